This design comes from an exercise in tuning for small area, a short achievable clock period and few clock cycles on the open sky130 flow, not from production work. Where RTL was checked, it was by simulation tests only, not by an equivalence proof against the original. Runs are listed by start time; runs that overlapped did not see each other's results, and the first one shown may already differ from the original design. Some runs may be left out. An edit can pass the tests and still lose a function that they never use. The RTL of runs 3, 4, 9, 10 and 12 was laid out without a check of its function. The flow treats the clock pin as an ideal source, which a real chip does not have.

**config.mk**
```make
export PLATFORM = sky130hd
export DESIGN_NAME = Freq_Counter
export DESIGN_NICKNAME = Freq_Counter
export VERILOG_FILES = /design/flow/design.v
export SDC_FILE = /design/flow/constraint.sdc
export NUM_CORES = 8
export LEC_CHECK = 0
export CAP_MARGIN = 20
export CORE_MARGIN = 2
export CORE_UTILIZATION = 40
export SLEW_MARGIN = 20
```
**constraint.sdc**
```tcl
create_clock -name core_clock -period 11.0 [get_ports {clock}]
set_input_delay 2.2000 -clock core_clock [delete_from_list [all_inputs] [get_ports {clock}]]
set_output_delay 2.2000 -clock core_clock [all_outputs]
set_load 0.01 [all_outputs]
```
**design.v**
```verilog
module Freq_Counter (clock, iReset_N, SW1, iValid, iPixel, oReady, oValid, iPixel_new);
input	clock, iReset_N;		 
input	SW1;					 
input	iValid;
input	[7:0] iPixel;
output	oReady;
output reg oValid;
output reg [7:0] iPixel_new;
parameter AREA = 16384;
localparam [13:0] LAST_PIXEL = AREA - 1;
localparam S_CLEAR = 3'd0;		 
localparam S_COUNT = 3'd1;		 
localparam S_DRAIN = 3'd2;		 
localparam S_CDF   = 3'd3;		 
localparam S_CALC  = 3'd4;		 
reg [14:0] count [0:255];
reg [14:0] CDF [0:255];
(* fsm_encoding = "none" *)
reg [2:0]  state;
reg [13:0] pixel_count;
reg [7:0]  idx;
reg        lut_valid;			 
reg        p_valid;
reg        p_sw;
reg [7:0]  p_pixel;
reg [14:0] CDF_temp;
reg [14:0] CDF_min;
reg        min_found;
reg        div_busy;
reg [3:0]  div_step;
reg [21:0] div_rem;
reg [21:0] div_den;
reg [7:0]  div_quo;
reg        div_zero;
wire [14:0] cdf_sum = CDF_temp + count[idx];
wire [14:0] cdf_sub = CDF[idx] - CDF_min;
wire [21:0] div_num = {7'd0, cdf_sub} * 22'd255;
wire [14:0] area_sub = AREA - CDF_min;
wire        div_ge = (div_rem >= div_den);
assign oReady = (state == S_COUNT);
always @(posedge clock)
begin
	if (!iReset_N)
		p_valid <= 1'b0;
	else
		p_valid <= iValid & oReady;
	p_sw    <= SW1;
	p_pixel <= iPixel;
end
always @(posedge clock)
begin
	if (!iReset_N)
		oValid <= 1'b0;
	else
		oValid <= p_valid;
	if (p_sw && lut_valid)
		iPixel_new <= CDF[p_pixel][7:0];
	else
		iPixel_new <= p_pixel;
end
always @(posedge clock)
begin
	if (!iReset_N)
	begin
		state       <= S_CLEAR;
		idx         <= 8'd0;
		pixel_count <= 14'd0;
		lut_valid   <= 1'b0;
		div_busy    <= 1'b0;
	end
	else
	begin
		case (state)
		S_CLEAR:
		begin
			idx <= idx + 8'd1;
			if (idx == 8'd255)
			begin
				state       <= S_COUNT;
				pixel_count <= 14'd0;
			end
		end
		S_COUNT:
		begin
			if (iValid)
			begin
				pixel_count <= pixel_count + 14'd1;
				if (pixel_count == LAST_PIXEL)
					state <= S_DRAIN;
			end
		end
		S_DRAIN:
		begin
			state     <= S_CDF;
			idx       <= 8'd0;
			CDF_temp  <= 15'd0;
			min_found <= 1'b0;
		end
		S_CDF:
		begin
			CDF_temp <= cdf_sum;
			if (!min_found && count[idx] != 15'd0)
			begin
				CDF_min   <= count[idx];
				min_found <= 1'b1;
			end
			idx <= idx + 8'd1;
			if (idx == 8'd255)
			begin
				state    <= S_CALC;
				div_busy <= 1'b0;
			end
		end
		S_CALC:
		begin
			if (!div_busy)
			begin
				div_busy <= 1'b1;
				div_step <= 4'd0;
				div_rem  <= div_num;
				div_den  <= {area_sub, 7'd0};
				div_quo  <= 8'd0;
				div_zero <= (CDF[idx] <= CDF_min);
			end
			else
			begin
				if (div_ge)
					div_rem <= div_rem - div_den;
				div_quo  <= {div_quo[6:0], div_ge};
				div_den  <= div_den >> 1;
				div_step <= div_step + 4'd1;
				if (div_step == 4'd7)
				begin
					div_busy <= 1'b0;
					idx      <= idx + 8'd1;
					if (idx == 8'd255)
					begin
						state       <= S_COUNT;
						pixel_count <= 14'd0;
						lut_valid   <= 1'b1;
					end
				end
			end
		end
		default:
			state <= S_CLEAR;
		endcase
	end
end
always @(posedge clock)
begin
	if (iReset_N && (state == S_CLEAR || state == S_CDF))
		count[idx] <= 15'd0;
	else if (iReset_N && p_valid)
		count[p_pixel] <= count[p_pixel] + 15'd1;
end
always @(posedge clock)
begin
	if (iReset_N && state == S_CDF)
		CDF[idx] <= cdf_sum;
	else if (iReset_N && state == S_CALC && div_busy && div_step == 4'd7)
		CDF[idx] <= div_zero ? 15'd0 : {7'd0, div_quo[6:0], div_ge};
end
endmodule
```
**run.sh**
```bash
#!/bin/bash
# synth_recipe.tcl (not shown) runs the flow's synth.tcl, then flattens the netlist and writes it again
# the make line also repeats each setting of config.mk as NAME=value (left out here)
make -C /OpenROAD-flow-scripts/flow DESIGN_CONFIG=/design/flow/config.mk WORK_HOME=/design/flow/orfs CLKGATE_MAP_FILE= SYNTH_SCRIPT=/design/flow/synth_recipe.tcl finish
```
==> results of run 1 <==
## registers in the layout (all words and copies together), names as in the netlist, 8 cells and up, named ones only
| name | flops |
|---|---|
| CDF | 3840 |
| CDF_min | 15 |
| CDF_temp | 15 |
| count | 3840 |
| div_den | 22 |
| div_rem | 22 |
| iPixel_new | 8 |
| idx | 8 |
| p_pixel | 8 |
| pixel_count | 14 |
## final timing paths
kind / startpoint / to / slack [ns] / depth (start not counted)
max: flop / div_rem[21]$_DFFE_PP_ / 0.63 / 29
min: pixel_count[13]$_SDFFE_PN0P_ / pixel_count[13]$_SDFFE_PN0P_ / 0.49 / 2
max reg2reg: flop / div_rem[21]$_DFFE_PP_ / 0.63 / 29
min reg2reg: pixel_count[13]$_SDFFE_PN0P_ / pixel_count[13]$_SDFFE_PN0P_ / 0.49 / 2
## final cells by class
class / instances / area share
tap: 11800 / 0.0368
clock inverter: 517 / 0.0139
antenna: 69 / 0.000431
inverter: 156 / 0.00155
multi-input combinational: 7221 / 0.284
timing repair buffer: 1135 / 0.0258
clock buffer: 973 / 0.0522
sequential: 7821 / 0.585
## per-stage QoR
stage / instance area (um^2) / utilization / hold WS [ns] / std cells / setup TNS (ns)
3_5_place_dp: 374000 / 0.424 / 0.474 / 28100 / 0
3_3_place_gp: 374000 / 0.424 / 0.462 / 28100 / 0
2_1_floorplan: 353000 / - / 0.449 / 16400 / -4364.79
6_report: 401000 / 0.455 / 0.485 / 29700 / 0
4_1_cts: 400000 / 0.454 / 0.491 / 29600 / 0
5_1_grt: 401000 / 0.454 / 0.517 / 29600 / 0
## Yosys cell counts (33+ instances only)
master,count
inv_1,150
mux4_1,83
edfxtp_1,7767
mux2i_1,338
o21ai_0,157
xnor2_1,72
a211oi_1,55
a221oi_1,46
nand2b_1,33
dfxtp_1,54
nor2_1,725
mux4_2,3938
nand4_1,42
mux2_2,82
nor2b_1,69
a22oi_1,102
ha_1,122
clkbuf_1,513
o22ai_1,109
fa_1,38
buf_4,87
o211ai_1,33
nor3_1,72
nand3_1,72
a21oi_1,149
xor2_1,63
buf_6,70
buf_2,256
nand2_1,395
buf_1,194
## worst register-to-register path: cells and delay by family (launching register included)
family                   cells  cell delay [ns]
XOR/XNOR                     2             0.69
adder cells (fa/ha/maj)      5             2.32
flip-flops                   1             0.69
AND/OR/NAND/NOR              6             0.82
multiplexers                 5             2.50
buffers and inverters        5             1.50
AO/OA/AOI/OAI                6             1.57
## metal layers
metal,track usage,vias to the layer above,part of all wire,wire [um]
met5,0,-,0.00052,606
met4,0.0905,74,0.042,48500
met3,0.0818,2192,0.13,150000
met2,0.382,12700,0.45,521000
met1,0.357,106000,0.38,446000
li1,-,73200,-,-
## kinds of logic (layout without fill, tap and decap cells)
kind of cell,count (synthesis),count (layout),synth area share
other,0,69,0
buffers and inverters,1337,2781,0.0196
xor gates and xnor gates,136,136,0.00341
muxes,4443,4443,0.270
adders and majority gates,162,162,0.00653
DFF,7821,7821,0.663
AOI/OAI and AO/OA,907,907,0.0175
and+or+nand+nor,1573,1573,0.0198
==> key figures, run 1 <==
Outcome
  • Outcome: finished clean

Logic synthesis
  • Post-synthesis cell type with the largest combined area: edfxtp_1
  • Mean post-synth cell area: 21.6 um^2
  • Synth warn: 1
  • Share of synthesized registers carrying an async set or reset: 0
  • Largest cells by area after synthesis: edfxtp_1 (66%), mux4_2 (25%), mux2i_1 (0.96%)
  • Seq/Total Area, Yosys: 0.663
  • Main flop type after synthesis: edfxtp_1
  • Synthesized cell area: 353000 um^2
  • Number of flops mapped to enable cells by yosys: 7767
  • Top cell type's share of synthesized area: 0.660
  • Flops & latches, synth: 7821
  • Post-Synthesis Cells: 16400
  • Net Count, Synth: 16600
  • Unique masters post-synth: 104

Clock tree
  • Post-CTS Setup Inserts: 0
  • Clock transition time at the flip-flop clock pins of the worst setup and hold paths: 0.06 ns
  • Clock sink count: 7821
  • Max Root-Sink Buffers: 4
  • Worst-Skew Late Latency: 1.25 ns
  • CTS tree: yes
  • H-tree levels: 6
  • Root Driver: clkbuf_16
  • CTS resizes: 0
  • Post-CTS Hold Buffers: 0
  • CTS Buf Count: 805

Placed design
  • Pre-CTS setup slack: 0.813 ns
  • RD Place Congestion: 0.929
  • IO Port Bufs: 21
  • Post-DP HPWL: 741000 um

Critical path
  • CP Buf/Inv Count: 5
  • Slowest stage cell, crit path: mux4_2
  • Crit path largest cell delay: 0.70 ns
  • Startpoint Class: flop
  • CP Data Arrival Time: 11.26 ns
  • Worst-path fanout max: 32
  • CP required: 11.90 ns
  • Critical path class: flop to flop
  • CP delay by family, top: multiplexers
  • Worst Setup End Kind: flop
  • Most used cell along the critical path: mux4_2

Floorplan
  • Die area: 890000 um^2
  • Chip width: 944 um
  • Die Height: 944 um
  • Num rows: 345
  • Core footprint: 881000 um^2
  • Ports: 22
  • Initial core utilization: 0.401

Cells and area
  • Area growth, synth to finish: 13.5%
  • NumNets Final: 17300
  • Most frequent cells in the layout: edfxtp_1 (7767), mux4_2 (3938), buf_4 (972)
  • Most common cell after layout, fill and taps aside: edfxtp_1
  • Fillers: 73300
  • Register area: 234000 um^2
  • Multi-input gate area: 114000 um^2
  • Share of layout cells above drive strength 1: 0.388

STA
  • Max-slew violation count: 0
  • Max-slew headroom: 0.102
  • Clock Skews: 0.118 ns
  • Period utilisation layout: 0.942
  • Max Fclk: 96.5 MHz
  • RSZ-0062 raised after global routing: no
  • Final setup vio count: 0
  • Final hold viol count: 0
  • Fin crit period: 10.37 ns
  • Worst Tran Pin Value: 1.31 ns
  • Setup ws final: 0.634 ns

Route
  • Routed Antenna Nets: 0
  • Drt drc: 0
  • DRT iter0 DRCs: 29600
  • Via count: 195000
  • First-pass detailed-route iteration total: 8
  • Vias per inst: 6.55
  • Routed len/inst: 39.3 um
  • Total Wirelength: 1170000 um

Global route
  • Vias in the first global route: 189000
  • GRT overflow: 0
  • Initial antenna violation count: 128
  • GRT Total Usage: 0.256
  • Largest net degree at the start of global routing: 209
  • First-pass GRT wire length: 1590000 um

Min path
  • Min-Delay Path Class: flop to flop

Run
  • Max-Cap Viols: 0
Testbench counts, summed over its fixed seeds: cycles 739,376.
Power of run 1 is not shown: the default activity estimate is doubtful for this run.
==> run 2, diff against run 1 <==
==> design.v (replaced) <==
module Freq_Counter (clock, iReset_N, SW1, iValid, iPixel, oReady, oValid, iPixel_new);
input	clock, iReset_N;
input	SW1;
input	iValid;
input	[7:0] iPixel;
output	oReady;
output reg oValid;
output reg [7:0] iPixel_new;
localparam S_CLEAR = 3'd0;		 
localparam S_COUNT = 3'd1;		 
localparam S_DRAIN = 3'd2;		 
localparam S_PASS  = 3'd3;		 
localparam S_WAIT  = 3'd4;		 
(* fsm_encoding = "none" *)
reg [2:0]  state;
reg        rdy;
reg [3:0]  ph;					 
reg [3:0]  tr;					 
reg [13:0] pixel_count;
reg        drain_first;
reg        lut_valid;
assign oReady = rdy;
reg        v1, s1;
reg [7:0]  p1;
reg        v2, s2;
reg [7:0]  p2;
reg [7:0]  a2;
reg [7:0]  tbase;				 
reg [15:0] rs;					 
reg [15:0] ps;					 
wire [3:0] pos_n = p1[3:0] - ph - 4'd1;
reg [2047:0] tq;				 
wire [7:0]  tq_rd = tq[{a2, 3'b000} +: 8];
always @(posedge clock)
begin
	v1 <= iReset_N & iValid & rdy;
	s1 <= SW1;
	p1 <= iPixel;
	v2 <= iReset_N & v1;
	s2 <= s1 & lut_valid;
	p2 <= p1;
	a2 <= p1 + tbase - 8'd1;
	oValid <= iReset_N & v2;
	iPixel_new <= s2 ? tq_rd : p2;
	rs <= (iReset_N & v1) ? (16'd1 << p1[7:4]) : 16'd0;
	ps <= 16'd1 << pos_n;
end
always @(posedge clock)
begin
	if (!iReset_N)
	begin
		state       <= S_CLEAR;
		rdy         <= 1'b0;
		ph          <= 4'd14;
		pixel_count <= 14'd0;
		lut_valid   <= 1'b0;
	end
	else
	begin
		ph <= ph + 4'd1;
		case (state)
		S_CLEAR:
			if (ph == 4'd13)
			begin
				state <= S_COUNT;
				rdy   <= 1'b1;
			end
		S_COUNT:
			if (iValid)
			begin
				pixel_count <= pixel_count + 14'd1;
				if (pixel_count == 14'd16383)
				begin
					state       <= S_DRAIN;
					rdy         <= 1'b0;
					drain_first <= 1'b1;
				end
			end
		S_DRAIN:
		begin
			drain_first <= 1'b0;
			tr <= 4'd0;
			if (ph == 4'd15 && !drain_first)
				state <= S_PASS;
		end
		S_PASS:
			if (ph == 4'd15)
			begin
				tr <= tr + 4'd1;
				if (tr == 4'd15)
					state <= S_WAIT;
			end
		S_WAIT:
			if (ph == 4'd13)
			begin
				state     <= S_COUNT;
				rdy       <= 1'b1;
				lut_valid <= 1'b1;
			end
		default:
			state <= S_CLEAR;
		endcase
	end
end
wire [16*14-1:0] head_cnt;
genvar r, j;
generate
for (r = 0; r < 16; r = r + 1)
begin : ring
	reg  [15*16-1:0] q;
	wire [15*16-1:0] d;
	wire clr = (state == S_CLEAR) || (state == S_PASS && tr == r);
	for (j = 0; j < 16; j = j + 1)
	begin : pos
		wire       c  = q[15*j + 14];
		wire [9:0] hi = q[15*j + 4 +: 10];
		wire [3:0] lo = q[15*j +: 4];
		wire       e  = rs[r] & ps[j];
		wire [4:0] lo_n = {1'b0, lo} + {4'd0, e};
		if (j == 0)
		begin : head
			wire [9:0] hi_n = hi + {9'd0, c};
			assign d[15*15 +: 15] = clr ? 15'd0 : {lo_n[4], hi_n, lo_n[3:0]};
			assign head_cnt[14*r +: 14] = {hi_n, lo};
		end
		else
		begin : body
			assign d[15*(j-1) +: 15] = {c | lo_n[4], hi, lo_n[3:0]};
		end
	end
	always @(posedge clock)
		q <= d;
end
endgenerate
reg        hval, hfirst;
reg [13:0] hcnt;
reg        found;
reg [13:0] D;
reg [21:0] X;
reg        xval, xfirst;
always @(posedge clock)
begin
	hval   <= iReset_N && state == S_PASS;
	hfirst <= (tr == 4'd0) && (ph == 4'd0);
	hcnt   <= head_cnt[14*tr +: 14];
	xval   <= iReset_N & hval;
	xfirst <= hfirst;
	if (hval)
	begin
		if (hfirst || !found)
		begin
			found <= (hcnt != 14'd0);
			D     <= (hcnt == 14'd0) ? 14'h3fff : 14'd0 - hcnt;
			X     <= 22'd0;
		end
		else
			X <= X + {hcnt, 8'd0} - {8'd0, hcnt};
	end
end
wire [14:0] D15 = {1'b0, D};
wire [14:0] t7  = X[21:7];
wire        g7  = t7 >= D15;
wire [20:0] x7  = {g7 ? t7[13:0] - D : t7[13:0], X[6:0]};
wire [14:0] t6  = x7[20:6];
wire        g6  = t6 >= D15;
wire [19:0] x6  = {g6 ? t6[13:0] - D : t6[13:0], x7[5:0]};
reg  [19:0] X1;
reg  [1:0]  q1;
reg         v1d, f1d;
always @(posedge clock)
begin
	X1 <= x6; q1 <= {g7, g6}; v1d <= iReset_N & xval; f1d <= xfirst;
end
wire [14:0] t5  = X1[19:5];
wire        g5  = t5 >= D15;
wire [18:0] x5  = {g5 ? t5[13:0] - D : t5[13:0], X1[4:0]};
wire [14:0] t4  = x5[18:4];
wire        g4  = t4 >= D15;
wire [17:0] x4  = {g4 ? t4[13:0] - D : t4[13:0], x5[3:0]};
reg  [17:0] X2;
reg  [3:0]  q2;
reg         v2d, f2d;
always @(posedge clock)
begin
	X2 <= x4; q2 <= {q1, g5, g4}; v2d <= iReset_N & v1d; f2d <= f1d;
end
wire [14:0] t3  = X2[17:3];
wire        g3  = t3 >= D15;
wire [16:0] x3  = {g3 ? t3[13:0] - D : t3[13:0], X2[2:0]};
wire [14:0] t2  = x3[16:2];
wire        g2  = t2 >= D15;
wire [15:0] x2  = {g2 ? t2[13:0] - D : t2[13:0], x3[1:0]};
reg  [15:0] X3;
reg  [5:0]  q3;
reg         v3d, f3d;
always @(posedge clock)
begin
	X3 <= x2; q3 <= {q2, g3, g2}; v3d <= iReset_N & v2d; f3d <= f2d;
end
wire [14:0] t1  = X3[15:1];
wire        g1  = t1 >= D15;
wire [14:0] x1  = {g1 ? t1[13:0] - D : t1[13:0], X3[0]};
wire        g0  = x1 >= D15;
wire [7:0]  t_new = {q3, g1, g0};
always @(posedge clock)
begin
	tq    <= {v3d ? t_new : tq[7:0], tq[2047:8]};
	tbase <= (v3d && f3d) ? 8'd255 : tbase - 8'd1;
end
endmodule
==> key figures, run 2 <==
Outcome
  • Outcome: finished clean

Critical path
  • CP Buf/Inv Count: 3 (-2)
  • Worst Setup End Kind: flop
  • Crit path largest cell delay: 0.54 ns (-0.16 ns)
  • Slowest stage cell, crit path: inv_1
  • CP required: 11.89 ns (about the same)
  • Critical path class: flop to flop
  • CP delay by family, top: compound AO/OA/AOI/OAI gates
  • Startpoint Class: flop
  • Worst-path fanout max: 22 (-31%)
  • Cells along the critical path: inv_1 > ha_1 > nor2b_1 > o2111ai_1 > a211oi_1 > nor3_1 > o31ai_4 > buf_4 > o21ai_0 > inv_1 > ha_1 > nor2b_4 > o31ai_2 > nand3_1 > a221o_1 > or4_4 > a31oi_2 > o221ai_4 > mux2_4
  • CP Data Arrival Time: 7.04 ns (-4.22 ns)

Logic synthesis
  • Flops & latches, synth: 6120 (-22%)
  • Mean post-synth cell area: 15.1 um^2 (-30%)
  • Main flop type after synthesis: dfxtp_1
  • Synthesized cell area: 170000 um^2 (-52%)
  • Post-synthesis cell type with the largest combined area: dfxtp_1
  • Synth warn: 1 (unchanged)
  • Seq/Total Area, Yosys: 0.724 (+0.0606)
  • Largest cells by area after synthesis: dfxtp_1 (72%), mux4_2 (7.4%), ha_1 (5.3%)
  • Post-Synthesis Cells: 11200 (-31%)
  • Post-synth top cells: dfxtp_1 (6078), ha_1 (717), mux4_2 (557), nand3_1 (393), xor2_1 (393)
  • Unique masters post-synth: 83 (-20%)
  • Number of flops mapped to enable cells by yosys: 42 (-99%)
  • Net Count, Synth: 12000 (-28%)
  • Share of synthesized registers carrying an async set or reset: 0 (unchanged)
  • Top cell type's share of synthesized area: 0.717 (+0.0562)
  • Most common cell in the netlist: dfxtp_1

Cells and area
  • Share of layout cells above drive strength 1: 0.162 (-0.226)
  • Max FFs per register: 3840
  • Fillers: 36200 (-51%)
  • Most common cell after layout, fill and taps aside: dfxtp_1
  • Area growth, synth to finish: 16.0%
  • Final instance area: 197000 um^2 (-51%)
  • Fin cells: 17800 (-40%)
  • Most frequent cells in the layout: dfxtp_1 (6059), ha_1 (717), clkbuf_16 (600)
  • NumNets Final: 12400 (-29%)
  • Biggest register: ring.q
  • Largest registers: ring.q: 3840 flops, tq: 2048 flops, X: 22 flops

Placed design
  • DP Area: 177000 um^2 (-53%)
  • IO Port Bufs: 21 (unchanged)
  • RD Place Congestion: 0.802 (-14%)
  • Placed Cells: 16700 (-41%)
  • Post-DP HPWL: 206000 um (-72%)

Floorplan
  • Ports: 22 (unchanged)
  • Chip width: 656 um (-31%)
  • Core footprint: 423000 um^2 (-52%)
  • Initial core utilization: 0.401 (+0.000605)
  • Num rows: 239 (-31%)
  • Die area: 430000 um^2 (-52%)
  • Die Height: 656 um (-31%)

Clock tree
  • Post-CTS Setup Inserts: 0 (unchanged)
  • Post-CTS Hold Buffers: 0 (unchanged)
  • H-tree levels: 6 (unchanged)
  • CTS tree: yes
  • CTS resizes: 0 (unchanged)
  • Worst-Skew Late Latency: 1.04 ns (-0.21 ns)
  • Max Root-Sink Buffers: 4 (unchanged)
  • Clock transition time at the flip-flop clock pins of the worst setup and hold paths: 0.06 ns (about the same)
  • CTS Buf Count: 588 (-27%)
  • Root Driver: clkbuf_16
  • Clock sink count: 6120 (-22%)

Route
  • Routed len/inst: 18.6 um (-53%)
  • Uppermost layer routed: met4
  • Total Wirelength: 330000 um (-72%)
  • Drt drc: 0 (unchanged)
  • Met1 Wirelength: 149000 um (-66%)
  • Vias per inst: 4.67 (-29%)
  • First-pass detailed-route iteration total: 8 (unchanged)
  • Routed Antenna Nets: 0 (unchanged)
  • Wire length on met3: 12800 um (-91%)
  • DRT iter0 DRCs: 4173 (-86%)
  • Met2 wire len: 157000 um (-70%)
  • Via count: 83000 (-57%)

STA
  • Clock Skews: 0.0532 ns (-0.0650 ns)
  • Final hold viol count: 0 (unchanged)
  • Setup_tns: 0 ns (unchanged)
  • Max-slew violation count: 0 (unchanged)
  • Worst Tran Pin Value: 1.14 ns (-0.166 ns)
  • Max Fclk: 163 MHz (+69%)
  • Max-slew headroom: 0.234 (+0.133)
  • RSZ-0062 raised after global routing: no
  • Period utilisation layout: 0.559 (-0.383)
  • Fin crit period: 6.15 ns (-4.22 ns)
  • Final setup vio count: 0 (unchanged)

Global route
  • Largest net degree at the start of global routing: 148 (-29%)
  • GRT overflow: 0 (unchanged)
  • GRT Total Usage: 0.151 (-0.105)
  • Initial antenna violation count: 23 (-82%)
  • Vias in the first global route: 88100 (-53%)
  • First-pass GRT wire length: 511000 um (-68%)

Run
  • Max-Cap Viols: 0 (unchanged)

Min path
  • Min-Delay Path Class: flop to flop
[run 2: cell count changes after synthesis, sizes merged, moves of 294 or more]
cell    change
buf       -537
clkbuf    -361
dfxtp    +6024
edfxtp   -7725
ha        +595
mux4     -3466
nand3     +322
nor2      -393
xnor2     +294
xor2      +330
[run 2: worst paths after layout]
kind	from	endpoint	slack (ns)	cells after the start
min	ring[0].q[233]$_SDFF_PP0_	ring[0].q[218]$_DFF_P_	0.28	0
min reg2reg	ring[0].q[233]$_SDFF_PP0_	ring[0].q[218]$_DFF_P_	0.28	0
max reg2reg	D[1]$_SDFFCE_PN1P_	X2[10]$_DFF_P_	4.85	19
max	D[1]$_SDFFCE_PN1P_	X2[10]$_DFF_P_	4.85	19
[run 2: worst register-to-register path: cells and delay by family (launching register included)]
| family | cells | cell delay, ns |
|---|---|---|
| buffers and inverters | 3 | 0.88 |
| adders and majority gates | 2 | 0.68 |
| AOI/OAI and AO/OA | 8 | 2.29 |
| muxes | 1 | 0.41 |
| DFF | 1 | 0.52 |
| and+or+nand+nor | 5 | 1.26 |
[run 2: logic make-up after synthesis]
kind of cell,count (synthesis),share of synthesized area
muxes,771,0.0873
adders and majority gates,733,0.0547
AOI/OAI and AO/OA,891,0.0383
and+or+nand+nor,1518,0.0458
DFF,6120,0.724
buffers and inverters,438,0.0107
xor gates and xnor gates,759,0.0392
[run 2: through the flow]
stage	setup slack (ns)	utilization	hold WS [ns]
6_report	4.85	0.466	0.284
5_1_grt	4.33	0.466	0.290
4_1_cts	4.62	0.466	0.287
3_5_place_dp	4.66	0.417	0.312
3_3_place_gp	4.49	0.417	0.310
2_1_floorplan	5.88	-	0.310
[run 2: final cells by class]
class / instances / area, um^2 / area share
flip-flops and latches: 6120 / 123000 / 0.624
clock buffers: 840 / 17300 / 0.0877
multi-input cells: 4672 / 45100 / 0.229
diodes: 7 / 17.5 / 0.0000889
repair buffers: 93 / 842 / 0.00427
clock inverters: 219 / 3100 / 0.0158
inverters: 155 / 582 / 0.00295
well taps: 5663 / 7090 / 0.0360
[run 2: layer usage]
| metal | vias up | GRT usage |
|---|---|---|
| met5 | - | 0 |
| met4 | 0 | 0.0534 |
| met3 | 634 | 0.0219 |
| met2 | 1475 | 0.254 |
| met1 | 41100 | 0.198 |
| li1 | 39800 | - |
Testbench counts for the RTL of run 2, summed over its fixed seeds: cycles 664,216.
Power of run 2 is not shown: the default activity estimate is doubtful for this run.
==> run 3, diff against run 2 <==
--- a/design.v
+++ b/design.v
@@ -25,7 +25,7 @@
 reg        v2, s2;
 reg [7:0]  p2;
 reg [7:0]  a2;
-reg [7:0]  tbase;				 
+reg [7:0]  tb1;				 
 reg [15:0] rs;					 
 reg [15:0] ps;					 
 wire [3:0] pos_n = p1[3:0] - ph - 4'd1;
@@ -39,7 +39,7 @@
 	v2 <= iReset_N & v1;
 	s2 <= s1 & lut_valid;
 	p2 <= p1;
-	a2 <= p1 + tbase - 8'd1;
+	a2 <= p1 + tb1;
 	oValid <= iReset_N & v2;
 	iPixel_new <= s2 ? tq_rd : p2;
 	rs <= (iReset_N & v1) ? (16'd1 << p1[7:4]) : 16'd0;
@@ -58,6 +58,8 @@
 	else
 	begin
 		ph <= ph + 4'd1;
+		if (ph == 4'd15)
+			tr <= tr + 4'd1;
 		case (state)
 		S_CLEAR:
 			if (ph == 4'd13)
@@ -84,12 +86,8 @@
 				state <= S_PASS;
 		end
 		S_PASS:
-			if (ph == 4'd15)
-			begin
-				tr <= tr + 4'd1;
-				if (tr == 4'd15)
-					state <= S_WAIT;
-			end
+			if (ph == 4'd15 && tr == 4'd15)
+				state <= S_WAIT;
 		S_WAIT:
 			if (ph == 4'd13)
 			begin
@@ -102,60 +100,113 @@
 		endcase
 	end
 end
-wire [16*14-1:0] head_cnt;
+wire [16*10-1:0] head_cnt;		 
+wire [15:0]      head_ovf;		 
+wire             sweep_en = (state == S_COUNT) || (state == S_DRAIN) || (state == S_WAIT);
 genvar r, j;
 generate
 for (r = 0; r < 16; r = r + 1)
 begin : ring
-	reg  [15*16-1:0] q;
-	wire [15*16-1:0] d;
+	reg  [12*16-1:0] q;
+	wire [12*16-1:0] d;
 	wire clr = (state == S_CLEAR) || (state == S_PASS && tr == r);
+	wire swp = sweep_en && (tr == r);
 	for (j = 0; j < 16; j = j + 1)
 	begin : pos
-		wire       c  = q[15*j + 14];
-		wire [9:0] hi = q[15*j + 4 +: 10];
-		wire [3:0] lo = q[15*j +: 4];
+		wire       o  = q[12*j + 11];
+		wire       c  = q[12*j + 10];
+		wire [5:0] hi = q[12*j + 4 +: 6];
+		wire [3:0] lo = q[12*j +: 4];
 		wire       e  = rs[r] & ps[j];
 		wire [4:0] lo_n = {1'b0, lo} + {4'd0, e};
 		if (j == 0)
 		begin : head
-			wire [9:0] hi_n = hi + {9'd0, c};
-			assign d[15*15 +: 15] = clr ? 15'd0 : {lo_n[4], hi_n, lo_n[3:0]};
-			assign head_cnt[14*r +: 14] = {hi_n, lo};
+			wire [6:0] hi_n = {1'b0, hi} + {6'd0, c};
+			wire       o_n  = o | hi_n[6];
+			assign d[12*15 +: 12] = clr ? 12'd0 : {o_n & ~swp, lo_n[4], hi_n[5:0], lo_n[3:0]};
+			assign head_cnt[10*r +: 10] = {hi_n[5:0], lo};
+			assign head_ovf[r] = o_n;
 		end
 		else
 		begin : body
-			assign d[15*(j-1) +: 15] = {c | lo_n[4], hi, lo_n[3:0]};
+			assign d[12*(j-1) +: 12] = {o, c | lo_n[4], hi, lo_n[3:0]};
 		end
 	end
 	always @(posedge clock)
 		q <= d;
 end
 endgenerate
+reg  [15:0] xv;					 
+reg  [7:0]  xtag [0:15];
+reg  [3:0]  xext [0:15];
+wire [7:0]  xkey = {tr, ph};		 
+wire [15:0] xhit;
+wire [15:0] xfree_lo;			 
+reg  [3:0]  xrd;
+integer k;
+generate
+for (r = 0; r < 16; r = r + 1)
+begin : xs
+	assign xhit[r] = xv[r] && (xtag[r] == xkey);
+	if (r == 0)
+		assign xfree_lo[r] = !xv[r];
+	else
+		assign xfree_lo[r] = !xv[r] && (&xv[r-1:0]);
+end
+endgenerate
+always @(*)
+begin
+	xrd = 4'd0;
+	for (k = 0; k < 16; k = k + 1)
+		xrd = xrd | (xhit[k] ? xext[k] : 4'd0);
+end
+wire x_inc = sweep_en && head_ovf[tr];
+always @(posedge clock)
+begin
+	for (k = 0; k < 16; k = k + 1)
+	begin
+		if (state == S_CLEAR || (state == S_PASS && tr == 4'd15 && ph == 4'd15))
+			xv[k] <= 1'b0;
+		else if (x_inc && xhit[k])
+			xext[k] <= xext[k] + 4'd1;
+		else if (x_inc && !(|xhit) && xfree_lo[k])
+		begin
+			xv[k]   <= 1'b1;
+			xtag[k] <= xkey;
+			xext[k] <= 4'd1;
+		end
+	end
+end
 reg        hval, hfirst;
 reg [13:0] hcnt;
 reg        found;
 reg [13:0] D;
+reg [13:0] N;
+reg        nval, nfirst;
 reg [21:0] X;
 reg        xval, xfirst;
+wire [9:0] hsel = head_cnt[10*tr +: 10];
 always @(posedge clock)
 begin
 	hval   <= iReset_N && state == S_PASS;
 	hfirst <= (tr == 4'd0) && (ph == 4'd0);
-	hcnt   <= head_cnt[14*tr +: 14];
-	xval   <= iReset_N & hval;
-	xfirst <= hfirst;
+	hcnt   <= {xrd + {3'd0, head_ovf[tr]}, hsel};
+	nval   <= iReset_N & hval;
+	nfirst <= hfirst;
 	if (hval)
 	begin
 		if (hfirst || !found)
 		begin
 			found <= (hcnt != 14'd0);
 			D     <= (hcnt == 14'd0) ? 14'h3fff : 14'd0 - hcnt;
-			X     <= 22'd0;
+			N     <= 14'd0;
 		end
 		else
-			X <= X + {hcnt, 8'd0} - {8'd0, hcnt};
-	end
+			N <= N + hcnt;
+	end
+	xval   <= iReset_N & nval;
+	xfirst <= nfirst;
+	X      <= {N, 8'd0} - {8'd0, N};
 end
 wire [14:0] D15 = {1'b0, D};
 wire [14:0] t7  = X[21:7];
@@ -205,6 +256,6 @@
 always @(posedge clock)
 begin
 	tq    <= {v3d ? t_new : tq[7:0], tq[2047:8]};
-	tbase <= (v3d && f3d) ? 8'd255 : tbase - 8'd1;
+	tb1 <= (v3d && f3d) ? 8'd254 : tb1 - 8'd1;
 end
 endmodule
--- a/config.mk
+++ b/config.mk
@@ -5,6 +5,7 @@
 export SDC_FILE = /design/flow/constraint.sdc
 export NUM_CORES = 8
 export LEC_CHECK = 0
+export ABC_CLOCK_PERIOD_IN_PS = 3500
 export CAP_MARGIN = 20
 export CORE_MARGIN = 2
 export CORE_UTILIZATION = 40
==> key figures, run 3 <==
Clock tree
  • Post-CTS Hold Buffers: 0 (unchanged)
  • Root Driver: clkbuf_16
  • CTS tree: yes
  • Max Root-Sink Buffers: 4 (unchanged)
  • Worst-Skew Late Latency: 1.01 ns (-0.03 ns)
  • Post-CTS Setup Inserts: 0 (unchanged)
  • CTS resizes: 0 (unchanged)
  • Clock transition time at the flip-flop clock pins of the worst setup and hold paths: 0.06 ns (about the same)
  • H-tree levels: 6 (unchanged)
  • CTS Buf Count: 544 (-7.5%)
  • Clock sink count: 5576 (-8.9%)

Min path
  • Min-Delay Path Class: flop to flop

Logic synthesis
  • Most common cell in the netlist: dfxtp_1
  • Seq/Total Area, Yosys: 0.703 (-0.0213)
  • Net Count, Synth: 11300 (-5.6%)
  • Mean post-synth cell area: 15.3 um^2 (+1.5%)
  • Main flop type after synthesis: dfxtp_1
  • Number of flops mapped to enable cells by yosys: 226 (+440%)
  • Post-synth top cells: dfxtp_1 (5350), ha_1 (714), mux4_2 (706), xnor2_1 (506), nand3_1 (393)
  • Synthesized cell area: 162000 um^2 (-4.5%)
  • Flops & latches, synth: 5576 (-8.9%)
  • Largest cells by area after synthesis: dfxtp_1 (66%), mux4_2 (9.8%), ha_1 (5.5%)
  • Post-Synthesis Cells: 10600 (-5.9%)
  • Synth warn: 3 (+2)
  • Share of synthesized registers carrying an async set or reset: 0 (unchanged)
  • Top cell type's share of synthesized area: 0.661 (-0.0558)
  • Post-synthesis cell type with the largest combined area: dfxtp_1
  • Unique masters post-synth: 71 (-14%)

STA
  • Setup ws final: 4.44 ns (-0.409 ns)
  • Max Fclk: 152 MHz (-6.2%)
  • Final hold viol count: 0 (unchanged)
  • Setup_tns: 0 ns (unchanged)
  • Clock Skews: 0.0642 ns (+0.0110 ns)
  • Max-slew headroom: 0.262 (+0.0278)
  • Fin crit period: 6.56 ns (+0.409 ns)
  • Final hold slack: 0.293 ns (+0.00985 ns)
  • Max-slew violation count: 0 (unchanged)
  • Period utilisation layout: 0.596 (+0.0372)
  • Worst Tran Pin Value: 1.10 ns (-0.0406 ns)
  • RSZ-0062 raised after global routing: no
  • Final setup vio count: 0 (unchanged)

Critical path
  • CP Data Arrival Time: 7.39 ns (+0.35 ns)
  • Worst Setup End Kind: flop
  • Worst-path fanout max: 22 (unchanged)
  • CP delay by family, top: compound AO/OA/AOI/OAI gates
  • Critical path class: flop to flop
  • CP required: 11.84 ns (-0.05 ns)
  • R2R Setup Slk: 4.44 ns (-0.41 ns)
  • Crit path largest cell delay: 0.51 ns (-0.03 ns)
  • Startpoint Class: flop
  • Cells along the critical path: inv_1 > buf_4 > ha_1 > nor2b_1 > o31a_1 > o41ai_1 > o41ai_1 > a31oi_1 > o21ai_2 > buf_4 > a21oi_1 > ha_1 > nor2b_1 > o31a_1 > o31a_1 > o21ai_0 > o21ai_0 > nor4_1 > nor2_1 > a2111oi_4 > buf_4 > mux2_2
  • Slowest stage cell, crit path: a2111oi_4
  • CP Buf/Inv Count: 4 (+1)

Cells and area
  • Max FFs per register: 3072 (-20%)
  • NumNets Final: 11700 (-5.7%)
  • Most frequent cells in the layout: dfxtp_1 (5325), ha_1 (714), mux4_2 (706)
  • Most common cell after layout, fill and taps aside: dfxtp_1
  • Area growth, synth to finish: 15.6%
  • Biggest register: ring.q
  • Final instance area: 187000 um^2 (-4.9%)
  • Largest registers: ring.q: 3072 flops, tq: 2048 flops, xtag: 128 flops
  • Share of layout cells above drive strength 1: 0.180 (+0.0183)

Global route
  • M2 GR Usage: 0.244 (-0.00915)
  • Met1 track demand over resource: 0.187 (-0.0117)
  • Vias in the first global route: 84300 (-4.3%)
  • First-pass GRT wire length: 468000 um (-8.3%)
  • Largest net degree at the start of global routing: 137 (-7.4%)
  • GRT overflow: 0 (unchanged)
  • Met3 Use GR: 0.0229 (+0.00101)
  • GRT Total Usage: 0.143 (-0.00778)
  • Initial antenna violation count: 25 (+8.7%)
  • Busiest grt layer: met2

Floorplan
  • Die Height: 641 um (-2.3%)
  • Ports: 22 (unchanged)
  • Chip width: 641 um (-2.3%)
  • Num rows: 233 (-2.5%)
  • Die area: 410000 um^2 (-4.5%)
  • Initial core utilization: 0.402 (+0.000697)
  • Core footprint: 403000 um^2 (-4.7%)

Placed design
  • IO Port Bufs: 21 (unchanged)
  • RD Place Congestion: 0.797 (-0.62%)
  • DP Area: 169000 um^2 (-4.5%)
  • Post-DP HPWL: 185000 um (-10%)
  • Pre-CTS setup slack: 4.29 ns (-0.364 ns)

Route
  • Vias per inst: 4.68 (+0.12%)
  • Routed Antenna Nets: 0 (unchanged)
  • First-pass detailed-route iteration total: 5 (-3)
  • DRT iter0 DRCs: 3987 (-4.5%)
  • Routed len/inst: 17.6 um (-5.3%)
  • Drt drc: 0 (unchanged)
  • Via count: 78500 (-5.4%)
  • Total Wirelength: 295000 um (-11%)

Run
  • Max-Cap Viols: 0 (unchanged)

Outcome
  • Outcome: finished clean
run 3: changes by cell type in the layout (fill, tap and decap cells not counted), sizes merged, moves of 49 or more:
cell / delta
inv: -55
a22oi: -91
xnor2: +140
mux4: +149
o21ai: -67
edfxtp: +184
a221oi: -49
dfxtp: -728
clkbuf: -52
mux2i: -126
run 3: worst paths after layout:
path                              start                     to  cells after the start
hold / removal    ring[5].q[92]$_DFF_P_  ring[5].q[80]$_DFF_P_                      0
setup / recovery     D[1]$_SDFFCE_PN1P_          X2[9]$_DFF_P_                     22
hold reg to reg   ring[5].q[92]$_DFF_P_  ring[5].q[80]$_DFF_P_                      0
setup reg to reg     D[1]$_SDFFCE_PN1P_          X2[9]$_DFF_P_                     22
run 3: cells by family after synthesis:
kind of cell | synth area share
AO/OA/AOI/OAI | 0.0310
XOR/XNOR | 0.0474
adder cells (fa/ha/maj) | 0.0564
buffers and inverters | 0.00924
flip-flops | 0.703
multiplexers | 0.106
AND/OR/NAND/NOR | 0.0476
run 3: area by class of cell:
class / instances / area (um^2)
fill: 34600 / 216000
antenna: 5 / 12.5
tap: 5405 / 6760
sequential: 5576 / 114000
timing repair buffer: 103 / 888
inverter: 103 / 387
multi-input combinational: 4610 / 46700
clock inverter: 195 / 2710
clock buffer: 788 / 15900
run 3: through the flow:
step | utilization | std cells
2_1_floorplan | - | 10600
3_3_place_gp | 0.418 | 15800
3_5_place_dp | 0.418 | 15800
4_1_cts | 0.464 | 16800
5_1_grt | 0.465 | 16800
6_report | 0.465 | 16800
run 3: metal layers:
metal / vias up / part of all wire
met5: - / 0.000024
met2: 1227 / 0.48
met4: 2 / 0.026
met1: 38900 / 0.45
met3: 530 / 0.037
li1: 37800 / -
Power of run 3 is not shown: the default activity estimate is doubtful for this run.
==> run 4, diff against run 3 <==
--- a/config.mk
+++ b/config.mk
@@ -9,4 +9,7 @@
 export CAP_MARGIN = 20
 export CORE_MARGIN = 2
 export CORE_UTILIZATION = 40
+export CTS_CLUSTER_DIAMETER = 60
+export CTS_CLUSTER_SIZE = 30
+export SETUP_SLACK_MARGIN = 5
 export SLEW_MARGIN = 20
==> key figures, run 4 <==
Outcome
  • Outcome: finished clean

Cells and area
  • Area growth, synth to finish: 12.5%
  • NumNets Final: 11500 (-1.6%)
  • Share of layout cells above drive strength 1: 0.168 (-0.0123)
  • Max FFs per register: 3072 (unchanged)
  • Biggest register: ring.q
  • Register area: 114000 um^2 (unchanged)
  • Fillers: 34900 (+0.80%)
  • Most common cell after layout, fill and taps aside: dfxtp_1
  • Largest registers: ring.q: 3072 flops, tq: 2048 flops, xtag: 128 flops
  • Multi-input gate area: 46800 um^2 (+0.14%)
  • Most frequent cells in the layout: dfxtp_1 (5325), ha_1 (713), mux4_2 (706)

Placed design
  • IO Port Bufs: 21 (unchanged)
  • Post-DP HPWL: 185000 um (+0.35%)
  • RD Place Congestion: 0.804 (+0.94%)

Route
  • Routed len/inst: 17.5 um (-0.37%)
  • Drt drc: 0 (unchanged)
  • Via count: 77100 (-1.8%)
  • Total Wirelength: 289000 um (-2.2%)
  • Routed Antenna Nets: 0 (unchanged)
  • Vias per inst: 4.68 (about the same)
  • DRT iter0 DRCs: 3696 (-7.3%)
  • First-pass detailed-route iteration total: 5 (unchanged)

STA
  • Fin crit period: 5.73 ns (-0.828 ns)
  • Setup_tns: 0 ns (unchanged)
  • Final hold viol count: 0 (unchanged)
  • Max-slew violation count: 0 (unchanged)
  • Max Fclk: 175 MHz (+14%)
  • Period utilisation layout: 0.521 (-0.0753)
  • Max-slew headroom: 0.271 (+0.00865)
  • Worst Tran Pin Value: 1.07 ns (-0.0374 ns)
  • RSZ-0062 raised after global routing: no
  • Final setup vio count: 0 (unchanged)
  • Clock Skews: 0.0919 ns (+0.0277 ns)

Critical path
  • Critical path class: flop to flop
  • Worst Setup End Kind: flop
  • CP required: 11.76 ns (-0.08 ns)
  • Startpoint Class: flop
  • R2R cell count: 22 (unchanged)
  • CP Data Arrival Time: 6.49 ns (-0.90 ns)
  • Worst-path fanout max: 22 (unchanged)

Clock tree
  • CTS tree: yes
  • Post-CTS Hold Buffers: 0 (unchanged)
  • Root Driver: clkbuf_16
  • Worst-Skew Late Latency: 0.98 ns (-0.03 ns)
  • Clock sink count: 5576 (unchanged)
  • Max Root-Sink Buffers: 4 (unchanged)
  • Clock transition time at the flip-flop clock pins of the worst setup and hold paths: 0.10 ns (+0.04 ns)
  • H-tree levels: 5 (-1)
  • CTS Buf Count: 353 (-35%)

Min path
  • Worst Hold Depth: 0 (unchanged)
  • Min-Delay Path Class: flop to flop

Logic synthesis
  • Post-Synth Simple-Gate Area: 0.0476 (unchanged)
  • Top cell type's share of synthesized area: 0.661 (unchanged)
  • Synthesized cell area: 162000 um^2 (unchanged)
  • Post-Synthesis Cells: 10600 (unchanged)
  • Net Count, Synth: 11300 (unchanged)
  • Synth Area in XOR/XNOR: 0.0474 (unchanged)
  • Area fraction in compound gates after synthesis: 0.0310 (unchanged)
  • Seq/Total Area, Yosys: 0.703 (unchanged)
  • Flops & latches, synth: 5576 (unchanged)
  • Synth warn: 3 (unchanged)
  • Largest cells by area after synthesis: dfxtp_1 (66%), mux4_2 (9.8%), ha_1 (5.5%)
  • Post-Synth Adder-Cell Area: 0.0564 (unchanged)
  • Mean post-synth cell area: 15.3 um^2 (unchanged)
  • Post-synth top cells: dfxtp_1 (5350), ha_1 (714), mux4_2 (706), xnor2_1 (506), nand3_1 (393)
  • Share of synthesized registers carrying an async set or reset: 0 (unchanged)
  • Largest family of logic cells by synthesized area: multiplexers
  • Most common cell in the netlist: dfxtp_1
  • Post-synthesis mux area share: 0.106 (unchanged)
  • Main flop type after synthesis: dfxtp_1
  • Number of flops mapped to enable cells by yosys: 226 (unchanged)
  • Unique masters post-synth: 71 (unchanged)
  • Post-synthesis cell type with the largest combined area: dfxtp_1

Run
  • Max-Cap Viols: 0 (unchanged)

Floorplan
  • Num rows: 233 (unchanged)
  • Initial core utilization: 0.402 (unchanged)
  • Core footprint: 403000 um^2 (unchanged)
  • Chip width: 641 um (unchanged)
  • Die Height: 641 um (unchanged)
  • Ports: 22 (unchanged)
  • Die area: 410000 um^2 (unchanged)

Global route
  • Initial antenna violation count: 21 (-16%)
  • Largest net degree at the start of global routing: 133 (-2.9%)
  • First-pass GRT wire length: 459000 um (-1.9%)
  • GRT overflow: 0 (unchanged)
  • Vias in the first global route: 81900 (-2.9%)
  • GRT Total Usage: 0.140 (-0.00271)
run 4: worst paths after layout:
path	startpoint	end	slack [ns]
setup reg to reg	D[1]$_SDFFCE_PN1P_	X2[6]$_DFF_P_	5.27
hold reg to reg	ring[10].q[52]$_DFF_P_	ring[10].q[40]$_DFF_P_	0.29
setup / recovery	D[1]$_SDFFCE_PN1P_	X2[6]$_DFF_P_	5.27
hold / removal	ring[10].q[52]$_DFF_P_	ring[10].q[40]$_DFF_P_	0.29
run 4: layout make-up:
cell class | count | share of cell area
flip-flops and latches | 5576 | 0.625
multi-input cells | 4611 | 0.257
clock buffers | 376 | 0.0501
well taps | 5405 | 0.0371
clock inverters | 281 | 0.0231
repair buffers | 110 | 0.00530
inverters | 103 | 0.00218
diodes | 19 | 0.000261
run 4: logic make-up (layout without fill, tap and decap cells):
kind of cell	count (synthesis)	after routing
mux	817	817
compound gates	692	692
fa+ha+maj	724	724
simple gates	1499	1500
flops	5576	5576
buf+inv	378	870
other cells	0	19
xor+xnor	878	878
run 4: worst max-delay path: stages (launching register included):
cell and delay [ns]:
edfxtp_1 0.38, clkinvlp_4 0.14, buf_4 0.18, ha_1 0.28, nor2b_1 0.16, o31a_1 0.20, o41ai_2 0.10, o41ai_2 0.48
a31oi_1 0.20, o21ai_2 0.14, buf_4 0.27, mux2_2 0.39, ha_1 0.35, o21a_1 0.20, o31a_1 0.12, o31a_1 0.30
o21ai_2 0.24, o21ai_0 0.19, nor4_1 0.30, nor2_1 0.13, a2111oi_4 0.25, buf_12 0.19, mux2_2 0.35
run 4: metal layers:
layer  track usage  vias up  routed length, um
li1              -    37400                  -
met1         0.185    38200             133000
met2         0.241      955             139000
met3        0.0198      431               9720
met4        0.0381        0               7370
met5             0        -                  0
run 4: per-stage QoR:
stage | util | setup WS, ns | std cells | hold slack, ns | instance area, um^2
floorplan | - | 5.03 | 10600 | 0.310 | 162000
global placement | 0.418 | 3.87 | 15800 | 0.310 | 169000
detailed placement | 0.418 | 4.06 | 15800 | 0.312 | 169000
CTS | 0.452 | 5.01 | 16500 | 0.283 | 182000
global route | 0.452 | 5.02 | 16500 | 0.287 | 182000
finish | 0.452 | 5.27 | 16500 | 0.287 | 182000
run 4: timing repair:
item / in CTS / in global routing
resized for setup: 10 / 10
buffers inserted: 3 / 9
pin swaps: 1 / 1
cloned: 1 / 0
setup endpoints to repair: 42 / 44
Power of run 4 is not shown: the default activity estimate is doubtful for this run.
==> run 5, diff against run 4 <==
--- a/design.v
+++ b/design.v
@@ -25,7 +25,7 @@
 reg        v2, s2;
 reg [7:0]  p2;
 reg [7:0]  a2;
-reg [7:0]  tb1;				 
+reg [7:0]  tb1;					 
 reg [15:0] rs;					 
 reg [15:0] ps;					 
 wire [3:0] pos_n = p1[3:0] - ph - 4'd1;
@@ -100,7 +100,7 @@
 		endcase
 	end
 end
-wire [16*10-1:0] head_cnt;		 
+wire [16*12-1:0] head_q;		 
 wire [15:0]      head_ovf;		 
 wire             sweep_en = (state == S_COUNT) || (state == S_DRAIN) || (state == S_WAIT);
 genvar r, j;
@@ -124,7 +124,7 @@
 			wire [6:0] hi_n = {1'b0, hi} + {6'd0, c};
 			wire       o_n  = o | hi_n[6];
 			assign d[12*15 +: 12] = clr ? 12'd0 : {o_n & ~swp, lo_n[4], hi_n[5:0], lo_n[3:0]};
-			assign head_cnt[10*r +: 10] = {hi_n[5:0], lo};
+			assign head_q[12*r +: 12] = q[11:0];
 			assign head_ovf[r] = o_n;
 		end
 		else
@@ -139,10 +139,13 @@
 reg  [15:0] xv;					 
 reg  [7:0]  xtag [0:15];
 reg  [3:0]  xext [0:15];
-wire [7:0]  xkey = {tr, ph};		 
+wire [7:0]  xkey = {tr, ph};	 
 wire [15:0] xhit;
 wire [15:0] xfree_lo;			 
 reg  [3:0]  xrd;
+reg         sw_inc;				 
+reg  [15:0] sw_hit;
+reg  [7:0]  sw_key;
 integer k;
 generate
 for (r = 0; r < 16; r = r + 1)
@@ -160,24 +163,29 @@
 	for (k = 0; k < 16; k = k + 1)
 		xrd = xrd | (xhit[k] ? xext[k] : 4'd0);
 end
-wire x_inc = sweep_en && head_ovf[tr];
-always @(posedge clock)
-begin
+always @(posedge clock)
+begin
+	sw_inc <= iReset_N && sweep_en && head_ovf[tr];
+	sw_hit <= xhit;
+	sw_key <= xkey;
 	for (k = 0; k < 16; k = k + 1)
 	begin
 		if (state == S_CLEAR || (state == S_PASS && tr == 4'd15 && ph == 4'd15))
 			xv[k] <= 1'b0;
-		else if (x_inc && xhit[k])
+		else if (sw_inc && sw_hit[k])
 			xext[k] <= xext[k] + 4'd1;
-		else if (x_inc && !(|xhit) && xfree_lo[k])
+		else if (sw_inc && !(|sw_hit) && xfree_lo[k])
 		begin
 			xv[k]   <= 1'b1;
-			xtag[k] <= xkey;
+			xtag[k] <= sw_key;
 			xext[k] <= 4'd1;
 		end
 	end
 end
-reg        hval, hfirst;
+reg        rval, rfirst;			 
+reg [11:0] hraw;
+reg [3:0]  hext;
+reg        hval, hfirst;			 
 reg [13:0] hcnt;
 reg        found;
 reg [13:0] D;
@@ -185,12 +193,16 @@
 reg        nval, nfirst;
 reg [21:0] X;
 reg        xval, xfirst;
-wire [9:0] hsel = head_cnt[10*tr +: 10];
-always @(posedge clock)
-begin
-	hval   <= iReset_N && state == S_PASS;
-	hfirst <= (tr == 4'd0) && (ph == 4'd0);
-	hcnt   <= {xrd + {3'd0, head_ovf[tr]}, hsel};
+wire [6:0] hraw_hi = {1'b0, hraw[9:4]} + {6'd0, hraw[10]};
+always @(posedge clock)
+begin
+	rval   <= iReset_N && state == S_PASS;
+	rfirst <= (tr == 4'd0) && (ph == 4'd0);
+	hraw   <= head_q[12*tr +: 12];
+	hext   <= xrd;
+	hval   <= iReset_N & rval;
+	hfirst <= rfirst;
+	hcnt   <= {hext + {3'd0, hraw[11]} + {3'd0, hraw_hi[6]}, hraw_hi[5:0], hraw[3:0]};
 	nval   <= iReset_N & hval;
 	nfirst <= hfirst;
 	if (hval)
@@ -208,54 +220,67 @@
 	xfirst <= nfirst;
 	X      <= {N, 8'd0} - {8'd0, N};
 end
+localparam [7:0] REG = 8'b1111_1110;
 wire [14:0] D15 = {1'b0, D};
-wire [14:0] t7  = X[21:7];
-wire        g7  = t7 >= D15;
-wire [20:0] x7  = {g7 ? t7[13:0] - D : t7[13:0], X[6:0]};
-wire [14:0] t6  = x7[20:6];
-wire        g6  = t6 >= D15;
-wire [19:0] x6  = {g6 ? t6[13:0] - D : t6[13:0], x7[5:0]};
-reg  [19:0] X1;
-reg  [1:0]  q1;
-reg         v1d, f1d;
-always @(posedge clock)
-begin
-	X1 <= x6; q1 <= {g7, g6}; v1d <= iReset_N & xval; f1d <= xfirst;
-end
-wire [14:0] t5  = X1[19:5];
-wire        g5  = t5 >= D15;
-wire [18:0] x5  = {g5 ? t5[13:0] - D : t5[13:0], X1[4:0]};
-wire [14:0] t4  = x5[18:4];
-wire        g4  = t4 >= D15;
-wire [17:0] x4  = {g4 ? t4[13:0] - D : t4[13:0], x5[3:0]};
-reg  [17:0] X2;
-reg  [3:0]  q2;
-reg         v2d, f2d;
-always @(posedge clock)
-begin
-	X2 <= x4; q2 <= {q1, g5, g4}; v2d <= iReset_N & v1d; f2d <= f1d;
-end
-wire [14:0] t3  = X2[17:3];
-wire        g3  = t3 >= D15;
-wire [16:0] x3  = {g3 ? t3[13:0] - D : t3[13:0], X2[2:0]};
-wire [14:0] t2  = x3[16:2];
-wire        g2  = t2 >= D15;
-wire [15:0] x2  = {g2 ? t2[13:0] - D : t2[13:0], x3[1:0]};
-reg  [15:0] X3;
-reg  [5:0]  q3;
-reg         v3d, f3d;
-always @(posedge clock)
-begin
-	X3 <= x2; q3 <= {q2, g3, g2}; v3d <= iReset_N & v2d; f3d <= f2d;
-end
-wire [14:0] t1  = X3[15:1];
-wire        g1  = t1 >= D15;
-wire [14:0] x1  = {g1 ? t1[13:0] - D : t1[13:0], X3[0]};
-wire        g0  = x1 >= D15;
-wire [7:0]  t_new = {q3, g1, g0};
-always @(posedge clock)
-begin
-	tq    <= {v3d ? t_new : tq[7:0], tq[2047:8]};
-	tb1 <= (v3d && f3d) ? 8'd254 : tb1 - 8'd1;
+generate
+for (j = 7; j >= 0; j = j - 1)
+begin : dv
+	wire [j+14:0] xin;			 
+	wire [7-j:0]  qin;			 
+	wire          vin, fin;
+	wire [14:0]   top = xin[j+14:j];
+	wire          ge  = top >= D15;
+	wire [13:0]   sub = top[13:0] - D;
+	wire [j+13:0] xout;			 
+	wire [8-j:0]  qout = {qin, ge};
+	if (j > 0)
+	begin : lowbits
+		assign xout = {ge ? sub : top[13:0], xin[j-1:0]};
+	end
+	else
+	begin : nolow
+		assign xout = ge ? sub : top[13:0];
+	end
+	if (j == 7)
+	begin : first
+		assign xin = X;
+		assign qin = 1'b0;
+		assign vin = xval;
+		assign fin = xfirst;
+	end
+	else
+	begin : next
+		assign xin = dv[j+1].xo;
+		assign qin = dv[j+1].qo;
+		assign vin = dv[j+1].vo;
+		assign fin = dv[j+1].fo;
+	end
+	wire [j+13:0] xo;
+	wire [8-j:0]  qo;
+	wire          vo, fo;
+	if (REG[j])
+	begin : r
+		reg [j+13:0] xr;
+		reg [8-j:0]  qr;
+		reg          vr, fr;
+		always @(posedge clock)
+		begin
+			xr <= xout; qr <= qout; vr <= iReset_N & vin; fr <= fin;
+		end
+		assign xo = xr; assign qo = qr; assign vo = vr; assign fo = fr;
+	end
+	else
+	begin : w
+		assign xo = xout; assign qo = qout; assign vo = vin; assign fo = fin;
+	end
+end
+endgenerate
+wire [7:0] t_new = dv[0].qo[7:0];
+wire       t_we  = dv[0].vo;
+wire       t_first = dv[0].fo;
+always @(posedge clock)
+begin
+	tq  <= {t_we ? t_new : tq[7:0], tq[2047:8]};
+	tb1 <= (t_we && t_first) ? 8'd254 : tb1 - 8'd1;
 end
 endmodule
==> key figures, run 5 <==
Logic synthesis
  • Share of synthesized registers carrying an async set or reset: 0 (unchanged)
  • Synth warn: 3 (unchanged)
  • Flops & latches, synth: 5715 (+2.5%)
  • Main flop type after synthesis: dfxtp_1
  • Post-Synthesis Cells: 11100 (+5.2%)
  • Post-synth top cells: dfxtp_1 (5489), ha_1 (715), mux4_2 (560), xnor2_1 (459), xor2_1 (413)
  • Synthesized cell area: 165000 um^2 (+2.1%)
  • Mean post-synth cell area: 14.9 um^2 (-2.9%)
  • Unique masters post-synth: 74 (+4.2%)
  • Number of flops mapped to enable cells by yosys: 226 (unchanged)
  • Seq/Total Area, Yosys: 0.705 (+0.00239)
  • Top cell type's share of synthesized area: 0.664 (+0.00325)
  • Net Count, Synth: 11900 (+4.9%)
  • Post-synthesis cell type with the largest combined area: dfxtp_1
  • Most common cell in the netlist: dfxtp_1
  • Largest cells by area after synthesis: dfxtp_1 (66%), mux4_2 (7.6%), ha_1 (5.4%)

Route
  • Routed Antenna Nets: 0 (unchanged)
  • Drt drc: 0 (unchanged)
  • Total Wirelength: 321000 um (+11%)
  • Routed len/inst: 18.8 um (+7.1%)
  • First-pass detailed-route iteration total: 6 (+1)
  • DRT iter0 DRCs: 4504 (+22%)
  • Via count: 81700 (+6.0%)
  • Vias per inst: 4.79 (+2.4%)

STA
  • Final hold slack: 0.303 ns (+0.0159 ns)
  • Fin crit period: 4.66 ns (-1.07 ns)
  • Clock Skews: 0.0672 ns (-0.0247 ns)
  • Worst Tran Pin Value: 1.09 ns (+0.0204 ns)
  • Final hold viol count: 0 (unchanged)
  • Setup ws final: 6.34 ns (+1.07 ns)
  • Max Fclk: 215 MHz (+23%)
  • Setup_tns: 0 ns (unchanged)
  • Final setup vio count: 0 (unchanged)
  • Period utilisation layout: 0.423 (-0.0975)
  • RSZ-0062 raised after global routing: no
  • Max-slew violation count: 0 (unchanged)
  • Max-slew headroom: 0.276 (+0.00479)

Critical path
  • CP Launch Point: a2[1]$_DFF_P_
  • CP Data Arrival Time: 5.46 ns (-1.03 ns)
  • Worst-path fanout max: 135 (+510%)
  • Crit path largest cell delay: 1.05 ns (+0.57 ns)
  • CP required: 11.80 ns (+0.04 ns)
  • Worst Setup End Kind: flop
  • FF-to-FF Start: a2[1]$_DFF_P_
  • CP delay by family, top: buffers and inverters
  • Reg2reg end: iPixel_new[0]$_DFF_P_
  • Cells along the critical path: buf_12 > buf_4 > mux4_2 > a22o_1 > a221oi_1 > o22ai_1 > o21ai_0 > nand4_1
  • Startpoint Class: flop
  • R2R Setup Slk: 6.34 ns (+1.07 ns)
  • Critical path class: flop to flop
  • R2R cell count: 8 (-64%)
  • Worst setup endpoint: iPixel_new[0]$_DFF_P_
  • CP Buf/Inv Count: 2 (-2)
  • Number of cells on the critical path: 8 (-64%)
  • Slowest stage cell, crit path: dfxtp_4

Global route
  • Met1 track demand over resource: 0.200 (+0.0154)
  • Busiest grt layer: met2
  • GRT Total Usage: 0.151 (+0.0110)
  • GRT overflow: 0 (unchanged)
  • Vias in the first global route: 85200 (+4.0%)
  • Initial antenna violation count: 30 (+43%)
  • First-pass GRT wire length: 497000 um (+8.1%)
  • Met3 Use GR: 0.0183 (-0.00148)
  • Largest net degree at the start of global routing: 136 (+2.3%)
  • M2 GR Usage: 0.258 (+0.0172)

Run
  • Max-Cap Viols: 0 (unchanged)

Cells and area
  • Area growth, synth to finish: 12.0%
  • Most common cell after layout, fill and taps aside: dfxtp_1
  • Most frequent cells in the layout: dfxtp_1 (5470), ha_1 (715), mux4_2 (560)
  • Largest registers: ring.q: 3072 flops, tq: 2048 flops, xtag: 128 flops
  • Biggest register: ring.q
  • NumNets Final: 12000 (+4.4%)
  • Multi-input gate area: 47300 um^2 (+0.99%)
  • Max FFs per register: 3072 (unchanged)
  • Register area: 117000 um^2 (+2.4%)
  • Share of layout cells above drive strength 1: 0.145 (-0.0225)
  • Fillers: 36000 (+3.1%)

Placed design
  • RD Place Congestion: 0.815 (+1.4%)
  • Post-DP HPWL: 208000 um (+12%)
  • Pre-CTS setup slack: 6.23 ns (+2.17 ns)
  • IO Port Bufs: 21 (unchanged)

Floorplan
  • Die area: 419000 um^2 (+2.1%)
  • Num rows: 236 (+1.3%)
  • Chip width: 647 um (+1.0%)
  • Core footprint: 413000 um^2 (+2.3%)
  • Ports: 22 (unchanged)
  • Initial core utilization: 0.401 (-0.000852)
  • Die Height: 647 um (+1.0%)

Clock tree
  • Post-CTS Setup Inserts: 0 (-3)
  • Root Driver: clkbuf_16
  • CTS Buf Count: 361 (+2.3%)
  • CTS tree: yes
  • CTS resizes: 0 (-10)
  • Max Root-Sink Buffers: 4 (unchanged)
  • Clock transition time at the flip-flop clock pins of the worst setup and hold paths: 0.10 ns (about the same)
  • H-tree levels: 5 (unchanged)
  • Worst-Skew Late Latency: 0.98 ns (about the same)
  • Post-CTS Hold Buffers: 0 (unchanged)
  • Clock sink count: 5715 (+2.5%)

Min path
  • Min-Delay Path Class: flop to flop
  • Worst Hold Depth: 0 (unchanged)

Outcome
  • Outcome: finished clean
run 5: routing by layer:
layer | vias up | wire, um
met1 | 40700 | 147000
met3 | 473 | 10200
li1 | 39300 | -
met4 | 4 | 8800
met5 | - | 23
met2 | 1203 | 154000
run 5: worst min path at each step:
| stage | from | endpoint | slack, ns |
|---|---|---|---|
| floorplan | dv[1].qin[0]$_DFF_P_ | dv[0].qin[1]$_DFF_P_ | 0.31 |
| global placement | ring[15].q[113]$_DFF_P_ | ring[15].q[101]$_DFF_P_ | 0.31 |
| detailed placement | ring[10].q[164]$_DFF_P_ | ring[10].q[152]$_DFF_P_ | 0.31 |
| CTS | ring[1].q[117]$_DFF_P_ | ring[1].q[105]$_DFF_P_ | 0.31 |
| global route | ring[0].q[68]$_DFF_P_ | ring[0].q[56]$_DFF_P_ | 0.31 |
| finish | ring[0].q[68]$_DFF_P_ | ring[0].q[56]$_DFF_P_ | 0.30 |
run 5: kinds of logic (layout without fill, tap and decap cells):
logic type               after synthesis  after routing  synth area share
AND/OR/NAND/NOR                     1664           1664            0.0519
other                                  0             28                 0
XOR/XNOR                             872            872            0.0462
adder cells (fa/ha/maj)              727            727            0.0555
multiplexers                         760            760            0.0890
AO/OA/AOI/OAI                        968            968            0.0423
buffers and inverters                406            856            0.0101
flip-flops                          5715           5715             0.705
run 5: area by class of cell:
cell class / instances / share of cell area
diodes: 28 / 0.000378
multi-input cells: 4991 / 0.255
repair buffers: 93 / 0.00418
clock inverters: 281 / 0.0217
well taps: 5474 / 0.0369
flip-flops and latches: 5715 / 0.630
clock buffers: 388 / 0.0504
inverters: 94 / 0.00190
run 5: metrics by stage:
| stage | instance area, um^2 | util | instances |
|---|---|---|---|
| 2_1_floorplan | 165000 | - | 11100 |
| 3_3_place_gp | 172000 | 0.417 | 16400 |
| 3_5_place_dp | 172000 | 0.417 | 16400 |
| 4_1_cts | 185000 | 0.449 | 17000 |
| 5_1_grt | 185000 | 0.449 | 17100 |
| 6_report | 185000 | 0.449 | 17100 |
Testbench counts for the RTL of run 5, summed over its fixed seeds: cycles 664,216.
Power of run 5 is not shown: the default activity estimate is doubtful for this run.
==> run 6, diff against run 5 <==
==> flow/run.sh (new file) <==
#!/bin/bash
set -euo pipefail
bash standard.sh SETUP_SLACK_MARGIN=7 finish > standard_flow.log 2>&1
==> standard.sh (new file) <==
#!/bin/bash
# synth_recipe.tcl (not shown) runs the flow's synth.tcl, then flattens the netlist and writes it again
# the make line also repeats each setting of config.mk as NAME=value (left out here)
make -C /OpenROAD-flow-scripts/flow DESIGN_CONFIG=/design/flow/config.mk WORK_HOME=/design/flow/orfs CLKGATE_MAP_FILE= SYNTH_SCRIPT=/design/flow/synth_recipe.tcl "${@:-finish}"
--- a/config.mk
+++ b/config.mk
@@ -11,5 +11,4 @@
 export CORE_UTILIZATION = 40
 export CTS_CLUSTER_DIAMETER = 60
 export CTS_CLUSTER_SIZE = 30
-export SETUP_SLACK_MARGIN = 5
 export SLEW_MARGIN = 20
removed: run.sh
==> key figures, run 6 <==
Outcome
  • Outcome: finished clean

Clock tree
  • Clock transition time at the flip-flop clock pins of the worst setup and hold paths: 0.10 ns (about the same)
  • Root Driver: clkbuf_16
  • CTS Buf Count: 361 (unchanged)
  • H-tree levels: 5 (unchanged)
  • Clock sink count: 5715 (unchanged)
  • Max Root-Sink Buffers: 4 (unchanged)
  • Worst-Skew Late Latency: 0.98 ns (about the same)
  • CTS tree: yes

Critical path
  • Worst Setup End Kind: output port
  • FF-to-FF Start: a2[1]$_DFF_P_
  • Slowest stage cell, crit path: dfxtp_2
  • CP required: 8.80 ns (-3.00 ns)
  • CP delay by family, top: flip-flops
  • CP Launch Point: iPixel_new[1]$_DFF_P_
  • Startpoint Class: flop
  • Critical path class: flop to output port
  • Crit path largest cell delay: 0.45 ns (-0.60 ns)
  • Worst-path fanout max: 1 (-99%)
  • CP Data Arrival Time: 1.70 ns (-3.76 ns)
  • R2R Setup Slk: 7.11 ns (+0.77 ns)
  • CP Buf/Inv Count: 1 (-1)
  • Cells along the critical path: clkdlybuf4s15_2

Cells and area
  • Most frequent cells in the layout: dfxtp_1 (5466), ha_1 (715), mux4_2 (560)
  • Area growth, synth to finish: 12.2%
  • NumNets Final: 12000 (+0.050%)
  • Most common cell after layout, fill and taps aside: dfxtp_1
  • Fillers: 36000 (-0.031%)
  • Max FFs per register: 3072 (unchanged)
  • Multi-input gate area: 47300 um^2 (+0.12%)
  • Register area: 117000 um^2 (about the same)
  • Biggest register: ring.q
  • Share of layout cells above drive strength 1: 0.147 (+0.00139)
  • Largest registers: ring.q: 3072 flops, tq: 2048 flops, xtag: 128 flops

Floorplan
  • Core footprint: 413000 um^2 (unchanged)
  • Die area: 419000 um^2 (unchanged)
  • Die Height: 647 um (unchanged)
  • Ports: 22 (unchanged)
  • Initial core utilization: 0.401 (unchanged)
  • Num rows: 236 (unchanged)
  • Chip width: 647 um (unchanged)

Logic synthesis
  • Synthesized cell area: 165000 um^2 (unchanged)
  • Seq/Total Area, Yosys: 0.705 (unchanged)
  • Number of flops mapped to enable cells by yosys: 226 (unchanged)
  • Share of synthesized registers carrying an async set or reset: 0 (unchanged)
  • Mean post-synth cell area: 14.9 um^2 (unchanged)
  • Most common cell in the netlist: dfxtp_1
  • Post-Synthesis Cells: 11100 (unchanged)
  • Main flop type after synthesis: dfxtp_1
  • Net Count, Synth: 11900 (unchanged)
  • Post-synth top cells: dfxtp_1 (5489), ha_1 (715), mux4_2 (560), xnor2_1 (459), xor2_1 (413)
  • Flops & latches, synth: 5715 (unchanged)
  • Post-synthesis cell type with the largest combined area: dfxtp_1
  • Largest cells by area after synthesis: dfxtp_1 (66%), mux4_2 (7.6%), ha_1 (5.4%)
  • Top cell type's share of synthesized area: 0.664 (unchanged)
  • Unique masters post-synth: 74 (unchanged)
  • Synth warn: 3 (unchanged)

STA
  • Clock Skews: 0.0711 ns (+0.00392 ns)
  • Final hold viol count: 0 (unchanged)
  • Max Fclk: 256 MHz (+19%)
  • Period utilisation layout: 0.355 (-0.0688)
  • Final setup vio count: 0 (unchanged)
  • Setup_tns: 0 ns (unchanged)
  • Max-slew headroom: 0.274 (-0.00157)
  • Worst Tran Pin Value: 1.09 ns (+0.00235 ns)
  • Fin crit period: 3.90 ns (-0.756 ns)
  • RSZ-0062 raised after global routing: yes
  • Max-slew violation count: 0 (unchanged)

Route
  • First-pass detailed-route iteration total: 5 (-1)
  • Total Wirelength: 322000 um (+0.41%)
  • Drt drc: 0 (unchanged)
  • Routed Antenna Nets: 0 (unchanged)
  • Routed len/inst: 18.9 um (+0.38%)
  • Vias per inst: 4.78 (-0.11%)
  • Via count: 81600 (-0.082%)
  • DRT iter0 DRCs: 4350 (-3.4%)

Placed design
  • RD Place Congestion: 0.815 (unchanged)
  • Post-DP HPWL: 208000 um (unchanged)
  • IO Port Bufs: 21 (unchanged)

Global route
  • GRT Total Usage: 0.152 (+0.000468)
  • GRT overflow: 0 (unchanged)
  • Vias in the first global route: 85300 (+0.16%)
  • First-pass GRT wire length: 498000 um (+0.25%)
  • Initial antenna violation count: 29 (-3.3%)
  • Largest net degree at the start of global routing: 108 (-21%)

Run
  • Max-Cap Viols: 0 (unchanged)

Min path
  • Min-Delay Path Class: flop to flop
  • Hold Crit Start: ring[0].q[68]$_DFF_P_
-- run 6: changes by cell type in the layout (fill, tap and decap cells not counted), sizes merged --
cell           before  now
buf                73   77
bufbuf              0    1
clkbuf            388  389
clkdlybuf4s15       0    2
clkdlybuf4s50      20   10
diode              28   27
dlygate4sd2         0    7
nor2b             103  104
-- run 6: metal layers --
layer  global-route usage  routed length, um  vias to the layer above
met5                    0                 23                        -
met4               0.0469               8880                        4
met3               0.0185              10900                      478
met2                0.259             155000                     1200
met1                0.201             147000                    40700
li1                     -                  -                    39300
-- run 6: kinds of logic (layout without fill, tap and decap cells) --
logic type / after synthesis / count (layout) / share of synthesized area
buf+inv: 406 / 861 / 0.0101
compound gates: 968 / 968 / 0.0423
xor+xnor: 872 / 872 / 0.0462
fa+ha+maj: 727 / 727 / 0.0555
other cells: 0 / 27 / 0
simple gates: 1664 / 1665 / 0.0519
mux: 760 / 760 / 0.0890
flops: 5715 / 5715 / 0.705
-- run 6: worst paths after layout --
path,depth (start not counted),to
max,1,iPixel_new[1]
min,0,ring[0].q[56]$_DFF_P_
max reg2reg,8,iPixel_new[0]$_DFF_P_
min reg2reg,0,ring[0].q[56]$_DFF_P_
-- run 6: cell type report --
cell class,count,share of cell area
Clock buffer,388,0.0504
Tap cell,5474,0.0369
Timing Repair Buffer,98,0.00505
Sequential cell,5715,0.629
Clock inverter,281,0.0217
Multi-Input combinational cell,4992,0.255
Inverter,94,0.00190
Antenna cell,27,0.000364
-- run 6: stage by stage --
stage               hold WS (ns)  utilization  instances  worst slack (ns)  instance area [um^2]
finish                     0.303        0.450      17100              7.10                186000
global route               0.309        0.450      17100              6.97                186000
CTS                        0.305        0.450      17000              6.87                185000
global placement           0.310        0.417      16400              6.29                172000
floorplan                  0.310            -      11100              7.55                165000
detailed placement         0.312        0.417      16400              6.23                172000
-- run 6: what timing repair did --
| item | in CTS | in global routing |
|---|---|---|
| buffers inserted | 2 | 2 |
| endpoints found under the setup margin | 34 | 71 |
| hold buffers | 0 | 0 |
| gates cloned | 1 | 1 |
| resized for setup | 39 | 18 |
| pin swaps | 0 | 0 |
Power of run 6 is not shown: the default activity estimate is doubtful for this run.
==> run 7, diff against run 6 <==
--- a/design.v
+++ b/design.v
@@ -16,11 +16,12 @@
 reg        rdy;
 reg [3:0]  ph;					 
 reg [3:0]  tr;					 
-reg [13:0] pixel_count;
+reg [13:0] pixel_count;			 
 reg        drain_first;
 reg        lut_valid;
+reg        v1, s1;
 assign oReady = rdy;
-reg        v1, s1;
+wire last_left = v1 ? (pixel_count == 14'd16382) : (pixel_count == 14'd16383);
 reg [7:0]  p1;
 reg        v2, s2;
 reg [7:0]  p2;
@@ -58,6 +59,8 @@
 	else
 	begin
 		ph <= ph + 4'd1;
+		if (v1)
+			pixel_count <= pixel_count + 14'd1;
 		if (ph == 4'd15)
 			tr <= tr + 4'd1;
 		case (state)
@@ -68,10 +71,8 @@
 				rdy   <= 1'b1;
 			end
 		S_COUNT:
-			if (iValid)
+			if (iValid && last_left)
 			begin
-				pixel_count <= pixel_count + 14'd1;
-				if (pixel_count == 14'd16383)
 				begin
 					state       <= S_DRAIN;
 					rdy         <= 1'b0;
@@ -145,16 +146,18 @@
 reg  [3:0]  xrd;
 reg         sw_inc;				 
 reg  [15:0] sw_hit;
+reg  [15:0] sw_alloc;
 reg  [7:0]  sw_key;
+wire [15:0] xfree = ~xv & ~(sw_alloc & {16{sw_inc}});
 integer k;
 generate
 for (r = 0; r < 16; r = r + 1)
 begin : xs
 	assign xhit[r] = xv[r] && (xtag[r] == xkey);
 	if (r == 0)
-		assign xfree_lo[r] = !xv[r];
-	else
-		assign xfree_lo[r] = !xv[r] && (&xv[r-1:0]);
+		assign xfree_lo[r] = xfree[r];
+	else
+		assign xfree_lo[r] = xfree[r] && !(|xfree[r-1:0]);
 end
 endgenerate
 always @(*)
@@ -167,6 +170,7 @@
 begin
 	sw_inc <= iReset_N && sweep_en && head_ovf[tr];
 	sw_hit <= xhit;
+	sw_alloc <= (|xhit) ? 16'd0 : xfree_lo;
 	sw_key <= xkey;
 	for (k = 0; k < 16; k = k + 1)
 	begin
@@ -174,7 +178,7 @@
 			xv[k] <= 1'b0;
 		else if (sw_inc && sw_hit[k])
 			xext[k] <= xext[k] + 4'd1;
-		else if (sw_inc && !(|sw_hit) && xfree_lo[k])
+		else if (sw_inc && sw_alloc[k])
 		begin
 			xv[k]   <= 1'b1;
 			xtag[k] <= sw_key;
==> flow/run.sh (replaced) <==
#!/bin/bash
set -euo pipefail
bash standard.sh SETUP_SLACK_MARGIN=8 "BUFFER_PORTS_ARGS=-buffer_cell sky130_fd_sc_hd__buf_4" finish > standard_flow.log 2>&1
==> key figures, run 7 <==
Critical path
  • CP Buf/Inv Count: 1 (unchanged)
  • Crit path largest cell delay: 0.41 ns (-0.04 ns)
  • CP delay by family, top: flip-flops
  • CP required: 8.80 ns (about the same)
  • CP Launch Point: iPixel_new[0]$_DFF_P_
  • FF-to-FF Start: D[2]$_SDFFCE_PN1P_
  • Critical path class: flop to output port
  • Reg2reg end: dv[1].r.xr[5]$_DFF_P_
  • R2R cell count: 16 (+8)
  • Worst Setup End Kind: output port
  • CP Data Arrival Time: 1.51 ns (-0.19 ns)
  • R2R Setup Slk: 7.74 ns (+0.63 ns)
  • Worst-path fanout max: 1 (unchanged)
  • Startpoint Class: flop
  • Slowest stage cell, crit path: dfxtp_4
  • Number of cells on the critical path: 1 (unchanged)
  • Worst setup endpoint: iPixel_new[0]
  • Cells along the critical path: buf_6

Logic synthesis
  • Post-synthesis mux area share: 0.101 (+0.0120)
  • Unique masters post-synth: 71 (-4.1%)
  • Synth warn: 3 (unchanged)
  • Post-Synthesis Cells: 10900 (-1.7%)
  • Share of synthesized registers carrying an async set or reset: 0 (unchanged)
  • Top cell type's share of synthesized area: 0.663 (-0.00151)
  • Synthesized cell area: 166000 um^2 (+0.52%)
  • Most common cell in the netlist: dfxtp_1
  • Number of flops mapped to enable cells by yosys: 226 (unchanged)
  • Seq/Total Area, Yosys: 0.703 (-0.00172)
  • Post-Synth Simple-Gate Area: 0.0497 (-0.00226)
  • Area fraction in compound gates after synthesis: 0.0333 (-0.00904)
  • Flops & latches, synth: 5731 (+0.28%)
  • Post-synth top cells: dfxtp_1 (5505), ha_1 (715), mux4_2 (669), xnor2_1 (532), nand3_1 (387)
  • Largest family of logic cells by synthesized area: multiplexers
  • Net Count, Synth: 11700 (-1.6%)
  • Main flop type after synthesis: dfxtp_1
  • Mean post-synth cell area: 15.2 um^2 (+2.3%)
  • Post-synthesis cell type with the largest combined area: dfxtp_1
  • Synth Area in XOR/XNOR: 0.0462 (+0.0000771)
  • Largest cells by area after synthesis: dfxtp_1 (66%), mux4_2 (9.1%), ha_1 (5.4%)
  • Post-Synth Adder-Cell Area: 0.0552 (-0.000287)

STA
  • Setup_tns: 0 ns (unchanged)
  • RSZ-0062 raised after global routing: yes
  • Clock Skews: 0.0823 ns (+0.0112 ns)
  • Fin crit period: 3.71 ns (-0.187 ns)
  • Max Fclk: 269 MHz (+5.0%)
  • Final setup vio count: 0 (unchanged)
  • Max-slew headroom: 0.239 (-0.0348)
  • Max-slew violation count: 0 (unchanged)
  • Worst Tran Pin Value: 1.14 ns (+0.0522 ns)
  • Period utilisation layout: 0.338 (-0.0170)
  • Final hold viol count: 0 (unchanged)

Global route
  • Vias in the first global route: 84900 (-0.46%)
  • Initial antenna violation count: 26 (-10%)
  • GRT Total Usage: 0.144 (-0.00781)
  • GRT overflow: 0 (unchanged)
  • Largest net degree at the start of global routing: 149 (+38%)
  • First-pass GRT wire length: 483000 um (-3.0%)

Outcome
  • Outcome: finished clean

Clock tree
  • CTS Buf Count: 370 (+2.5%)
  • Clock transition time at the flip-flop clock pins of the worst setup and hold paths: 0.10 ns (about the same)
  • Clock sink count: 5731 (+0.28%)
  • Root Driver: clkbuf_16
  • Post-CTS Hold Buffers: 0 (unchanged)
  • H-tree levels: 5 (unchanged)
  • Worst-Skew Late Latency: 0.99 ns (about the same)
  • Max Root-Sink Buffers: 4 (unchanged)
  • CTS tree: yes

Run
  • Max-Cap Viols: 0 (unchanged)

Route
  • Drt drc: 0 (unchanged)
  • Wire length on met3: 11100 um (+2.1%)
  • Routed Antenna Nets: 0 (unchanged)
  • Total Wirelength: 313000 um (-2.9%)
  • DRT iter0 DRCs: 4102 (-5.7%)
  • First-pass detailed-route iteration total: 5 (unchanged)
  • Met1 Wirelength: 143000 um (-2.8%)
  • Vias per inst: 4.74 (-0.79%)
  • Via count: 81100 (-0.69%)
  • Routed len/inst: 18.3 um (-3.0%)
  • Uppermost layer routed: met4
  • Met2 wire len: 149000 um (-3.5%)

Min path
  • Min-Delay Path Class: flop to flop

Floorplan
  • Initial core utilization: 0.402 (+0.000936)
  • Die Height: 649 um (+0.26%)
  • Chip width: 649 um (+0.26%)
  • Core footprint: 414000 um^2 (+0.29%)
  • Num rows: 236 (unchanged)
  • Die area: 421000 um^2 (+0.52%)
  • Ports: 22 (unchanged)

Cells and area
  • Area growth, synth to finish: 14.6%
  • Most frequent cells in the layout: dfxtp_1 (5476), ha_1 (702), mux4_2 (669)
  • Max FFs per register: 3072 (unchanged)
  • Largest registers: ring.q: 3072 flops, tq: 2048 flops, xtag: 128 flops
  • Most common cell after layout, fill and taps aside: dfxtp_1
  • NumNets Final: 12000 (+0.18%)
  • Biggest register: ring.q
  • Share of layout cells above drive strength 1: 0.184 (+0.0375)

Placed design
  • IO Port Bufs: 21 (unchanged)
  • RD Place Congestion: 0.788 (-3.3%)
  • Post-DP HPWL: 191000 um (-8.3%)
==> run 7: changes by cell type after synthesis, moves of 41 or more <==
cell	previous run	this run
a21oi_1	179	138
a22o_1	60	8
a22oi_1	140	52
clkbuf_1	190	148
mux2_2	57	111
mux2i_1	116	48
mux4_2	560	669
nand2_1	199	155
xnor2_1	459	532
xor2_1	413	346
==> run 7: metrics by stage <==
| step | hold WS, ns | setup slack, ns | instances | utilization | cell area (um^2) |
|---|---|---|---|---|---|
| after detailed placement | 0.312 | 6.19 | 16200 | 0.417 | 173000 |
| after floorplan | 0.310 | 7.74 | 10900 | - | 166000 |
| final | 0.297 | 7.29 | 17100 | 0.461 | 191000 |
| after CTS | 0.292 | 7.20 | 17000 | 0.456 | 189000 |
| after global placement | 0.310 | 6.27 | 16200 | 0.417 | 173000 |
| after global routing | 0.298 | 7.21 | 17100 | 0.461 | 191000 |
==> run 7: area by class of cell <==
| class | instances | area (um^2) |
|---|---|---|
| Inverter | 113 | 454 |
| Clock buffer | 395 | 9590 |
| Multi-Input combinational cell | 4792 | 48400 |
| Fill cell | 35500 | 223000 |
| Clock inverter | 292 | 4240 |
| Timing Repair Buffer | 276 | 4070 |
| Sequential cell | 5731 | 117000 |
| Tap cell | 5474 | 6850 |
| Antenna cell | 14 | 35.0 |
==> run 7: kinds of logic after synthesis <==
kind of cell,count (synthesis)
buffers and inverters,400
multiplexers,828
flip-flops,5731
AND/OR/NAND/NOR,1597
AO/OA/AOI/OAI,762
adder cells (fa/ha/maj),727
XOR/XNOR,878
==> run 7: routing by layer <==
metal	vias to the layer above	track usage
met1	40400	0.192
met4	0	0.0425
met3	512	0.0180
met2	1173	0.245
li1	39000	-
met5	-	0
==> run 7: worst min path at each step <==
stage	slack [ns]	to	depth (start not counted)	startpoint
after floorplan	0.31	dv[0].qin[1]$_DFF_P_	0	dv[1].qin[0]$_DFF_P_
after global placement	0.31	ring[7].q[55]$_DFF_P_	0	ring[7].q[67]$_DFF_P_
after detailed placement	0.31	ring[13].q[174]$_DFF_P_	0	ring[13].q[186]$_SDFF_PP0_
after CTS	0.29	tq[576]$_DFF_P_	0	tq[584]$_DFF_P_
after global routing	0.30	tq[576]$_DFF_P_	0	tq[584]$_DFF_P_
final	0.30	ring[15].q[131]$_DFF_P_	0	ring[15].q[143]$_DFF_P_
==> run 7: timing repair <==
item | 4_1_cts | 5_1_grt
gates resized for setup | 182 | 150
endpoints found under the setup margin | 448 | 153
pin swaps | 34 | 66
buffers inserted | 75 | 63
gates cloned | 27 | 22
Testbench counts for the RTL of run 7, summed over its fixed seeds: cycles 664,216.
Power of run 7 is not shown: the default activity estimate is doubtful for this run.
==> run 8, diff against run 7 <==
==> flow/run.sh (replaced) <==
#!/bin/bash
set -euo pipefail
bash standard.sh SETUP_SLACK_MARGIN=7.4 \
  "BUFFER_PORTS_ARGS=-buffer_cell sky130_fd_sc_hd__buf_4" \
  "CTS_ARGS=-sink_clustering_enable -repair_clock_nets -sink_clustering_size 30 -sink_clustering_max_diameter 60 -dont_use_dummy_load" \
  finish > standard_flow.log 2>&1
--- a/config.mk
+++ b/config.mk
@@ -8,7 +8,5 @@
 export ABC_CLOCK_PERIOD_IN_PS = 3500
 export CAP_MARGIN = 20
 export CORE_MARGIN = 2
-export CORE_UTILIZATION = 40
-export CTS_CLUSTER_DIAMETER = 60
-export CTS_CLUSTER_SIZE = 30
+export CORE_UTILIZATION = 60
 export SLEW_MARGIN = 20
==> key figures, run 8 <==
Route
  • Routed Antenna Nets: 0 (unchanged)
  • First-pass detailed-route iteration total: 5 (unchanged)
  • DRT iter0 DRCs: 3841 (-6.4%)
  • Via count: 78600 (-3.1%)
  • Vias per inst: 5.33 (+12%)
  • Total Wirelength: 293000 um (-6.1%)
  • Routed len/inst: 19.9 um (+8.7%)
  • Drt drc: 0 (unchanged)

Logic synthesis
  • Net Count, Synth: 11700 (unchanged)
  • Most common cell in the netlist: dfxtp_1
  • Mean post-synth cell area: 15.2 um^2 (unchanged)
  • Seq/Total Area, Yosys: 0.703 (unchanged)
  • Post-synthesis cell type with the largest combined area: dfxtp_1
  • Post-synth top cells: dfxtp_1 (5505), ha_1 (715), mux4_2 (669), xnor2_1 (532), nand3_1 (387)
  • Number of flops mapped to enable cells by yosys: 226 (unchanged)
  • Synth warn: 3 (unchanged)
  • Top cell type's share of synthesized area: 0.663 (unchanged)
  • Main flop type after synthesis: dfxtp_1
  • Largest cells by area after synthesis: dfxtp_1 (66%), mux4_2 (9.1%), ha_1 (5.4%)
  • Unique masters post-synth: 71 (unchanged)
  • Share of synthesized registers carrying an async set or reset: 0 (unchanged)
  • Synthesized cell area: 166000 um^2 (unchanged)
  • Flops & latches, synth: 5731 (unchanged)
  • Post-Synthesis Cells: 10900 (unchanged)

STA
  • Fin crit period: 3.62 ns (-0.0898 ns)
  • Worst Tran Pin Value: 1.13 ns (-0.0156 ns)
  • RSZ-0062 raised after global routing: yes
  • Setup_tns: 0 ns (unchanged)
  • Max Fclk: 276 MHz (+2.5%)
  • Period utilisation layout: 0.329 (-0.00817)
  • Max-slew headroom: 0.250 (+0.0104)
  • Max-slew violation count: 0 (unchanged)
  • Final setup vio count: 0 (unchanged)
  • Final hold viol count: 0 (unchanged)
  • Clock Skews: 0.0720 ns (-0.0103 ns)

Clock tree
  • Worst-Skew Late Latency: 0.92 ns (-0.07 ns)
  • Clock transition time at the flip-flop clock pins of the worst setup and hold paths: 0.10 ns (about the same)
  • Root Driver: clkbuf_16
  • CTS Buf Count: 293 (-21%)
  • Max Root-Sink Buffers: 4 (unchanged)
  • Post-CTS Hold Buffers: 0 (unchanged)
  • Clock sink count: 5731 (unchanged)
  • H-tree levels: 5 (unchanged)
  • CTS tree: yes

Placed design
  • Placed Cells: 14400 (-11%)
  • RD Place Congestion: 0.819 (+3.9%)
  • IO Port Bufs: 21 (unchanged)
  • Post-DP HPWL: 187000 um (-1.7%)

Run
  • Max-Cap Viols: 0 (unchanged)

Global route
  • Initial antenna violation count: 32 (+23%)
  • Vias in the first global route: 81100 (-4.5%)
  • GRT Total Usage: 0.209 (+0.0649)
  • Largest net degree at the start of global routing: 101 (-32%)
  • First-pass GRT wire length: 459000 um (-5.0%)
  • GRT overflow: 0 (unchanged)

Critical path
  • Slowest stage cell, crit path: dfxtp_4
  • Worst-path fanout max: 1 (unchanged)
  • Crit path largest cell delay: 0.43 ns (+0.02 ns)
  • Startpoint Class: flop
  • CP required: 8.80 ns (about the same)
  • Critical path class: flop to output port
  • Worst Setup End Kind: output port
  • Cells along the critical path: buf_6
  • CP delay by family, top: flip-flops
  • CP Buf/Inv Count: 1 (unchanged)
  • CP Data Arrival Time: 1.42 ns (-0.09 ns)

Floorplan
  • Die Height: 531 um (-18%)
  • Num rows: 193 (-18%)
  • Initial core utilization: 0.603 (+0.201)
  • Die area: 281000 um^2 (-33%)
  • Chip width: 531 um (-18%)
  • Core footprint: 276000 um^2 (-33%)
  • Ports: 22 (unchanged)

Outcome
  • Outcome: finished clean

Cells and area
  • Most frequent cells in the layout: dfxtp_1 (5474), ha_1 (715), mux4_2 (669)
  • Biggest register: ring.q
  • Largest registers: ring.q: 3072 flops, tq: 2048 flops, xtag: 128 flops
  • Area growth, synth to finish: 7.20%
  • Most common cell after layout, fill and taps aside: dfxtp_1
  • Max FFs per register: 3072 (unchanged)
  • Fin cells: 14800 (-14%)
  • NumNets Final: 11800 (-2.1%)
  • Share of layout cells above drive strength 1: 0.137 (-0.0470)

Min path
  • Min-Delay Path Class: flop to flop
==> run 8: changes by cell type in the layout (fill, tap and decap cells not counted), moves of 39 or more <==
cell	delta
buf_4	-55
clkbuf_16	-103
clkinv_8	-65
inv_6	-42
inv_8	-39
mux2_2	+68
mux2_4	-68
==> run 8: layout make-up <==
type	instances	area, um^2
diodes	25	62.6
well taps	3705	4640
flip-flops and latches	5731	117000
clock buffers	293	7330
multi-input cells	4792	47600
fillers	20100	97700
repair buffers	98	1150
inverters	113	424
==> run 8: final timing paths <==
check	start	end	slack (ns)	cells past startpoint
worst max-delay path	iPixel_new[0]$_DFF_P_	iPixel_new[0]	7.38	1
worst min-delay path	ring[12].q[148]$_DFF_P_	ring[12].q[136]$_DFF_P_	0.26	0
worst min register to register	ring[12].q[148]$_DFF_P_	ring[12].q[136]$_DFF_P_	0.26	0
worst max register to register	a2[1]$_DFF_P_	iPixel_new[4]$_DFF_P_	7.52	7
==> run 8: repair_timing <==
action | 4_1_cts | 5_1_grt
gates resized for setup | 66 | 11
buffers inserted | 5 | 0
setup endpoints to repair | 217 | 39
cloned | 6 | 1
==> run 8: logic make-up after synthesis <==
logic type	share of synthesized area
and+or+nand+nor	0.0497
adders and majority gates	0.0552
buffers and inverters	0.0113
muxes	0.101
xor gates and xnor gates	0.0462
AOI/OAI and AO/OA	0.0333
DFF	0.703
==> run 8: metal layers <==
metal,vias up,share of wire,track usage
met2,1132,0.47,0.349
met5,-,0,0
met4,0,0.022,0.0485
met1,39000,0.47,0.292
li1,38100,-,-
met3,397,0.037,0.0255
==> run 8: per-stage QoR <==
| stage | hold slack [ns] | setup slack (ns) | utilization | area, um^2 |
|---|---|---|---|---|
| finish | 0.264 | 7.38 | 0.646 | 178000 |
| global route | 0.272 | 7.30 | 0.646 | 178000 |
| CTS | 0.249 | 7.20 | 0.646 | 178000 |
| detailed placement | 0.312 | 6.28 | 0.617 | 170000 |
| global placement | 0.310 | 6.18 | 0.617 | 170000 |
| floorplan | 0.310 | 7.59 | - | 166000 |
Power of run 8 is not shown: the default activity estimate is doubtful for this run.
==> run 9, diff against run 8 <==
--- a/design.v
+++ b/design.v
@@ -26,12 +26,25 @@
 reg        v2, s2;
 reg [7:0]  p2;
 reg [7:0]  a2;
+reg        v3, s3;
+reg [7:0]  p3;
+reg [1:0]  a3;
+reg [31:0] t3;					 
 reg [7:0]  tb1;					 
 reg [15:0] rs;					 
 reg [15:0] ps;					 
 wire [3:0] pos_n = p1[3:0] - ph - 4'd1;
 reg [2047:0] tq;				 
-wire [7:0]  tq_rd = tq[{a2, 3'b000} +: 8];
+wire [31:0] tq_q;
+generate
+genvar g;
+for (g = 0; g < 4; g = g + 1)
+begin : tqr
+	wire [511:0] part = tq[512*g +: 512];
+	assign tq_q[8*g +: 8] = part[{a2[5:0], 3'b000} +: 8];
+end
+endgenerate
+wire [7:0]  tq_rd = t3[{a3, 3'b000} +: 8];
 always @(posedge clock)
 begin
 	v1 <= iReset_N & iValid & rdy;
@@ -41,8 +54,13 @@
 	s2 <= s1 & lut_valid;
 	p2 <= p1;
 	a2 <= p1 + tb1;
-	oValid <= iReset_N & v2;
-	iPixel_new <= s2 ? tq_rd : p2;
+	v3 <= iReset_N & v2;
+	s3 <= s2;
+	p3 <= p2;
+	a3 <= a2[7:6];
+	t3 <= tq_q;
+	oValid <= iReset_N & v3;
+	iPixel_new <= s3 ? tq_rd : p3;
 	rs <= (iReset_N & v1) ? (16'd1 << p1[7:4]) : 16'd0;
 	ps <= 16'd1 << pos_n;
 end
==> key figures, run 9 <==
Critical path
  • Startpoint Class: flop
  • CP Buf/Inv Count: 1 (unchanged)
  • Cells along the critical path: buf_6
  • CP delay by family, top: flip-flops
  • R2R cell count: 5 (-2)
  • CP required: 8.80 ns (about the same)
  • CP Data Arrival Time: 1.43 ns (about the same)
  • FF-to-FF Start: a2[1]$_DFF_P_
  • Slowest stage cell, crit path: dfxtp_4
  • Crit path largest cell delay: 0.42 ns (about the same)
  • Reg2reg end: t3[12]$_DFF_P_
  • Critical path class: flop to output port
  • R2R Setup Slk: 7.54 ns (+0.02 ns)
  • Worst Setup End Kind: output port
  • Worst-path fanout max: 2 (+1)

Floorplan
  • Initial core utilization: 0.603 (+0.000762)
  • Chip width: 531 um (+0.15%)
  • Core footprint: 276000 um^2 (+0.17%)
  • Num rows: 193 (unchanged)
  • Ports: 22 (unchanged)
  • Die area: 282000 um^2 (+0.30%)
  • Die Height: 531 um (+0.15%)

Route
  • First-pass detailed-route iteration total: 6 (+1)
  • Routed Antenna Nets: 0 (unchanged)
  • Total Wirelength: 288000 um (-1.8%)
  • Vias per inst: 5.30 (-0.56%)
  • Routed len/inst: 19.8 um (-0.68%)
  • Drt drc: 0 (unchanged)
  • DRT iter0 DRCs: 3909 (+1.8%)
  • Via count: 77200 (-1.7%)

Placed design
  • IO Port Bufs: 21 (unchanged)
  • Post-DP HPWL: 186000 um (-0.82%)
  • DP Area: 171000 um^2 (+0.33%)
  • RD Place Congestion: 0.810 (-1.1%)

Cells and area
  • Final core occ: 0.647 (+0.000885)
  • Share of layout cells above drive strength 1: 0.142 (+0.00507)
  • Final instance area: 179000 um^2 (+0.31%)
  • NumNets Final: 11600 (-1.4%)
  • Most frequent cells in the layout: dfxtp_1 (5520), mux4_2 (745), ha_1 (715)
  • Max FFs per register: 3072 (unchanged)
  • Area growth, synth to finish: 7.21% (about the same)
  • Largest registers: ring.q: 3072 flops, tq: 2048 flops, xtag: 128 flops
  • Most common cell after layout, fill and taps aside: dfxtp_1
  • Biggest register: ring.q

Logic synthesis
  • Post-synthesis cell type with the largest combined area: dfxtp_1
  • Seq/Total Area, Yosys: 0.707 (+0.00316)
  • Most common cell in the netlist: dfxtp_1
  • Mean post-synth cell area: 15.5 um^2 (+1.8%)
  • Number of flops mapped to enable cells by yosys: 226 (unchanged)
  • Net Count, Synth: 11500 (-1.4%)
  • Largest cells by area after synthesis: dfxtp_1 (67%), mux4_2 (10%), ha_1 (5.4%)
  • Post-Synthesis Cells: 10800 (-1.5%)
  • Unique masters post-synth: 66 (-7.0%)
  • Share of synthesized registers carrying an async set or reset: 0 (unchanged)
  • Post-synth top cells: dfxtp_1 (5549), mux4_2 (745), ha_1 (715), xnor2_1 (529), nand3_1 (409)
  • Main flop type after synthesis: dfxtp_1
  • Flops & latches, synth: 5775 (+0.77%)
  • Synthesized cell area: 167000 um^2 (+0.30%)
  • Top cell type's share of synthesized area: 0.666 (+0.00329)
  • Synth warn: 3 (unchanged)

Min path
  • Hold Crit Start: ring[13].q[16]$_DFF_P_
  • Min-Delay Path Class: flop to flop
  • Hold endpoint: ring[13].q[4]$_DFF_P_
  • Worst Hold Depth: 0 (unchanged)

STA
  • Max Fclk: 275 MHz (-0.21%)
  • Max-slew headroom: 0.244 (-0.00532)
  • Final setup vio count: 0 (unchanged)
  • Max-slew violation count: 0 (unchanged)
  • Worst Tran Pin Value: 1.13 ns (+0.00798 ns)
  • Fin crit period: 3.63 ns (+0.00781 ns)
  • Period utilisation layout: 0.330 (+0.000710)
  • RSZ-0062 raised after global routing: yes
  • Clock Skews: 0.0871 ns (+0.0151 ns)
  • Final hold viol count: 0 (unchanged)
  • Setup_tns: 0 ns (unchanged)

Clock tree
  • Max Root-Sink Buffers: 4 (unchanged)
  • Worst-Skew Late Latency: 0.92 ns (about the same)
  • Clock transition time at the flip-flop clock pins of the worst setup and hold paths: 0.11 ns (about the same)
  • Root Driver: clkbuf_16
  • Post-CTS Hold Buffers: 0 (unchanged)
  • CTS Buf Count: 301 (+2.7%)
  • H-tree levels: 5 (unchanged)
  • CTS tree: yes
  • Clock sink count: 5775 (+0.77%)

Global route
  • Largest net degree at the start of global routing: 164 (+62%)
  • GRT Total Usage: 0.205 (-0.00413)
  • First-pass GRT wire length: 451000 um (-1.8%)
  • Vias in the first global route: 80200 (-1.1%)
  • GRT overflow: 0 (unchanged)
  • Initial antenna violation count: 20 (-38%)

Run
  • Max-Cap Viols: 0 (unchanged)

Outcome
  • Outcome: finished clean
## run 9: through the flow
stage	std cells	setup slack (ns)	hold slack [ns]
2_1_floorplan	10800	7.56	0.310
3_3_place_gp	14300	6.45	0.310
3_5_place_dp	14300	6.39	0.312
4_1_cts	14600	7.28	0.275
5_1_grt	14600	7.30	0.275
6_report	14600	7.37	0.271
## run 9: worst max-delay path by stage
| stage | from | end | slack (ns) | depth (start not counted) |
|---|---|---|---|---|
| after detailed placement | a2[0]$_DFF_P_ | t3[29]$_DFF_P_ | 6.39 | 5 |
| after floorplan | iValid | drain_first$_DFFE_PP_ | 7.56 | 6 |
| final | rdy$_SDFFE_PN0P_ | oReady | 7.37 | 1 |
| after global placement | a2[0]$_DFF_P_ | t3[29]$_DFF_P_ | 6.45 | 5 |
| after global routing | rdy$_SDFFE_PN0P_ | oReady | 7.30 | 1 |
| after CTS | rdy$_SDFFE_PN0P_ | oReady | 7.28 | 1 |
## run 9: layout make-up
type	count	area (um^2)
Sequential cell	5775	118000
Fill cell	20000	97600
Multi-Input combinational cell	4610	47400
Clock buffer	301	7530
Tap cell	3705	4640
Timing Repair Buffer	86	923
Inverter	94	353
Antenna cell	14	35.0
## run 9: cells by family after synthesis
family                   share of synthesized area
XOR/XNOR                                    0.0461
AO/OA/AOI/OAI                               0.0276
buffers and inverters                      0.00991
adder cells (fa/ha/maj)                     0.0549
flip-flops                                   0.707
multiplexers                                 0.108
AND/OR/NAND/NOR                             0.0470
## run 9: layer usage
layer  track usage  wire [um]
met3        0.0219       9000
met5             0          8
met2         0.343     137000
met1         0.282     134000
met4        0.0613       8300
## run 9: timing repair
| item | in CTS | in global routing |
|---|---|---|
| buffers inserted | 3 | 0 |
| resized for setup | 44 | 17 |
| endpoints found under the setup margin | 180 | 149 |
| cloned | 2 | 2 |
Power of run 9 is not shown: the default activity estimate is doubtful for this run.
==> run 10, diff against run 9 <==
--- a/design.v
+++ b/design.v
@@ -25,26 +25,22 @@
 reg [7:0]  p1;
 reg        v2, s2;
 reg [7:0]  p2;
-reg [7:0]  a2;
-reg        v3, s3;
-reg [7:0]  p3;
-reg [1:0]  a3;
-reg [31:0] t3;					 
+reg [15:0] a2_lo;				 
+reg [15:0] a2_hi;
 reg [7:0]  tb1;					 
 reg [15:0] rs;					 
 reg [15:0] ps;					 
 wire [3:0] pos_n = p1[3:0] - ph - 4'd1;
 reg [2047:0] tq;				 
-wire [31:0] tq_q;
-generate
-genvar g;
-for (g = 0; g < 4; g = g + 1)
-begin : tqr
-	wire [511:0] part = tq[512*g +: 512];
-	assign tq_q[8*g +: 8] = part[{a2[5:0], 3'b000} +: 8];
+reg  [7:0]  tq_rd;
+integer m;
+always @(*)
+begin
+	tq_rd = 8'd0;
+	for (m = 0; m < 256; m = m + 1)
+		tq_rd = tq_rd | (tq[8*m +: 8] & {8{a2_hi[m >> 4] & a2_lo[m & 15]}});
 end
-endgenerate
-wire [7:0]  tq_rd = t3[{a3, 3'b000} +: 8];
+wire [7:0] a1 = p1 + tb1;
 always @(posedge clock)
 begin
 	v1 <= iReset_N & iValid & rdy;
@@ -53,14 +49,10 @@
 	v2 <= iReset_N & v1;
 	s2 <= s1 & lut_valid;
 	p2 <= p1;
-	a2 <= p1 + tb1;
-	v3 <= iReset_N & v2;
-	s3 <= s2;
-	p3 <= p2;
-	a3 <= a2[7:6];
-	t3 <= tq_q;
-	oValid <= iReset_N & v3;
-	iPixel_new <= s3 ? tq_rd : p3;
+	a2_lo <= 16'd1 << a1[3:0];
+	a2_hi <= 16'd1 << a1[7:4];
+	oValid <= iReset_N & v2;
+	iPixel_new <= s2 ? tq_rd : p2;
 	rs <= (iReset_N & v1) ? (16'd1 << p1[7:4]) : 16'd0;
 	ps <= 16'd1 << pos_n;
 end
==> key figures, run 10 <==
Cells and area
  • Biggest register: ring.q
  • Final instance area: 177000 um^2 (-1.3%)
  • Max FFs per register: 3072 (unchanged)
  • Fillers: 20000 (+0.010%)
  • Most common cell after layout, fill and taps aside: dfxtp_1
  • NumNets Final: 12900 (+11%)
  • Largest registers: ring.q: 3072 flops, tq: 2048 flops, xtag: 128 flops
  • Share of layout cells above drive strength 1: 0.0781 (-0.0640)
  • Most frequent cells in the layout: dfxtp_1 (5471), ha_1 (715), nand3_1 (631)
  • Area growth, synth to finish: 7.26% (about the same)
  • Fin cells: 15800 (+8.5%)

STA
  • Clock Skews: 0.0837 ns (-0.00344 ns)
  • Final setup vio count: 0 (unchanged)
  • Final hold viol count: 0 (unchanged)
  • RSZ-0062 raised after global routing: yes
  • Setup_tns: 0 ns (unchanged)
  • Max Fclk: 262 MHz (-4.8%)
  • Max-slew violation count: 0 (unchanged)
  • Final hold slack: 0.286 ns (+0.0152 ns)
  • Worst Tran Pin Value: 1.42 ns (+0.287 ns)
  • Fin crit period: 3.82 ns (+0.184 ns)
  • Period utilisation layout: 0.347 (+0.0168)
  • Max-slew headroom: 0.0533 (-0.191)

Route
  • First-pass detailed-route iteration total: 10 (+4)
  • Routed Antenna Nets: 0 (unchanged)
  • Routed len/inst: 31.2 um (+58%)
  • Via count: 97900 (+27%)
  • Vias per inst: 6.19 (+17%)
  • Total Wirelength: 494000 um (+71%)
  • Drt drc: 0 (unchanged)
  • DRT iter0 DRCs: 12000 (+210%)

Logic synthesis
  • Most common cell in the netlist: dfxtp_1
  • Post-synth top cells: dfxtp_1 (5529), ha_1 (715), nand3_1 (631), xnor2_1 (532), nor2_1 (398)
  • Unique masters post-synth: 77 (+17%)
  • Post-Synthesis Cells: 12200 (+13%)
  • Number of flops mapped to enable cells by yosys: 226 (unchanged)
  • Mean post-synth cell area: 13.5 um^2 (-13%)
  • Synth warn: 3 (unchanged)
  • Net Count, Synth: 12900 (+12%)
  • Main flop type after synthesis: dfxtp_1
  • Largest cells by area after synthesis: dfxtp_1 (67%), ha_1 (5.4%), edfxtp_1 (4.1%)
  • Top cell type's share of synthesized area: 0.673 (+0.00670)
  • Share of synthesized registers carrying an async set or reset: 0 (unchanged)
  • Synthesized cell area: 165000 um^2 (-1.4%)
  • Flops & latches, synth: 5755 (-0.35%)
  • Post-synthesis cell type with the largest combined area: dfxtp_1
  • Seq/Total Area, Yosys: 0.714 (+0.00726)

Placed design
  • Post-DP HPWL: 330000 um (+78%)
  • RD Place Congestion: 1.04 (+29%)
  • Placed Cells: 15500 (+8.5%)
  • IO Port Bufs: 21 (unchanged)
  • DP Area: 169000 um^2 (-1.2%)

Critical path
  • Startpoint Class: flop
  • Worst Setup End Kind: flop
  • Critical path class: flop to flop
  • CP Buf/Inv Count: 1 (unchanged)
  • CP required: 11.84 ns (+3.04 ns)
  • Crit path largest cell delay: 1.17 ns (+0.75 ns)
  • Cells along the critical path: buf_4 > and2_1 > a221oi_1 > nand4_1 > nor3_1 > o2111ai_1 > nor4_1 > nor2_1
  • CP Data Arrival Time: 4.66 ns (+3.23 ns)
  • CP delay by family, top: simple AND/OR/NAND/NOR gates
  • Worst-path fanout max: 31 (+29)
  • Slowest stage cell, crit path: and2_1

Clock tree
  • Post-CTS Hold Buffers: 0 (unchanged)
  • Max Root-Sink Buffers: 4 (unchanged)
  • Clock sink count: 5755 (-0.35%)
  • CTS tree: yes
  • Clock transition time at the flip-flop clock pins of the worst setup and hold paths: 0.10 ns (about the same)
  • Root Driver: clkbuf_16
  • CTS Buf Count: 287 (-4.7%)
  • H-tree levels: 5 (unchanged)
  • Worst-Skew Late Latency: 0.94 ns (+0.02 ns)

Floorplan
  • Die Height: 528 um (-0.67%)
  • Chip width: 528 um (-0.67%)
  • Initial core utilization: 0.602 (-0.000854)
  • Ports: 22 (unchanged)
  • Die area: 278000 um^2 (-1.3%)
  • Num rows: 192 (-0.52%)
  • Core footprint: 273000 um^2 (-1.2%)

Global route
  • Met1 track demand over resource: 0.438 (+0.155)
  • Initial antenna violation count: 48 (+140%)
  • First-pass GRT wire length: 690000 um (+53%)
  • Met3 Use GR: 0.0915 (+0.0696)
  • Busiest grt layer: met2
  • M2 GR Usage: 0.529 (+0.186)
  • Vias in the first global route: 96400 (+20%)
  • Largest net degree at the start of global routing: 84 (-49%)
  • GRT Total Usage: 0.347 (+0.143)
  • GRT overflow: 0 (unchanged)

Min path
  • Min-Delay Path Class: flop to flop

Run
  • Max-Cap Viols: 0 (unchanged)

Outcome
  • Outcome: finished clean
-- run 10: kinds of logic after synthesis --
| group | share of synthesized area |
|---|---|
| DFF | 0.714 |
| muxes | 0.0109 |
| and+or+nand+nor | 0.0743 |
| AOI/OAI and AO/OA | 0.0833 |
| xor gates and xnor gates | 0.0474 |
| adders and majority gates | 0.0557 |
| buffers and inverters | 0.0146 |
-- run 10: cell type report --
| type | count | area (um^2) | area share |
|---|---|---|---|
| multi-input cells | 5812 | 44900 | 0.255 |
| diodes | 59 | 148 | 0.000836 |
| flip-flops and latches | 5755 | 118000 | 0.666 |
| well taps | 3589 | 4490 | 0.0254 |
| clock buffers | 287 | 7180 | 0.0407 |
| repair buffers | 204 | 1730 | 0.00982 |
| inverters | 115 | 435 | 0.00247 |
-- run 10: worst register-to-register path, cell delays in order (launching register included) --
cell and delay [ns]:
dfxtp_4 0.79, buf_4 0.66, and2_1 1.24, a221oi_1 0.43
nand4_1 0.23, nor3_1 0.09, o2111ai_1 0.09, nor4_1 0.08
nor2_1 0.09
-- run 10: layer usage --
metal,vias to the layer above,wire (um)
li1,42700,-
met1,48000,192000
met2,5488,215000
met3,1682,48600
met4,22,37900
met5,-,181
-- run 10: metrics by stage --
step,utilization,setup WS (ns)
floorplan,-,7.41
global placement,0.618,6.78
detailed placement,0.618,6.75
CTS,0.645,7.28
global route,0.646,7.28
finish,0.646,7.18
-- run 10: timing repair --
action,CTS,global route
pin swaps,0,0
setup endpoints to repair,219,45
buffers inserted,2,0
cloned,1,0
resized for setup,45,11
-- run 10: worst paths after layout --
check                           cells after the start                     from  slack, ns                 endpoint
worst max register to register                      8      a2_lo[5]$_SDFF_PP0_       7.18    iPixel_new[5]$_DFF_P_
worst min register to register                      0  ring[15].q[137]$_DFF_P_       0.29  ring[15].q[125]$_DFF_P_
worst max-delay path                                8      a2_lo[5]$_SDFF_PP0_       7.18    iPixel_new[5]$_DFF_P_
worst min-delay path                                0  ring[15].q[137]$_DFF_P_       0.29  ring[15].q[125]$_DFF_P_
Power of run 10 is not shown: the default activity estimate is doubtful for this run.
==> run 11, diff against run 10 <==
--- a/design.v
+++ b/design.v
@@ -25,22 +25,13 @@
 reg [7:0]  p1;
 reg        v2, s2;
 reg [7:0]  p2;
-reg [15:0] a2_lo;				 
-reg [15:0] a2_hi;
+reg [7:0]  a2;
 reg [7:0]  tb1;					 
 reg [15:0] rs;					 
 reg [15:0] ps;					 
 wire [3:0] pos_n = p1[3:0] - ph - 4'd1;
 reg [2047:0] tq;				 
-reg  [7:0]  tq_rd;
-integer m;
-always @(*)
-begin
-	tq_rd = 8'd0;
-	for (m = 0; m < 256; m = m + 1)
-		tq_rd = tq_rd | (tq[8*m +: 8] & {8{a2_hi[m >> 4] & a2_lo[m & 15]}});
-end
-wire [7:0] a1 = p1 + tb1;
+wire [7:0]  tq_rd = tq[{a2, 3'b000} +: 8];
 always @(posedge clock)
 begin
 	v1 <= iReset_N & iValid & rdy;
@@ -49,8 +40,7 @@
 	v2 <= iReset_N & v1;
 	s2 <= s1 & lut_valid;
 	p2 <= p1;
-	a2_lo <= 16'd1 << a1[3:0];
-	a2_hi <= 16'd1 << a1[7:4];
+	a2 <= p1 + tb1;
 	oValid <= iReset_N & v2;
 	iPixel_new <= s2 ? tq_rd : p2;
 	rs <= (iReset_N & v1) ? (16'd1 << p1[7:4]) : 16'd0;
--- a/config.mk
+++ b/config.mk
@@ -8,5 +8,5 @@
 export ABC_CLOCK_PERIOD_IN_PS = 3500
 export CAP_MARGIN = 20
 export CORE_MARGIN = 2
-export CORE_UTILIZATION = 60
+export CORE_UTILIZATION = 70
 export SLEW_MARGIN = 20
==> key figures, run 11 <==
Cells and area
  • Largest registers: ring.q: 3072 flops, tq: 2048 flops, xtag: 128 flops
  • Max FFs per register: 3072 (unchanged)
  • Multi-input gate area: 47600 um^2 (+5.9%)
  • Most frequent cells in the layout: dfxtp_1 (5478), ha_1 (715), mux4_2 (669)
  • Area growth, synth to finish: 5.84%
  • Biggest register: ring.q
  • NumNets Final: 11700 (-9.3%)
  • Fillers: 14400 (-28%)
  • Most common cell after layout, fill and taps aside: dfxtp_1
  • Share of layout cells above drive strength 1: 0.132 (+0.0539)
  • Register area: 117000 um^2 (-0.46%)

Critical path
  • CP Data Arrival Time: 1.43 ns (-3.23 ns)
  • Crit path largest cell delay: 0.42 ns (-0.75 ns)
  • CP required: 8.80 ns (-3.04 ns)
  • CP Buf/Inv Count: 1 (unchanged)
  • CP delay by family, top: flip-flops
  • R2R Setup Slk: 7.47 ns (+0.29 ns)
  • Worst Setup End Kind: output port
  • Worst-path fanout max: 2 (-94%)
  • Critical path class: flop to output port
  • Startpoint Class: flop
  • Cells along the critical path: buf_6
  • Slowest stage cell, crit path: dfxtp_4

STA
  • Clock Skews: 0.0647 ns (-0.0190 ns)
  • Worst Tran Pin Value: 1.13 ns (-0.292 ns)
  • Max-slew violation count: 0 (unchanged)
  • Max Fclk: 276 MHz (+5.2%)
  • Fin crit period: 3.63 ns (-0.187 ns)
  • RSZ-0062 raised after global routing: yes
  • Period utilisation layout: 0.330 (-0.0170)
  • Max-slew headroom: 0.248 (+0.194)
  • Setup_tns: 0 ns (unchanged)
  • Final hold viol count: 0 (unchanged)
  • Final setup vio count: 0 (unchanged)

Logic synthesis
  • Top cell type's share of synthesized area: 0.663 (-0.00999)
  • Mean post-synth cell area: 15.2 um^2 (+12%)
  • Synthesized cell area: 166000 um^2 (+1.1%)
  • Share of synthesized registers carrying an async set or reset: 0 (unchanged)
  • Flops & latches, synth: 5731 (-0.42%)
  • Main flop type after synthesis: dfxtp_1
  • Post-Synthesis Cells: 10900 (-10%)
  • Synth warn: 3 (unchanged)
  • Post-synthesis cell type with the largest combined area: dfxtp_1
  • Seq/Total Area, Yosys: 0.703 (-0.0104)
  • Most common cell in the netlist: dfxtp_1
  • Unique masters post-synth: 71 (-7.8%)
  • Post-synth top cells: dfxtp_1 (5505), ha_1 (715), mux4_2 (669), xnor2_1 (532), nand3_1 (387)
  • Number of flops mapped to enable cells by yosys: 226 (unchanged)
  • Net Count, Synth: 11700 (-9.5%)
  • Largest cells by area after synthesis: dfxtp_1 (66%), mux4_2 (9.1%), ha_1 (5.4%)

Floorplan
  • Num rows: 178 (-7.3%)
  • Die Height: 491 um (-6.9%)
  • Chip width: 491 um (-6.9%)
  • Ports: 22 (unchanged)
  • Core footprint: 236000 um^2 (-14%)
  • Die area: 242000 um^2 (-13%)
  • Initial core utilization: 0.705 (+0.103)

Route
  • DRT iter0 DRCs: 4782 (-60%)
  • First-pass detailed-route iteration total: 6 (-4)
  • Total Wirelength: 288000 um (-42%)
  • Drt drc: 0 (unchanged)
  • Routed len/inst: 20.4 um (-35%)
  • Via count: 79000 (-19%)
  • Routed Antenna Nets: 0 (unchanged)
  • Vias per inst: 5.58 (-9.9%)

Clock tree
  • CTS Buf Count: 235 (-18%)
  • Clock sink count: 5731 (-0.42%)
  • Root Driver: clkbuf_16
  • Post-CTS Hold Buffers: 0 (unchanged)
  • H-tree levels: 4 (-1)
  • Clock transition time at the flip-flop clock pins of the worst setup and hold paths: 0.11 ns (about the same)
  • Max Root-Sink Buffers: 3 (-1)
  • Worst-Skew Late Latency: 0.91 ns (-0.03 ns)
  • CTS tree: yes

Run
  • Max-Cap Viols: 0 (unchanged)

Placed design
  • IO Port Bufs: 21 (unchanged)
  • Post-DP HPWL: 186000 um (-44%)
  • RD Place Congestion: 0.851 (-18%)

Outcome
  • Outcome: finished clean

Global route
  • Vias in the first global route: 80800 (-16%)
  • GRT Total Usage: 0.237 (-0.110)
  • Initial antenna violation count: 19 (-60%)
  • GRT overflow: 0 (unchanged)
  • First-pass GRT wire length: 449000 um (-35%)
  • Largest net degree at the start of global routing: 160 (+90%)

Min path
  • Min-Delay Path Class: flop to flop
## run 11: cell types whose count changed after synthesis, moves of 69 or more
cell	before	now
buf_1	104	29
mux4_2	65	669
a22oi_1	259	52
clkbuf_1	343	148
nand4_1	171	44
a32o_1	70	0
nand2_1	297	155
nand3_1	631	387
mux2_2	18	111
a22o_1	201	8
a221oi_1	100	23
o21ai_0	153	84
a32oi_1	264	0
and2_1	362	291
## run 11: kinds of logic (layout without fill, tap and decap cells)
kind of cell,count (synthesis),after routing,synth area share
multiplexers,828,828,0.101
adder cells (fa/ha/maj),727,727,0.0552
AND/OR/NAND/NOR,1597,1597,0.0497
other,0,25,0
XOR/XNOR,878,878,0.0462
flip-flops,5731,5731,0.703
buffers and inverters,400,454,0.0113
AO/OA/AOI/OAI,762,762,0.0333
## run 11: per-stage QoR
| stage | util | hold slack [ns] | area, um^2 | instances | setup WS, ns |
|---|---|---|---|---|---|
| final | 0.746 | 0.289 | 176000 | 14200 | 7.37 |
| after global routing | 0.746 | 0.299 | 176000 | 14100 | 7.31 |
| after CTS | 0.746 | 0.289 | 176000 | 14100 | 7.27 |
| after detailed placement | 0.719 | 0.312 | 170000 | 13900 | 5.94 |
| after global placement | 0.719 | 0.310 | 170000 | 13900 | 6.05 |
| after floorplan | - | 0.310 | 166000 | 10900 | 7.59 |
## run 11: worst paths after layout
kind                         startpoint  cells past startpoint                    end
hold / removal    dv[4].r.xr[2]$_DFF_P_                      0  dv[3].r.xr[2]$_DFF_P_
setup reg to reg          a2[1]$_DFF_P_                      9  iPixel_new[4]$_DFF_P_
setup / recovery       rdy$_SDFFE_PN0P_                      1                 oReady
hold reg to reg   dv[4].r.xr[2]$_DFF_P_                      0  dv[3].r.xr[2]$_DFF_P_
## run 11: layer usage
metal | part of all wire | routed length, um | GRT usage | up-vias
li1 | - | - | - | 38000
met5 | 0 | 0 | 0 | -
met1 | 0.45 | 130000 | 0.327 | 39300
met2 | 0.49 | 141000 | 0.404 | 1268
met3 | 0.038 | 10800 | 0.0272 | 386
met4 | 0.023 | 6560 | 0.0588 | 0
## run 11: cell type report
cell class                      count  area share
Sequential cell                  5731       0.665
Multi-Input combinational cell   4792       0.270
Clock buffer                      235      0.0334
Tap cell                         3150      0.0224
Timing Repair Buffer              106     0.00608
Inverter                          113     0.00241
Antenna cell                       25    0.000355
## run 11: timing repair
action	4_1_cts	5_1_grt
hold endpoints to repair	0	0
setup endpoints to repair	201	20
setup buffers	9	1
cloned	2	0
gates resized for setup	63	5
pin swaps	1	0
Testbench counts for the RTL of run 11, summed over its fixed seeds: cycles 664,216.
Power of run 11 is not shown: the default activity estimate is doubtful for this run.
==> run 12, diff against run 11 <==
--- a/design.v
+++ b/design.v
@@ -17,7 +17,7 @@
 reg [3:0]  ph;					 
 reg [3:0]  tr;					 
 reg [13:0] pixel_count;			 
-reg        drain_first;
+reg [1:0]  drain_wait;
 reg        lut_valid;
 reg        v1, s1;
 assign oReady = rdy;
@@ -27,9 +27,15 @@
 reg [7:0]  p2;
 reg [7:0]  a2;
 reg [7:0]  tb1;					 
-reg [15:0] rs;					 
-reg [15:0] ps;					 
-wire [3:0] pos_n = p1[3:0] - ph - 4'd1;
+reg [15:0] xr, yr;				 
+reg [7:0]  xq, yq;				 
+reg        x2;					 
+reg        pd_v;				 
+reg [7:0]  pd_p;
+reg [2:0]  pd_q;
+wire [3:0] pos_n = p1[3:0] - ph - 4'd1;	 
+wire       y_go  = v1 & ~pos_n[0];
+wire       merge = pd_v & v1 & (pd_p == p1);
 reg [2047:0] tq;				 
 wire [7:0]  tq_rd = tq[{a2, 3'b000} +: 8];
 always @(posedge clock)
@@ -43,8 +49,14 @@
 	a2 <= p1 + tb1;
 	oValid <= iReset_N & v2;
 	iPixel_new <= s2 ? tq_rd : p2;
-	rs <= (iReset_N & v1) ? (16'd1 << p1[7:4]) : 16'd0;
-	ps <= 16'd1 << pos_n;
+	pd_v <= iReset_N & v1 & pos_n[0];
+	pd_p <= p1;
+	pd_q <= pos_n[3:1];
+	xr   <= (iReset_N & pd_v) ? (16'd1 << pd_p[7:4]) : 16'd0;
+	xq   <= 8'd1 << pd_q;
+	x2   <= merge;
+	yr   <= (iReset_N & y_go & ~merge) ? (16'd1 << p1[7:4]) : 16'd0;
+	yq   <= 8'd1 << pos_n[3:1];
 end
 always @(posedge clock)
 begin
@@ -52,7 +64,7 @@
 	begin
 		state       <= S_CLEAR;
 		rdy         <= 1'b0;
-		ph          <= 4'd14;
+		ph          <= 4'd13;
 		pixel_count <= 14'd0;
 		lut_valid   <= 1'b0;
 	end
@@ -65,7 +77,7 @@
 			tr <= tr + 4'd1;
 		case (state)
 		S_CLEAR:
-			if (ph == 4'd13)
+			if (ph == 4'd12)
 			begin
 				state <= S_COUNT;
 				rdy   <= 1'b1;
@@ -76,21 +88,21 @@
 				begin
 					state       <= S_DRAIN;
 					rdy         <= 1'b0;
-					drain_first <= 1'b1;
+					drain_wait  <= 2'b11;
 				end
 			end
 		S_DRAIN:
 		begin
-			drain_first <= 1'b0;
+			drain_wait <= {drain_wait[0], 1'b0};
 			tr <= 4'd0;
-			if (ph == 4'd15 && !drain_first)
+			if (ph == 4'd15 && drain_wait == 2'b00)
 				state <= S_PASS;
 		end
 		S_PASS:
 			if (ph == 4'd15 && tr == 4'd15)
 				state <= S_WAIT;
 		S_WAIT:
-			if (ph == 4'd13)
+			if (ph == 4'd12)
 			begin
 				state     <= S_COUNT;
 				rdy       <= 1'b1;
@@ -118,8 +130,22 @@
 		wire       c  = q[12*j + 10];
 		wire [5:0] hi = q[12*j + 4 +: 6];
 		wire [3:0] lo = q[12*j +: 4];
-		wire       e  = rs[r] & ps[j];
-		wire [4:0] lo_n = {1'b0, lo} + {4'd0, e};
+		wire [4:0] lo_n;
+		if (j % 2 == 0)
+		begin : inc
+			wire ex = xr[r] & xq[j/2];
+			wire ey = yr[r] & yq[j/2];
+			wire e1 = (ex & ~x2) | ey;
+			wire e2 = ex & x2;
+			wire k1 = (lo[0] & e1) | e2;
+			wire k2 = lo[1] & k1;
+			wire k3 = lo[2] & k2;
+			assign lo_n = {lo[3] & k3, lo[3] ^ k3, lo[2] ^ k2, lo[1] ^ k1, lo[0] ^ e1};
+		end
+		else
+		begin : noinc
+			assign lo_n = {1'b0, lo};
+		end
 		if (j == 0)
 		begin : head
 			wire [6:0] hi_n = {1'b0, hi} + {6'd0, c};
==> key figures, run 12 <==
Outcome
  • Outcome: finished clean

Critical path
  • Startpoint Class: flop
  • Slowest stage cell, crit path: dfxtp_4
  • Number of cells on the critical path: 1 (unchanged)
  • FF-to-FF Start: a2[1]$_DFF_P_
  • CP Data Arrival Time: 1.41 ns (-0.02 ns)
  • Cells along the critical path: buf_6
  • R2R cell count: 9 (unchanged)
  • CP Launch Point: rdy$_SDFFE_PN0P_
  • CP required: 8.80 ns (about the same)
  • CP Buf/Inv Count: 1 (unchanged)
  • Worst Setup End Kind: output port
  • Critical path class: flop to output port
  • Crit path largest cell delay: 0.42 ns (about the same)
  • CP delay by family, top: flip-flops
  • Worst-path fanout max: 2 (unchanged)

Cells and area
  • NumNets Final: 11100 (-5.4%)
  • Area growth, synth to finish: 5.88% (about the same)
  • Biggest register: ring.q
  • Most common cell after layout, fill and taps aside: dfxtp_1
  • Share of layout cells above drive strength 1: 0.120 (-0.0119)
  • Largest registers: ring.q: 3072 flops, tq: 2048 flops, xtag: 128 flops
  • Max FFs per register: 3072 (unchanged)
  • Most frequent cells in the layout: dfxtp_1 (5510), ha_1 (714), mux4_2 (579)

Clock tree
  • Post-CTS Hold Buffers: 0 (unchanged)
  • Root Driver: clkbuf_16
  • CTS Buf Count: 232 (-1.3%)
  • Clock transition time at the flip-flop clock pins of the worst setup and hold paths: 0.11 ns (about the same)
  • H-tree levels: 4 (unchanged)
  • Clock sink count: 5753 (+0.38%)
  • Worst-Skew Late Latency: 0.92 ns (about the same)
  • CTS tree: yes
  • Max Root-Sink Buffers: 3 (unchanged)

Logic synthesis
  • Number of flops mapped to enable cells by yosys: 227 (+0.44%)
  • Seq/Total Area, Yosys: 0.730 (+0.0266)
  • Synthesized cell area: 161000 um^2 (-3.3%)
  • Synth warn: 3 (unchanged)
  • Post-synthesis cell type with the largest combined area: dfxtp_1
  • Share of synthesized registers carrying an async set or reset: 0 (unchanged)
  • Most common cell in the netlist: dfxtp_1
  • Post-synth top cells: dfxtp_1 (5526), ha_1 (714), mux4_2 (579), nor2_1 (300), xnor2_1 (297)
  • Flops & latches, synth: 5753 (+0.38%)
  • Net Count, Synth: 11100 (-4.8%)
  • Largest cells by area after synthesis: dfxtp_1 (69%), mux4_2 (8.1%), ha_1 (5.6%)
  • Top cell type's share of synthesized area: 0.688 (+0.0250)
  • Post-Synthesis Cells: 10400 (-5.1%)
  • Unique masters post-synth: 75 (+5.6%)
  • Mean post-synth cell area: 15.5 um^2 (+1.9%)
  • Main flop type after synthesis: dfxtp_1

Global route
  • Vias in the first global route: 77800 (-3.8%)
  • Initial antenna violation count: 8 (-11)
  • GRT Total Usage: 0.251 (+0.0141)
  • First-pass GRT wire length: 452000 um (+0.63%)
  • GRT overflow: 0 (unchanged)
  • Largest net degree at the start of global routing: 128 (-20%)

Route
  • Vias per inst: 5.63 (+0.93%)
  • Via count: 75200 (-4.8%)
  • Drt drc: 0 (unchanged)
  • Routed len/inst: 22.1 um (+8.3%)
  • First-pass detailed-route iteration total: 6 (unchanged)
  • DRT iter0 DRCs: 4957 (+3.7%)
  • Total Wirelength: 294000 um (+2.2%)
  • Routed Antenna Nets: 0 (unchanged)

Floorplan
  • Core footprint: 228000 um^2 (-3.4%)
  • Num rows: 175 (-1.7%)
  • Chip width: 483 um (-1.6%)
  • Die area: 234000 um^2 (-3.2%)
  • Initial core utilization: 0.706 (about the same)
  • Ports: 22 (unchanged)
  • Die Height: 483 um (-1.6%)

STA
  • Setup_tns: 0 ns (unchanged)
  • RSZ-0062 raised after global routing: yes
  • Worst Tran Pin Value: 1.28 ns (+0.150 ns)
  • Final hold viol count: 0 (unchanged)
  • Period utilisation layout: 0.328 (-0.00148)
  • Clock Skews: 0.105 ns (+0.0402 ns)
  • Max-slew headroom: 0.147 (-0.101)
  • Max Fclk: 277 MHz (+0.45%)
  • Final setup vio count: 0 (unchanged)
  • Fin crit period: 3.61 ns (-0.0163 ns)
  • Max-slew violation count: 0 (unchanged)

Placed design
  • IO Port Bufs: 21 (unchanged)
  • RD Place Congestion: 0.857 (+0.66%)
  • Post-DP HPWL: 189000 um (+1.7%)

Min path
  • Hold Crit Start: ring[4].q[102]$_DFF_P_
  • Min-Delay Path Class: flop to flop
  • Worst Hold Depth: 0 (unchanged)

Run
  • Max-Cap Viols: 0 (unchanged)
==> run 12: metrics by stage <==
step	hold WS [ns]	util	instances	cell area, um^2	worst slack [ns]
2_1_floorplan	0.310	-	10400	161000	7.62
3_3_place_gp	0.310	0.718	13100	164000	6.65
3_5_place_dp	0.312	0.718	13100	164000	6.66
4_1_cts	0.272	0.746	13300	170000	7.31
5_1_grt	0.283	0.747	13400	170000	7.24
6_report	0.277	0.747	13400	170000	7.39
==> run 12: cell type report <==
type	count	area (um^2)
antenna	2	5.00
clock buffer	232	5810
fill	13800	57600
inverter	111	420
multi-input combinational	4118	41400
sequential	5753	117000
tap	3009	3760
timing repair buffer	128	1430
==> run 12: what timing repair did <==
action	4_1_cts	5_1_grt
pin swaps	4	3
gates cloned	4	0
setup endpoints to repair	324	199
setup buffers	13	13
gates resized for setup	62	26
==> run 12: cells by family after synthesis <==
family,count (synthesis),share of synthesized area
fa+ha+maj,725,0.0569
compound gates,925,0.0406
simple gates,1264,0.0408
mux,830,0.0975
flops,5753,0.730
xor+xnor,373,0.0203
buf+inv,494,0.0138
==> run 12: worst paths after layout <==
kind                      endpoint  slack (ns)
max                         oReady        7.39
min          ring[4].q[90]$_DFF_P_        0.28
max reg2reg  iPixel_new[2]$_DFF_P_        7.52
min reg2reg  ring[4].q[90]$_DFF_P_        0.28
==> run 12: metal layers <==
metal | GRT usage | vias to the layer above | share of wire
met5 | 0 | - | 0.000078
li1 | - | 35700 | -
met3 | 0.0340 | 476 | 0.043
met2 | 0.417 | 1505 | 0.48
met4 | 0.0749 | 4 | 0.031
met1 | 0.348 | 37500 | 0.45
Power of run 12 is not shown: the default activity estimate is doubtful for this run.
==> run 13, diff against run 12 <==
--- a/design.v
+++ b/design.v
@@ -20,10 +20,12 @@
 reg [1:0]  drain_wait;
 reg        lut_valid;
 reg        v1, s1;
-assign oReady = rdy;
+assign oReady = rdy;			 
 wire last_left = v1 ? (pixel_count == 14'd16382) : (pixel_count == 14'd16383);
 reg [7:0]  p1;
 reg        v2, s2;
+reg        v3;					 
+reg [7:0]  q3;
 reg [7:0]  p2;
 reg [7:0]  a2;
 reg [7:0]  tb1;					 
@@ -40,15 +42,17 @@
 wire [7:0]  tq_rd = tq[{a2, 3'b000} +: 8];
 always @(posedge clock)
 begin
-	v1 <= iReset_N & iValid & rdy;
+	v1 <= iReset_N & iValid & (state == S_COUNT);
 	s1 <= SW1;
 	p1 <= iPixel;
 	v2 <= iReset_N & v1;
 	s2 <= s1 & lut_valid;
 	p2 <= p1;
 	a2 <= p1 + tb1;
-	oValid <= iReset_N & v2;
-	iPixel_new <= s2 ? tq_rd : p2;
+	v3 <= iReset_N & v2;
+	q3 <= s2 ? tq_rd : p2;
+	oValid <= iReset_N & v3;
+	iPixel_new <= q3;
 	pd_v <= iReset_N & v1 & pos_n[0];
 	pd_p <= p1;
 	pd_q <= pos_n[3:1];
==> key figures, run 13 <==
Floorplan
  • Initial core utilization: 0.702 (-0.00364)
  • Die area: 234000 um^2 (about the same)
  • Chip width: 484 um (about the same)
  • Ports: 22 (unchanged)
  • Die Height: 484 um (about the same)
  • Core footprint: 229000 um^2 (+0.57%)
  • Num rows: 176 (+0.57%)

Route
  • Vias per inst: 5.59 (-0.83%)
  • Via count: 73800 (-1.9%)
  • First-pass detailed-route iteration total: 5 (-1)
  • Routed Antenna Nets: 0 (unchanged)
  • Routed len/inst: 21.8 um (-1.1%)
  • Drt drc: 0 (unchanged)
  • DRT iter0 DRCs: 4426 (-11%)
  • Total Wirelength: 288000 um (-2.2%)

STA
  • Final setup vio count: 0 (unchanged)
  • Final hold viol count: 0 (unchanged)
  • Max Fclk: 280 MHz (+1.2%)
  • Fin crit period: 3.57 ns (-0.0441 ns)
  • Max-slew violation count: 0 (unchanged)
  • Setup_tns: 0 ns (unchanged)
  • Max-slew headroom: 0.111 (-0.0353)
  • Clock Skews: 0.0929 ns (-0.0121 ns)
  • Worst Tran Pin Value: 1.32 ns (+0.0445 ns)
  • Period utilisation layout: 0.324 (-0.00401)
  • RSZ-0062 raised after global routing: yes

Outcome
  • Outcome: finished clean

Logic synthesis
  • Net Count, Synth: 10900 (-1.6%)
  • Main flop type after synthesis: dfxtp_1
  • Unique masters post-synth: 78 (+4.0%)
  • Synthesized cell area: 161000 um^2 (about the same)
  • Most common cell in the netlist: dfxtp_1
  • Seq/Total Area, Yosys: 0.731 (+0.000733)
  • Mean post-synth cell area: 15.8 um^2 (+1.8%)
  • Post-Synthesis Cells: 10200 (-1.8%)
  • Post-synthesis cell type with the largest combined area: dfxtp_1
  • Synth warn: 3 (unchanged)
  • Post-synth top cells: dfxtp_1 (5535), ha_1 (714), mux4_2 (669), nor2_1 (343), xnor2_1 (291)
  • Largest cells by area after synthesis: dfxtp_1 (69%), mux4_2 (9.4%), ha_1 (5.5%)
  • Share of synthesized registers carrying an async set or reset: 0 (unchanged)
  • Number of flops mapped to enable cells by yosys: 227 (unchanged)
  • Top cell type's share of synthesized area: 0.688 (+0.000756)
  • Flops & latches, synth: 5762 (+0.16%)

Cells and area
  • Biggest register: ring.q
  • Largest registers: ring.q: 3072 flops, tq: 2048 flops, xtag: 128 flops
  • Max FFs per register: 3072 (unchanged)
  • Register area: 118000 um^2 (+0.14%)
  • NumNets Final: 10900 (-1.5%)
  • Most common cell after layout, fill and taps aside: dfxtp_1
  • Most frequent cells in the layout: dfxtp_1 (5526), ha_1 (714), mux4_2 (669)
  • Area growth, synth to finish: 5.84% (about the same)
  • Fillers: 14000 (+0.95%)
  • Multi-input gate area: 41500 um^2 (about the same)
  • Share of layout cells above drive strength 1: 0.129 (+0.00861)

Critical path
  • CP Data Arrival Time: 1.37 ns (-0.04 ns)
  • CP Buf/Inv Count: 1 (unchanged)
  • Slowest stage cell, crit path: dfxtp_4
  • FF-to-FF Start: a2[0]$_DFF_P_
  • Startpoint Class: flop
  • CP delay by family, top: flip-flops
  • Critical path class: flop to output port
  • CP Launch Point: rdy$_SDFFE_PN0P_
  • Crit path largest cell delay: 0.40 ns (-0.02 ns)
  • Worst-path fanout max: 2 (unchanged)
  • Worst Setup End Kind: output port
  • CP required: 8.80 ns (about the same)
  • Cells along the critical path: buf_6

Global route
  • Met1 track demand over resource: 0.341 (-0.00633)
  • First-pass GRT wire length: 445000 um (-1.5%)
  • Initial antenna violation count: 14 (+6)
  • Largest net degree at the start of global routing: 130 (+1.6%)
  • GRT overflow: 0 (unchanged)
  • M2 GR Usage: 0.412 (-0.00499)
  • GRT Total Usage: 0.247 (-0.00441)
  • Busiest grt layer: met2
  • Vias in the first global route: 76600 (-1.5%)
  • Met3 Use GR: 0.0335 (-0.000437)

Clock tree
  • Clock transition time at the flip-flop clock pins of the worst setup and hold paths: 0.11 ns (about the same)
  • Worst-Skew Late Latency: 0.92 ns (about the same)
  • H-tree levels: 4 (unchanged)
  • Root Driver: clkbuf_16
  • Post-CTS Hold Buffers: 0 (unchanged)
  • CTS Buf Count: 231 (-0.43%)
  • Max Root-Sink Buffers: 3 (unchanged)
  • CTS tree: yes
  • Clock sink count: 5762 (+0.16%)

Min path
  • Hold Crit Start: ring[7].q[180]$_SDFF_PP0_
  • Min-Delay Path Class: flop to flop

Placed design
  • Post-DP HPWL: 188000 um (-0.76%)
  • RD Place Congestion: 0.878 (+2.4%)
  • IO Port Bufs: 21 (unchanged)

Run
  • Max-Cap Viols: 0 (unchanged)
## run 13: cell types whose count changed after synthesis, sizes merged, moves of 22 or more
cell,change
a22oi,+24
and3,-22
o211ai,-22
nand3,+24
mux4,+90
a211oi,-27
o21ai,-61
nand2,-36
mux2i,-92
nor2,+43
## run 13: final cells by class
type | instances | area share
repair buffers | 118 | 0.00731
clock buffers | 231 | 0.0339
well taps | 3026 | 0.0222
multi-input cells | 3950 | 0.243
flip-flops and latches | 5762 | 0.691
diodes | 9 | 0.000132
inverters | 110 | 0.00245
## run 13: cell families after synthesis
family	synth area share
buf+inv	0.0133
simple gates	0.0397
xor+xnor	0.0202
flops	0.731
fa+ha+maj	0.0569
compound gates	0.0347
mux	0.104
## run 13: path summary, 6_finish.rpt
| check | cells after the start | end | slack, ns |
|---|---|---|---|
| setup / recovery | 1 | oReady | 7.43 |
| hold reg to reg | 0 | ring[7].q[168]$_DFF_P_ | 0.26 |
| hold / removal | 0 | ring[7].q[168]$_DFF_P_ | 0.26 |
| setup reg to reg | 7 | q3[4]$_DFF_P_ | 7.54 |
## run 13: through the flow
step                 util  hold WS [ns]  worst slack [ns]  std cells  area (um^2)
global route        0.743         0.268              7.22      13200       170000
global placement    0.715         0.310              6.50      12900       164000
floorplan               -         0.310              7.57      10200       161000
detailed placement  0.715         0.312              6.33      12900       164000
finish              0.743         0.264              7.43      13200       170000
CTS                 0.742         0.251              7.01      13200       170000
## run 13: repair_timing
item                                    CTS  global route
pin swaps                                 1             8
gates cloned                              3             0
buffers inserted                          5            17
endpoints found under the setup margin  356           292
resized for setup                        39            28
## run 13: routing by layer
| layer | share of wire | routed length (um) |
|---|---|---|
| met5 | 0.00016 | 47 |
| met4 | 0.029 | 8430 |
| met3 | 0.041 | 11700 |
| met2 | 0.48 | 139000 |
| met1 | 0.45 | 129000 |
## run 13: worst reg2reg max path, cell delays in order, from the launching register on
cell,delay (ns)
dfxtp_4,0.60
buf_16,0.60
mux4_2,0.77
mux4_2,0.49
a22oi_1,0.25
a21oi_1,0.17
nor4b_2,0.37
o21ai_1,0.08
Testbench counts for the RTL of run 13, summed over its fixed seeds: cycles 664,224.
Power of run 13 is not shown: the default activity estimate is doubtful for this run.
==> run 14, diff against run 13 <==
==> flow/run.sh (replaced) <==
#!/bin/bash
set -euo pipefail
bash standard.sh SETUP_SLACK_MARGIN=7.6 \
  "BUFFER_PORTS_ARGS=-buffer_cell sky130_fd_sc_hd__buf_4" \
  "CTS_ARGS=-sink_clustering_enable -repair_clock_nets -sink_clustering_size 30 -sink_clustering_max_diameter 60 -dont_use_dummy_load" \
  finish > standard_flow.log 2>&1
==> key figures, run 14 <==
Outcome
  • Outcome: finished clean

Floorplan
  • Chip width: 484 um (unchanged)
  • Core footprint: 229000 um^2 (unchanged)
  • Ports: 22 (unchanged)
  • Die area: 234000 um^2 (unchanged)
  • Num rows: 176 (unchanged)
  • Die Height: 484 um (unchanged)
  • Initial core utilization: 0.702 (unchanged)

Placed design
  • RD Place Congestion: 0.850 (-3.2%)
  • Post-DP HPWL: 187000 um (-0.49%)
  • DP Area: 164000 um^2 (about the same)
  • IO Port Bufs: 21 (unchanged)

Global route
  • Met3 Use GR: 0.0305 (-0.00306)
  • Largest net degree at the start of global routing: 82 (-37%)
  • GRT overflow: 0 (unchanged)
  • GRT Total Usage: 0.249 (+0.00182)
  • First-pass GRT wire length: 447000 um (+0.45%)
  • Vias in the first global route: 76900 (+0.40%)
  • Met1 track demand over resource: 0.346 (+0.00522)
  • M2 GR Usage: 0.414 (+0.00193)
  • Initial antenna violation count: 16 (+2)
  • Busiest grt layer: met2

Cells and area
  • Max FFs per register: 3072 (unchanged)
  • Most frequent cells in the layout: dfxtp_1 (5515), ha_1 (709), mux4_2 (669)
  • Fillers: 13800 (-1.6%)
  • Largest registers: ring.q: 3072 flops, tq: 2048 flops, xtag: 128 flops
  • Share of layout cells above drive strength 1: 0.135 (+0.00582)
  • NumNets Final: 11000 (+0.39%)
  • Biggest register: ring.q
  • Most common cell after layout, fill and taps aside: dfxtp_1
  • Area growth, synth to finish: 6.33%
  • Final instance area: 171000 um^2 (+0.47%)

STA
  • Max-slew violation count: 0 (unchanged)
  • Max-slew headroom: 0.182 (+0.0700)
  • Clock Skews: 0.101 ns (+0.00863 ns)
  • Setup_tns: 0 ns (unchanged)
  • Final setup vio count: 0 (unchanged)
  • Worst Tran Pin Value: 1.23 ns (-0.0949 ns)
  • Period utilisation layout: 0.322 (-0.00220)
  • Final hold viol count: 0 (unchanged)
  • Max Fclk: 282 MHz (+0.68%)
  • RSZ-0062 raised after global routing: yes
  • Fin crit period: 3.54 ns (-0.0242 ns)

Min path
  • Min-Delay Path Class: flop to flop

Critical path
  • Cells along the critical path: buf_6
  • Worst-path fanout max: 2 (unchanged)
  • CP Data Arrival Time: 1.34 ns (-0.03 ns)
  • Worst Setup End Kind: output port
  • Startpoint Class: flop
  • CP required: 8.80 ns (about the same)
  • Crit path largest cell delay: 0.39 ns (about the same)
  • CP delay by family, top: flip-flops
  • CP Buf/Inv Count: 1 (unchanged)
  • Slowest stage cell, crit path: dfxtp_4
  • Critical path class: flop to output port

Logic synthesis
  • Most common cell in the netlist: dfxtp_1
  • Post-Synthesis Cells: 10200 (unchanged)
  • Share of synthesized registers carrying an async set or reset: 0 (unchanged)
  • Flops & latches, synth: 5762 (unchanged)
  • Number of flops mapped to enable cells by yosys: 227 (unchanged)
  • Largest cells by area after synthesis: dfxtp_1 (69%), mux4_2 (9.4%), ha_1 (5.5%)
  • Post-synthesis cell type with the largest combined area: dfxtp_1
  • Post-synth top cells: dfxtp_1 (5535), ha_1 (714), mux4_2 (669), nor2_1 (343), xnor2_1 (291)
  • Net Count, Synth: 10900 (unchanged)
  • Unique masters post-synth: 78 (unchanged)
  • Mean post-synth cell area: 15.8 um^2 (unchanged)
  • Synthesized cell area: 161000 um^2 (unchanged)
  • Seq/Total Area, Yosys: 0.731 (unchanged)
  • Top cell type's share of synthesized area: 0.688 (unchanged)
  • Synth warn: 3 (unchanged)
  • Main flop type after synthesis: dfxtp_1

Clock tree
  • CTS tree: yes
  • H-tree levels: 4 (unchanged)
  • Clock transition time at the flip-flop clock pins of the worst setup and hold paths: 0.10 ns (about the same)
  • Worst-Skew Late Latency: 0.93 ns (about the same)
  • Clock sink count: 5762 (unchanged)
  • Max Root-Sink Buffers: 3 (unchanged)
  • Root Driver: clkbuf_16
  • CTS Buf Count: 235 (+1.7%)

Run
  • Max-Cap Viols: 0 (unchanged)

Route
  • Via count: 74100 (+0.41%)
  • Drt drc: 0 (unchanged)
  • Vias per inst: 5.59 (+0.12%)
  • Total Wirelength: 292000 um (+1.3%)
  • Routed len/inst: 22.0 um (+1.0%)
  • Routed Antenna Nets: 0 (unchanged)
  • DRT iter0 DRCs: 4888 (+10%)
  • First-pass detailed-route iteration total: 5 (unchanged)
-- run 14: changes by cell type in the layout (fill, tap and decap cells not counted), moves of 5 or more --
cell,previous run,this run
buf_16,4,9
buf_4,87,100
buf_6,7,19
bufbuf_16,1,6
clkbuf_16,232,238
dfxtp_1,5526,5515
dfxtp_2,3,15
ha_1,714,709
ha_2,0,5
o21ai_1,17,12
o21ai_2,2,7
-- run 14: kinds of logic (layout without fill, tap and decap cells) --
group | count (synthesis) | after routing | share of synthesized area
flops | 5762 | 5762 | 0.731
simple gates | 1247 | 1247 | 0.0397
xor+xnor | 372 | 372 | 0.0202
fa+ha+maj | 725 | 725 | 0.0569
buf+inv | 471 | 503 | 0.0133
other cells | 0 | 5 | 0
mux | 829 | 829 | 0.104
compound gates | 776 | 776 | 0.0347
-- run 14: stage by stage --
step	cells	util	worst slack (ns)	hold slack (ns)
final	13200	0.747	7.46	0.258
after global routing	13200	0.747	7.40	0.251
after CTS	13200	0.745	7.39	0.239
after detailed placement	12900	0.715	6.12	0.312
after global placement	12900	0.715	6.17	0.309
after floorplan	10200	-	7.66	0.310
-- run 14: layer usage --
layer / share of wire / vias up
met1: 0.45 / 37100
li1: - / 35200
met5: 0.00027 / -
met2: 0.48 / 1319
met4: 0.030 / 8
met3: 0.039 / 457
-- run 14: cell type report --
type	count	area, um^2	share of cell area
multi-input cells	3949	41500	0.243
diodes	5	12.5	0.0000731
inverters	110	427	0.00249
well taps	3026	3790	0.0221
flip-flops and latches	5762	118000	0.687
clock buffers	235	5880	0.0344
repair buffers	158	1890	0.0110
-- run 14: final timing paths --
kind                                        startpoint                     end  slack (ns)  cells past startpoint
worst max-delay path                  rdy$_SDFFE_PN0P_                  oReady        7.46                      1
worst min-delay path            ring[8].q[124]$_DFF_P_  ring[8].q[112]$_DFF_P_        0.26                      0
worst max register to register      D[2]$_SDFFCE_PN1P_  dv[4].r.xr[15]$_DFF_P_        7.70                     12
worst min register to register  ring[8].q[124]$_DFF_P_  ring[8].q[112]$_DFF_P_        0.26                      0
-- run 14: repair_timing --
item	CTS	global route
hold buffers	0	0
resized for setup	76	34
gates cloned	6	3
endpoints found under the hold margin	0	0
pin swaps	6	9
setup endpoints to repair	389	266
setup buffers	30	23
Power of run 14 is not shown: the default activity estimate is doubtful for this run.
==> run 15, diff against run 14 <==
--- a/design.v
+++ b/design.v
@@ -29,9 +29,14 @@
 reg [7:0]  p2;
 reg [7:0]  a2;
 reg [7:0]  tb1;					 
-reg [15:0] xr, yr;				 
-reg [7:0]  xq, yq;				 
+reg        ix_v, iy_v;			 
+reg [3:0]  xr, yr;				 
+reg [2:0]  xq, yq;				 
 reg        x2;					 
+wire [15:0] xr_1h = ix_v ? (16'd1 << xr) : 16'd0;
+wire [15:0] yr_1h = iy_v ? (16'd1 << yr) : 16'd0;
+wire [7:0]  xq_1h = 8'd1 << xq;
+wire [7:0]  yq_1h = 8'd1 << yq;
 reg        pd_v;				 
 reg [7:0]  pd_p;
 reg [2:0]  pd_q;
@@ -56,18 +61,22 @@
 	pd_v <= iReset_N & v1 & pos_n[0];
 	pd_p <= p1;
 	pd_q <= pos_n[3:1];
-	xr   <= (iReset_N & pd_v) ? (16'd1 << pd_p[7:4]) : 16'd0;
-	xq   <= 8'd1 << pd_q;
+	ix_v <= iReset_N & pd_v;
+	xr   <= pd_p[7:4];
+	xq   <= pd_q;
 	x2   <= merge;
-	yr   <= (iReset_N & y_go & ~merge) ? (16'd1 << p1[7:4]) : 16'd0;
-	yq   <= 8'd1 << pos_n[3:1];
+	iy_v <= iReset_N & y_go & ~merge;
+	yr   <= p1[7:4];
+	yq   <= pos_n[3:1];
 end
 always @(posedge clock)
+	rdy <= iReset_N && (((state == S_CLEAR || state == S_WAIT) && ph == 4'd12) ||
+	                    (state == S_COUNT && !(iValid && last_left)));
+always @(posedge clock)
 begin
 	if (!iReset_N)
 	begin
 		state       <= S_CLEAR;
-		rdy         <= 1'b0;
 		ph          <= 4'd13;
 		pixel_count <= 14'd0;
 		lut_valid   <= 1'b0;
@@ -84,14 +93,12 @@
 			if (ph == 4'd12)
 			begin
 				state <= S_COUNT;
-				rdy   <= 1'b1;
 			end
 		S_COUNT:
 			if (iValid && last_left)
 			begin
 				begin
 					state       <= S_DRAIN;
-					rdy         <= 1'b0;
 					drain_wait  <= 2'b11;
 				end
 			end
@@ -109,7 +116,6 @@
 			if (ph == 4'd12)
 			begin
 				state     <= S_COUNT;
-				rdy       <= 1'b1;
 				lut_valid <= 1'b1;
 			end
 		default:
@@ -137,8 +143,8 @@
 		wire [4:0] lo_n;
 		if (j % 2 == 0)
 		begin : inc
-			wire ex = xr[r] & xq[j/2];
-			wire ey = yr[r] & yq[j/2];
+			wire ex = xr_1h[r] & xq_1h[j/2];
+			wire ey = yr_1h[r] & yq_1h[j/2];
 			wire e1 = (ex & ~x2) | ey;
 			wire e2 = ex & x2;
 			wire k1 = (lo[0] & e1) | e2;
@@ -175,10 +181,12 @@
 wire [15:0] xfree_lo;			 
 reg  [3:0]  xrd;
 reg         sw_inc;				 
-reg  [15:0] sw_hit;
-reg  [15:0] sw_alloc;
+reg  [3:0]  sw_slot;				 
+reg         sw_new;				 
 reg  [7:0]  sw_key;
-wire [15:0] xfree = ~xv & ~(sw_alloc & {16{sw_inc}});
+wire [15:0] sw_1h = 16'd1 << sw_slot;
+wire [15:0] xfree = ~xv & ~(sw_1h & {16{sw_inc & sw_new}});
+reg  [3:0]  xhit_bin, xfree_bin;
 integer k;
 generate
 for (r = 0; r < 16; r = r + 1)
@@ -192,6 +200,16 @@
 endgenerate
 always @(*)
 begin
+	xhit_bin  = 4'd0;
+	xfree_bin = 4'd0;
+	for (k = 0; k < 16; k = k + 1)
+	begin
+		xhit_bin  = xhit_bin  | (xhit[k]     ? k[3:0] : 4'd0);
+		xfree_bin = xfree_bin | (xfree_lo[k] ? k[3:0] : 4'd0);
+	end
+end
+always @(*)
+begin
 	xrd = 4'd0;
 	for (k = 0; k < 16; k = k + 1)
 		xrd = xrd | (xhit[k] ? xext[k] : 4'd0);
@@ -199,16 +217,16 @@
 always @(posedge clock)
 begin
 	sw_inc <= iReset_N && sweep_en && head_ovf[tr];
-	sw_hit <= xhit;
-	sw_alloc <= (|xhit) ? 16'd0 : xfree_lo;
-	sw_key <= xkey;
+	sw_slot <= (|xhit) ? xhit_bin : xfree_bin;
+	sw_new  <= ~(|xhit);
+	sw_key  <= xkey;
 	for (k = 0; k < 16; k = k + 1)
 	begin
 		if (state == S_CLEAR || (state == S_PASS && tr == 4'd15 && ph == 4'd15))
 			xv[k] <= 1'b0;
-		else if (sw_inc && sw_hit[k])
+		else if (sw_inc && sw_1h[k] && !sw_new)
 			xext[k] <= xext[k] + 4'd1;
-		else if (sw_inc && sw_alloc[k])
+		else if (sw_inc && sw_1h[k] && sw_new)
 		begin
 			xv[k]   <= 1'b1;
 			xtag[k] <= sw_key;
@@ -222,7 +240,7 @@
 reg        hval, hfirst;			 
 reg [13:0] hcnt;
 reg        found;
-reg [13:0] D;
+reg [13:0] Dn;					 
 reg [13:0] N;
 reg        nval, nfirst;
 reg [21:0] X;
@@ -244,7 +262,7 @@
 		if (hfirst || !found)
 		begin
 			found <= (hcnt != 14'd0);
-			D     <= (hcnt == 14'd0) ? 14'h3fff : 14'd0 - hcnt;
+			Dn    <= (hcnt == 14'd0) ? 14'd0 : hcnt - 14'd1;
 			N     <= 14'd0;
 		end
 		else
@@ -254,8 +272,31 @@
 	xfirst <= nfirst;
 	X      <= {N, 8'd0} - {8'd0, N};
 end
+function [14:0] csub(input [14:0] a, input [13:0] dn);
+	reg [15:0] g, p;
+	integer i, l, k;
+	begin
+		g[0] = 1'b1;				 
+		p[0] = 1'b0;
+		for (i = 0; i < 15; i = i + 1)
+		begin
+			g[i+1] = a[i] & ((i < 14) ? dn[i] : 1'b1);
+			p[i+1] = a[i] ^ ((i < 14) ? dn[i] : 1'b1);
+		end
+		csub[13:0] = p[14:1];
+		for (l = 0; l < 4; l = l + 1)
+			for (i = 0; i < 16; i = i + 1)
+				if ((i >> l) & 1)
+				begin
+					k = ((i >> l) << l) - 1;
+					g[i] = g[i] | (p[i] & g[k]);
+					p[i] = p[i] & p[k];
+				end
+		csub[13:0] = csub[13:0] ^ g[13:0];
+		csub[14]   = g[15];
+	end
+endfunction
 localparam [7:0] REG = 8'b1111_1110;
-wire [14:0] D15 = {1'b0, D};
 generate
 for (j = 7; j >= 0; j = j - 1)
 begin : dv
@@ -263,8 +304,9 @@
 	wire [7-j:0]  qin;			 
 	wire          vin, fin;
 	wire [14:0]   top = xin[j+14:j];
-	wire          ge  = top >= D15;
-	wire [13:0]   sub = top[13:0] - D;
+	wire [14:0]   cs  = csub(top, Dn);
+	wire          ge  = cs[14];
+	wire [13:0]   sub = cs[13:0];
 	wire [j+13:0] xout;			 
 	wire [8-j:0]  qout = {qin, ge};
 	if (j > 0)
==> flow/run.sh (replaced) <==
#!/bin/bash
set -euo pipefail
bash standard.sh SETUP_SLACK_MARGIN=7.6 \
  "BUFFER_PORTS_ARGS=-buffer_cell sky130_fd_sc_hd__buf_4" \
  "CTS_ARGS=-sink_clustering_enable -repair_clock_nets -sink_clustering_size 20 -sink_clustering_max_diameter 45 -dont_use_dummy_load" \
  finish > standard_flow.log 2>&1
==> key figures, run 15 <==
Logic synthesis
  • Flops & latches, synth: 5696 (-1.1%)
  • Post-synthesis mux area share: 0.0978 (-0.00664)
  • Main flop type after synthesis: dfxtp_1
  • Net Count, Synth: 10900 (+0.25%)
  • Seq/Total Area, Yosys: 0.735 (+0.00391)
  • Area fraction in compound gates after synthesis: 0.0366 (+0.00190)
  • Post-Synth Simple-Gate Area: 0.0409 (+0.00121)
  • Share of synthesized registers carrying an async set or reset: 0 (unchanged)
  • Top cell type's share of synthesized area: 0.692 (+0.00320)
  • Synthesized cell area: 158000 um^2 (-1.7%)
  • Unique masters post-synth: 70 (-10%)
  • Post-Synth Adder-Cell Area: 0.0595 (+0.00265)
  • Largest cells by area after synthesis: dfxtp_1 (69%), mux4_2 (7.7%), ha_1 (5.6%)
  • Post-Synthesis Cells: 10200 (+0.14%)
  • Mean post-synth cell area: 15.5 um^2 (-1.8%)
  • Largest family of logic cells by synthesized area: multiplexers
  • Synth warn: 3 (unchanged)
  • Post-synth top cells: dfxtp_1 (5469), ha_1 (713), mux4_2 (538), nor2_1 (326), xnor2_1 (254)
  • Most common cell in the netlist: dfxtp_1
  • Synth Area in XOR/XNOR: 0.0197 (-0.000546)
  • Number of flops mapped to enable cells by yosys: 227 (unchanged)
  • Post-synthesis cell type with the largest combined area: dfxtp_1

Global route
  • Largest net degree at the start of global routing: 75 (-8.5%)
  • GRT overflow: 0 (unchanged)
  • Met3 Use GR: 0.0401 (+0.00962)
  • Busiest grt layer: met2
  • First-pass GRT wire length: 475000 um (+6.2%)
  • Met1 track demand over resource: 0.352 (+0.00584)
  • Vias in the first global route: 81500 (+5.9%)
  • GRT Total Usage: 0.270 (+0.0214)
  • M2 GR Usage: 0.455 (+0.0410)
  • Initial antenna violation count: 15 (-1)

STA
  • Max-slew headroom: 0.150 (-0.0315)
  • Fin crit period: 3.63 ns (+0.0880 ns)
  • Clock Skews: 0.130 ns (+0.0289 ns)
  • Max Fclk: 275 MHz (-2.4%)
  • Worst Tran Pin Value: 1.27 ns (+0.0376 ns)
  • Setup_tns: 0 ns (unchanged)
  • RSZ-0062 raised after global routing: yes
  • Period utilisation layout: 0.330 (+0.00800)
  • Max-slew violation count: 0 (unchanged)
  • Final setup vio count: 0 (unchanged)
  • Final hold slack: 0.256 ns (-0.00253 ns)
  • Final hold viol count: 0 (unchanged)

Critical path
  • Startpoint Class: flop
  • Crit path largest cell delay: 0.37 ns (-0.02 ns)
  • CP Data Arrival Time: 1.43 ns (+0.09 ns)
  • Critical path class: flop to output port
  • CP delay by family, top: flip-flops
  • Cells along the critical path: buf_6
  • Worst-path fanout max: 1 (-1)
  • CP Buf/Inv Count: 1 (unchanged)
  • Worst Setup End Kind: output port
  • CP required: 8.80 ns (about the same)
  • Slowest stage cell, crit path: dfxtp_4

Floorplan
  • Ports: 22 (unchanged)
  • Initial core utilization: 0.704 (+0.00176)
  • Die area: 230000 um^2 (-1.6%)
  • Chip width: 480 um (-0.82%)
  • Core footprint: 225000 um^2 (-1.9%)
  • Num rows: 174 (-1.1%)
  • Die Height: 480 um (-0.82%)

Clock tree
  • Post-CTS Hold Buffers: 0 (unchanged)
  • CTS Buf Count: 461 (+96%)
  • Clock transition time at the flip-flop clock pins of the worst setup and hold paths: 0.07 ns (-0.03 ns)
  • CTS tree: yes
  • Clock sink count: 5696 (-1.1%)
  • H-tree levels: 5 (+1)
  • Worst-Skew Late Latency: 1.03 ns (+0.10 ns)
  • Max Root-Sink Buffers: 4 (+1)
  • Root Driver: clkbuf_16

Cells and area
  • NumNets Final: 11200 (+2.4%)
  • Multi-input gate area: 40600 um^2 (-2.2%)
  • Biggest register: ring.q
  • Fillers: 12700 (-7.3%)
  • Final instance area: 174000 um^2 (+1.8%)
  • Largest registers: ring.q: 3072 flops, tq: 2048 flops, xtag: 128 flops
  • Area growth, synth to finish: 10.0%
  • Most common cell after layout, fill and taps aside: dfxtp_1
  • Share of layout cells above drive strength 1: 0.140 (+0.00555)
  • Register area: 116000 um^2 (-1.1%)
  • Most frequent cells in the layout: dfxtp_1 (5454), ha_1 (712), mux4_2 (538)
  • Max FFs per register: 3072 (unchanged)

Route
  • Routed Antenna Nets: 0 (unchanged)
  • Vias per inst: 5.68 (+1.5%)
  • Total Wirelength: 310000 um (+6.4%)
  • Routed len/inst: 23.1 um (+4.7%)
  • Via count: 76400 (+3.1%)
  • DRT iter0 DRCs: 4775 (-2.3%)
  • First-pass detailed-route iteration total: 6 (+1)
  • Drt drc: 0 (unchanged)

Placed design
  • Post-DP HPWL: 193000 um (+3.3%)
  • DP Area: 162000 um^2 (-1.4%)
  • RD Place Congestion: 0.873 (+2.7%)
  • IO Port Bufs: 21 (unchanged)

Min path
  • Min-Delay Path Class: flop to flop

Run
  • Max-Cap Viols: 0 (unchanged)

Outcome
  • Outcome: finished clean
==> run 15: through the flow <==
stage	utilization	cells	setup WS (ns)
after floorplan	-	10200	7.62
after global placement	0.719	12900	6.52
after detailed placement	0.719	12900	6.43
after CTS	0.773	13400	7.30
after global routing	0.774	13500	7.31
final	0.774	13500	7.37
==> run 15: final timing paths <==
path	from	endpoint	slack, ns	cells after the start
worst max-delay path	iPixel_new[5]$_DFF_P_	iPixel_new[5]	7.37	1
worst min-delay path	tq[684]$_DFF_P_	tq[676]$_DFF_P_	0.26	0
worst max register to register	p2[7]$_DFF_P_	ring[15].q[183]$_SDFF_PP0_	7.62	10
worst min register to register	tq[684]$_DFF_P_	tq[676]$_DFF_P_	0.26	0
==> run 15: layout make-up <==
cell class                      instances  share of cell area
Sequential cell                      5696               0.668
Multi-Input combinational cell       4083               0.233
Clock buffer                          461              0.0662
Tap cell                             2992              0.0215
Timing Repair Buffer                  141             0.00949
Inverter                               78             0.00168
Antenna cell                            6           0.0000862
==> run 15: logic make-up after synthesis <==
kind of cell / after synthesis
mux: 859
xor+xnor: 356
compound gates: 859
flops: 5696
simple gates: 1270
fa+ha+maj: 738
buf+inv: 418
==> run 15: what timing repair did <==
item / in CTS / in global routing
gates resized for setup: 73 / 22
pin swaps: 4 / 4
endpoints found under the setup margin: 215 / 159
buffers inserted: 23 / 8
cloned: 7 / 2
==> run 15: layer usage <==
metal,share of wire,up-vias,routed length (um)
met5,0.00036,-,113
met4,0.044,14,13500
met3,0.044,647,13800
met2,0.49,1817,151000
met1,0.42,38100,132000
li1,-,35800,-
Testbench counts for the RTL of run 15, summed over its fixed seeds: cycles 664,224.
Power of run 15 is not shown: the default activity estimate is doubtful for this run.
==> run 16, diff against run 15 <==
--- a/design.v
+++ b/design.v
@@ -296,19 +296,16 @@
 		csub[14]   = g[15];
 	end
 endfunction
-localparam [7:0] REG = 8'b1111_1110;
 generate
 for (j = 7; j >= 0; j = j - 1)
 begin : dv
 	wire [j+14:0] xin;			 
-	wire [7-j:0]  qin;			 
 	wire          vin, fin;
 	wire [14:0]   top = xin[j+14:j];
 	wire [14:0]   cs  = csub(top, Dn);
 	wire          ge  = cs[14];
 	wire [13:0]   sub = cs[13:0];
 	wire [j+13:0] xout;			 
-	wire [8-j:0]  qout = {qin, ge};
 	if (j > 0)
 	begin : lowbits
 		assign xout = {ge ? sub : top[13:0], xin[j-1:0]};
@@ -320,43 +317,51 @@
 	if (j == 7)
 	begin : first
 		assign xin = X;
-		assign qin = 1'b0;
 		assign vin = xval;
 		assign fin = xfirst;
 	end
 	else
 	begin : next
 		assign xin = dv[j+1].xo;
-		assign qin = dv[j+1].qo;
 		assign vin = dv[j+1].vo;
 		assign fin = dv[j+1].fo;
 	end
 	wire [j+13:0] xo;
-	wire [8-j:0]  qo;
-	wire          vo, fo;
-	if (REG[j])
+	wire          qo, vo, fo;
+	if (j > 0)
 	begin : r
 		reg [j+13:0] xr;
-		reg [8-j:0]  qr;
-		reg          vr, fr;
+		reg          qr, vr, fr;
 		always @(posedge clock)
 		begin
-			xr <= xout; qr <= qout; vr <= iReset_N & vin; fr <= fin;
+			xr <= xout; qr <= ge; vr <= iReset_N & vin; fr <= fin;
 		end
 		assign xo = xr; assign qo = qr; assign vo = vr; assign fo = fr;
 	end
 	else
 	begin : w
-		assign xo = xout; assign qo = qout; assign vo = vin; assign fo = fin;
+		assign xo = xout; assign qo = ge; assign vo = vin; assign fo = fin;
 	end
 end
 endgenerate
-wire [7:0] t_new = dv[0].qo[7:0];
-wire       t_we  = dv[0].vo;
+wire       t_we    = dv[0].vo;
 wire       t_first = dv[0].fo;
+reg [2047:0] tq_n;
+always @(*)
+begin
+	tq_n = {tq[7:0], tq[2047:8]};
+	if (dv[0].vo) tq_n[8*255 + 0] = dv[0].qo;
+	if (dv[1].vo) tq_n[8*255 + 1] = dv[1].qo;
+	if (dv[2].vo) tq_n[8*0 + 2]   = dv[2].qo;
+	if (dv[3].vo) tq_n[8*1 + 3]   = dv[3].qo;
+	if (dv[4].vo) tq_n[8*2 + 4]   = dv[4].qo;
+	if (dv[5].vo) tq_n[8*3 + 5]   = dv[5].qo;
+	if (dv[6].vo) tq_n[8*4 + 6]   = dv[6].qo;
+	if (dv[7].vo) tq_n[8*5 + 7]   = dv[7].qo;
+end
 always @(posedge clock)
 begin
-	tq  <= {t_we ? t_new : tq[7:0], tq[2047:8]};
+	tq  <= tq_n;
 	tb1 <= (t_we && t_first) ? 8'd254 : tb1 - 8'd1;
 end
 endmodule
==> flow/run.sh (replaced) <==
#!/bin/bash
set -euo pipefail
bash standard.sh SETUP_SLACK_MARGIN=7.6 \
  "BUFFER_PORTS_ARGS=-buffer_cell sky130_fd_sc_hd__buf_4" \
  "CTS_ARGS=-sink_clustering_enable -repair_clock_nets -sink_clustering_size 30 -sink_clustering_max_diameter 60 -dont_use_dummy_load" \
  finish > standard_flow.log 2>&1
==> key figures, run 16 <==
Logic synthesis
  • Number of flops mapped to enable cells by yosys: 227 (unchanged)
  • Largest family of logic cells by synthesized area: multiplexers
  • Post-synthesis mux area share: 0.0948 (-0.00300)
  • Top cell type's share of synthesized area: 0.690 (-0.00208)
  • Mean post-synth cell area: 15.5 um^2 (about the same)
  • Flops & latches, synth: 5675 (-0.37%)
  • Synth warn: 3 (unchanged)
  • Synth Area in XOR/XNOR: 0.0199 (+0.000238)
  • Post-Synthesis Cells: 10200 (-0.078%)
  • Post-Synth Adder-Cell Area: 0.0596 (about the same)
  • Area fraction in compound gates after synthesis: 0.0377 (+0.00105)
  • Net Count, Synth: 10900 (-0.073%)
  • Share of synthesized registers carrying an async set or reset: 0 (unchanged)
  • Synthesized cell area: 158000 um^2 (about the same)
  • Post-Synth Simple-Gate Area: 0.0428 (+0.00189)
  • Most common cell in the netlist: dfxtp_1
  • Unique masters post-synth: 76 (+8.6%)
  • Seq/Total Area, Yosys: 0.733 (-0.00204)
  • Post-synth top cells: dfxtp_1 (5448), ha_1 (713), mux4_2 (544), nor2_1 (346), xnor2_1 (239)
  • Main flop type after synthesis: dfxtp_1
  • Largest cells by area after synthesis: dfxtp_1 (69%), mux4_2 (7.7%), ha_1 (5.6%)
  • Post-synthesis cell type with the largest combined area: dfxtp_1

Cells and area
  • Largest registers: ring.q: 3072 flops, tq: 2048 flops, xtag: 128 flops
  • Share of layout cells above drive strength 1: 0.118 (-0.0223)
  • NumNets Final: 11000 (-2.3%)
  • Max FFs per register: 3072 (unchanged)
  • Biggest register: ring.q
  • Most frequent cells in the layout: dfxtp_1 (5433), ha_1 (712), mux4_2 (544)
  • Area growth, synth to finish: 6.01%
  • Final instance area: 168000 um^2 (-3.7%)
  • Most common cell after layout, fill and taps aside: dfxtp_1

Placed design
  • Post-DP HPWL: 195000 um (+1.1%)
  • Pre-CTS setup slack: 6.38 ns (-0.0567 ns)
  • IO Port Bufs: 21 (unchanged)
  • DP Area: 161000 um^2 (-0.37%)
  • RD Place Congestion: 0.894 (+2.5%)

Clock tree
  • H-tree levels: 4 (-1)
  • Max Root-Sink Buffers: 3 (-1)
  • Clock sink count: 5675 (-0.37%)
  • Root Driver: clkbuf_16
  • CTS tree: yes
  • Worst-Skew Late Latency: 0.92 ns (-0.11 ns)
  • Post-CTS Hold Buffers: 0 (unchanged)
  • Clock transition time at the flip-flop clock pins of the worst setup and hold paths: 0.10 ns (+0.03 ns)
  • CTS Buf Count: 233 (-49%)

STA
  • Period utilisation layout: 0.327 (-0.00314)
  • Max-slew headroom: 0.217 (+0.0665)
  • Final hold viol count: 0 (unchanged)
  • Worst Tran Pin Value: 1.17 ns (-0.0936 ns)
  • RSZ-0062 raised after global routing: yes
  • Setup ws final: 7.40 ns (+0.0345 ns)
  • Setup_tns: 0 ns (unchanged)
  • Clock Skews: 0.103 ns (-0.0270 ns)
  • Max-slew violation count: 0 (unchanged)
  • Max Fclk: 278 MHz (+0.96%)
  • Fin crit period: 3.60 ns (-0.0345 ns)
  • Final setup vio count: 0 (unchanged)

Route
  • Routed Antenna Nets: 0 (unchanged)
  • DRT iter0 DRCs: 4528 (-5.2%)
  • Met2 wire len: 145000 um (-3.9%)
  • First-pass detailed-route iteration total: 7 (+1)
  • Wire length on met3: 11700 um (-15%)
  • Met1 Wirelength: 131000 um (-0.28%)
  • Drt drc: 0 (unchanged)
  • Uppermost layer routed: met5
  • Via count: 74500 (-2.5%)
  • Routed len/inst: 22.5 um (-2.4%)
  • Total Wirelength: 297000 um (-4.2%)
  • Vias per inst: 5.64 (-0.63%)

Critical path
  • CP Data Arrival Time: 1.40 ns (-0.03 ns)
  • Critical path class: flop to output port
  • CP required: 8.80 ns (about the same)
  • CP Buf/Inv Count: 1 (unchanged)
  • CP delay by family, top: flip-flops
  • Worst-path fanout max: 1 (unchanged)
  • Crit path largest cell delay: 0.42 ns (+0.05 ns)
  • Worst Setup End Kind: output port
  • Slowest stage cell, crit path: dfxtp_4
  • Startpoint Class: flop
  • FF-to-FF Start: yr[2]$_DFF_P_
  • CP Launch Point: iPixel_new[6]$_DFF_P_
  • Cells along the critical path: buf_6

Floorplan
  • Ports: 22 (unchanged)
  • Die area: 230000 um^2 (about the same)
  • Chip width: 479 um (about the same)
  • Die Height: 479 um (about the same)
  • Core footprint: 225000 um^2 (about the same)
  • Num rows: 174 (unchanged)
  • Initial core utilization: 0.704 (about the same)

Global route
  • First-pass GRT wire length: 458000 um (-3.6%)
  • Largest net degree at the start of global routing: 75 (unchanged)
  • Vias in the first global route: 77500 (-4.9%)
  • Initial antenna violation count: 11 (-4)
  • GRT overflow: 0 (unchanged)
  • GRT Total Usage: 0.260 (-0.00997)

Run
  • Max-Cap Viols: 0 (unchanged)

Min path
  • Min-Delay Path Class: flop to flop
  • Hold Crit Start: ring[13].q[85]$_DFF_P_

Outcome
  • Outcome: finished clean
-- run 16: changes by cell type in the layout (fill, tap and decap cells not counted), sizes merged, moves of 15 or more --
cell | previous run | this run
a211oi | 10 | 60
a21oi | 172 | 133
a22o | 29 | 13
clkbuf | 462 | 233
dfxtp | 5469 | 5448
mux2 | 120 | 87
mux2i | 201 | 170
nor2 | 326 | 346
o221ai | 44 | 0
o22ai | 178 | 232
xnor2 | 254 | 239
xor2 | 102 | 121
-- run 16: final cells by class --
class,count,area (um^2)
sequential,5675,116000
fill,13700,57000
multi-input combinational,4098,40400
clock buffer,233,5830
tap,2992,3740
timing repair buffer,124,1430
inverter,76,289
antenna,7,17.5
-- run 16: logic make-up after synthesis --
| group | count (synthesis) |
|---|---|
| AOI/OAI and AO/OA | 878 |
| xor gates and xnor gates | 360 |
| adders and majority gates | 738 |
| buffers and inverters | 416 |
| DFF | 5675 |
| muxes | 801 |
| and+or+nand+nor | 1320 |
-- run 16: routing by layer --
| metal | GRT usage | vias up |
|---|---|---|
| met5 | 0 | - |
| met4 | 0.0750 | 4 |
| met3 | 0.0318 | 474 |
| met2 | 0.441 | 1496 |
| met1 | 0.355 | 37300 |
| li1 | - | 35300 |
-- run 16: stage by stage --
stage,std cells,utilization,hold slack [ns]
after global placement,12900,0.717,0.309
after global routing,13200,0.746,0.258
after detailed placement,12900,0.717,0.312
final,13200,0.746,0.262
after CTS,13200,0.745,0.246
after floorplan,10200,-,0.310
-- run 16: worst register-to-register path, cell delays in order (launching register included) --
cell and delay, ns:
dfxtp_1 0.77, inv_1 0.35, nor2_2 0.50, nand2_1 0.34, o22ai_1 0.23, ha_1 0.21, o21bai_1 0.15, ha_1 0.27
ha_1 0.20, ha_1 0.25
-- run 16: worst paths after layout --
check,slack (ns),to,cells after the start
setup reg to reg,7.63,ring[4].q[135]$_DFF_P_,9
hold reg to reg,0.26,ring[13].q[73]$_DFF_P_,0
setup / recovery,7.40,iPixel_new[6],1
hold / removal,0.26,ring[13].q[73]$_DFF_P_,0
-- run 16: timing repair --
action                                 CTS  global route
resized for setup                       64            13
endpoints found under the hold margin    0             0
pin swaps                                0             5
gates cloned                             5             0
setup buffers                           14            16
setup endpoints to repair              162           128
Testbench counts for the RTL of run 16, summed over its fixed seeds: cycles 664,224.
Power of run 16 is not shown: the default activity estimate is doubtful for this run.
==> run 17, diff against run 16 <==
==> flow/run.sh (replaced) <==
#!/bin/bash
set -euo pipefail
bash standard.sh SETUP_SLACK_MARGIN=7.8 \
  "BUFFER_PORTS_ARGS=-buffer_cell sky130_fd_sc_hd__buf_4" \
  "CTS_ARGS=-sink_clustering_enable -repair_clock_nets -sink_clustering_size 30 -sink_clustering_max_diameter 60 -dont_use_dummy_load" \
  finish > standard_flow.log 2>&1
==> key figures, run 17 <==
Outcome
  • Outcome: finished clean

Floorplan
  • Core footprint: 225000 um^2 (unchanged)
  • Die Height: 479 um (unchanged)
  • Num rows: 174 (unchanged)
  • Die area: 230000 um^2 (unchanged)
  • Chip width: 479 um (unchanged)
  • Initial core utilization: 0.704 (unchanged)
  • Ports: 22 (unchanged)

Logic synthesis
  • Post-synth top cells: dfxtp_1 (5448), ha_1 (713), mux4_2 (544), nor2_1 (346), xnor2_1 (239)
  • Largest cells by area after synthesis: dfxtp_1 (69%), mux4_2 (7.7%), ha_1 (5.6%)
  • Seq/Total Area, Yosys: 0.733 (unchanged)
  • Flops & latches, synth: 5675 (unchanged)
  • Unique masters post-synth: 76 (unchanged)
  • Number of flops mapped to enable cells by yosys: 227 (unchanged)
  • Net Count, Synth: 10900 (unchanged)
  • Main flop type after synthesis: dfxtp_1
  • Mean post-synth cell area: 15.5 um^2 (unchanged)
  • Share of synthesized registers carrying an async set or reset: 0 (unchanged)
  • Post-synthesis cell type with the largest combined area: dfxtp_1
  • Synth warn: 3 (unchanged)
  • Most common cell in the netlist: dfxtp_1
  • Synthesized cell area: 158000 um^2 (unchanged)
  • Top cell type's share of synthesized area: 0.690 (unchanged)
  • Post-Synthesis Cells: 10200 (unchanged)

STA
  • Max Fclk: 277 MHz (-0.27%)
  • RSZ-0062 raised after global routing: yes
  • Worst Tran Pin Value: 1.23 ns (+0.0585 ns)
  • Max-slew violation count: 0 (unchanged)
  • Max-slew headroom: 0.177 (-0.0391)
  • Final hold viol count: 0 (unchanged)
  • Clock Skews: 0.104 ns (+0.000219 ns)
  • Final setup vio count: 0 (unchanged)
  • Setup_tns: 0 ns (unchanged)
  • Period utilisation layout: 0.328 (+0.000889)
  • Fin crit period: 3.61 ns (+0.00978 ns)

Clock tree
  • CTS tree: yes
  • Worst-Skew Late Latency: 0.93 ns (about the same)
  • H-tree levels: 4 (unchanged)
  • Post-CTS Hold Buffers: 0 (unchanged)
  • Clock sink count: 5675 (unchanged)
  • CTS Buf Count: 231 (-0.86%)
  • Root Driver: clkbuf_16
  • Clock transition time at the flip-flop clock pins of the worst setup and hold paths: 0.10 ns (about the same)
  • Max Root-Sink Buffers: 3 (unchanged)

Cells and area
  • Area growth, synth to finish: 6.23%
  • Biggest register: ring.q
  • NumNets Final: 11000 (+0.13%)
  • Max FFs per register: 3072 (unchanged)
  • Most frequent cells in the layout: dfxtp_1 (5430), ha_1 (713), mux4_2 (544)
  • Share of layout cells above drive strength 1: 0.121 (+0.00326)
  • Fin cells: 13200 (+0.13%)
  • Final core occ: 0.748 (+0.00161)
  • Most common cell after layout, fill and taps aside: dfxtp_1
  • Largest registers: ring.q: 3072 flops, tq: 2048 flops, xtag: 128 flops

Critical path
  • Startpoint Class: flop
  • CP required: 8.80 ns (about the same)
  • Cells along the critical path: buf_6
  • Worst Setup End Kind: output port
  • CP Buf/Inv Count: 1 (unchanged)
  • Critical path class: flop to output port
  • CP Data Arrival Time: 1.41 ns (about the same)
  • Crit path largest cell delay: 0.38 ns (-0.04 ns)
  • Slowest stage cell, crit path: dfxtp_4
  • Worst-path fanout max: 1 (unchanged)
  • CP delay by family, top: flip-flops

Route
  • Routed Antenna Nets: 0 (unchanged)
  • DRT iter0 DRCs: 5376 (+19%)
  • Routed len/inst: 22.9 um (+1.5%)
  • First-pass detailed-route iteration total: 6 (-1)
  • Vias per inst: 5.65 (+0.11%)
  • Drt drc: 0 (unchanged)
  • Via count: 74700 (+0.24%)
  • Total Wirelength: 302000 um (+1.6%)

Global route
  • Largest net degree at the start of global routing: 95 (+27%)
  • Vias in the first global route: 77100 (-0.56%)
  • Initial antenna violation count: 9 (-2)
  • GRT overflow: 0 (unchanged)
  • GRT Total Usage: 0.262 (+0.00177)
  • First-pass GRT wire length: 459000 um (+0.26%)

Placed design
  • IO Port Bufs: 21 (unchanged)
  • Post-DP HPWL: 196000 um (+0.34%)
  • RD Place Congestion: 0.884 (-1.2%)
  • Placed Cells: 12900 (+0.023%)

Min path
  • Min-Delay Path Class: flop to flop

Run
  • Max-Cap Viols: 0 (unchanged)
run 17: cell count changes in the layout (fill, tap and decap cells not counted), moves of 4 or more:
cell / change
clkbuf_16: +4
nand2_1: -4
nand2_2: +4
nor2_1: -12
nor2_2: +7
nor2_4: +5
run 17: logic make-up (layout without fill, tap and decap cells):
family          count (synthesis)  after routing  share of synthesized area
compound gates                878            878                     0.0377
xor+xnor                      360            360                     0.0199
fa+ha+maj                     738            738                     0.0596
buf+inv                       416            448                     0.0126
flops                        5675           5675                      0.733
mux                           801            801                     0.0948
other cells                     0             10                          0
simple gates                 1320           1320                     0.0428
run 17: final cells by class:
type	count	area, um^2
Clock buffer	231	5780
Sequential cell	5675	116000
Multi-Input combinational cell	4097	40500
Tap cell	2992	3740
Antenna cell	10	25.0
Timing Repair Buffer	141	1760
Inverter	76	298
Fill cell	13700	56600
run 17: timing repair:
| item | 4_1_cts | 5_1_grt |
|---|---|---|
| endpoints found under the setup margin | 440 | 228 |
| setup buffers | 27 | 13 |
| hold endpoints to repair | 0 | 0 |
| gates resized for setup | 83 | 37 |
| cloned | 3 | 5 |
| pin swaps | 7 | 2 |
run 17: metrics by stage:
| step | instance area [um^2] | setup WS, ns | hold slack, ns |
|---|---|---|---|
| after floorplan | 158000 | 7.49 | 0.310 |
| after global placement | 161000 | 6.33 | 0.310 |
| after detailed placement | 161000 | 6.34 | 0.312 |
| after CTS | 168000 | 7.32 | 0.253 |
| after global routing | 168000 | 7.34 | 0.258 |
| final | 168000 | 7.39 | 0.258 |
run 17: worst paths after layout:
check	start	to	slack (ns)	cells after the start
setup reg to reg	x2$_DFF_P_	ring[6].q[94]$_DFF_P_	7.82	9
hold / removal	ring[13].q[142]$_DFF_P_	ring[13].q[130]$_DFF_P_	0.26	0
hold reg to reg	ring[13].q[142]$_DFF_P_	ring[13].q[130]$_DFF_P_	0.26	0
setup / recovery	iPixel_new[5]$_DFF_P_	iPixel_new[5]	7.39	1
run 17: metal layers:
metal,part of all wire,vias up,global-route usage
li1,-,35300,-
met1,0.44,37300,0.357
met2,0.48,1623,0.440
met3,0.044,495,0.0346
met4,0.032,10,0.0804
met5,0.00022,-,0
run 17: worst register-to-register path: cells and delay by family (launching register included):
kind,cells,cell delay (ns)
AOI/OAI and AO/OA,2,0.45
DFF,1,0.58
adders and majority gates,4,0.83
and+or+nand+nor,3,1.27
Power of run 17 is not shown: the default activity estimate is doubtful for this run.
==> run 18, diff against run 17 <==
--- a/design.v
+++ b/design.v
@@ -296,16 +296,19 @@
 		csub[14]   = g[15];
 	end
 endfunction
+localparam [7:0] REG = 8'b1111_1110;
 generate
 for (j = 7; j >= 0; j = j - 1)
 begin : dv
 	wire [j+14:0] xin;			 
+	wire [7-j:0]  qin;			 
 	wire          vin, fin;
 	wire [14:0]   top = xin[j+14:j];
 	wire [14:0]   cs  = csub(top, Dn);
 	wire          ge  = cs[14];
 	wire [13:0]   sub = cs[13:0];
 	wire [j+13:0] xout;			 
+	wire [8-j:0]  qout = {qin, ge};
 	if (j > 0)
 	begin : lowbits
 		assign xout = {ge ? sub : top[13:0], xin[j-1:0]};
@@ -317,51 +320,43 @@
 	if (j == 7)
 	begin : first
 		assign xin = X;
+		assign qin = 1'b0;
 		assign vin = xval;
 		assign fin = xfirst;
 	end
 	else
 	begin : next
 		assign xin = dv[j+1].xo;
+		assign qin = dv[j+1].qo;
 		assign vin = dv[j+1].vo;
 		assign fin = dv[j+1].fo;
 	end
 	wire [j+13:0] xo;
-	wire          qo, vo, fo;
-	if (j > 0)
+	wire [8-j:0]  qo;
+	wire          vo, fo;
+	if (REG[j])
 	begin : r
 		reg [j+13:0] xr;
-		reg          qr, vr, fr;
+		reg [8-j:0]  qr;
+		reg          vr, fr;
 		always @(posedge clock)
 		begin
-			xr <= xout; qr <= ge; vr <= iReset_N & vin; fr <= fin;
+			xr <= xout; qr <= qout; vr <= iReset_N & vin; fr <= fin;
 		end
 		assign xo = xr; assign qo = qr; assign vo = vr; assign fo = fr;
 	end
 	else
 	begin : w
-		assign xo = xout; assign qo = ge; assign vo = vin; assign fo = fin;
+		assign xo = xout; assign qo = qout; assign vo = vin; assign fo = fin;
 	end
 end
 endgenerate
-wire       t_we    = dv[0].vo;
+wire [7:0] t_new = dv[0].qo[7:0];
+wire       t_we  = dv[0].vo;
 wire       t_first = dv[0].fo;
-reg [2047:0] tq_n;
-always @(*)
-begin
-	tq_n = {tq[7:0], tq[2047:8]};
-	if (dv[0].vo) tq_n[8*255 + 0] = dv[0].qo;
-	if (dv[1].vo) tq_n[8*255 + 1] = dv[1].qo;
-	if (dv[2].vo) tq_n[8*0 + 2]   = dv[2].qo;
-	if (dv[3].vo) tq_n[8*1 + 3]   = dv[3].qo;
-	if (dv[4].vo) tq_n[8*2 + 4]   = dv[4].qo;
-	if (dv[5].vo) tq_n[8*3 + 5]   = dv[5].qo;
-	if (dv[6].vo) tq_n[8*4 + 6]   = dv[6].qo;
-	if (dv[7].vo) tq_n[8*5 + 7]   = dv[7].qo;
-end
 always @(posedge clock)
 begin
-	tq  <= tq_n;
+	tq  <= {t_we ? t_new : tq[7:0], tq[2047:8]};
 	tb1 <= (t_we && t_first) ? 8'd254 : tb1 - 8'd1;
 end
 endmodule
==> flow/run.sh (replaced) <==
#!/bin/bash
set -euo pipefail
bash standard.sh SETUP_SLACK_MARGIN=7.6 \
  "BUFFER_PORTS_ARGS=-buffer_cell sky130_fd_sc_hd__buf_4" \
  "CTS_ARGS=-sink_clustering_enable -repair_clock_nets -sink_clustering_size 30 -sink_clustering_max_diameter 60 -dont_use_dummy_load" \
  finish > standard_flow.log 2>&1
==> key figures, run 18 <==
Floorplan
  • Core footprint: 225000 um^2 (about the same)
  • Initial core utilization: 0.704 (about the same)
  • Num rows: 174 (unchanged)
  • Die area: 230000 um^2 (about the same)
  • Ports: 22 (unchanged)
  • Chip width: 480 um (about the same)
  • Die Height: 480 um (about the same)

Critical path
  • Worst-path fanout max: 1 (unchanged)
  • CP Data Arrival Time: 1.35 ns (-0.06 ns)
  • Crit path largest cell delay: 0.37 ns (about the same)
  • CP delay by family, top: flip-flops
  • Slowest stage cell, crit path: dfxtp_4
  • Worst Setup End Kind: output port
  • Critical path class: flop to output port
  • Startpoint Class: flop
  • CP Buf/Inv Count: 1 (unchanged)
  • R2R Setup Slk: 7.70 ns (-0.12 ns)
  • CP required: 8.80 ns (about the same)
  • Cells along the critical path: buf_6

Cells and area
  • Max FFs per register: 3072 (unchanged)
  • Area growth, synth to finish: 6.37%
  • Most frequent cells in the layout: dfxtp_1 (5454), ha_1 (712), mux4_2 (538)
  • Share of layout cells above drive strength 1: 0.121 (-0.000290)
  • Largest registers: ring.q: 3072 flops, tq: 2048 flops, xtag: 128 flops
  • NumNets Final: 11000 (+0.073%)
  • Biggest register: ring.q
  • Most common cell after layout, fill and taps aside: dfxtp_1
  • Fin cells: 13200 (+0.053%)

Logic synthesis
  • Top cell type's share of synthesized area: 0.692 (+0.00208)
  • Post-synthesis cell type with the largest combined area: dfxtp_1
  • Unique masters post-synth: 70 (-7.9%)
  • Mean post-synth cell area: 15.5 um^2 (about the same)
  • Share of synthesized registers carrying an async set or reset: 0 (unchanged)
  • Number of flops mapped to enable cells by yosys: 227 (unchanged)
  • Synthesized cell area: 158000 um^2 (about the same)
  • Post-Synthesis Cells: 10200 (+0.079%)
  • Largest cells by area after synthesis: dfxtp_1 (69%), mux4_2 (7.7%), ha_1 (5.6%)
  • Synth warn: 3 (unchanged)
  • Flops & latches, synth: 5696 (+0.37%)
  • Most common cell in the netlist: dfxtp_1
  • Seq/Total Area, Yosys: 0.735 (+0.00204)
  • Net Count, Synth: 10900 (+0.073%)
  • Post-synth top cells: dfxtp_1 (5469), ha_1 (713), mux4_2 (538), nor2_1 (326), xnor2_1 (254)
  • Main flop type after synthesis: dfxtp_1

STA
  • Clock Skews: 0.0891 ns (-0.0145 ns)
  • Max Fclk: 282 MHz (+1.7%)
  • Final setup vio count: 0 (unchanged)
  • Period utilisation layout: 0.323 (-0.00542)
  • RSZ-0062 raised after global routing: yes
  • Fin crit period: 3.55 ns (-0.0597 ns)
  • Final hold viol count: 0 (unchanged)
  • Worst Tran Pin Value: 1.21 ns (-0.0219 ns)
  • Setup_tns: 0 ns (unchanged)
  • Max-slew headroom: 0.194 (+0.0171)
  • Max-slew violation count: 0 (unchanged)

Route
  • Vias per inst: 5.64 (about the same)
  • First-pass detailed-route iteration total: 5 (-1)
  • Via count: 74600 (-0.044%)
  • DRT iter0 DRCs: 4958 (-7.8%)
  • Drt drc: 0 (unchanged)
  • Routed Antenna Nets: 0 (unchanged)
  • Routed len/inst: 22.4 um (-2.0%)
  • Total Wirelength: 296000 um (-1.9%)

Outcome
  • Outcome: finished clean

Clock tree
  • Worst-Skew Late Latency: 0.89 ns (-0.04 ns)
  • CTS Buf Count: 233 (+0.87%)
  • Clock transition time at the flip-flop clock pins of the worst setup and hold paths: 0.10 ns (about the same)
  • Post-CTS Hold Buffers: 0 (unchanged)
  • Max Root-Sink Buffers: 3 (unchanged)
  • H-tree levels: 4 (unchanged)
  • CTS tree: yes
  • Clock sink count: 5696 (+0.37%)
  • Root Driver: clkbuf_16

Global route
  • Busiest grt layer: met2
  • Vias in the first global route: 77700 (+0.88%)
  • Initial antenna violation count: 16 (+7)
  • First-pass GRT wire length: 453000 um (-1.3%)
  • GRT Total Usage: 0.257 (-0.00441)
  • Met3 Use GR: 0.0348 (+0.000140)
  • M2 GR Usage: 0.434 (-0.00683)
  • Met1 track demand over resource: 0.347 (-0.00990)
  • GRT overflow: 0 (unchanged)
  • Largest net degree at the start of global routing: 101 (+6.3%)

Min path
  • Min-Delay Path Class: flop to flop

Placed design
  • Post-DP HPWL: 193000 um (-1.4%)
  • RD Place Congestion: 0.873 (-1.2%)
  • IO Port Bufs: 21 (unchanged)
  • Placed Cells: 12900 (+0.12%)

Run
  • Max-Cap Viols: 0 (unchanged)
-- run 18: cell count changes in the layout (fill, tap and decap cells not counted), moves of 13 or more --
cell	delta
xnor2_1	+15
dfxtp_1	+24
a211oi_1	-50
mux2i_1	+31
mux2_2	+50
or2_2	-13
nor2_1	-14
a21oi_1	+36
mux2_4	-16
o221ai_1	+44
a22o_1	+16
xor2_1	-19
o22ai_1	-54
-- run 18: what timing repair did --
item                                    4_1_cts  5_1_grt
gates resized for setup                      68       20
cloned                                        5        3
setup buffers                                15       14
pin swaps                                     2        6
endpoints found under the setup margin      245      167
hold endpoints to repair                      0        0
-- run 18: final cells by class --
type | instances | area [um^2]
Antenna cell | 9 | 22.5
Clock buffer | 233 | 5830
Fill cell | 13600 | 56500
Inverter | 78 | 293
Multi-Input combinational cell | 4083 | 40600
Sequential cell | 5696 | 116000
Tap cell | 2992 | 3740
Timing Repair Buffer | 138 | 1580
-- run 18: through the flow --
| stage | util | hold WS [ns] | instance area (um^2) | setup slack [ns] |
|---|---|---|---|---|
| floorplan | - | 0.310 | 158000 | 7.62 |
| global placement | 0.719 | 0.309 | 162000 | 6.52 |
| detailed placement | 0.719 | 0.312 | 162000 | 6.43 |
| CTS | 0.747 | 0.258 | 168000 | 7.37 |
| global route | 0.749 | 0.257 | 168000 | 7.38 |
| finish | 0.749 | 0.277 | 168000 | 7.45 |
-- run 18: cell families (layout without fill, tap and decap cells) --
logic type | Yosys count | after routing | synth area share
AO/OA/AOI/OAI | 859 | 859 | 0.0366
XOR/XNOR | 356 | 356 | 0.0197
adder cells (fa/ha/maj) | 738 | 738 | 0.0595
buffers and inverters | 418 | 449 | 0.0108
flip-flops | 5696 | 5696 | 0.735
multiplexers | 859 | 859 | 0.0978
other | 0 | 9 | 0
AND/OR/NAND/NOR | 1270 | 1271 | 0.0409
-- run 18: path summary, 6_finish.rpt --
check,to,cells past startpoint,start
worst min register to register,ring[13].q[168]$_DFF_P_,0,ring[13].q[180]$_SDFF_PP0_
worst min-delay path,ring[13].q[168]$_DFF_P_,0,ring[13].q[180]$_SDFF_PP0_
worst max register to register,xext[11][2]$_SDFFCE_PN0P_,7,tr[1]$_SDFFCE_PN0P_
worst max-delay path,iPixel_new[5],1,iPixel_new[5]$_DFF_P_
-- run 18: routing by layer --
metal,vias up,share of wire,routed length [um]
li1,35400,-,-
met5,-,0.00017,50
met3,489,0.044,13000
met4,8,0.036,10700
met2,1582,0.48,143000
met1,37200,0.44,129000
Testbench counts for the RTL of run 18, summed over its fixed seeds: cycles 664,224.
Power of run 18 is not shown: the default activity estimate is doubtful for this run.
==> run 19, diff against run 18 <==
--- a/design.v
+++ b/design.v
@@ -296,19 +296,16 @@
 		csub[14]   = g[15];
 	end
 endfunction
-localparam [7:0] REG = 8'b1111_1110;
 generate
 for (j = 7; j >= 0; j = j - 1)
 begin : dv
 	wire [j+14:0] xin;			 
-	wire [7-j:0]  qin;			 
 	wire          vin, fin;
 	wire [14:0]   top = xin[j+14:j];
 	wire [14:0]   cs  = csub(top, Dn);
 	wire          ge  = cs[14];
 	wire [13:0]   sub = cs[13:0];
 	wire [j+13:0] xout;			 
-	wire [8-j:0]  qout = {qin, ge};
 	if (j > 0)
 	begin : lowbits
 		assign xout = {ge ? sub : top[13:0], xin[j-1:0]};
@@ -320,43 +317,51 @@
 	if (j == 7)
 	begin : first
 		assign xin = X;
-		assign qin = 1'b0;
 		assign vin = xval;
 		assign fin = xfirst;
 	end
 	else
 	begin : next
 		assign xin = dv[j+1].xo;
-		assign qin = dv[j+1].qo;
 		assign vin = dv[j+1].vo;
 		assign fin = dv[j+1].fo;
 	end
 	wire [j+13:0] xo;
-	wire [8-j:0]  qo;
-	wire          vo, fo;
-	if (REG[j])
+	wire          qo, vo, fo;
+	if (j > 0)
 	begin : r
 		reg [j+13:0] xr;
-		reg [8-j:0]  qr;
-		reg          vr, fr;
+		reg          qr, vr, fr;
 		always @(posedge clock)
 		begin
-			xr <= xout; qr <= qout; vr <= iReset_N & vin; fr <= fin;
+			xr <= xout; qr <= ge; vr <= iReset_N & vin; fr <= fin;
 		end
 		assign xo = xr; assign qo = qr; assign vo = vr; assign fo = fr;
 	end
 	else
 	begin : w
-		assign xo = xout; assign qo = qout; assign vo = vin; assign fo = fin;
+		assign xo = xout; assign qo = ge; assign vo = vin; assign fo = fin;
 	end
 end
 endgenerate
-wire [7:0] t_new = dv[0].qo[7:0];
-wire       t_we  = dv[0].vo;
+wire       t_we    = dv[0].vo;
 wire       t_first = dv[0].fo;
+reg [2047:0] tq_n;
+always @(*)
+begin
+	tq_n = {tq[7:0], tq[2047:8]};
+	if (dv[0].vo) tq_n[8*255 + 0] = dv[0].qo;
+	if (dv[1].vo) tq_n[8*255 + 1] = dv[1].qo;
+	if (dv[2].vo) tq_n[8*0 + 2]   = dv[2].qo;
+	if (dv[3].vo) tq_n[8*1 + 3]   = dv[3].qo;
+	if (dv[4].vo) tq_n[8*2 + 4]   = dv[4].qo;
+	if (dv[5].vo) tq_n[8*3 + 5]   = dv[5].qo;
+	if (dv[6].vo) tq_n[8*4 + 6]   = dv[6].qo;
+	if (dv[7].vo) tq_n[8*5 + 7]   = dv[7].qo;
+end
 always @(posedge clock)
 begin
-	tq  <= {t_we ? t_new : tq[7:0], tq[2047:8]};
+	tq  <= tq_n;
 	tb1 <= (t_we && t_first) ? 8'd254 : tb1 - 8'd1;
 end
 endmodule
--- a/config.mk
+++ b/config.mk
@@ -8,5 +8,5 @@
 export ABC_CLOCK_PERIOD_IN_PS = 3500
 export CAP_MARGIN = 20
 export CORE_MARGIN = 2
-export CORE_UTILIZATION = 70
+export CORE_UTILIZATION = 65
 export SLEW_MARGIN = 20
==> key figures, run 19 <==
STA
  • Worst Tran Pin Value: 1.19 ns (-0.0231 ns)
  • Setup_tns: 0 ns (unchanged)
  • Period utilisation layout: 0.325 (+0.00255)
  • Max Fclk: 280 MHz (-0.78%)
  • Final hold viol count: 0 (unchanged)
  • Final setup vio count: 0 (unchanged)
  • Max-slew violation count: 0 (unchanged)
  • Max-slew headroom: 0.208 (+0.0135)
  • RSZ-0062 raised after global routing: yes
  • Fin crit period: 3.58 ns (+0.0280 ns)
  • Clock Skews: 0.122 ns (+0.0334 ns)

Clock tree
  • Post-CTS Hold Buffers: 0 (unchanged)
  • Clock transition time at the flip-flop clock pins of the worst setup and hold paths: 0.11 ns (about the same)
  • Clock sink count: 5675 (-0.37%)
  • Worst-Skew Late Latency: 0.92 ns (+0.03 ns)
  • H-tree levels: 4 (unchanged)
  • CTS Buf Count: 237 (+1.7%)
  • Max Root-Sink Buffers: 3 (unchanged)
  • Root Driver: clkbuf_16
  • CTS tree: yes

Logic synthesis
  • Net Count, Synth: 10900 (-0.073%)
  • Top cell type's share of synthesized area: 0.690 (-0.00208)
  • Unique masters post-synth: 76 (+8.6%)
  • Synthesized cell area: 158000 um^2 (about the same)
  • Area fraction in compound gates after synthesis: 0.0377 (+0.00105)
  • Post-synth top cells: dfxtp_1 (5448), ha_1 (713), mux4_2 (544), nor2_1 (346), xnor2_1 (239)
  • Post-synthesis cell type with the largest combined area: dfxtp_1
  • Mean post-synth cell area: 15.5 um^2 (about the same)
  • Share of synthesized registers carrying an async set or reset: 0 (unchanged)
  • Synth warn: 3 (unchanged)
  • Number of flops mapped to enable cells by yosys: 227 (unchanged)
  • Synth Area in XOR/XNOR: 0.0199 (+0.000238)
  • Largest cells by area after synthesis: dfxtp_1 (69%), mux4_2 (7.7%), ha_1 (5.6%)
  • Most common cell in the netlist: dfxtp_1
  • Largest family of logic cells by synthesized area: multiplexers
  • Post-synthesis mux area share: 0.0948 (-0.00300)
  • Post-Synth Adder-Cell Area: 0.0596 (about the same)
  • Seq/Total Area, Yosys: 0.733 (-0.00204)
  • Flops & latches, synth: 5675 (-0.37%)
  • Post-Synthesis Cells: 10200 (-0.078%)
  • Post-Synth Simple-Gate Area: 0.0428 (+0.00189)
  • Main flop type after synthesis: dfxtp_1

Run
  • Max-Cap Viols: 0 (unchanged)

Route
  • Routed len/inst: 21.9 um (-2.2%)
  • Via count: 74200 (-0.55%)
  • Routed Antenna Nets: 0 (unchanged)
  • First-pass detailed-route iteration total: 7 (+2)
  • DRT iter0 DRCs: 4796 (-3.3%)
  • Vias per inst: 5.52 (-2.1%)
  • Total Wirelength: 294000 um (-0.67%)
  • Drt drc: 0 (unchanged)

Critical path
  • CP delay by family, top: flip-flops
  • Crit path largest cell delay: 0.37 ns (about the same)
  • R2R cell count: 9 (+2)
  • CP Buf/Inv Count: 1 (unchanged)
  • Slowest stage cell, crit path: dfxtp_4
  • CP Launch Point: iPixel_new[5]$_DFF_P_
  • Number of cells on the critical path: 1 (unchanged)
  • Worst-path fanout max: 1 (unchanged)
  • CP Data Arrival Time: 1.38 ns (+0.03 ns)
  • Worst setup endpoint: iPixel_new[5]
  • Cells along the critical path: buf_6
  • R2R Setup Slk: 7.76 ns (+0.06 ns)
  • CP required: 8.80 ns (about the same)
  • Worst Setup End Kind: output port
  • Startpoint Class: flop
  • Reg2reg end: ring[10].q[22]$_DFF_P_
  • Critical path class: flop to output port
  • FF-to-FF Start: yr[2]$_DFF_P_

Placed design
  • IO Port Bufs: 21 (unchanged)
  • Post-DP HPWL: 193000 um (about the same)
  • RD Place Congestion: 0.848 (-2.8%)

Global route
  • First-pass GRT wire length: 452000 um (-0.23%)
  • Initial antenna violation count: 14 (-2)
  • Vias in the first global route: 76500 (-1.5%)
  • GRT Total Usage: 0.238 (-0.0197)
  • Largest net degree at the start of global routing: 73 (-28%)
  • GRT overflow: 0 (unchanged)

Floorplan
  • Chip width: 497 um (+3.7%)
  • Die area: 247000 um^2 (+7.5%)
  • Initial core utilization: 0.652 (-0.0518)
  • Die Height: 497 um (+3.7%)
  • Ports: 22 (unchanged)
  • Core footprint: 243000 um^2 (+7.8%)
  • Num rows: 181 (+4.0%)

Cells and area
  • Max FFs per register: 3072 (unchanged)
  • Largest registers: ring.q: 3072 flops, tq: 2048 flops, xtag: 128 flops
  • Share of layout cells above drive strength 1: 0.121 (-0.000145)
  • Final core occ: 0.693 (-0.0554)
  • NumNets Final: 11000 (+0.036%)
  • Area growth, synth to finish: 6.32% (about the same)
  • Most common cell after layout, fill and taps aside: dfxtp_1
  • Biggest register: ring.q
  • Most frequent cells in the layout: dfxtp_1 (5433), ha_1 (713), mux4_2 (544)

Outcome
  • Outcome: finished clean

Min path
  • Min-Delay Path Class: flop to flop
-- run 19: worst reg2reg max path, cell delays in order (launching register included) --
cell	delay (ns)
dfxtp_1	0.83
nor2_1	0.42
nand2_1	0.38
o22ai_1	0.14
ha_1	0.23
a21o_1	0.18
ha_1	0.19
ha_1	0.18
ha_1	0.17
or2_2	0.39
-- run 19: metrics by stage --
step | cell area (um^2) | cells | worst slack (ns) | hold WS [ns]
4_1_cts | 168000 | 13400 | 7.34 | 0.250
2_1_floorplan | 158000 | 10200 | 7.49 | 0.310
5_1_grt | 168000 | 13400 | 7.36 | 0.251
3_3_place_gp | 161000 | 13200 | 6.79 | 0.310
6_report | 168000 | 13400 | 7.42 | 0.252
3_5_place_dp | 161000 | 13200 | 6.77 | 0.312
-- run 19: how the worst min path moves through the flow --
stage | slack (ns) | end | from | cells past startpoint
global placement | 0.31 | ring[15].q[113]$_DFF_P_ | ring[15].q[125]$_DFF_P_ | 0
finish | 0.25 | tq[1480]$_DFF_P_ | tq[1488]$_DFF_P_ | 0
CTS | 0.25 | tq[1504]$_DFF_P_ | tq[1512]$_DFF_P_ | 0
floorplan | 0.31 | dv[1].r.fr$_DFF_P_ | dv[2].r.fr$_DFF_P_ | 0
global route | 0.25 | tq[1504]$_DFF_P_ | tq[1512]$_DFF_P_ | 0
detailed placement | 0.31 | ring[0].q[8]$_DFF_P_ | ring[0].q[20]$_DFF_P_ | 0
-- run 19: timing repair --
action                     4_1_cts  5_1_grt
cloned                           3        1
setup endpoints to repair      263      297
gates resized for setup         52       23
pin swaps                        1        4
setup buffers                   16       19
-- run 19: cell families after synthesis --
family / after synthesis
AND/OR/NAND/NOR: 1320
multiplexers: 801
buffers and inverters: 416
adder cells (fa/ha/maj): 738
XOR/XNOR: 360
AO/OA/AOI/OAI: 878
flip-flops: 5675
-- run 19: final cells by class --
| type | instances | area (um^2) |
|---|---|---|
| antenna | 7 | 17.5 |
| tap | 3202 | 4010 |
| sequential | 5675 | 116000 |
| clock buffer | 237 | 5930 |
| timing repair buffer | 147 | 1530 |
| fill | 16200 | 74400 |
| multi-input combinational | 4097 | 40500 |
| inverter | 76 | 288 |
-- run 19: metal layers --
layer,vias up,GRT usage,part of all wire
li1,35300,-,-
met1,37100,0.328,0.45
met2,1403,0.400,0.48
met3,437,0.0283,0.039
met4,2,0.0643,0.027
met5,-,0,0.000044
Testbench counts for the RTL of run 19, summed over its fixed seeds: cycles 664,224.
Power of run 19 is not shown: the default activity estimate is doubtful for this run.
==> run 20, diff against run 19 <==
==> flow/run.sh (replaced) <==
#!/bin/bash
set -euo pipefail
ARGS=(SETUP_SLACK_MARGIN=7.6
  "BUFFER_PORTS_ARGS=-buffer_cell sky130_fd_sc_hd__buf_4"
  "CTS_ARGS=-sink_clustering_enable -repair_clock_nets -sink_clustering_size 30 -sink_clustering_max_diameter 60 -dont_use_dummy_load")
bash standard.sh "${ARGS[@]}" place > standard_place.log 2>&1
PLACE_ODB=$(pwd)/orfs/results/sky130hd/Freq_Counter/base/3_place.odb openroad -no_init -exit flow/pull_outputs.tcl > pull_outputs.log 2>&1
bash standard.sh "${ARGS[@]}" finish > standard_finish.log 2>&1
==> flow/pull_outputs.tcl (new file) <==
# Move each output port's driving flip-flop next to the port's output buffer,
# then legalize. Reads and writes the placed design given in PLACE_ODB.
read_db $::env(PLACE_ODB)
set block [ord::get_db_block]
set moved 0
foreach bterm [$block getBTerms] {
  if {[$bterm getIoType] ne "OUTPUT"} { continue }
  set net [$bterm getNet]
  set buf ""
  foreach it [$net getITerms] { if {[$it isOutputSignal]} { set buf [$it getInst] } }
  if {$buf eq ""} { continue }
  set in ""
  foreach it [$buf getITerms] { if {[$it isInputSignal]} { set in [$it getNet] } }
  if {$in eq ""} { continue }
  set ff ""
  set nload 0
  foreach it [$in getITerms] {
    if {[$it isOutputSignal]} { set ff [$it getInst] } else { incr nload }
  }
  if {$ff eq "" || $nload != 1} { continue }
  if {![[$ff getMaster] isSequential]} { continue }
  set loc [$buf getLocation]
  $ff setLocation [lindex $loc 0] [lindex $loc 1]
  $ff setPlacementStatus PLACED
  incr moved
  puts "moved [$ff getName] next to [$buf getName]"
}
puts "moved $moved flip-flops"
detailed_placement
check_placement -verbose
write_db $::env(PLACE_ODB)
--- a/config.mk
+++ b/config.mk
@@ -8,5 +8,5 @@
 export ABC_CLOCK_PERIOD_IN_PS = 3500
 export CAP_MARGIN = 20
 export CORE_MARGIN = 2
-export CORE_UTILIZATION = 65
+export CORE_UTILIZATION = 70
 export SLEW_MARGIN = 20
==> key figures, run 20 <==
Outcome
  • Outcome: finished clean

Critical path
  • Critical path class: flop to output port
  • CP Buf/Inv Count: 1 (unchanged)
  • Startpoint Class: flop
  • CP required: 8.80 ns (about the same)
  • CP delay by family, top: flip-flops
  • Worst-path fanout max: 1 (unchanged)
  • Cells along the critical path: buf_6
  • CP Data Arrival Time: 1.36 ns (-0.02 ns)
  • Crit path largest cell delay: 0.33 ns (-0.04 ns)
  • Worst Setup End Kind: output port
  • Slowest stage cell, crit path: dfxtp_2

STA
  • Worst Tran Pin Value: 1.15 ns (-0.0318 ns)
  • Setup_tns: 0 ns (unchanged)
  • Clock Skews: 0.0942 ns (-0.0282 ns)
  • RSZ-0062 raised after global routing: yes
  • Max-slew headroom: 0.225 (+0.0172)
  • Fin crit period: 3.56 ns (-0.0178 ns)
  • Final setup vio count: 0 (unchanged)
  • Max-slew violation count: 0 (unchanged)
  • Final hold viol count: 0 (unchanged)
  • Max Fclk: 281 MHz (+0.50%)
  • Period utilisation layout: 0.323 (-0.00162)

Global route
  • Initial antenna violation count: 12 (-2)
  • GRT overflow: 0 (unchanged)
  • GRT Total Usage: 0.260 (+0.0220)
  • Largest net degree at the start of global routing: 75 (+2.7%)
  • First-pass GRT wire length: 456000 um (+0.91%)
  • Vias in the first global route: 77300 (+1.1%)

Route
  • Total Wirelength: 298000 um (+1.1%)
  • Vias per inst: 5.66 (+2.5%)
  • Drt drc: 0 (unchanged)
  • Via count: 74700 (+0.64%)
  • DRT iter0 DRCs: 4836 (+0.83%)
  • First-pass detailed-route iteration total: 5 (-2)
  • Routed len/inst: 22.5 um (+3.0%)
  • Routed Antenna Nets: 0 (unchanged)

Logic synthesis
  • Synth warn: 3 (unchanged)
  • Most common cell in the netlist: dfxtp_1
  • Post-synth top cells: dfxtp_1 (5448), ha_1 (713), mux4_2 (544), nor2_1 (346), xnor2_1 (239)
  • Main flop type after synthesis: dfxtp_1
  • Seq/Total Area, Yosys: 0.733 (unchanged)
  • Synthesized cell area: 158000 um^2 (unchanged)
  • Mean post-synth cell area: 15.5 um^2 (unchanged)
  • Number of flops mapped to enable cells by yosys: 227 (unchanged)
  • Post-Synthesis Cells: 10200 (unchanged)
  • Flops & latches, synth: 5675 (unchanged)
  • Top cell type's share of synthesized area: 0.690 (unchanged)
  • Unique masters post-synth: 76 (unchanged)
  • Net Count, Synth: 10900 (unchanged)
  • Share of synthesized registers carrying an async set or reset: 0 (unchanged)
  • Post-synthesis cell type with the largest combined area: dfxtp_1
  • Largest cells by area after synthesis: dfxtp_1 (69%), mux4_2 (7.7%), ha_1 (5.6%)

Cells and area
  • Most frequent cells in the layout: dfxtp_1 (5434), ha_1 (712), mux4_2 (544)
  • Largest registers: ring.q: 3072 flops, tq: 2048 flops, xtag: 128 flops
  • Most common cell after layout, fill and taps aside: dfxtp_1
  • Max FFs per register: 3072 (unchanged)
  • Area growth, synth to finish: 5.98%
  • Share of layout cells above drive strength 1: 0.118 (-0.00278)
  • NumNets Final: 11000 (-0.27%)
  • Final core occ: 0.746 (+0.0528)
  • Biggest register: ring.q

Clock tree
  • Max Root-Sink Buffers: 3 (unchanged)
  • Root Driver: clkbuf_16
  • Worst-Skew Late Latency: 0.92 ns (about the same)
  • Clock transition time at the flip-flop clock pins of the worst setup and hold paths: 0.10 ns (about the same)
  • CTS tree: yes
  • CTS Buf Count: 233 (-1.7%)
  • H-tree levels: 4 (unchanged)
  • Clock sink count: 5675 (unchanged)

Floorplan
  • Num rows: 174 (-3.9%)
  • Ports: 22 (unchanged)
  • Core footprint: 225000 um^2 (-7.4%)
  • Die Height: 479 um (-3.6%)
  • Chip width: 479 um (-3.6%)
  • Initial core utilization: 0.704 (+0.0519)
  • Die area: 230000 um^2 (-7.1%)

Run
  • Max-Cap Viols: 0 (unchanged)

Placed design
  • IO Port Bufs: 21 (unchanged)
  • RD Place Congestion: 0.894 (+5.4%)
  • Post-DP HPWL: 195000 um (+1.0%)

Min path
  • Min-Delay Path Class: flop to flop
-- run 20: changes by cell type in the layout (fill, tap and decap cells not counted), sizes merged --
cell and delta:
and2 +1, buf -25, bufbuf +1, clkbuf -7, diode +1
-- run 20: logic make-up (layout without fill, tap and decap cells) --
logic type,Yosys count,count (layout),share of synthesized area
and+or+nand+nor,1320,1321,0.0428
buffers and inverters,416,429,0.0126
adders and majority gates,738,738,0.0596
xor gates and xnor gates,360,360,0.0199
DFF,5675,5675,0.733
other,0,8,0
AOI/OAI and AO/OA,878,878,0.0377
muxes,801,801,0.0948
-- run 20: path summary, 6_finish.rpt --
check                        start                     to  slack [ns]  depth (start not counted)
min reg2reg  ring[9].q[63]$_DFF_P_  ring[9].q[51]$_DFF_P_        0.29                          0
max reg2reg          a2[6]$_DFF_P_          q3[6]$_DFF_P_        7.65                          9
max          iPixel_new[6]$_DFF_P_          iPixel_new[6]        7.44                          1
min          ring[9].q[63]$_DFF_P_  ring[9].q[51]$_DFF_P_        0.29                          0
-- run 20: area by class of cell --
| type | count | area [um^2] |
|---|---|---|
| multi-input combinational | 4098 | 40500 |
| timing repair buffer | 120 | 1380 |
| tap | 2992 | 3740 |
| fill | 13600 | 57000 |
| sequential | 5675 | 116000 |
| clock buffer | 233 | 5830 |
| inverter | 76 | 289 |
| antenna | 8 | 20.0 |
-- run 20: layer usage --
metal	vias to the layer above	wire length, um	global-route usage
li1	35200	-	-
met1	37500	130000	0.350
met2	1518	146000	0.444
met3	473	11600	0.0308
met4	0	9240	0.0810
met5	-	0	0
-- run 20: metrics by stage --
stage	setup slack [ns]	area, um^2	std cells	hold WS [ns]
CTS	7.38	167000	13200	0.284
detailed placement	6.38	161000	12900	0.312
global placement	6.41	161000	12900	0.309
floorplan	7.49	158000	10200	0.310
finish	7.44	168000	13200	0.287
global route	7.39	168000	13200	0.286
-- run 20: repair_timing --
item                                    in CTS  in global routing
hold buffers                                 0                  0
setup buffers                               12                 14
gates resized for setup                     59                 18
gates cloned                                 5                  0
pin swaps                                    0                  5
endpoints found under the setup margin     159                140
Power of run 20 is not shown: the default activity estimate is doubtful for this run.
==> run 21, diff against run 20 <==
--- a/design.v
+++ b/design.v
@@ -173,40 +173,31 @@
 		q <= d;
 end
 endgenerate
-reg  [15:0] xv;					 
+reg  [4:0]  xn;					 
 reg  [7:0]  xtag [0:15];
 reg  [3:0]  xext [0:15];
 wire [7:0]  xkey = {tr, ph};	 
 wire [15:0] xhit;
-wire [15:0] xfree_lo;			 
 reg  [3:0]  xrd;
 reg         sw_inc;				 
 reg  [3:0]  sw_slot;				 
 reg         sw_new;				 
 reg  [7:0]  sw_key;
 wire [15:0] sw_1h = 16'd1 << sw_slot;
-wire [15:0] xfree = ~xv & ~(sw_1h & {16{sw_inc & sw_new}});
-reg  [3:0]  xhit_bin, xfree_bin;
+wire [3:0]  xfree_bin = xn[3:0] + {3'd0, sw_inc & sw_new};	 
+reg  [3:0]  xhit_bin;
 integer k;
 generate
 for (r = 0; r < 16; r = r + 1)
 begin : xs
-	assign xhit[r] = xv[r] && (xtag[r] == xkey);
-	if (r == 0)
-		assign xfree_lo[r] = xfree[r];
-	else
-		assign xfree_lo[r] = xfree[r] && !(|xfree[r-1:0]);
+	assign xhit[r] = (xn > r) && (xtag[r] == xkey);
 end
 endgenerate
 always @(*)
 begin
 	xhit_bin  = 4'd0;
-	xfree_bin = 4'd0;
 	for (k = 0; k < 16; k = k + 1)
-	begin
 		xhit_bin  = xhit_bin  | (xhit[k]     ? k[3:0] : 4'd0);
-		xfree_bin = xfree_bin | (xfree_lo[k] ? k[3:0] : 4'd0);
-	end
 end
 always @(*)
 begin
@@ -220,15 +211,16 @@
 	sw_slot <= (|xhit) ? xhit_bin : xfree_bin;
 	sw_new  <= ~(|xhit);
 	sw_key  <= xkey;
+	if (state == S_CLEAR || (state == S_PASS && tr == 4'd15 && ph == 4'd15))
+		xn <= 5'd0;
+	else if (sw_inc && sw_new)
+		xn <= xn + 5'd1;
 	for (k = 0; k < 16; k = k + 1)
 	begin
-		if (state == S_CLEAR || (state == S_PASS && tr == 4'd15 && ph == 4'd15))
-			xv[k] <= 1'b0;
-		else if (sw_inc && sw_1h[k] && !sw_new)
+		if (sw_inc && sw_1h[k] && !sw_new)
 			xext[k] <= xext[k] + 4'd1;
 		else if (sw_inc && sw_1h[k] && sw_new)
 		begin
-			xv[k]   <= 1'b1;
 			xtag[k] <= sw_key;
 			xext[k] <= 4'd1;
 		end
==> key figures, run 21 <==
Critical path
  • Crit path largest cell delay: 0.34 ns (about the same)
  • Worst-path fanout max: 1 (unchanged)
  • CP Launch Point: iPixel_new[1]$_DFF_P_
  • Number of cells on the critical path: 1 (unchanged)
  • Cells along the critical path: buf_6
  • Slowest stage cell, crit path: dfxtp_2
  • Critical path class: flop to output port
  • Startpoint Class: flop
  • CP required: 8.80 ns (about the same)
  • CP Data Arrival Time: 1.33 ns (-0.03 ns)
  • R2R cell count: 7 (-2)
  • FF-to-FF Start: a2[1]$_DFF_P_
  • CP delay by family, top: flip-flops
  • CP Buf/Inv Count: 1 (unchanged)
  • Worst Setup End Kind: output port

STA
  • Setup_tns: 0 ns (unchanged)
  • Fin crit period: 3.53 ns (-0.0235 ns)
  • Setup ws final: 7.47 ns (+0.0235 ns)
  • Max-slew violation count: 0 (unchanged)
  • RSZ-0062 raised after global routing: yes
  • Max Fclk: 283 MHz (+0.67%)
  • Worst Tran Pin Value: 1.26 ns (+0.108 ns)
  • Final hold viol count: 0 (unchanged)
  • Max-slew headroom: 0.157 (-0.0681)
  • Final setup vio count: 0 (unchanged)
  • Clock Skews: 0.0702 ns (-0.0240 ns)
  • Period utilisation layout: 0.321 (-0.00214)

Logic synthesis
  • Synth Area in XOR/XNOR: 0.0203 (+0.000414)
  • Seq/Total Area, Yosys: 0.732 (about the same)
  • Largest family of logic cells by synthesized area: multiplexers
  • Number of flops mapped to enable cells by yosys: 227 (unchanged)
  • Largest cells by area after synthesis: dfxtp_1 (69%), mux4_2 (7.7%), ha_1 (5.7%)
  • Post-synthesis cell type with the largest combined area: dfxtp_1
  • Most common cell in the netlist: dfxtp_1
  • Synth warn: 3 (unchanged)
  • Post-Synthesis Cells: 10100 (-0.43%)
  • Post-Synth Adder-Cell Area: 0.0602 (+0.000630)
  • Share of synthesized registers carrying an async set or reset: 0 (unchanged)
  • Area fraction in compound gates after synthesis: 0.0367 (-0.000974)
  • Unique masters post-synth: 74 (-2.6%)
  • Post-synthesis mux area share: 0.0970 (+0.00223)
  • Synthesized cell area: 158000 um^2 (-0.13%)
  • Mean post-synth cell area: 15.6 um^2 (+0.31%)
  • Flops & latches, synth: 5664 (-0.19%)
  • Main flop type after synthesis: dfxtp_1
  • Post-Synth Simple-Gate Area: 0.0412 (-0.00165)
  • Top cell type's share of synthesized area: 0.689 (about the same)
  • Post-synth top cells: dfxtp_1 (5437), ha_1 (720), mux4_2 (537), nor2_1 (267), edfxtp_1 (227)
  • Net Count, Synth: 10900 (-0.34%)

Placed design
  • IO Port Bufs: 21 (unchanged)
  • DP Area: 161000 um^2 (about the same)
  • RD Place Congestion: 0.871 (-2.6%)
  • Pre-CTS setup slack: 6.36 ns (-0.0170 ns)
  • Post-DP HPWL: 188000 um (-3.9%)
  • Placed Cells: 12900 (-0.32%)

Cells and area
  • Biggest register: ring.q
  • Largest registers: ring.q: 3072 flops, tq: 2048 flops, xtag: 128 flops
  • Most common cell after layout, fill and taps aside: dfxtp_1
  • Max FFs per register: 3072 (unchanged)
  • Most frequent cells in the layout: dfxtp_1 (5421), ha_1 (720), mux4_2 (537)
  • NumNets Final: 10900 (-0.33%)
  • Share of layout cells above drive strength 1: 0.118 (+0.000597)
  • Area growth, synth to finish: 6.05% (about the same)
  • Fin cells: 13200 (-0.35%)
  • Final instance area: 168000 um^2 (about the same)
  • Fillers: 13900 (+2.1%)

Global route
  • Vias in the first global route: 76600 (-0.92%)
  • First-pass GRT wire length: 445000 um (-2.5%)
  • GRT overflow: 0 (unchanged)
  • GRT Total Usage: 0.253 (-0.00682)
  • Largest net degree at the start of global routing: 140 (+87%)
  • Initial antenna violation count: 6 (-6)

Route
  • DRT iter0 DRCs: 4618 (-4.5%)
  • Uppermost layer routed: met5
  • First-pass detailed-route iteration total: 5 (unchanged)
  • Vias per inst: 5.63 (-0.48%)
  • Met1 Wirelength: 130000 um (-0.14%)
  • Via count: 74100 (-0.83%)
  • Routed len/inst: 22.0 um (-2.5%)
  • Routed Antenna Nets: 0 (unchanged)
  • Total Wirelength: 289000 um (-2.8%)
  • Drt drc: 0 (unchanged)
  • Wire length on met3: 12600 um (+9.1%)
  • Met2 wire len: 138000 um (-5.9%)

Clock tree
  • CTS Buf Count: 229 (-1.7%)
  • H-tree levels: 4 (unchanged)
  • Clock transition time at the flip-flop clock pins of the worst setup and hold paths: 0.10 ns (about the same)
  • Max Root-Sink Buffers: 3 (unchanged)
  • Clock sink count: 5664 (-0.19%)
  • Root Driver: clkbuf_16
  • CTS tree: yes
  • Worst-Skew Late Latency: 0.90 ns (-0.02 ns)

Min path
  • Min-Delay Path Class: flop to flop
  • Worst Hold Depth: 0 (unchanged)
  • Hold Crit Start: tq[328]$_DFF_P_

Floorplan
  • Ports: 22 (unchanged)
  • Num rows: 174 (unchanged)
  • Initial core utilization: 0.703 (-0.000897)
  • Die Height: 479 um (about the same)
  • Core footprint: 225000 um^2 (unchanged)
  • Chip width: 479 um (about the same)
  • Die area: 229000 um^2 (-0.13%)

Run
  • Max-Cap Viols: 0 (unchanged)

Outcome
  • Outcome: finished clean
[run 21: cell types whose count changed after synthesis, moves of 26 or more]
cell / previous run / this run
xor2_1: 121 / 171
o22ai_1: 232 / 199
nand3_1: 153 / 125
mux2_2: 70 / 119
buf_2: 54 / 84
xnor2_1: 239 / 196
o221ai_1: 0 / 32
buf_4: 60 / 34
nor2_1: 346 / 267
and2_1: 35 / 71
[run 21: cell families (layout without fill, tap and decap cells)]
group           Yosys count  after routing
compound gates          868            868
xor+xnor                367            367
fa+ha+maj               745            745
buf+inv                 421            436
flops                  5664           5664
mux                     845            845
other cells               0              5
simple gates           1234           1234
[run 21: repair_timing]
item,4_1_cts,5_1_grt
setup buffers,19,8
setup endpoints to repair,116,130
pin swaps,2,6
hold buffers,0,0
gates cloned,4,1
resized for setup,58,18
[run 21: worst register-to-register path, cell delays in order, from the launching register on]
cell,delay [ns]
dfxtp_4,0.72
buf_16,0.38
buf_6,0.55
mux4_2,0.43
a2111oi_1,0.58
nor3_1,0.13
a21oi_1,0.31
nand4_1,0.13
[run 21: worst paths after layout]
kind | to | slack [ns]
hold / removal | tq[320]$_DFF_P_ | 0.29
hold reg to reg | tq[320]$_DFF_P_ | 0.29
setup reg to reg | q3[7]$_DFF_P_ | 7.68
setup / recovery | iPixel_new[1] | 7.47
[run 21: layout make-up]
cell class,instances,area [um^2],share of cell area
timing repair buffer,131,1550,0.00926
inverter,76,289,0.00173
antenna,5,12.5,0.0000747
clock buffer,229,5730,0.0342
tap,2992,3740,0.0223
multi-input combinational,4059,40500,0.242
sequential,5664,116000,0.691
[run 21: routing by layer]
metal | global-route usage | vias up
met5 | 0 | -
met4 | 0.0766 | 4
met3 | 0.0329 | 455
met2 | 0.420 | 1502
met1 | 0.350 | 37000
li1 | - | 35200
[run 21: metrics by stage]
step	hold slack, ns	utilization
floorplan	0.310	-
global placement	0.310	0.716
detailed placement	0.312	0.716
CTS	0.288	0.744
global route	0.293	0.746
finish	0.288	0.746
Testbench counts for the RTL of run 21, summed over its fixed seeds: cycles 664,224.
Power of run 21 is not shown: the default activity estimate is doubtful for this run.
==> run 22, diff against run 21 <==
==> flow/run.sh (replaced) <==
#!/bin/bash
set -euo pipefail
ARGS=(SETUP_SLACK_MARGIN=7.5
  "BUFFER_PORTS_ARGS=-buffer_cell sky130_fd_sc_hd__buf_4"
  "CTS_ARGS=-sink_clustering_enable -repair_clock_nets -sink_clustering_size 30 -sink_clustering_max_diameter 60 -dont_use_dummy_load -balance_levels")
bash standard.sh "${ARGS[@]}" place > standard_place.log 2>&1
PLACE_ODB=$(pwd)/orfs/results/sky130hd/Freq_Counter/base/3_place.odb openroad -no_init -exit flow/pull_outputs.tcl > pull_outputs.log 2>&1
bash standard.sh "${ARGS[@]}" finish > standard_finish.log 2>&1
==> key figures, run 22 <==
Logic synthesis
  • Net Count, Synth: 10900 (unchanged)
  • Post-Synthesis Cells: 10100 (unchanged)
  • Largest cells by area after synthesis: dfxtp_1 (69%), mux4_2 (7.7%), ha_1 (5.7%)
  • Main flop type after synthesis: dfxtp_1
  • Mean post-synth cell area: 15.6 um^2 (unchanged)
  • Unique masters post-synth: 74 (unchanged)
  • Synthesized cell area: 158000 um^2 (unchanged)
  • Top cell type's share of synthesized area: 0.689 (unchanged)
  • Synth warn: 3 (unchanged)
  • Seq/Total Area, Yosys: 0.732 (unchanged)
  • Post-synth top cells: dfxtp_1 (5437), ha_1 (720), mux4_2 (537), nor2_1 (267), edfxtp_1 (227)
  • Number of flops mapped to enable cells by yosys: 227 (unchanged)
  • Flops & latches, synth: 5664 (unchanged)
  • Post-synthesis cell type with the largest combined area: dfxtp_1
  • Most common cell in the netlist: dfxtp_1
  • Share of synthesized registers carrying an async set or reset: 0 (unchanged)

Critical path
  • Worst-path fanout max: 1 (unchanged)
  • Startpoint Class: flop
  • Slowest stage cell, crit path: dfxtp_2
  • R2R Setup Slk: 7.62 ns (-0.06 ns)
  • Cells along the critical path: buf_6
  • Crit path largest cell delay: 0.34 ns (about the same)
  • Critical path class: flop to output port
  • CP delay by family, top: flip-flops
  • CP Data Arrival Time: 1.33 ns (about the same)
  • CP required: 8.80 ns (about the same)
  • Worst Setup End Kind: output port
  • CP Launch Point: iPixel_new[1]$_DFF_P_
  • CP Buf/Inv Count: 1 (unchanged)
  • R2R cell count: 7 (unchanged)
  • FF-to-FF Start: a2[4]$_DFF_P_
  • Reg2reg end: q3[1]$_DFF_P_

Global route
  • First-pass GRT wire length: 445000 um (about the same)
  • GRT overflow: 0 (unchanged)
  • M2 GR Usage: 0.419 (-0.000659)
  • Initial antenna violation count: 6 (unchanged)
  • GRT Total Usage: 0.253 (about the same)
  • Vias in the first global route: 76600 (-0.025%)
  • Met1 track demand over resource: 0.350 (about the same)
  • Largest net degree at the start of global routing: 140 (unchanged)
  • Busiest grt layer: met2
  • Met3 Use GR: 0.0328 (about the same)

Route
  • Routed Antenna Nets: 0 (unchanged)
  • DRT iter0 DRCs: 4718 (+2.2%)
  • Via count: 74000 (-0.061%)
  • Routed len/inst: 21.9 um (-0.18%)
  • Vias per inst: 5.63 (about the same)
  • Drt drc: 0 (unchanged)
  • First-pass detailed-route iteration total: 6 (+1)
  • Total Wirelength: 288000 um (-0.24%)

Cells and area
  • NumNets Final: 10900 (-0.055%)
  • Biggest register: ring.q
  • Fillers: 13900 (+0.072%)
  • Share of layout cells above drive strength 1: 0.118 (-0.000816)
  • Largest registers: ring.q: 3072 flops, tq: 2048 flops, xtag: 128 flops
  • Max FFs per register: 3072 (unchanged)
  • Most common cell after layout, fill and taps aside: dfxtp_1
  • Most frequent cells in the layout: dfxtp_1 (5422), ha_1 (720), mux4_2 (537)
  • Area growth, synth to finish: 5.97% (about the same)

STA
  • RSZ-0062 raised after global routing: yes
  • Max-slew violation count: 0 (unchanged)
  • Max-slew headroom: 0.114 (-0.0427)
  • Worst Tran Pin Value: 1.33 ns (+0.0640 ns)
  • Final hold viol count: 0 (unchanged)
  • Fin crit period: 3.53 ns (-0.00439 ns)
  • Max Fclk: 283 MHz (+0.12%)
  • Final setup vio count: 0 (unchanged)
  • Period utilisation layout: 0.321 (-0.000399)
  • Clock Skews: 0.0719 ns (+0.00172 ns)
  • Setup_tns: 0 ns (unchanged)

Outcome
  • Outcome: finished clean

Clock tree
  • Root Driver: clkbuf_16
  • Max Root-Sink Buffers: 3 (unchanged)
  • Clock sink count: 5664 (unchanged)
  • CTS Buf Count: 229 (unchanged)
  • Worst-Skew Late Latency: 0.90 ns (about the same)
  • Post-CTS Hold Buffers: 0 (unchanged)
  • CTS tree: yes
  • Clock transition time at the flip-flop clock pins of the worst setup and hold paths: 0.10 ns (about the same)
  • H-tree levels: 4 (unchanged)

Placed design
  • RD Place Congestion: 0.871 (unchanged)
  • IO Port Bufs: 21 (unchanged)
  • Post-DP HPWL: 188000 um (unchanged)

Min path
  • Hold Crit Start: tq[328]$_DFF_P_
  • Min-Delay Path Class: flop to flop
  • Hold endpoint: tq[320]$_DFF_P_
  • Worst Hold Depth: 0 (unchanged)

Floorplan
  • Ports: 22 (unchanged)
  • Num rows: 174 (unchanged)
  • Die Height: 479 um (unchanged)
  • Chip width: 479 um (unchanged)
  • Core footprint: 225000 um^2 (unchanged)
  • Die area: 229000 um^2 (unchanged)
  • Initial core utilization: 0.703 (unchanged)

Run
  • Max-Cap Viols: 0 (unchanged)
run 22: worst max path at each step:
| stage | end | cells past startpoint |
|---|---|---|
| 2_1_floorplan | tr[0]$_SDFFCE_PN0P_ | 2 |
| 5_1_grt | iPixel_new[1] | 1 |
| 6_report | iPixel_new[1] | 1 |
| 4_1_cts | iPixel_new[0] | 1 |
| 3_5_place_dp | q3[3]$_DFF_P_ | 7 |
| 3_3_place_gp | q3[3]$_DFF_P_ | 7 |
run 22: cells by family after synthesis:
| kind of cell | share of synthesized area |
|---|---|
| buf+inv | 0.0124 |
| mux | 0.0970 |
| xor+xnor | 0.0203 |
| flops | 0.732 |
| fa+ha+maj | 0.0602 |
| compound gates | 0.0367 |
| simple gates | 0.0412 |
run 22: per-stage QoR:
step / setup slack (ns) / util / hold WS [ns] / std cells / cell area, um^2
detailed placement: 6.36 / 0.716 / 0.312 / 12900 / 161000
finish: 7.47 / 0.745 / 0.286 / 13100 / 167000
global placement: 6.40 / 0.716 / 0.310 / 12900 / 161000
global route: 7.39 / 0.745 / 0.292 / 13100 / 167000
floorplan: 7.82 / - / 0.310 / 10100 / 158000
CTS: 7.38 / 0.744 / 0.288 / 13100 / 167000
run 22: layout make-up:
type,instances,area [um^2],share of cell area
antenna,3,7.51,0.0000448
timing repair buffer,125,1430,0.00853
sequential,5664,116000,0.691
inverter,76,285,0.00170
multi-input combinational,4059,40500,0.242
clock buffer,229,5730,0.0342
tap,2992,3740,0.0224
run 22: layer usage:
layer / share of wire / vias up
met5: 0.000097 / -
met4: 0.030 / 4
met3: 0.043 / 479
met2: 0.48 / 1469
met1: 0.45 / 36900
li1: - / 35100
run 22: repair_timing:
item | in CTS | in global routing
buffers inserted | 15 | 7
resized for setup | 55 | 12
endpoints found under the setup margin | 112 | 106
cloned | 4 | 0
endpoints found under the hold margin | 0 | 0
pin swaps | 2 | 2
Power of run 22 is not shown: the default activity estimate is doubtful for this run.
==> run 23, diff against run 22 <==
==> flow/run.sh (replaced) <==
#!/bin/bash
set -euo pipefail
ARGS=(SETUP_SLACK_MARGIN=7.5
  "BUFFER_PORTS_ARGS=-buffer_cell sky130_fd_sc_hd__buf_4"
  "CTS_ARGS=-sink_clustering_enable -repair_clock_nets -sink_clustering_size 30 -sink_clustering_max_diameter 60 -dont_use_dummy_load")
bash standard.sh "${ARGS[@]}" place > standard_place.log 2>&1
PLACE_ODB=$(pwd)/orfs/results/sky130hd/Freq_Counter/base/3_place.odb openroad -no_init -exit flow/pull_outputs.tcl > pull_outputs.log 2>&1
bash standard.sh "${ARGS[@]}" finish > standard_finish.log 2>&1
--- a/config.mk
+++ b/config.mk
@@ -8,5 +8,5 @@
 export ABC_CLOCK_PERIOD_IN_PS = 3500
 export CAP_MARGIN = 20
 export CORE_MARGIN = 2
-export CORE_UTILIZATION = 70
+export CORE_UTILIZATION = 75
 export SLEW_MARGIN = 20
==> key figures, run 23 <==
Critical path
  • Slowest stage cell, crit path: dfxtp_2
  • R2R cell count: 8 (+1)
  • FF-to-FF Start: a2[2]$_DFF_P_
  • Worst Setup End Kind: output port
  • CP Buf/Inv Count: 1 (unchanged)
  • CP delay by family, top: flip-flops
  • Number of cells on the critical path: 1 (unchanged)
  • CP required: 8.80 ns (about the same)
  • Critical path class: flop to output port
  • Startpoint Class: flop
  • Worst-path fanout max: 1 (unchanged)
  • CP Data Arrival Time: 1.38 ns (+0.05 ns)
  • Crit path largest cell delay: 0.33 ns (about the same)
  • CP Launch Point: rdy$_DFF_P_
  • Cells along the critical path: buf_6

Clock tree
  • Max Root-Sink Buffers: 3 (unchanged)
  • H-tree levels: 4 (unchanged)
  • Clock sink count: 5664 (unchanged)
  • Root Driver: clkbuf_16
  • Worst-Skew Late Latency: 0.94 ns (+0.04 ns)
  • CTS Buf Count: 226 (-1.3%)
  • Clock transition time at the flip-flop clock pins of the worst setup and hold paths: 0.11 ns (about the same)
  • CTS tree: yes

Cells and area
  • Share of layout cells above drive strength 1: 0.118 (+0.000289)
  • Biggest register: ring.q
  • Most frequent cells in the layout: dfxtp_1 (5422), ha_1 (720), mux4_2 (537)
  • Most common cell after layout, fill and taps aside: dfxtp_1
  • Area growth, synth to finish: 5.84%
  • Max FFs per register: 3072 (unchanged)
  • Largest registers: ring.q: 3072 flops, tq: 2048 flops, xtag: 128 flops
  • Fillers: 11200 (-20%)
  • NumNets Final: 10900 (+0.082%)

STA
  • Max-slew violation count: 0 (unchanged)
  • Fin crit period: 3.58 ns (+0.0463 ns)
  • RSZ-0062 raised after global routing: yes
  • Final setup vio count: 0 (unchanged)
  • Max Fclk: 280 MHz (-1.3%)
  • Setup_tns: 0 ns (unchanged)
  • Clock Skews: 0.0941 ns (+0.0222 ns)
  • Worst Tran Pin Value: 1.27 ns (-0.0540 ns)
  • Final hold viol count: 0 (unchanged)
  • Period utilisation layout: 0.325 (+0.00421)
  • Max-slew headroom: 0.150 (+0.0361)

Route
  • Wire length on met3: 13300 um (+6.5%)
  • DRT iter0 DRCs: 5418 (+15%)
  • Met1 Wirelength: 130000 um (+0.53%)
  • First-pass detailed-route iteration total: 8 (+2)
  • Uppermost layer routed: met5
  • Routed Antenna Nets: 0 (unchanged)
  • Met2 wire len: 149000 um (+7.9%)
  • Vias per inst: 5.80 (+2.9%)
  • Drt drc: 0 (unchanged)
  • Via count: 75200 (+1.6%)
  • Total Wirelength: 302000 um (+4.7%)
  • Routed len/inst: 23.3 um (+6.1%)

Global route
  • First-pass GRT wire length: 460000 um (+3.4%)
  • Largest net degree at the start of global routing: 139 (-0.71%)
  • GRT overflow: 0 (unchanged)
  • Initial antenna violation count: 15 (+9)
  • Vias in the first global route: 78100 (+1.9%)
  • GRT Total Usage: 0.281 (+0.0282)

Placed design
  • RD Place Congestion: 0.852 (-2.2%)
  • IO Port Bufs: 21 (unchanged)
  • Post-DP HPWL: 194000 um (+3.3%)

Run
  • Max-Cap Viols: 0 (unchanged)

Outcome
  • Outcome: finished clean

Floorplan
  • Die Height: 463 um (-3.4%)
  • Num rows: 168 (-3.4%)
  • Initial core utilization: 0.754 (+0.0507)
  • Ports: 22 (unchanged)
  • Chip width: 463 um (-3.4%)
  • Core footprint: 210000 um^2 (-6.7%)
  • Die area: 214000 um^2 (-6.6%)

Logic synthesis
  • Synth warn: 3 (unchanged)
  • Unique masters post-synth: 74 (unchanged)
  • Most common cell in the netlist: dfxtp_1
  • Number of flops mapped to enable cells by yosys: 227 (unchanged)
  • Post-synth top cells: dfxtp_1 (5437), ha_1 (720), mux4_2 (537), nor2_1 (267), edfxtp_1 (227)
  • Main flop type after synthesis: dfxtp_1
  • Top cell type's share of synthesized area: 0.689 (unchanged)
  • Share of synthesized registers carrying an async set or reset: 0 (unchanged)
  • Largest cells by area after synthesis: dfxtp_1 (69%), mux4_2 (7.7%), ha_1 (5.7%)
  • Net Count, Synth: 10900 (unchanged)
  • Mean post-synth cell area: 15.6 um^2 (unchanged)
  • Post-Synthesis Cells: 10100 (unchanged)
  • Seq/Total Area, Yosys: 0.732 (unchanged)
  • Post-synthesis cell type with the largest combined area: dfxtp_1
  • Synthesized cell area: 158000 um^2 (unchanged)
  • Flops & latches, synth: 5664 (unchanged)

Min path
  • Hold Crit Start: ring[12].q[94]$_DFF_P_
  • Worst Hold Depth: 0 (unchanged)
  • Min-Delay Path Class: flop to flop
-- run 23: cell counts after synthesis --
Identical to the previous run, type by type.
-- run 23: cell families (layout without fill, tap and decap cells) --
family / Yosys count / in the layout / synth area share
other: 0 / 10 / 0
and+or+nand+nor: 1234 / 1234 / 0.0412
adders and majority gates: 745 / 745 / 0.0602
buffers and inverters: 421 / 439 / 0.0124
AOI/OAI and AO/OA: 868 / 868 / 0.0367
muxes: 845 / 845 / 0.0970
xor gates and xnor gates: 367 / 367 / 0.0203
DFF: 5664 / 5664 / 0.732
-- run 23: layout make-up --
class                      count  area, um^2  area share
antenna                       10        25.0    0.000150
inverter                      76         285     0.00171
clock buffer                 226        5660      0.0338
timing repair buffer         137        1540     0.00920
sequential                  5664      116000       0.692
multi-input combinational   4059       40500       0.242
tap                         2805        3510      0.0210
-- run 23: per-layer routing --
layer | up-vias | GRT usage
met5 | - | 0
met4 | 4 | 0.0903
met3 | 530 | 0.0327
met2 | 1761 | 0.477
met1 | 37700 | 0.381
li1 | 35200 | -
-- run 23: worst reg2reg max path, delay by kind of cell, from the launching register on --
family	cells	cell delay, ns
AND/OR/NAND/NOR	2	1.04
AO/OA/AOI/OAI	4	0.77
buffers and inverters	2	0.83
flip-flops	1	0.79
-- run 23: worst paths after layout --
path                            slack [ns]                endpoint
worst max-delay path                  7.42                  oReady
worst min-delay path                  0.27  ring[12].q[82]$_DFF_P_
worst min register to register        0.27  ring[12].q[82]$_DFF_P_
worst max register to register        7.52           q3[5]$_DFF_P_
-- run 23: per-stage QoR --
step	cells	hold slack, ns	instance area [um^2]	setup WS (ns)	util
2_1_floorplan	10100	0.310	158000	7.82	-
3_3_place_gp	12700	0.310	161000	6.21	0.767
3_5_place_dp	12700	0.312	161000	6.15	0.767
4_1_cts	12900	0.273	167000	7.33	0.796
5_1_grt	13000	0.271	167000	7.38	0.798
6_report	13000	0.275	167000	7.42	0.798
-- run 23: repair_timing --
action / in CTS / in global routing
cloned: 3 / 0
pin swaps: 0 / 6
resized for setup: 63 / 16
hold buffers: 0 / 0
buffers inserted: 9 / 24
endpoints found under the setup margin: 257 / 91
Power of run 23 is not shown: the default activity estimate is doubtful for this run.
==> run 24, diff against run 23 <==
--- a/config.mk
+++ b/config.mk
@@ -8,5 +8,5 @@
 export ABC_CLOCK_PERIOD_IN_PS = 3500
 export CAP_MARGIN = 20
 export CORE_MARGIN = 2
-export CORE_UTILIZATION = 75
+export CORE_UTILIZATION = 70
 export SLEW_MARGIN = 20
==> key figures, run 24 <==
Floorplan
  • Die area: 229000 um^2 (+7.1%)
  • Die Height: 479 um (+3.5%)
  • Initial core utilization: 0.703 (-0.0507)
  • Chip width: 479 um (+3.5%)
  • Core footprint: 225000 um^2 (+7.2%)
  • Num rows: 174 (+3.6%)
  • Ports: 22 (unchanged)

Cells and area
  • Area growth, synth to finish: 5.97%
  • Share of layout cells above drive strength 1: 0.118 (-0.000289)
  • Max FFs per register: 3072 (unchanged)
  • NumNets Final: 10900 (-0.082%)
  • Most common cell after layout, fill and taps aside: dfxtp_1
  • Most frequent cells in the layout: dfxtp_1 (5422), ha_1 (720), mux4_2 (537)
  • Final core occ: 0.745 (-0.0528)
  • Final instance area: 167000 um^2 (+0.12%)
  • Biggest register: ring.q
  • Largest registers: ring.q: 3072 flops, tq: 2048 flops, xtag: 128 flops

Route
  • Drt drc: 0 (unchanged)
  • Vias per inst: 5.63 (-2.9%)
  • First-pass detailed-route iteration total: 6 (-2)
  • Total Wirelength: 288000 um (-4.5%)
  • DRT iter0 DRCs: 4718 (-13%)
  • Routed len/inst: 21.9 um (-5.7%)
  • Via count: 74000 (-1.6%)
  • Routed Antenna Nets: 0 (unchanged)

Critical path
  • Crit path largest cell delay: 0.34 ns (about the same)
  • Cells along the critical path: buf_6
  • Slowest stage cell, crit path: dfxtp_2
  • Startpoint Class: flop
  • CP Buf/Inv Count: 1 (unchanged)
  • Worst-path fanout max: 1 (unchanged)
  • CP required: 8.80 ns (about the same)
  • Worst Setup End Kind: output port
  • CP delay by family, top: flip-flops
  • Critical path class: flop to output port
  • CP Data Arrival Time: 1.33 ns (-0.05 ns)

STA
  • Max-slew violation count: 0 (unchanged)
  • Max-slew headroom: 0.114 (-0.0361)
  • Final setup vio count: 0 (unchanged)
  • RSZ-0062 raised after global routing: yes
  • Final hold viol count: 0 (unchanged)
  • Period utilisation layout: 0.321 (-0.00421)
  • Setup_tns: 0 ns (unchanged)
  • Max Fclk: 283 MHz (+1.3%)
  • Fin crit period: 3.53 ns (-0.0463 ns)
  • Worst Tran Pin Value: 1.33 ns (+0.0540 ns)
  • Final hold slack: 0.286 ns (+0.0115 ns)
  • Clock Skews: 0.0719 ns (-0.0222 ns)

Clock tree
  • Root Driver: clkbuf_16
  • Clock transition time at the flip-flop clock pins of the worst setup and hold paths: 0.10 ns (about the same)
  • Worst-Skew Late Latency: 0.90 ns (-0.04 ns)
  • Max Root-Sink Buffers: 3 (unchanged)
  • Post-CTS Hold Buffers: 0 (unchanged)
  • H-tree levels: 4 (unchanged)
  • CTS tree: yes
  • Clock sink count: 5664 (unchanged)
  • CTS Buf Count: 229 (+1.3%)

Logic synthesis
  • Mean post-synth cell area: 15.6 um^2 (unchanged)
  • Seq/Total Area, Yosys: 0.732 (unchanged)
  • Flops & latches, synth: 5664 (unchanged)
  • Post-synth top cells: dfxtp_1 (5437), ha_1 (720), mux4_2 (537), nor2_1 (267), edfxtp_1 (227)
  • Main flop type after synthesis: dfxtp_1
  • Synthesized cell area: 158000 um^2 (unchanged)
  • Synth warn: 3 (unchanged)
  • Number of flops mapped to enable cells by yosys: 227 (unchanged)
  • Net Count, Synth: 10900 (unchanged)
  • Post-synthesis cell type with the largest combined area: dfxtp_1
  • Most common cell in the netlist: dfxtp_1
  • Unique masters post-synth: 74 (unchanged)
  • Share of synthesized registers carrying an async set or reset: 0 (unchanged)
  • Top cell type's share of synthesized area: 0.689 (unchanged)
  • Post-Synthesis Cells: 10100 (unchanged)
  • Largest cells by area after synthesis: dfxtp_1 (69%), mux4_2 (7.7%), ha_1 (5.7%)

Global route
  • M2 GR Usage: 0.419 (-0.0578)
  • Busiest grt layer: met2
  • First-pass GRT wire length: 445000 um (-3.3%)
  • Met3 Use GR: 0.0328 (+0.000137)
  • Initial antenna violation count: 6 (-9)
  • GRT overflow: 0 (unchanged)
  • Met1 track demand over resource: 0.350 (-0.0311)
  • Vias in the first global route: 76600 (-1.8%)
  • Largest net degree at the start of global routing: 140 (+0.72%)
  • GRT Total Usage: 0.253 (-0.0282)

Min path
  • Min-Delay Path Class: flop to flop

Outcome
  • Outcome: finished clean

Placed design
  • RD Place Congestion: 0.871 (+2.2%)
  • IO Port Bufs: 21 (unchanged)
  • Post-DP HPWL: 188000 um (-3.2%)
  • DP Area: 161000 um^2 (+0.13%)

Run
  • Max-Cap Viols: 0 (unchanged)
-- run 24: cell counts after synthesis --
Identical to the previous run, type by type.
-- run 24: per-stage QoR --
| stage | worst slack [ns] | cells |
|---|---|---|
| 2_1_floorplan | 7.82 | 10100 |
| 3_3_place_gp | 6.40 | 12900 |
| 3_5_place_dp | 6.36 | 12900 |
| 4_1_cts | 7.38 | 13100 |
| 5_1_grt | 7.39 | 13100 |
| 6_report | 7.47 | 13100 |
-- run 24: path summary, 6_finish.rpt --
path / from / depth (start not counted) / slack, ns / end
min: tq[328]$_DFF_P_ / 0 / 0.29 / tq[320]$_DFF_P_
max: iPixel_new[1]$_DFF_P_ / 1 / 7.47 / iPixel_new[1]
min reg2reg: tq[328]$_DFF_P_ / 0 / 0.29 / tq[320]$_DFF_P_
max reg2reg: a2[4]$_DFF_P_ / 7 / 7.62 / q3[1]$_DFF_P_
-- run 24: area by class of cell --
| class | count | area, um^2 |
|---|---|---|
| Fill cell | 13900 | 57300 |
| Clock buffer | 229 | 5730 |
| Antenna cell | 3 | 7.51 |
| Multi-Input combinational cell | 4059 | 40500 |
| Timing Repair Buffer | 125 | 1430 |
| Inverter | 76 | 285 |
| Sequential cell | 5664 | 116000 |
| Tap cell | 2992 | 3740 |
-- run 24: routing by layer --
layer	vias to the layer above	part of all wire
li1	35100	-
met1	36900	0.45
met2	1469	0.48
met3	479	0.043
met4	4	0.030
met5	-	0.000097
-- run 24: kinds of logic (layout without fill, tap and decap cells) --
group | Yosys count | count (layout) | share of synthesized area
simple gates | 1234 | 1234 | 0.0412
buf+inv | 421 | 430 | 0.0124
mux | 845 | 845 | 0.0970
xor+xnor | 367 | 367 | 0.0203
other cells | 0 | 3 | 0
flops | 5664 | 5664 | 0.732
fa+ha+maj | 745 | 745 | 0.0602
compound gates | 868 | 868 | 0.0367
-- run 24: repair_timing --
item	4_1_cts	5_1_grt
endpoints found under the setup margin	112	106
buffers inserted	15	7
gates resized for setup	55	12
cloned	4	0
pin swaps	2	2
Power of run 24 is not shown: the default activity estimate is doubtful for this run.
==> run 25, diff against run 24 <==
==> flow/run.sh (replaced) <==
#!/bin/bash
set -euo pipefail
ARGS=(SETUP_SLACK_MARGIN=7.5
  "BUFFER_PORTS_ARGS=-buffer_cell sky130_fd_sc_hd__buf_4"
  "CTS_ARGS=-sink_clustering_enable -repair_clock_nets -sink_clustering_size 30 -sink_clustering_max_diameter 80 -dont_use_dummy_load")
bash standard.sh "${ARGS[@]}" place > standard_place.log 2>&1
PLACE_ODB=$(pwd)/orfs/results/sky130hd/Freq_Counter/base/3_place.odb openroad -no_init -exit flow/pull_outputs.tcl > pull_outputs.log 2>&1
bash standard.sh "${ARGS[@]}" finish > standard_finish.log 2>&1
==> key figures, run 25 <==
Critical path
  • CP delay by family, top: flip-flops
  • CP required: 8.80 ns (about the same)
  • Cells along the critical path: buf_6
  • Slowest stage cell, crit path: dfxtp_2
  • Worst-path fanout max: 1 (unchanged)
  • Startpoint Class: flop
  • Worst Setup End Kind: output port
  • Crit path largest cell delay: 0.33 ns (about the same)
  • CP Data Arrival Time: 1.33 ns (about the same)
  • Critical path class: flop to output port
  • CP Buf/Inv Count: 1 (unchanged)

Clock tree
  • H-tree levels: 4 (unchanged)
  • Clock sink count: 5664 (unchanged)
  • CTS tree: yes
  • Max Root-Sink Buffers: 3 (unchanged)
  • Post-CTS Hold Buffers: 0 (unchanged)
  • CTS Buf Count: 211 (-7.9%)
  • Worst-Skew Late Latency: 0.93 ns (+0.03 ns)
  • Root Driver: clkbuf_16
  • Clock transition time at the flip-flop clock pins of the worst setup and hold paths: 0.10 ns (about the same)

Logic synthesis
  • Unique masters post-synth: 74 (unchanged)
  • Main flop type after synthesis: dfxtp_1
  • Synth warn: 3 (unchanged)
  • Post-Synthesis Cells: 10100 (unchanged)
  • Number of flops mapped to enable cells by yosys: 227 (unchanged)
  • Flops & latches, synth: 5664 (unchanged)
  • Post-synth top cells: dfxtp_1 (5437), ha_1 (720), mux4_2 (537), nor2_1 (267), edfxtp_1 (227)
  • Mean post-synth cell area: 15.6 um^2 (unchanged)
  • Post-synthesis cell type with the largest combined area: dfxtp_1
  • Synthesized cell area: 158000 um^2 (unchanged)
  • Net Count, Synth: 10900 (unchanged)
  • Largest cells by area after synthesis: dfxtp_1 (69%), mux4_2 (7.7%), ha_1 (5.7%)
  • Share of synthesized registers carrying an async set or reset: 0 (unchanged)
  • Top cell type's share of synthesized area: 0.689 (unchanged)
  • Most common cell in the netlist: dfxtp_1
  • Seq/Total Area, Yosys: 0.732 (unchanged)

Floorplan
  • Chip width: 479 um (unchanged)
  • Num rows: 174 (unchanged)
  • Die Height: 479 um (unchanged)
  • Die area: 229000 um^2 (unchanged)
  • Core footprint: 225000 um^2 (unchanged)
  • Ports: 22 (unchanged)
  • Initial core utilization: 0.703 (unchanged)

Min path
  • Min-Delay Path Class: flop to flop

Cells and area
  • Max FFs per register: 3072 (unchanged)
  • Area growth, synth to finish: 5.73%
  • Register area: 116000 um^2 (unchanged)
  • Multi-input gate area: 40500 um^2 (about the same)
  • Most common cell after layout, fill and taps aside: dfxtp_1
  • Fillers: 14000 (+0.24%)
  • Most frequent cells in the layout: dfxtp_1 (5422), ha_1 (720), mux4_2 (537)
  • NumNets Final: 10900 (-0.092%)
  • Biggest register: ring.q
  • Largest registers: ring.q: 3072 flops, tq: 2048 flops, xtag: 128 flops
  • Share of layout cells above drive strength 1: 0.117 (-0.000969)

Route
  • Drt drc: 0 (unchanged)
  • First-pass detailed-route iteration total: 6 (unchanged)
  • Total Wirelength: 288000 um (-0.32%)
  • Via count: 74000 (-0.10%)
  • Routed Antenna Nets: 0 (unchanged)
  • DRT iter0 DRCs: 4621 (-2.1%)
  • Routed len/inst: 21.9 um (-0.27%)
  • Vias per inst: 5.63 (about the same)

STA
  • RSZ-0062 raised after global routing: yes
  • Period utilisation layout: 0.321 (about the same)
  • Max-slew headroom: 0.106 (-0.00831)
  • Max-slew violation count: 0 (unchanged)
  • Setup_tns: 0 ns (unchanged)
  • Clock Skews: 0.0784 ns (+0.00645 ns)
  • Max Fclk: 283 MHz (about the same)
  • Worst Tran Pin Value: 1.34 ns (+0.0124 ns)
  • Final setup vio count: 0 (unchanged)
  • Fin crit period: 3.53 ns (-0.000730 ns)
  • Final hold viol count: 0 (unchanged)

Outcome
  • Outcome: finished clean

Placed design
  • IO Port Bufs: 21 (unchanged)
  • RD Place Congestion: 0.871 (unchanged)
  • Post-DP HPWL: 188000 um (unchanged)

Global route
  • Initial antenna violation count: 6 (unchanged)
  • GRT Total Usage: 0.252 (-0.00117)
  • Largest net degree at the start of global routing: 140 (unchanged)
  • Vias in the first global route: 76400 (-0.33%)
  • First-pass GRT wire length: 443000 um (-0.31%)
  • GRT overflow: 0 (unchanged)

Run
  • Max-Cap Viols: 0 (unchanged)
## run 25: cell type report
class,instances,share of cell area
antenna,6,0.0000899
sequential,5664,0.693
multi-input combinational,4059,0.243
inverter,76,0.00171
tap,2992,0.0224
clock buffer,211,0.0316
timing repair buffer,133,0.00897
## run 25: metal layers
layer | up-vias | GRT usage | routed length, um
met5 | - | 0 | 13
met4 | 2 | 0.0770 | 8760
met3 | 462 | 0.0311 | 12100
met2 | 1468 | 0.416 | 136000
met1 | 36900 | 0.351 | 130000
li1 | 35100 | - | -
## run 25: cell families after synthesis
group                    count (synthesis)  synth area share
flip-flops                            5664             0.732
AND/OR/NAND/NOR                       1234            0.0412
AO/OA/AOI/OAI                          868            0.0367
multiplexers                           845            0.0970
adder cells (fa/ha/maj)                745            0.0602
buffers and inverters                  421            0.0124
XOR/XNOR                               367            0.0203
## run 25: path summary, 6_finish.rpt
path | from | end | slack (ns) | cells after the start
setup / recovery | iPixel_new[4]$_DFF_P_ | iPixel_new[4] | 7.47 | 1
hold / removal | ring[14].q[43]$_DFF_P_ | ring[14].q[31]$_DFF_P_ | 0.27 | 0
setup reg to reg | a2[6]$_DFF_P_ | q3[2]$_DFF_P_ | 7.59 | 9
hold reg to reg | ring[14].q[43]$_DFF_P_ | ring[14].q[31]$_DFF_P_ | 0.27 | 0
## run 25: timing repair
action	CTS	global route
cloned	4	0
pin swaps	2	4
resized for setup	55	9
setup endpoints to repair	108	107
setup buffers	15	14
## run 25: through the flow
step	setup WS (ns)	util	hold slack, ns	area, um^2	std cells
floorplan	7.82	-	0.310	158000	10100
global placement	6.40	0.716	0.310	161000	12900
detailed placement	6.36	0.716	0.312	161000	12900
CTS	7.39	0.742	0.248	167000	13100
global route	7.39	0.743	0.261	167000	13100
finish	7.47	0.743	0.268	167000	13100
Power of run 25 is not shown: the default activity estimate is doubtful for this run.
==> run 26, diff against run 25 <==
==> flow/run.sh (replaced) <==
#!/bin/bash
set -euo pipefail
ARGS=(SETUP_SLACK_MARGIN=7.5
  "BUFFER_PORTS_ARGS=-buffer_cell sky130_fd_sc_hd__buf_4"
  "CTS_ARGS=-sink_clustering_enable -repair_clock_nets -sink_clustering_size 34 -sink_clustering_max_diameter 60 -dont_use_dummy_load")
bash standard.sh "${ARGS[@]}" place > standard_place.log 2>&1
PLACE_ODB=$(pwd)/orfs/results/sky130hd/Freq_Counter/base/3_place.odb openroad -no_init -exit flow/pull_outputs.tcl > pull_outputs.log 2>&1
bash standard.sh "${ARGS[@]}" finish > standard_finish.log 2>&1
==> key figures, run 26 <==
Logic synthesis
  • Most common cell in the netlist: dfxtp_1
  • Mean post-synth cell area: 15.6 um^2 (unchanged)
  • Number of flops mapped to enable cells by yosys: 227 (unchanged)
  • Post-synth top cells: dfxtp_1 (5437), ha_1 (720), mux4_2 (537), nor2_1 (267), edfxtp_1 (227)
  • Net Count, Synth: 10900 (unchanged)
  • Main flop type after synthesis: dfxtp_1
  • Synthesized cell area: 158000 um^2 (unchanged)
  • Largest cells by area after synthesis: dfxtp_1 (69%), mux4_2 (7.7%), ha_1 (5.7%)
  • Seq/Total Area, Yosys: 0.732 (unchanged)
  • Share of synthesized registers carrying an async set or reset: 0 (unchanged)
  • Synth warn: 3 (unchanged)
  • Flops & latches, synth: 5664 (unchanged)
  • Post-synthesis cell type with the largest combined area: dfxtp_1
  • Top cell type's share of synthesized area: 0.689 (unchanged)
  • Unique masters post-synth: 74 (unchanged)
  • Post-Synthesis Cells: 10100 (unchanged)

Cells and area
  • Biggest register: ring.q
  • Most frequent cells in the layout: dfxtp_1 (5421), ha_1 (720), mux4_2 (537)
  • NumNets Final: 10900 (+0.0092%)
  • Largest registers: ring.q: 3072 flops, tq: 2048 flops, xtag: 128 flops
  • Share of layout cells above drive strength 1: 0.117 (+0.000284)
  • Area growth, synth to finish: 5.82% (about the same)
  • Most common cell after layout, fill and taps aside: dfxtp_1
  • Max FFs per register: 3072 (unchanged)

Route
  • Routed Antenna Nets: 0 (unchanged)
  • First-pass detailed-route iteration total: 5 (-1)
  • Total Wirelength: 287000 um (about the same)
  • Via count: 73900 (-0.081%)
  • Vias per inst: 5.62 (about the same)
  • Drt drc: 0 (unchanged)
  • DRT iter0 DRCs: 4664 (+0.93%)
  • Routed len/inst: 21.9 um (about the same)

Floorplan
  • Ports: 22 (unchanged)
  • Die Height: 479 um (unchanged)
  • Chip width: 479 um (unchanged)
  • Num rows: 174 (unchanged)
  • Core footprint: 225000 um^2 (unchanged)
  • Die area: 229000 um^2 (unchanged)
  • Initial core utilization: 0.703 (unchanged)

STA
  • Max-slew headroom: 0.127 (+0.0211)
  • Final setup vio count: 0 (unchanged)
  • Setup_tns: 0 ns (unchanged)
  • Final hold slack: 0.283 ns (+0.0148 ns)
  • Clock Skews: 0.0683 ns (-0.0101 ns)
  • Fin crit period: 3.55 ns (+0.0164 ns)
  • Period utilisation layout: 0.322 (+0.00149)
  • Max Fclk: 282 MHz (-0.46%)
  • Final hold viol count: 0 (unchanged)
  • Max-slew violation count: 0 (unchanged)
  • Worst Tran Pin Value: 1.31 ns (-0.0316 ns)
  • RSZ-0062 raised after global routing: yes

Critical path
  • Startpoint Class: flop
  • Crit path largest cell delay: 0.34 ns (about the same)
  • Worst Setup End Kind: output port
  • Worst-path fanout max: 1 (unchanged)
  • Cells along the critical path: buf_6
  • Slowest stage cell, crit path: dfxtp_2
  • CP required: 8.80 ns (about the same)
  • Critical path class: flop to output port
  • CP Buf/Inv Count: 1 (unchanged)
  • CP delay by family, top: flip-flops
  • CP Data Arrival Time: 1.35 ns (+0.02 ns)

Global route
  • GRT Total Usage: 0.252 (about the same)
  • Largest net degree at the start of global routing: 140 (unchanged)
  • First-pass GRT wire length: 443000 um (about the same)
  • Initial antenna violation count: 7 (+1)
  • Vias in the first global route: 76400 (+0.11%)
  • GRT overflow: 0 (unchanged)

Min path
  • Min-Delay Path Class: flop to flop

Outcome
  • Outcome: finished clean

Run
  • Max-Cap Viols: 0 (unchanged)

Clock tree
  • CTS tree: yes
  • CTS Buf Count: 218 (+3.3%)
  • Worst-Skew Late Latency: 0.91 ns (-0.02 ns)
  • Root Driver: clkbuf_16
  • Post-CTS Hold Buffers: 0 (unchanged)
  • Clock transition time at the flip-flop clock pins of the worst setup and hold paths: 0.12 ns (+0.02 ns)
  • Max Root-Sink Buffers: 3 (unchanged)
  • H-tree levels: 4 (unchanged)
  • Clock sink count: 5664 (unchanged)

Placed design
  • Post-DP HPWL: 188000 um (unchanged)
  • RD Place Congestion: 0.871 (unchanged)
  • IO Port Bufs: 21 (unchanged)
==> run 26: cell counts after synthesis <==
No cell type changed its count.
==> run 26: final cells by class <==
| cell class | instances | area (um^2) |
|---|---|---|
| Inverter | 76 | 285 |
| Multi-Input combinational cell | 4059 | 40500 |
| Clock buffer | 218 | 5460 |
| Sequential cell | 5664 | 116000 |
| Antenna cell | 4 | 10.0 |
| Tap cell | 2992 | 3740 |
| Timing Repair Buffer | 127 | 1470 |
| Fill cell | 14000 | 57500 |
==> run 26: metrics by stage <==
step	std cells	worst slack (ns)	area (um^2)	util
floorplan	10100	7.82	158000	-
global placement	12900	6.40	161000	0.716
detailed placement	12900	6.36	161000	0.716
CTS	13100	7.37	167000	0.743
global route	13100	7.40	167000	0.744
finish	13100	7.45	167000	0.744
==> run 26: kinds of logic (layout without fill, tap and decap cells) <==
group,count (synthesis),count (layout),share of synthesized area
flops,5664,5664,0.732
simple gates,1234,1234,0.0412
compound gates,868,868,0.0367
mux,845,845,0.0970
fa+ha+maj,745,745,0.0602
buf+inv,421,421,0.0124
xor+xnor,367,367,0.0203
other cells,0,4,0
==> run 26: layer usage <==
metal  vias up  share of wire  GRT usage
met5         -       0.000066          0
met1     36900           0.45      0.349
met2      1400           0.48      0.419
met3       478          0.042     0.0337
li1      35200              -          -
met4         4          0.030     0.0744
==> run 26: path summary, 6_finish.rpt <==
kind,startpoint,endpoint,slack [ns],depth (start not counted)
worst max-delay path,iPixel_new[0]$_DFF_P_,iPixel_new[0],7.45,1
worst min-delay path,ring[8].q[137]$_DFF_P_,ring[8].q[125]$_DFF_P_,0.28,0
worst max register to register,yr[1]$_DFF_P_,ring[2].q[63]$_DFF_P_,7.51,9
worst min register to register,ring[8].q[137]$_DFF_P_,ring[8].q[125]$_DFF_P_,0.28,0
==> run 26: repair_timing <==
item,CTS,global route
pin swaps,2,3
endpoints found under the setup margin,101,94
resized for setup,55,11
gates cloned,4,0
setup buffers,15,9
Power of run 26 is not shown: the default activity estimate is doubtful for this run.
==> run 27, diff against run 26 <==
--- a/design.v
+++ b/design.v
@@ -78,6 +78,7 @@
 	begin
 		state       <= S_CLEAR;
 		ph          <= 4'd13;
+		tr          <= 4'd0;
 		pixel_count <= 14'd0;
 		lut_valid   <= 1'b0;
 	end
==> flow/run.sh (replaced) <==
#!/bin/bash
set -euo pipefail
ARGS=(SETUP_SLACK_MARGIN=7.5
  "BUFFER_PORTS_ARGS=-buffer_cell sky130_fd_sc_hd__buf_4"
  "CTS_ARGS=-sink_clustering_enable -repair_clock_nets -sink_clustering_size 30 -sink_clustering_max_diameter 60 -dont_use_dummy_load")
bash standard.sh "${ARGS[@]}" place > standard_place.log 2>&1
PLACE_ODB=$(pwd)/orfs/results/sky130hd/Freq_Counter/base/3_place.odb openroad -no_init -exit flow/pull_outputs.tcl > pull_outputs.log 2>&1
bash standard.sh "${ARGS[@]}" finish > standard_finish.log 2>&1
==> key figures, run 27 <==
Critical path
  • Crit path largest cell delay: 0.34 ns (about the same)
  • Worst Setup End Kind: output port
  • Critical path class: flop to output port
  • Cells along the critical path: buf_6
  • Startpoint Class: flop
  • Slowest stage cell, crit path: dfxtp_2
  • CP delay by family, top: flip-flops
  • CP required: 8.80 ns (about the same)
  • CP Buf/Inv Count: 1 (unchanged)
  • CP Data Arrival Time: 1.36 ns (about the same)
  • Worst-path fanout max: 1 (unchanged)

Cells and area
  • Max FFs per register: 3072 (unchanged)
  • Area growth, synth to finish: 6.20%
  • Most common cell after layout, fill and taps aside: dfxtp_1
  • NumNets Final: 10900 (+0.34%)
  • Biggest register: ring.q
  • Final instance area: 167000 um^2 (about the same)
  • Most frequent cells in the layout: dfxtp_1 (5422), ha_1 (720), mux4_2 (543)
  • Largest registers: ring.q: 3072 flops, tq: 2048 flops, xtag: 128 flops
  • Share of layout cells above drive strength 1: 0.114 (-0.00298)

Logic synthesis
  • Post-Synthesis Cells: 10100 (unchanged)
  • Top cell type's share of synthesized area: 0.692 (+0.00285)
  • Post-synth top cells: dfxtp_1 (5441), ha_1 (720), mux4_2 (543), nor2_1 (300), xnor2_1 (237)
  • Synthesized cell area: 157000 um^2 (-0.34%)
  • Unique masters post-synth: 72 (-2.7%)
  • Most common cell in the netlist: dfxtp_1
  • Synth warn: 3 (unchanged)
  • Flops & latches, synth: 5664 (unchanged)
  • Post-synthesis cell type with the largest combined area: dfxtp_1
  • Share of synthesized registers carrying an async set or reset: 0 (unchanged)
  • Number of flops mapped to enable cells by yosys: 223 (-1.8%)
  • Net Count, Synth: 10900 (unchanged)
  • Seq/Total Area, Yosys: 0.734 (+0.00224)
  • Mean post-synth cell area: 15.5 um^2 (-0.34%)
  • Main flop type after synthesis: dfxtp_1
  • Largest cells by area after synthesis: dfxtp_1 (69%), mux4_2 (7.8%), ha_1 (5.7%)

STA
  • Clock Skews: 0.0832 ns (+0.0149 ns)
  • Worst Tran Pin Value: 1.17 ns (-0.137 ns)
  • Fin crit period: 3.56 ns (+0.0114 ns)
  • Setup ws final: 7.44 ns (-0.0114 ns)
  • Period utilisation layout: 0.323 (+0.00104)
  • Max Fclk: 281 MHz (-0.32%)
  • Max-slew headroom: 0.219 (+0.0920)
  • RSZ-0062 raised after global routing: yes
  • Final hold viol count: 0 (unchanged)
  • Final setup vio count: 0 (unchanged)
  • Setup_tns: 0 ns (unchanged)
  • Max-slew violation count: 0 (unchanged)

Route
  • Vias per inst: 5.63 (+0.16%)
  • Via count: 74300 (+0.50%)
  • Routed len/inst: 22.2 um (+1.7%)
  • First-pass detailed-route iteration total: 6 (+1)
  • Total Wirelength: 293000 um (+2.0%)
  • DRT iter0 DRCs: 4787 (+2.6%)
  • Routed Antenna Nets: 0 (unchanged)
  • Drt drc: 0 (unchanged)

Clock tree
  • Post-CTS Hold Buffers: 0 (unchanged)
  • CTS Buf Count: 230 (+5.5%)
  • Clock transition time at the flip-flop clock pins of the worst setup and hold paths: 0.10 ns (-0.02 ns)
  • Max Root-Sink Buffers: 3 (unchanged)
  • H-tree levels: 4 (unchanged)
  • Root Driver: clkbuf_16
  • CTS tree: yes
  • Clock sink count: 5664 (unchanged)
  • Worst-Skew Late Latency: 0.93 ns (+0.02 ns)

Floorplan
  • Num rows: 174 (unchanged)
  • Die Height: 478 um (-0.17%)
  • Core footprint: 224000 um^2 (-0.19%)
  • Ports: 22 (unchanged)
  • Initial core utilization: 0.702 (-0.00102)
  • Die area: 229000 um^2 (-0.34%)
  • Chip width: 478 um (-0.17%)

Outcome
  • Outcome: finished clean

Global route
  • Largest net degree at the start of global routing: 102 (-27%)
  • First-pass GRT wire length: 447000 um (+0.89%)
  • GRT Total Usage: 0.257 (+0.00475)
  • GRT overflow: 0 (unchanged)
  • Initial antenna violation count: 15 (+8)
  • Vias in the first global route: 76200 (-0.34%)

Placed design
  • IO Port Bufs: 21 (unchanged)
  • Post-DP HPWL: 192000 um (+2.3%)
  • Pre-CTS setup slack: 6.28 ns (-0.0808 ns)
  • DP Area: 161000 um^2 (-0.20%)
  • RD Place Congestion: 0.808 (-7.2%)

Run
  • Max-Cap Viols: 0 (unchanged)

Min path
  • Min-Delay Path Class: flop to flop
-- run 27: cell count changes after synthesis, sizes merged, moves of 26 or more --
cell and delta:
xor2 -57, a21o -63, o21bai +63, o22ai +26
mux2 -45, o221ai -32, xnor2 +41, nor2 +33
-- run 27: kinds of logic after synthesis --
group                    synth area share
AND/OR/NAND/NOR                    0.0418
adder cells (fa/ha/maj)            0.0604
buffers and inverters              0.0113
flip-flops                          0.734
XOR/XNOR                           0.0195
AO/OA/AOI/OAI                      0.0375
multiplexers                       0.0950
-- run 27: worst paths after layout --
| path | startpoint | to | slack [ns] | depth (start not counted) |
|---|---|---|---|---|
| worst max register to register | a2[4]$_DFF_P_ | q3[2]$_DFF_P_ | 7.60 | 11 |
| worst min register to register | X[2]$_DFF_P_ | dv[7].r.xr[2]$_DFF_P_ | 0.28 | 0 |
| worst max-delay path | rdy$_DFF_P_ | oReady | 7.44 | 1 |
| worst min-delay path | X[2]$_DFF_P_ | dv[7].r.xr[2]$_DFF_P_ | 0.28 | 0 |
-- run 27: final cells by class --
type,count,area (um^2)
diodes,11,27.5
clock buffers,230,5760
fillers,13800,57000
inverters,83,314
multi-input cells,4064,40200
flip-flops and latches,5664,116000
well taps,2992,3740
repair buffers,140,1510
-- run 27: stage by stage --
| stage | instances | hold WS (ns) | utilization |
|---|---|---|---|
| finish | 13200 | 0.278 | 0.746 |
| CTS | 13200 | 0.275 | 0.744 |
| global route | 13200 | 0.282 | 0.746 |
| detailed placement | 12900 | 0.312 | 0.716 |
| global placement | 12900 | 0.310 | 0.716 |
| floorplan | 10100 | 0.310 | - |
-- run 27: layer usage --
layer,global-route usage,up-vias,part of all wire
met2,0.426,1513,0.48
met1,0.357,37100,0.45
met3,0.0333,466,0.044
li1,-,35200,-
met5,0,-,0.000031
met4,0.0754,2,0.029
-- run 27: timing repair --
| item | in CTS | in global routing |
|---|---|---|
| setup buffers | 23 | 12 |
| resized for setup | 51 | 21 |
| gates cloned | 2 | 1 |
| setup endpoints to repair | 113 | 65 |
| pin swaps | 3 | 3 |
Testbench counts for the RTL of run 27, summed over its fixed seeds: cycles 664,224.
Power of run 27 is not shown: the default activity estimate is doubtful for this run.

==> static timing again, ports no longer ideal <==
The results above use ideal ports. As a check the final layouts listed here were re-extracted and re-timed, cells and wires unchanged.
Step 1 sets driving cells, clkbuf_16 on the clock port and buf_2 on the other inputs (assumed; they add their load-dependent delay and slew).
Step 2 moves the port delays by t, midway between the first and last clock arrival at a register: inputs arrive t later, outputs are due t later. That takes back most of the time a late clock gives input paths.
a / b / c = no drivers / after step 1 / after step 2; a / b = the first two.
run | t, ns | setup WS [ns] | hold WS [ns]
run 1 | 1.338 | 0.634 / 0.634 / 0.634 | 0.485 / 0.485 / 0.485
run 2 | 1.115 | 4.851 / 4.851 / 4.851 | 0.284 / 0.284 / 0.284
run 3 | 1.083 | 4.442 / 4.442 / 4.442 | 0.293 / 0.293 / 0.293
run 4 | 1.023 | 5.270 / 5.270 / 5.270 | 0.287 / 0.287 / 0.287
run 5 | 1.059 | 6.343 / 6.343 / 6.343 | 0.303 / 0.303 / 0.303
run 6 | 1.056 | 7.099 / 6.992 / 6.696 | 0.303 / 0.303 / 0.303
run 7 | 1.060 | 7.286 / 7.179 / 7.234 | 0.297 / 0.297 / 0.297
run 8 | 0.968 | 7.376 / 7.284 / 7.153 | 0.264 / 0.264 / 0.264
run 9 | 0.963 | 7.368 / 7.275 / 6.812 | 0.271 / 0.271 / 0.271
run 10 | 1.002 | 7.183 / 7.183 / 7.041 | 0.286 / 0.286 / 0.286
run 11 | 0.955 | 7.371 / 7.283 / 7.151 | 0.289 / 0.289 / 0.289
run 12 | 0.949 | 7.387 / 7.298 / 7.334 | 0.277 / 0.277 / 0.277
run 13 | 0.946 | 7.431 / 7.342 / 7.103 | 0.264 / 0.264 / 0.264
run 14 | 0.952 | 7.455 / 7.366 / 7.156 | 0.258 / 0.258 / 0.258
run 15 | 1.048 | 7.367 / 7.277 / 7.241 | 0.256 / 0.256 / 0.256
run 16 | 0.959 | 7.402 / 7.310 / 7.182 | 0.262 / 0.262 / 0.262
run 17 | 0.972 | 7.392 / 7.298 / 7.067 | 0.258 / 0.258 / 0.258
run 18 | 0.943 | 7.452 / 7.360 / 7.324 | 0.277 / 0.277 / 0.277
run 19 | 0.973 | 7.424 / 7.328 / 7.198 | 0.252 / 0.252 / 0.252
run 20 | 0.954 | 7.442 / 7.349 / 7.200 | 0.287 / 0.287 / 0.287
run 21 | 0.965 | 7.465 / 7.378 / 7.198 | 0.288 / 0.288 / 0.288
run 22 | 0.962 | 7.470 / 7.380 / 7.230 | 0.286 / 0.286 / 0.286
run 23 | 0.988 | 7.423 / 7.323 / 7.146 | 0.275 / 0.275 / 0.275
run 24 | 0.962 | 7.470 / 7.380 / 7.230 | 0.286 / 0.286 / 0.286
run 25 | 0.963 | 7.470 / 7.383 / 7.169 | 0.268 / 0.268 / 0.268
run 26 | 0.960 | 7.454 / 7.364 / 7.212 | 0.283 / 0.283 / 0.283
run 27 | 0.968 | 7.443 / 7.352 / 6.926 | 0.278 / 0.278 / 0.278
After both steps setup and hold are still met in every run listed. The setup slack of run 9, which loses most, moves by -0.093 ns with the drivers and by -0.556 ns with both steps.
